This is an optimization exercise on Yosys and OpenROAD, whose aim is small area, a short achievable clock period and few clock cycles per item, not a production implementation.
RTL that was checked went through simulation tests only; none was proved equivalent to the original.
The runs stand in the order in which they began. Some may have run side by side, so a run need not build on the results above it, and the first need not be the original design.
Not every run is shown, and edits may drop behaviour that the tests do not exercise.
Only the layout flow was run in runs 2 and 3; the RTL was not checked for function there.
Power is estimated from default activity; no workload was simulated.

[flow/run.sh]
#!/bin/bash
# synth_recipe.tcl (not shown) runs the flow's synth.tcl, then flattens the netlist and writes it again
# the make line also repeats each setting of config.mk as NAME=value (left out here)
make -C /OpenROAD-flow-scripts/flow DESIGN_CONFIG=/design/flow/config.mk WORK_HOME=/design/flow/orfs CLKGATE_MAP_FILE= SYNTH_SCRIPT=/design/flow/synth_recipe.tcl finish
[flow/design.v]
module md5round(
  input  [31:0] io_a,
  input  [31:0] io_b,
  input  [31:0] io_c,
  input  [31:0] io_d,
  input  [31:0] io_m,
  input  [4:0]  io_s,
  input  [31:0] io_t,
  input  [1:0]  io_r,
  output [31:0] io_next_a
);
  wire [31:0] _add_res_T = io_b & io_c;  
  wire [31:0] _add_res_T_1 = ~io_b;  
  wire [31:0] _add_res_T_2 = _add_res_T_1 & io_d;  
  wire [31:0] _add_res_T_3 = _add_res_T | _add_res_T_2;  
  wire [31:0] _add_res_T_5 = io_a + _add_res_T_3;  
  wire [31:0] _add_res_T_7 = _add_res_T_5 + io_m;  
  wire [31:0] _add_res_T_9 = _add_res_T_7 + io_t;  
  wire [31:0] _add_res_T_10 = io_b & io_d;  
  wire [31:0] _add_res_T_11 = ~io_d;  
  wire [31:0] _add_res_T_12 = io_c & _add_res_T_11;  
  wire [31:0] _add_res_T_13 = _add_res_T_10 | _add_res_T_12;  
  wire [31:0] _add_res_T_15 = io_a + _add_res_T_13;  
  wire [31:0] _add_res_T_17 = _add_res_T_15 + io_m;  
  wire [31:0] _add_res_T_19 = _add_res_T_17 + io_t;  
  wire [31:0] _add_res_T_20 = io_b ^ io_c;  
  wire [31:0] _add_res_T_21 = _add_res_T_20 ^ io_d;  
  wire [31:0] _add_res_T_23 = io_a + _add_res_T_21;  
  wire [31:0] _add_res_T_25 = _add_res_T_23 + io_m;  
  wire [31:0] _add_res_T_27 = _add_res_T_25 + io_t;  
  wire [31:0] _add_res_T_29 = io_b | _add_res_T_11;  
  wire [31:0] _add_res_T_30 = io_c ^ _add_res_T_29;  
  wire [31:0] _add_res_T_32 = io_a + _add_res_T_30;  
  wire [31:0] _add_res_T_34 = _add_res_T_32 + io_m;  
  wire [31:0] _add_res_T_36 = _add_res_T_34 + io_t;  
  wire [31:0] _GEN_0 = 2'h3 == io_r ? _add_res_T_36 : 32'h0;  
  wire [31:0] _GEN_1 = 2'h2 == io_r ? _add_res_T_27 : _GEN_0;  
  wire [31:0] _GEN_2 = 2'h1 == io_r ? _add_res_T_19 : _GEN_1;  
  wire [31:0] add_res = 2'h0 == io_r ? _add_res_T_9 : _GEN_2;  
  wire [62:0] _GEN_3 = {{31'd0}, add_res};  
  wire [62:0] _T = _GEN_3 << io_s;  
  wire [5:0] _GEN_4 = {{1'd0}, io_s};  
  wire [5:0] _T_2 = 6'h20 - _GEN_4;  
  wire [31:0] rot_res_1 = add_res >> _T_2;  
  wire [31:0] rot_res_0 = _T[31:0];  
  wire [31:0] _io_next_a_T = rot_res_0 | rot_res_1;  
  assign io_next_a = io_b + _io_next_a_T;  
endmodule
module md5(
  input          clock,
  input          reset,
  input  [127:0] io_in,
  input          io_in_valid,
  output [127:0] io_out,
  output         io_out_valid,
  output         io_ready
);
  wire [31:0] r_io_a;  
  wire [31:0] r_io_b;  
  wire [31:0] r_io_c;  
  wire [31:0] r_io_d;  
  wire [31:0] r_io_m;  
  wire [4:0] r_io_s;  
  wire [31:0] r_io_t;  
  wire [1:0] r_io_r;  
  wire [31:0] r_io_next_a;  
  reg [31:0] A;  
  reg [31:0] B;  
  reg [31:0] C;  
  reg [31:0] D;  
  reg [31:0] AA;  
  reg [31:0] BB;  
  reg [31:0] CC;  
  reg [31:0] DD;  
  reg [3:0] phase;  
  reg [7:0] state;  
  reg [511:0] msg;  
  reg  out_r;  
  wire [7:0] _out_r_T = {{5'd0}, state[7:5]};  
  wire [95:0] _io_out_T_1 = {A,B,C};  
  wire [7:0] _T_140 = {{6'd0}, state[7:6]};  
  wire [7:0] _T_110 = {{4'd0}, state[7:4]};  
  wire  _T_135 = phase == 4'hf;  
  wire [7:0] _T_84 = {{3'd0}, state[7:3]};  
  wire [7:0] _T_58 = {{2'd0}, state[7:2]};  
  wire [7:0] _T_32 = {{1'd0}, state[7:1]};  
  wire [7:0] _GEN_15 = io_in_valid ? 8'h2 : state;  
  wire [7:0] _GEN_16 = state[0] ? _GEN_15 : state;  
  wire [7:0] _GEN_91 = _T_135 ? 8'h4 : _GEN_16;  
  wire [7:0] _GEN_104 = _T_32[0] ? _GEN_91 : _GEN_16;  
  wire [7:0] _GEN_163 = _T_135 ? 8'h8 : _GEN_104;  
  wire [7:0] _GEN_176 = _T_58[0] ? _GEN_163 : _GEN_104;  
  wire [7:0] _GEN_235 = _T_135 ? 8'h10 : _GEN_176;  
  wire [7:0] _GEN_248 = _T_84[0] ? _GEN_235 : _GEN_176;  
  wire [7:0] _GEN_307 = phase == 4'hf ? 8'h20 : _GEN_248;  
  wire [7:0] _GEN_320 = _T_110[0] ? _GEN_307 : _GEN_248;  
  wire [7:0] _GEN_325 = _out_r_T[0] ? 8'h40 : _GEN_320;  
  wire [7:0] next_state = _T_140[0] ? 8'h1 : _GEN_325;  
  wire [7:0] _T_2 = {{1'd0}, next_state[7:1]};  
  wire  _T_6 = _T_2[0] & state[0];  
  wire [31:0] _next_A_T_1 = AA + A;  
  wire  _T_115 = 2'h0 == phase[1:0];  
  wire [31:0] _GEN_39 = _T_115 ? r_io_next_a : A;  
  wire [31:0] _GEN_93 = _T_32[0] ? _GEN_39 : A;  
  wire [31:0] _GEN_111 = _T_115 ? r_io_next_a : _GEN_93;  
  wire [31:0] _GEN_165 = _T_58[0] ? _GEN_111 : _GEN_93;  
  wire [31:0] _GEN_183 = _T_115 ? r_io_next_a : _GEN_165;  
  wire [31:0] _GEN_237 = _T_84[0] ? _GEN_183 : _GEN_165;  
  wire [31:0] _GEN_255 = 2'h0 == phase[1:0] ? r_io_next_a : _GEN_237;  
  wire [31:0] _next_B_T_1 = BB + B;  
  wire  _T_38 = 2'h1 == phase[1:0];  
  wire  _T_39 = 2'h2 == phase[1:0];  
  wire  _T_40 = 2'h3 == phase[1:0];  
  wire [31:0] _GEN_33 = 2'h3 == phase[1:0] ? r_io_next_a : B;  
  wire [31:0] _GEN_35 = 2'h2 == phase[1:0] ? B : _GEN_33;  
  wire [31:0] _GEN_38 = 2'h1 == phase[1:0] ? B : _GEN_35;  
  wire [31:0] _GEN_42 = _T_115 ? B : _GEN_38;  
  wire [31:0] _GEN_96 = _T_32[0] ? _GEN_42 : B;  
  wire [31:0] _GEN_105 = _T_40 ? r_io_next_a : _GEN_96;  
  wire [31:0] _GEN_107 = _T_39 ? _GEN_96 : _GEN_105;  
  wire [31:0] _GEN_110 = _T_38 ? _GEN_96 : _GEN_107;  
  wire [31:0] _GEN_114 = _T_115 ? _GEN_96 : _GEN_110;  
  wire [31:0] _GEN_168 = _T_58[0] ? _GEN_114 : _GEN_96;  
  wire [31:0] _GEN_177 = _T_40 ? r_io_next_a : _GEN_168;  
  wire [31:0] _GEN_179 = _T_39 ? _GEN_168 : _GEN_177;  
  wire [31:0] _GEN_182 = _T_38 ? _GEN_168 : _GEN_179;  
  wire [31:0] _GEN_186 = _T_115 ? _GEN_168 : _GEN_182;  
  wire [31:0] _GEN_240 = _T_84[0] ? _GEN_186 : _GEN_168;  
  wire [31:0] _GEN_249 = _T_40 ? r_io_next_a : _GEN_240;  
  wire [31:0] _GEN_251 = _T_39 ? _GEN_240 : _GEN_249;  
  wire [31:0] _GEN_254 = _T_38 ? _GEN_240 : _GEN_251;  
  wire [31:0] _GEN_258 = 2'h0 == phase[1:0] ? _GEN_240 : _GEN_254;  
  wire [31:0] _next_C_T_1 = CC + C;  
  wire [31:0] _GEN_34 = 2'h2 == phase[1:0] ? r_io_next_a : C;  
  wire [31:0] _GEN_37 = 2'h1 == phase[1:0] ? C : _GEN_34;  
  wire [31:0] _GEN_41 = _T_115 ? C : _GEN_37;  
  wire [31:0] _GEN_95 = _T_32[0] ? _GEN_41 : C;  
  wire [31:0] _GEN_106 = _T_39 ? r_io_next_a : _GEN_95;  
  wire [31:0] _GEN_109 = _T_38 ? _GEN_95 : _GEN_106;  
  wire [31:0] _GEN_113 = _T_115 ? _GEN_95 : _GEN_109;  
  wire [31:0] _GEN_167 = _T_58[0] ? _GEN_113 : _GEN_95;  
  wire [31:0] _GEN_178 = _T_39 ? r_io_next_a : _GEN_167;  
  wire [31:0] _GEN_181 = _T_38 ? _GEN_167 : _GEN_178;  
  wire [31:0] _GEN_185 = _T_115 ? _GEN_167 : _GEN_181;  
  wire [31:0] _GEN_239 = _T_84[0] ? _GEN_185 : _GEN_167;  
  wire [31:0] _GEN_250 = _T_39 ? r_io_next_a : _GEN_239;  
  wire [31:0] _GEN_253 = _T_38 ? _GEN_239 : _GEN_250;  
  wire [31:0] _GEN_257 = 2'h0 == phase[1:0] ? _GEN_239 : _GEN_253;  
  wire [31:0] _next_D_T_1 = DD + D;  
  wire [31:0] _GEN_36 = 2'h1 == phase[1:0] ? r_io_next_a : D;  
  wire [31:0] _GEN_40 = _T_115 ? D : _GEN_36;  
  wire [31:0] _GEN_94 = _T_32[0] ? _GEN_40 : D;  
  wire [31:0] _GEN_108 = _T_38 ? r_io_next_a : _GEN_94;  
  wire [31:0] _GEN_112 = _T_115 ? _GEN_94 : _GEN_108;  
  wire [31:0] _GEN_166 = _T_58[0] ? _GEN_112 : _GEN_94;  
  wire [31:0] _GEN_180 = _T_38 ? r_io_next_a : _GEN_166;  
  wire [31:0] _GEN_184 = _T_115 ? _GEN_166 : _GEN_180;  
  wire [31:0] _GEN_238 = _T_84[0] ? _GEN_184 : _GEN_166;  
  wire [31:0] _GEN_252 = _T_38 ? r_io_next_a : _GEN_238;  
  wire [31:0] _GEN_256 = 2'h0 == phase[1:0] ? _GEN_238 : _GEN_252;  
  wire [3:0] _phase_T_1 = phase + 4'h1;  
  wire [511:0] _msg_T = {io_in,io_in,io_in,io_in};  
  wire  _T_24 = ~reset;  
  wire [31:0] _GEN_17 = _T_40 ? B : 32'h0;  
  wire [31:0] _GEN_18 = _T_40 ? C : 32'h0;  
  wire [31:0] _GEN_19 = _T_40 ? D : 32'h0;  
  wire [31:0] _GEN_20 = _T_40 ? A : 32'h0;  
  wire [31:0] _GEN_21 = _T_39 ? C : _GEN_17;  
  wire [31:0] _GEN_22 = _T_39 ? D : _GEN_18;  
  wire [31:0] _GEN_23 = _T_39 ? A : _GEN_19;  
  wire [31:0] _GEN_24 = _T_39 ? B : _GEN_20;  
  wire [31:0] _GEN_25 = _T_38 ? D : _GEN_21;  
  wire [31:0] _GEN_26 = _T_38 ? A : _GEN_22;  
  wire [31:0] _GEN_27 = _T_38 ? B : _GEN_23;  
  wire [31:0] _GEN_28 = _T_38 ? C : _GEN_24;  
  wire [31:0] cya = _T_115 ? A : _GEN_25;  
  wire [31:0] cyb = _T_115 ? B : _GEN_26;  
  wire [31:0] cyc = _T_115 ? C : _GEN_27;  
  wire [31:0] cyd = _T_115 ? D : _GEN_28;  
  wire  _T_41 = phase == 4'h0;  
  wire [31:0] _GEN_43 = phase == 4'h0 ? msg[31:0] : 32'h0;  
  wire [4:0] _GEN_44 = phase == 4'h0 ? 5'h7 : 5'h0;  
  wire [31:0] _GEN_45 = phase == 4'h0 ? 32'hd76aa478 : 32'h0;  
  wire  _T_42 = phase == 4'h1;  
  wire [31:0] _GEN_46 = phase == 4'h1 ? msg[63:32] : _GEN_43;  
  wire [4:0] _GEN_47 = phase == 4'h1 ? 5'hc : _GEN_44;  
  wire [31:0] _GEN_48 = phase == 4'h1 ? 32'he8c7b756 : _GEN_45;  
  wire  _T_43 = phase == 4'h2;  
  wire [31:0] _GEN_49 = phase == 4'h2 ? msg[95:64] : _GEN_46;  
  wire [4:0] _GEN_50 = phase == 4'h2 ? 5'h11 : _GEN_47;  
  wire [31:0] _GEN_51 = phase == 4'h2 ? 32'h242070db : _GEN_48;  
  wire  _T_44 = phase == 4'h3;  
  wire [31:0] _GEN_52 = phase == 4'h3 ? msg[127:96] : _GEN_49;  
  wire [4:0] _GEN_53 = phase == 4'h3 ? 5'h16 : _GEN_50;  
  wire [31:0] _GEN_54 = phase == 4'h3 ? 32'hc1bdceee : _GEN_51;  
  wire  _T_45 = phase == 4'h4;  
  wire [31:0] _GEN_55 = phase == 4'h4 ? msg[159:128] : _GEN_52;  
  wire [4:0] _GEN_56 = phase == 4'h4 ? 5'h7 : _GEN_53;  
  wire [31:0] _GEN_57 = phase == 4'h4 ? 32'hf57c0faf : _GEN_54;  
  wire  _T_46 = phase == 4'h5;  
  wire [31:0] _GEN_58 = phase == 4'h5 ? msg[191:160] : _GEN_55;  
  wire [4:0] _GEN_59 = phase == 4'h5 ? 5'hc : _GEN_56;  
  wire [31:0] _GEN_60 = phase == 4'h5 ? 32'h4787c62a : _GEN_57;  
  wire  _T_47 = phase == 4'h6;  
  wire [31:0] _GEN_61 = phase == 4'h6 ? msg[223:192] : _GEN_58;  
  wire [4:0] _GEN_62 = phase == 4'h6 ? 5'h11 : _GEN_59;  
  wire [31:0] _GEN_63 = phase == 4'h6 ? 32'ha8304613 : _GEN_60;  
  wire  _T_48 = phase == 4'h7;  
  wire [31:0] _GEN_64 = phase == 4'h7 ? msg[255:224] : _GEN_61;  
  wire [4:0] _GEN_65 = phase == 4'h7 ? 5'h16 : _GEN_62;  
  wire [31:0] _GEN_66 = phase == 4'h7 ? 32'hfd469501 : _GEN_63;  
  wire  _T_49 = phase == 4'h8;  
  wire [31:0] _GEN_67 = phase == 4'h8 ? msg[287:256] : _GEN_64;  
  wire [4:0] _GEN_68 = phase == 4'h8 ? 5'h7 : _GEN_65;  
  wire [31:0] _GEN_69 = phase == 4'h8 ? 32'h698098d8 : _GEN_66;  
  wire  _T_50 = phase == 4'h9;  
  wire [31:0] _GEN_70 = phase == 4'h9 ? msg[319:288] : _GEN_67;  
  wire [4:0] _GEN_71 = phase == 4'h9 ? 5'hc : _GEN_68;  
  wire [31:0] _GEN_72 = phase == 4'h9 ? 32'h8b44f7af : _GEN_69;  
  wire  _T_51 = phase == 4'ha;  
  wire [31:0] _GEN_73 = phase == 4'ha ? msg[351:320] : _GEN_70;  
  wire [4:0] _GEN_74 = phase == 4'ha ? 5'h11 : _GEN_71;  
  wire [31:0] _GEN_75 = phase == 4'ha ? 32'hffff5bb1 : _GEN_72;  
  wire  _T_52 = phase == 4'hb;  
  wire [31:0] _GEN_76 = phase == 4'hb ? msg[383:352] : _GEN_73;  
  wire [4:0] _GEN_77 = phase == 4'hb ? 5'h16 : _GEN_74;  
  wire [31:0] _GEN_78 = phase == 4'hb ? 32'h895cd7be : _GEN_75;  
  wire  _T_53 = phase == 4'hc;  
  wire [31:0] _GEN_79 = phase == 4'hc ? msg[415:384] : _GEN_76;  
  wire [4:0] _GEN_80 = phase == 4'hc ? 5'h7 : _GEN_77;  
  wire [31:0] _GEN_81 = phase == 4'hc ? 32'h6b901122 : _GEN_78;  
  wire  _T_54 = phase == 4'hd;  
  wire [31:0] _GEN_82 = phase == 4'hd ? msg[447:416] : _GEN_79;  
  wire [4:0] _GEN_83 = phase == 4'hd ? 5'hc : _GEN_80;  
  wire [31:0] _GEN_84 = phase == 4'hd ? 32'hfd987193 : _GEN_81;  
  wire  _T_55 = phase == 4'he;  
  wire [31:0] _GEN_85 = phase == 4'he ? msg[479:448] : _GEN_82;  
  wire [4:0] _GEN_86 = phase == 4'he ? 5'h11 : _GEN_83;  
  wire [31:0] _GEN_87 = phase == 4'he ? 32'ha679438e : _GEN_84;  
  wire [31:0] _GEN_88 = _T_135 ? msg[511:480] : _GEN_85;  
  wire [4:0] _GEN_89 = _T_135 ? 5'h16 : _GEN_86;  
  wire [31:0] _GEN_90 = _T_135 ? 32'h49b40821 : _GEN_87;  
  wire [31:0] _GEN_97 = _T_32[0] ? cya : 32'h0;  
  wire [31:0] _GEN_98 = _T_32[0] ? cyb : 32'h0;  
  wire [31:0] _GEN_99 = _T_32[0] ? cyc : 32'h0;  
  wire [31:0] _GEN_100 = _T_32[0] ? cyd : 32'h0;  
  wire [31:0] _GEN_101 = _T_32[0] ? _GEN_88 : 32'h0;  
  wire [4:0] _GEN_102 = _T_32[0] ? _GEN_89 : 5'h0;  
  wire [31:0] _GEN_103 = _T_32[0] ? _GEN_90 : 32'h0;  
  wire [31:0] _GEN_115 = _T_41 ? msg[31:0] : _GEN_101;  
  wire [4:0] _GEN_116 = _T_41 ? 5'h5 : _GEN_102;  
  wire [31:0] _GEN_117 = _T_41 ? 32'hf61e2562 : _GEN_103;  
  wire [31:0] _GEN_118 = _T_42 ? msg[287:256] : _GEN_115;  
  wire [4:0] _GEN_119 = _T_42 ? 5'h9 : _GEN_116;  
  wire [31:0] _GEN_120 = _T_42 ? 32'hc040b340 : _GEN_117;  
  wire [31:0] _GEN_121 = _T_43 ? msg[63:32] : _GEN_118;  
  wire [4:0] _GEN_122 = _T_43 ? 5'he : _GEN_119;  
  wire [31:0] _GEN_123 = _T_43 ? 32'h265e5a51 : _GEN_120;  
  wire [31:0] _GEN_124 = _T_44 ? msg[319:288] : _GEN_121;  
  wire [4:0] _GEN_125 = _T_44 ? 5'h14 : _GEN_122;  
  wire [31:0] _GEN_126 = _T_44 ? 32'he9b6c7aa : _GEN_123;  
  wire [31:0] _GEN_127 = _T_45 ? msg[95:64] : _GEN_124;  
  wire [4:0] _GEN_128 = _T_45 ? 5'h5 : _GEN_125;  
  wire [31:0] _GEN_129 = _T_45 ? 32'hd62f105d : _GEN_126;  
  wire [31:0] _GEN_130 = _T_46 ? msg[351:320] : _GEN_127;  
  wire [4:0] _GEN_131 = _T_46 ? 5'h9 : _GEN_128;  
  wire [31:0] _GEN_132 = _T_46 ? 32'h2441453 : _GEN_129;  
  wire [31:0] _GEN_133 = _T_47 ? msg[127:96] : _GEN_130;  
  wire [4:0] _GEN_134 = _T_47 ? 5'he : _GEN_131;  
  wire [31:0] _GEN_135 = _T_47 ? 32'hd8a1e681 : _GEN_132;  
  wire [31:0] _GEN_136 = _T_48 ? msg[383:352] : _GEN_133;  
  wire [4:0] _GEN_137 = _T_48 ? 5'h14 : _GEN_134;  
  wire [31:0] _GEN_138 = _T_48 ? 32'he7d3fbc8 : _GEN_135;  
  wire [31:0] _GEN_139 = _T_49 ? msg[159:128] : _GEN_136;  
  wire [4:0] _GEN_140 = _T_49 ? 5'h5 : _GEN_137;  
  wire [31:0] _GEN_141 = _T_49 ? 32'h21e1cde6 : _GEN_138;  
  wire [31:0] _GEN_142 = _T_50 ? msg[415:384] : _GEN_139;  
  wire [4:0] _GEN_143 = _T_50 ? 5'h9 : _GEN_140;  
  wire [31:0] _GEN_144 = _T_50 ? 32'hc33707d6 : _GEN_141;  
  wire [31:0] _GEN_145 = _T_51 ? msg[191:160] : _GEN_142;  
  wire [4:0] _GEN_146 = _T_51 ? 5'he : _GEN_143;  
  wire [31:0] _GEN_147 = _T_51 ? 32'hf4d50d87 : _GEN_144;  
  wire [31:0] _GEN_148 = _T_52 ? msg[447:416] : _GEN_145;  
  wire [4:0] _GEN_149 = _T_52 ? 5'h14 : _GEN_146;  
  wire [31:0] _GEN_150 = _T_52 ? 32'h455a14ed : _GEN_147;  
  wire [31:0] _GEN_151 = _T_53 ? msg[223:192] : _GEN_148;  
  wire [4:0] _GEN_152 = _T_53 ? 5'h5 : _GEN_149;  
  wire [31:0] _GEN_153 = _T_53 ? 32'ha9e3e905 : _GEN_150;  
  wire [31:0] _GEN_154 = _T_54 ? msg[479:448] : _GEN_151;  
  wire [4:0] _GEN_155 = _T_54 ? 5'h9 : _GEN_152;  
  wire [31:0] _GEN_156 = _T_54 ? 32'hfcefa3f8 : _GEN_153;  
  wire [31:0] _GEN_157 = _T_55 ? msg[255:224] : _GEN_154;  
  wire [4:0] _GEN_158 = _T_55 ? 5'he : _GEN_155;  
  wire [31:0] _GEN_159 = _T_55 ? 32'h676f02d9 : _GEN_156;  
  wire [31:0] _GEN_160 = _T_135 ? msg[511:480] : _GEN_157;  
  wire [4:0] _GEN_161 = _T_135 ? 5'h14 : _GEN_158;  
  wire [31:0] _GEN_162 = _T_135 ? 32'h8d2a4c8a : _GEN_159;  
  wire [31:0] _GEN_169 = _T_58[0] ? cya : _GEN_97;  
  wire [31:0] _GEN_170 = _T_58[0] ? cyb : _GEN_98;  
  wire [31:0] _GEN_171 = _T_58[0] ? cyc : _GEN_99;  
  wire [31:0] _GEN_172 = _T_58[0] ? cyd : _GEN_100;  
  wire [31:0] _GEN_173 = _T_58[0] ? _GEN_160 : _GEN_101;  
  wire [4:0] _GEN_174 = _T_58[0] ? _GEN_161 : _GEN_102;  
  wire [31:0] _GEN_175 = _T_58[0] ? _GEN_162 : _GEN_103;  
  wire [31:0] _GEN_187 = _T_41 ? msg[31:0] : _GEN_173;  
  wire [4:0] _GEN_188 = _T_41 ? 5'h4 : _GEN_174;  
  wire [31:0] _GEN_189 = _T_41 ? 32'hfffa3942 : _GEN_175;  
  wire [31:0] _GEN_190 = _T_42 ? msg[159:128] : _GEN_187;  
  wire [4:0] _GEN_191 = _T_42 ? 5'hb : _GEN_188;  
  wire [31:0] _GEN_192 = _T_42 ? 32'h8771f681 : _GEN_189;  
  wire [31:0] _GEN_193 = _T_43 ? msg[287:256] : _GEN_190;  
  wire [4:0] _GEN_194 = _T_43 ? 5'h10 : _GEN_191;  
  wire [31:0] _GEN_195 = _T_43 ? 32'h6d9d6122 : _GEN_192;  
  wire [31:0] _GEN_196 = _T_44 ? msg[415:384] : _GEN_193;  
  wire [4:0] _GEN_197 = _T_44 ? 5'h17 : _GEN_194;  
  wire [31:0] _GEN_198 = _T_44 ? 32'hfde5380c : _GEN_195;  
  wire [31:0] _GEN_199 = _T_45 ? msg[63:32] : _GEN_196;  
  wire [4:0] _GEN_200 = _T_45 ? 5'h4 : _GEN_197;  
  wire [31:0] _GEN_201 = _T_45 ? 32'ha4beea44 : _GEN_198;  
  wire [31:0] _GEN_202 = _T_46 ? msg[191:160] : _GEN_199;  
  wire [4:0] _GEN_203 = _T_46 ? 5'hb : _GEN_200;  
  wire [31:0] _GEN_204 = _T_46 ? 32'h4bdecfa9 : _GEN_201;  
  wire [31:0] _GEN_205 = _T_47 ? msg[319:288] : _GEN_202;  
  wire [4:0] _GEN_206 = _T_47 ? 5'h10 : _GEN_203;  
  wire [31:0] _GEN_207 = _T_47 ? 32'hf6bb4b60 : _GEN_204;  
  wire [31:0] _GEN_208 = _T_48 ? msg[447:416] : _GEN_205;  
  wire [4:0] _GEN_209 = _T_48 ? 5'h17 : _GEN_206;  
  wire [31:0] _GEN_210 = _T_48 ? 32'hbebfbc70 : _GEN_207;  
  wire [31:0] _GEN_211 = _T_49 ? msg[95:64] : _GEN_208;  
  wire [4:0] _GEN_212 = _T_49 ? 5'h4 : _GEN_209;  
  wire [31:0] _GEN_213 = _T_49 ? 32'h289b7ec6 : _GEN_210;  
  wire [31:0] _GEN_214 = _T_50 ? msg[223:192] : _GEN_211;  
  wire [4:0] _GEN_215 = _T_50 ? 5'hb : _GEN_212;  
  wire [31:0] _GEN_216 = _T_50 ? 32'heaa127fa : _GEN_213;  
  wire [31:0] _GEN_217 = _T_51 ? msg[351:320] : _GEN_214;  
  wire [4:0] _GEN_218 = _T_51 ? 5'h10 : _GEN_215;  
  wire [31:0] _GEN_219 = _T_51 ? 32'hd4ef3085 : _GEN_216;  
  wire [31:0] _GEN_220 = _T_52 ? msg[479:448] : _GEN_217;  
  wire [4:0] _GEN_221 = _T_52 ? 5'h17 : _GEN_218;  
  wire [31:0] _GEN_222 = _T_52 ? 32'h4881d05 : _GEN_219;  
  wire [31:0] _GEN_223 = _T_53 ? msg[127:96] : _GEN_220;  
  wire [4:0] _GEN_224 = _T_53 ? 5'h4 : _GEN_221;  
  wire [31:0] _GEN_225 = _T_53 ? 32'hd9d4d039 : _GEN_222;  
  wire [31:0] _GEN_226 = _T_54 ? msg[255:224] : _GEN_223;  
  wire [4:0] _GEN_227 = _T_54 ? 5'hb : _GEN_224;  
  wire [31:0] _GEN_228 = _T_54 ? 32'he6db99e5 : _GEN_225;  
  wire [31:0] _GEN_229 = _T_55 ? msg[383:352] : _GEN_226;  
  wire [4:0] _GEN_230 = _T_55 ? 5'h10 : _GEN_227;  
  wire [31:0] _GEN_231 = _T_55 ? 32'h1fa27cf8 : _GEN_228;  
  wire [31:0] _GEN_232 = _T_135 ? msg[511:480] : _GEN_229;  
  wire [4:0] _GEN_233 = _T_135 ? 5'h17 : _GEN_230;  
  wire [31:0] _GEN_234 = _T_135 ? 32'hc4ac5665 : _GEN_231;  
  wire [1:0] _GEN_236 = _T_84[0] ? 2'h2 : {{1'd0}, _T_58[0]};  
  wire [31:0] _GEN_241 = _T_84[0] ? cya : _GEN_169;  
  wire [31:0] _GEN_242 = _T_84[0] ? cyb : _GEN_170;  
  wire [31:0] _GEN_243 = _T_84[0] ? cyc : _GEN_171;  
  wire [31:0] _GEN_244 = _T_84[0] ? cyd : _GEN_172;  
  wire [31:0] _GEN_245 = _T_84[0] ? _GEN_232 : _GEN_173;  
  wire [4:0] _GEN_246 = _T_84[0] ? _GEN_233 : _GEN_174;  
  wire [31:0] _GEN_247 = _T_84[0] ? _GEN_234 : _GEN_175;  
  wire [31:0] _GEN_259 = _T_41 ? msg[31:0] : _GEN_245;  
  wire [4:0] _GEN_260 = _T_41 ? 5'h6 : _GEN_246;  
  wire [31:0] _GEN_261 = _T_41 ? 32'hf4292244 : _GEN_247;  
  wire [31:0] _GEN_262 = _T_42 ? msg[95:64] : _GEN_259;  
  wire [4:0] _GEN_263 = _T_42 ? 5'ha : _GEN_260;  
  wire [31:0] _GEN_264 = _T_42 ? 32'h432aff97 : _GEN_261;  
  wire [31:0] _GEN_265 = _T_43 ? msg[159:128] : _GEN_262;  
  wire [4:0] _GEN_266 = _T_43 ? 5'hf : _GEN_263;  
  wire [31:0] _GEN_267 = _T_43 ? 32'hab9423a7 : _GEN_264;  
  wire [31:0] _GEN_268 = _T_44 ? msg[223:192] : _GEN_265;  
  wire [4:0] _GEN_269 = _T_44 ? 5'h15 : _GEN_266;  
  wire [31:0] _GEN_270 = _T_44 ? 32'hfc93a039 : _GEN_267;  
  wire [31:0] _GEN_271 = _T_45 ? msg[287:256] : _GEN_268;  
  wire [4:0] _GEN_272 = _T_45 ? 5'h6 : _GEN_269;  
  wire [31:0] _GEN_273 = _T_45 ? 32'h655b59c3 : _GEN_270;  
  wire [31:0] _GEN_274 = _T_46 ? msg[351:320] : _GEN_271;  
  wire [4:0] _GEN_275 = _T_46 ? 5'ha : _GEN_272;  
  wire [31:0] _GEN_276 = _T_46 ? 32'h8f0ccc92 : _GEN_273;  
  wire [31:0] _GEN_277 = _T_47 ? msg[415:384] : _GEN_274;  
  wire [4:0] _GEN_278 = _T_47 ? 5'hf : _GEN_275;  
  wire [31:0] _GEN_279 = _T_47 ? 32'hffeff47d : _GEN_276;  
  wire [31:0] _GEN_280 = _T_48 ? msg[479:448] : _GEN_277;  
  wire [4:0] _GEN_281 = _T_48 ? 5'h15 : _GEN_278;  
  wire [31:0] _GEN_282 = _T_48 ? 32'h85845dd1 : _GEN_279;  
  wire [31:0] _GEN_283 = _T_49 ? msg[63:32] : _GEN_280;  
  wire [4:0] _GEN_284 = _T_49 ? 5'h6 : _GEN_281;  
  wire [31:0] _GEN_285 = _T_49 ? 32'h6fa87e4f : _GEN_282;  
  wire [31:0] _GEN_286 = _T_50 ? msg[127:96] : _GEN_283;  
  wire [4:0] _GEN_287 = _T_50 ? 5'ha : _GEN_284;  
  wire [31:0] _GEN_288 = _T_50 ? 32'hfe2ce6e0 : _GEN_285;  
  wire [31:0] _GEN_289 = _T_51 ? msg[191:160] : _GEN_286;  
  wire [4:0] _GEN_290 = _T_51 ? 5'hf : _GEN_287;  
  wire [31:0] _GEN_291 = _T_51 ? 32'ha3014314 : _GEN_288;  
  wire [31:0] _GEN_292 = _T_52 ? msg[255:224] : _GEN_289;  
  wire [4:0] _GEN_293 = _T_52 ? 5'h15 : _GEN_290;  
  wire [31:0] _GEN_294 = _T_52 ? 32'h4e0811a1 : _GEN_291;  
  wire [31:0] _GEN_295 = _T_53 ? msg[319:288] : _GEN_292;  
  wire [4:0] _GEN_296 = _T_53 ? 5'h6 : _GEN_293;  
  wire [31:0] _GEN_297 = _T_53 ? 32'hf7537e82 : _GEN_294;  
  wire [31:0] _GEN_298 = _T_54 ? msg[383:352] : _GEN_295;  
  wire [4:0] _GEN_299 = _T_54 ? 5'ha : _GEN_296;  
  wire [31:0] _GEN_300 = _T_54 ? 32'hbd3af235 : _GEN_297;  
  wire [31:0] _GEN_301 = _T_55 ? msg[447:416] : _GEN_298;  
  wire [4:0] _GEN_302 = _T_55 ? 5'hf : _GEN_299;  
  wire [31:0] _GEN_303 = _T_55 ? 32'h2ad7d2bb : _GEN_300;  
  wire [31:0] _GEN_304 = _T_135 ? msg[511:480] : _GEN_301;  
  wire [4:0] _GEN_305 = _T_135 ? 5'h15 : _GEN_302;  
  wire [31:0] _GEN_306 = _T_135 ? 32'heb86d391 : _GEN_303;  
  md5round r (  
    .io_a(r_io_a),
    .io_b(r_io_b),
    .io_c(r_io_c),
    .io_d(r_io_d),
    .io_m(r_io_m),
    .io_s(r_io_s),
    .io_t(r_io_t),
    .io_r(r_io_r),
    .io_next_a(r_io_next_a)
  );
  assign io_out = {_io_out_T_1,D};  
  assign io_out_valid = out_r;  
  assign io_ready = state[0];  
  assign r_io_a = _T_110[0] ? cya : _GEN_241;  
  assign r_io_b = _T_110[0] ? cyb : _GEN_242;  
  assign r_io_c = _T_110[0] ? cyc : _GEN_243;  
  assign r_io_d = _T_110[0] ? cyd : _GEN_244;  
  assign r_io_m = _T_110[0] ? _GEN_304 : _GEN_245;  
  assign r_io_s = _T_110[0] ? _GEN_305 : _GEN_246;  
  assign r_io_t = _T_110[0] ? _GEN_306 : _GEN_247;  
  assign r_io_r = _T_110[0] ? 2'h3 : _GEN_236;  
  always @(posedge clock) begin
    if (reset) begin  
      A <= 32'h67452301;  
    end else if (next_state[0]) begin  
      A <= 32'h67452301;  
    end else if (_out_r_T[0]) begin  
      A <= _next_A_T_1;  
    end else if (_T_110[0]) begin  
      A <= _GEN_255;
    end else begin
      A <= _GEN_237;
    end
    if (reset) begin  
      B <= 32'hefcdab89;  
    end else if (next_state[0]) begin  
      B <= 32'hefcdab89;  
    end else if (_out_r_T[0]) begin  
      B <= _next_B_T_1;  
    end else if (_T_110[0]) begin  
      B <= _GEN_258;
    end else begin
      B <= _GEN_240;
    end
    if (reset) begin  
      C <= 32'h98badcfe;  
    end else if (next_state[0]) begin  
      C <= 32'h98badcfe;  
    end else if (_out_r_T[0]) begin  
      C <= _next_C_T_1;  
    end else if (_T_110[0]) begin  
      C <= _GEN_257;
    end else begin
      C <= _GEN_239;
    end
    if (reset) begin  
      D <= 32'h10325476;  
    end else if (next_state[0]) begin  
      D <= 32'h10325476;  
    end else if (_out_r_T[0]) begin  
      D <= _next_D_T_1;  
    end else if (_T_110[0]) begin  
      D <= _GEN_256;
    end else begin
      D <= _GEN_238;
    end
    if (reset) begin  
      AA <= 32'h0;  
    end else if (next_state[0]) begin  
      AA <= 32'h0;  
    end else if (_T_2[0] & state[0]) begin  
      AA <= A;  
    end
    if (reset) begin  
      BB <= 32'h0;  
    end else if (next_state[0]) begin  
      BB <= 32'h0;  
    end else if (_T_2[0] & state[0]) begin  
      BB <= B;  
    end
    if (reset) begin  
      CC <= 32'h0;  
    end else if (next_state[0]) begin  
      CC <= 32'h0;  
    end else if (_T_2[0] & state[0]) begin  
      CC <= C;  
    end
    if (reset) begin  
      DD <= 32'h0;  
    end else if (next_state[0]) begin  
      DD <= 32'h0;  
    end else if (_T_2[0] & state[0]) begin  
      DD <= D;  
    end
    if (reset) begin  
      phase <= 4'h0;  
    end else if (_T_6) begin  
      phase <= 4'h0;  
    end else begin
      phase <= _phase_T_1;  
    end
    if (reset) begin  
      state <= 8'h1;  
    end else if (_T_140[0]) begin  
      state <= 8'h1;  
    end else if (_out_r_T[0]) begin  
      state <= 8'h40;  
    end else if (_T_110[0]) begin  
      state <= _GEN_307;
    end else begin
      state <= _GEN_248;
    end
    if (reset) begin  
      msg <= 512'h0;  
    end else if (next_state[0]) begin  
      msg <= 512'h0;  
    end else if (_T_6) begin  
      msg <= _msg_T;  
    end
    if (reset) begin  
      out_r <= 1'h0;  
    end else begin
      out_r <= _out_r_T[0];  
    end
  end
endmodule
[flow/constraint.sdc]
create_clock -name core_clock -period 13.5 [get_ports {clock}]
set_input_delay 2.7000 -clock core_clock [delete_from_list [all_inputs] [get_ports {clock}]]
set_output_delay 2.7000 -clock core_clock [all_outputs]
set_load 0.01 [all_outputs]
[flow/config.mk]
export PLATFORM = sky130hd
export DESIGN_NAME = md5
export DESIGN_NICKNAME = md5
export VERILOG_FILES = /design/flow/design.v
export SDC_FILE = /design/flow/constraint.sdc
export NUM_CORES = 8
export LEC_CHECK = 0
export CAP_MARGIN = 20
export CORE_MARGIN = 2
export CORE_UTILIZATION = 25
export SLEW_MARGIN = 20
==> reports/metrics.cfg, run 1 <==
[setup_path]
crit_fanout = 14
worst_setup_path_start_kind = flop
crit_type = flop to flop
max_stage_delay_ns = 0.76
reg2reg_slack_ns = 0.47
arrival_ns = 13.56
r2r-start = phase[0]
end_kind = flop
crit_path_frequent_cell = buf_4
required_ns = 14.02
slowest_stage = or4b_2
rr_worst_depth = 60
reg2reg_to = C[27]

[synth]
syn_nets = 9747
synth_seq_area_share_pct = 12.9
async_reset_ff_share_pct = 0
synthFlopType = dfxtp_1
synthCells = 9078
synth_seq_cells = 396
synth_cell_types = 110
syn_area_mm2 = 0.0613
synth.avg_cell_area_um2 = 6.75
ys_warn_count = 1
synth_edf_count = 0

[cells_and_area]
area_growth_pct = 29.5
fin_util_pct = 32.6
drive_above_1_share_pct = 18.1
fin_nets = 10800

[power_and_ir_drop]
p_clk_share_pct = 17.6
vdd_drop_max_uv = 111
p_total_uw = 7970
p_sw_uw = 3810
combPwrFrac_pct = 65.7
seqPwrFrac_pct = 16.7
leakagePower_uw = 0.0335
switching_share_pct = 47.8
p_int_uw = 4160
p_per_area_mw_per_mm2 = 100

[placement]
hpwl_um = 356000
numPortBuffers = 260
routabilityCongestion = 1.18

[timing]
layout_min_cycle_time_ns = 13.03
max_freq_ghz = 0.0767
report.final.hold_viol_count = 0
fin_crit_sh_pct = 96.5
finClkSkew_ns = 0.0266
tightest_slew_ns = 1.35
slew_headroom_pct = 9.67
drv_slew = 0
final-setup-viol-count = 0
tns_ns = 0

[routing]
num_vias = 83000
drt-pass1-iter-count = 14
ant_nets = 0
drc = 0
post_drt_wl_per_cell_um = 34.2
first_iter_violations = 13200
via_per_inst = 6.21
routed_wl_um = 457000

[clock_network]
cts-root-buf = clkbuf_16
cts_buffers = 49
clock_latency_ns = 0.70
cts_max_level = 2
cts.sinks = 396
cts_tree = done
ctsHoldBuffers = 0
clk_pin_slew_ns = 0.06
clock_tree.buffer_depth = 3

[floorplanning]
io_pins = 261
die_h_um = 499
rows = 181
die_x_um = 499
core-area_mm2 = 0.243
dieArea_mm2 = 0.249
start_util_pct = 25.2

[grt]
gr-total-overflow = 0
grt_usage_pct = 34.9
antenna_found_initial = 50
grt_pass1_wl_um = 621000
grt_max_degree = 147
first_global_vias = 77300

[hold_path]
min_path_type = flop to flop
hold-path-endpoint = CC[28]
min_path_cells = 2
hold_start = CC[28]

[flow_run]
max-cap-violations = 0

[run_status]
status = no timing/DRC/antenna violations

==> repair_timing <==
item / in CTS / in global routing
pin swaps: 1 / 16
setup endpoints to repair: 12 / 60
setup buffers: 1 / 22
gates resized for setup: 3 / 81
==> synthesized netlist by cell type (all sizes together) (40+ instances only) <==
master     n  area, um2
a211oi   182       1370
a21o     107        803
a21oi   1045       5230
a221o     40        400
a221oi   188       1650
a22oi    150       1130
a31oi    118        753
and2      51        319
and3     178       1110
buf      159        744
clkbuf   645       2420
dfxtp    396       7930
fa       253       5060
ha       285       3570
inv      442       1660
mux2i    118       1180
nand2   1293       4860
nand2b    73        457
nand3    122        611
nor2     793       3000
nor2b     50        315
nor3     163        816
o211ai   154       1180
o21a     111        833
o21ai    743       3730
o221ai    94        823
o22ai    125        782
o31ai     46        345
or3       49        307
xnor2    175       1530
xor2      97        865
==> registers in the layout, summed over array words and instances, names as in the netlist <==
name   flops
B         32
DD        32
C         32
D         32
AA        32
msg      128
phase      4
A         32
out_r      1
state      7
CC        32
BB        32
==> final cells by class <==
type / instances / area, um2
fillers: 26700 / 164000
multi-input cells: 7434 / 49100
repair buffers: 1765 / 14900
flip-flops and latches: 396 / 7950
well taps: 3202 / 4010
inverters: 444 / 1680
clock buffers: 72 / 1430
clock inverters: 17 / 218
diodes: 31 / 77.6
==> layout by cell type, fill, tap and decap left out, drive strengths merged, types with 107 or more instances in the layout <==
master,instances
buf,1504
nand2,1293
a21oi,1045
nor2,793
o21ai,743
inv,444
dfxtp,396
ha,285
clkdlybuf4s50,260
fa,253
a221oi,188
a211oi,182
and3,178
xnor2,175
nor3,163
o211ai,154
a22oi,150
o22ai,125
nand3,122
a31oi,118
mux2i,118
o21a,111
a21o,107
==> worst max path at each step <==
stage | to | from
5_1_grt | C[27] | phase[1]
4_1_cts | A[28] | phase[1]
3_3_place_gp | A[28] | phase[1]
3_5_place_dp | A[28] | phase[1]
2_1_floorplan | D[27] | phase[0]
6_report | C[27] | phase[0]
==> power by group through the flow <==
stage                     sequential, uW  combinational (uW)  clock [uW]
after floorplan                     1270                2550           0
after global placement              1350                4980           0
after detailed placement            1350                4960           0
after CTS                           1320                4990        1420
after global routing                1330                5500        1460
final                               1330                5240        1400
==> per-layer routing <==
layer	vias up	part of all wire, %	wire (um)	GRT usage [%]
li1	35100	-	-	-
met1	39400	36	164000	39.8
met2	6224	40	184000	50.4
met3	2194	13	57200	13.0
met4	50	11	51900	31.9
met5	-	0.11	524	0.540
==> through the flow <==
step,cells,hold WS (ns),setup WS (ns),area [um2]
finish,13400,0.458,0.466,79400
CTS,13300,0.460,0.0266,78800
floorplan,9078,0.438,1.84,61300
global route,13300,0.474,-0.0755,79300
global placement,13200,0.446,-0.112,77100
detailed placement,13200,0.452,-0.173,77100
==> cell families (layout without fill, tap and decap cells) <==
logic type | Yosys count | in the layout | share of synthesized area [%]
XOR/XNOR | 273 | 273 | 3.95
other | 0 | 31 | 0
flip-flops | 396 | 396 | 12.9
AND/OR/NAND/NOR | 2959 | 2959 | 21.5
buffers and inverters | 1248 | 2298 | 7.89
multiplexers | 145 | 145 | 2.44
adder cells (fa/ha/maj) | 539 | 539 | 14.1
AO/OA/AOI/OAI | 3518 | 3518 | 37.2
==> critical path: cells and delay by family (launching register included) <==
kind	cells	cell delay [ns]
compound gates	28	5.06
xor+xnor	2	0.31
fa+ha+maj	5	1.74
buf+inv	13	2.27
flops	1	0.31
mux	2	0.45
simple gates	10	2.66
Testbench counts, summed over its fixed seeds: cycles 51,456, items 768.
==> run 2, diff against run 1 <==
==> flow/design.v (replaced) <==
module md5(
  input          clock,
  input          reset,
  input  [127:0] io_in,
  input          io_in_valid,
  output [127:0] io_out,
  output         io_out_valid,
  output         io_ready
);
  reg         v0;
  reg [3:0]   p0;
  reg [127:0] x0;
  reg [31:0]  pre0, b0, c0, d0;
  reg         v1;
  reg [3:0]   p1;
  reg [127:0] x1;
  reg [31:0]  pre1, b1, c1, d1;
  reg         v2;
  reg [3:0]   p2;
  reg [127:0] x2;
  reg [31:0]  pre2, b2, c2, d2;
  reg         v3;
  reg [3:0]   p3;
  reg [127:0] x3;
  reg [31:0]  pre3, b3, c3, d3;
  reg         ov;
  wire done = v3 & (p3 == 4'd15);
  wire free = ~v3 | done;
  wire accept = free & io_in_valid & ~reset;
  assign io_ready = free;
  assign io_out_valid = ov;
  assign io_out = {pre0, b0, c0, d0};
  wire [1:0] r0 = p0[3:2];
  wire first = (p0 == 4'd0);
  reg [31:0] f0;
  always @* begin
    case (r0)
      2'd0: f0 = (b0 & c0) | (~b0 & d0);
      2'd1: f0 = (b0 & d0) | (c0 & ~d0);
      2'd2: f0 = b0 ^ c0 ^ d0;
      default: f0 = c0 ^ (b0 | ~d0);
    endcase
  end
  wire [31:0] opa0 = first ? x0[31:0] : pre0;
  wire [31:0] opb0 = first ? 32'hd76aa477 : f0;
  wire [31:0] sum0 = opa0 + opb0;
  wire [31:0] be0 = first ? 32'hefcdab89 : b0;
  wire [31:0] ce0 = first ? 32'h98badcfe : c0;
  wire [31:0] de0 = first ? 32'h10325476 : d0;
  reg [31:0] rot0;
  always @* begin
    case (r0)
      2'd0: rot0 = {sum0[24:0], sum0[31:25]};
      2'd1: rot0 = {sum0[26:0], sum0[31:27]};
      2'd2: rot0 = {sum0[27:0], sum0[31:28]};
      default: rot0 = {sum0[25:0], sum0[31:26]};
    endcase
  end
  wire [31:0] kn0 =
    ({32{p0 == 4'd0}} & 32'he8c7b756) |
    ({32{p0 == 4'd1}} & 32'h4787c62a) |
    ({32{p0 == 4'd2}} & 32'h8b44f7af) |
    ({32{p0 == 4'd3}} & 32'hfd987193) |
    ({32{p0 == 4'd4}} & 32'hc040b340) |
    ({32{p0 == 4'd5}} & 32'h02441453) |
    ({32{p0 == 4'd6}} & 32'hc33707d6) |
    ({32{p0 == 4'd7}} & 32'hfcefa3f8) |
    ({32{p0 == 4'd8}} & 32'h8771f681) |
    ({32{p0 == 4'd9}} & 32'h4bdecfa9) |
    ({32{p0 == 4'd10}} & 32'heaa127fa) |
    ({32{p0 == 4'd11}} & 32'he6db99e5) |
    ({32{p0 == 4'd12}} & 32'h432aff97) |
    ({32{p0 == 4'd13}} & 32'h8f0ccc92) |
    ({32{p0 == 4'd14}} & 32'hfe2ce6e0) |
    ({32{p0 == 4'd15}} & 32'hbd3af235);
  wire [1:0] ws0 =
    ({2{p0 == 4'd0}} & 2'd1) |
    ({2{p0 == 4'd1}} & 2'd1) |
    ({2{p0 == 4'd2}} & 2'd1) |
    ({2{p0 == 4'd3}} & 2'd1) |
    ({2{p0 == 4'd4}} & 2'd0) |
    ({2{p0 == 4'd5}} & 2'd2) |
    ({2{p0 == 4'd6}} & 2'd0) |
    ({2{p0 == 4'd7}} & 2'd2) |
    ({2{p0 == 4'd8}} & 2'd0) |
    ({2{p0 == 4'd9}} & 2'd1) |
    ({2{p0 == 4'd10}} & 2'd2) |
    ({2{p0 == 4'd11}} & 2'd3) |
    ({2{p0 == 4'd12}} & 2'd2) |
    ({2{p0 == 4'd13}} & 2'd2) |
    ({2{p0 == 4'd14}} & 2'd3) |
    ({2{p0 == 4'd15}} & 2'd3);
  reg [31:0] wn0;
  always @* begin
    case (ws0)
      2'd0: wn0 = x0[31:0];
      2'd1: wn0 = x0[63:32];
      2'd2: wn0 = x0[95:64];
      default: wn0 = x0[127:96];
    endcase
  end
  wire [31:0] npre0 = de0 + wn0 + kn0;
  wire [31:0] nb0 = be0 + rot0;
  wire [31:0] nc0 = be0;
  wire [31:0] nd0 = ce0;
  wire [1:0] r1 = p1[3:2];
  reg [31:0] f1;
  always @* begin
    case (r1)
      2'd0: f1 = (b1 & c1) | (~b1 & d1);
      2'd1: f1 = (b1 & d1) | (c1 & ~d1);
      2'd2: f1 = b1 ^ c1 ^ d1;
      default: f1 = c1 ^ (b1 | ~d1);
    endcase
  end
  wire [31:0] sum1 = pre1 + f1;
  wire [31:0] be1 = b1;
  wire [31:0] ce1 = c1;
  wire [31:0] de1 = d1;
  reg [31:0] rot1;
  always @* begin
    case (r1)
      2'd0: rot1 = {sum1[19:0], sum1[31:20]};
      2'd1: rot1 = {sum1[22:0], sum1[31:23]};
      2'd2: rot1 = {sum1[20:0], sum1[31:21]};
      default: rot1 = {sum1[21:0], sum1[31:22]};
    endcase
  end
  wire [31:0] kn1 =
    ({32{p1 == 4'd0}} & 32'h242070db) |
    ({32{p1 == 4'd1}} & 32'ha8304613) |
    ({32{p1 == 4'd2}} & 32'hffff5bb1) |
    ({32{p1 == 4'd3}} & 32'ha679438e) |
    ({32{p1 == 4'd4}} & 32'h265e5a51) |
    ({32{p1 == 4'd5}} & 32'hd8a1e681) |
    ({32{p1 == 4'd6}} & 32'hf4d50d87) |
    ({32{p1 == 4'd7}} & 32'h676f02d9) |
    ({32{p1 == 4'd8}} & 32'h6d9d6122) |
    ({32{p1 == 4'd9}} & 32'hf6bb4b60) |
    ({32{p1 == 4'd10}} & 32'hd4ef3085) |
    ({32{p1 == 4'd11}} & 32'h1fa27cf8) |
    ({32{p1 == 4'd12}} & 32'hab9423a7) |
    ({32{p1 == 4'd13}} & 32'hffeff47d) |
    ({32{p1 == 4'd14}} & 32'ha3014314) |
    ({32{p1 == 4'd15}} & 32'h2ad7d2bb);
  wire [1:0] ws1 =
    ({2{p1 == 4'd0}} & 2'd2) |
    ({2{p1 == 4'd1}} & 2'd2) |
    ({2{p1 == 4'd2}} & 2'd2) |
    ({2{p1 == 4'd3}} & 2'd2) |
    ({2{p1 == 4'd4}} & 2'd1) |
    ({2{p1 == 4'd5}} & 2'd3) |
    ({2{p1 == 4'd6}} & 2'd1) |
    ({2{p1 == 4'd7}} & 2'd3) |
    ({2{p1 == 4'd8}} & 2'd0) |
    ({2{p1 == 4'd9}} & 2'd1) |
    ({2{p1 == 4'd10}} & 2'd2) |
    ({2{p1 == 4'd11}} & 2'd3) |
    ({2{p1 == 4'd12}} & 2'd0) |
    ({2{p1 == 4'd13}} & 2'd0) |
    ({2{p1 == 4'd14}} & 2'd1) |
    ({2{p1 == 4'd15}} & 2'd1);
  reg [31:0] wn1;
  always @* begin
    case (ws1)
      2'd0: wn1 = x1[31:0];
      2'd1: wn1 = x1[63:32];
      2'd2: wn1 = x1[95:64];
      default: wn1 = x1[127:96];
    endcase
  end
  wire [31:0] npre1 = de1 + wn1 + kn1;
  wire [31:0] nb1 = be1 + rot1;
  wire [31:0] nc1 = be1;
  wire [31:0] nd1 = ce1;
  wire [1:0] r2 = p2[3:2];
  reg [31:0] f2;
  always @* begin
    case (r2)
      2'd0: f2 = (b2 & c2) | (~b2 & d2);
      2'd1: f2 = (b2 & d2) | (c2 & ~d2);
      2'd2: f2 = b2 ^ c2 ^ d2;
      default: f2 = c2 ^ (b2 | ~d2);
    endcase
  end
  wire [31:0] sum2 = pre2 + f2;
  wire [31:0] be2 = b2;
  wire [31:0] ce2 = c2;
  wire [31:0] de2 = d2;
  reg [31:0] rot2;
  always @* begin
    case (r2)
      2'd0: rot2 = {sum2[14:0], sum2[31:15]};
      2'd1: rot2 = {sum2[17:0], sum2[31:18]};
      2'd2: rot2 = {sum2[15:0], sum2[31:16]};
      default: rot2 = {sum2[16:0], sum2[31:17]};
    endcase
  end
  wire [31:0] kn2 =
    ({32{p2 == 4'd0}} & 32'hc1bdceee) |
    ({32{p2 == 4'd1}} & 32'hfd469501) |
    ({32{p2 == 4'd2}} & 32'h895cd7be) |
    ({32{p2 == 4'd3}} & 32'h49b40821) |
    ({32{p2 == 4'd4}} & 32'he9b6c7aa) |
    ({32{p2 == 4'd5}} & 32'he7d3fbc8) |
    ({32{p2 == 4'd6}} & 32'h455a14ed) |
    ({32{p2 == 4'd7}} & 32'h8d2a4c8a) |
    ({32{p2 == 4'd8}} & 32'hfde5380c) |
    ({32{p2 == 4'd9}} & 32'hbebfbc70) |
    ({32{p2 == 4'd10}} & 32'h04881d05) |
    ({32{p2 == 4'd11}} & 32'hc4ac5665) |
    ({32{p2 == 4'd12}} & 32'hfc93a039) |
    ({32{p2 == 4'd13}} & 32'h85845dd1) |
    ({32{p2 == 4'd14}} & 32'h4e0811a1) |
    ({32{p2 == 4'd15}} & 32'heb86d391);
  wire [1:0] ws2 =
    ({2{p2 == 4'd0}} & 2'd3) |
    ({2{p2 == 4'd1}} & 2'd3) |
    ({2{p2 == 4'd2}} & 2'd3) |
    ({2{p2 == 4'd3}} & 2'd3) |
    ({2{p2 == 4'd4}} & 2'd1) |
    ({2{p2 == 4'd5}} & 2'd3) |
    ({2{p2 == 4'd6}} & 2'd1) |
    ({2{p2 == 4'd7}} & 2'd3) |
    ({2{p2 == 4'd8}} & 2'd0) |
    ({2{p2 == 4'd9}} & 2'd1) |
    ({2{p2 == 4'd10}} & 2'd2) |
    ({2{p2 == 4'd11}} & 2'd3) |
    ({2{p2 == 4'd12}} & 2'd2) |
    ({2{p2 == 4'd13}} & 2'd2) |
    ({2{p2 == 4'd14}} & 2'd3) |
    ({2{p2 == 4'd15}} & 2'd3);
  reg [31:0] wn2;
  always @* begin
    case (ws2)
      2'd0: wn2 = x2[31:0];
      2'd1: wn2 = x2[63:32];
      2'd2: wn2 = x2[95:64];
      default: wn2 = x2[127:96];
    endcase
  end
  wire [31:0] npre2 = de2 + wn2 + kn2;
  wire [31:0] nb2 = be2 + rot2;
  wire [31:0] nc2 = be2;
  wire [31:0] nd2 = ce2;
  wire [1:0] r3 = p3[3:2];
  wire last = (p3 == 4'd15);
  reg [31:0] f3;
  always @* begin
    case (r3)
      2'd0: f3 = (b3 & c3) | (~b3 & d3);
      2'd1: f3 = (b3 & d3) | (c3 & ~d3);
      2'd2: f3 = b3 ^ c3 ^ d3;
      default: f3 = c3 ^ (b3 | ~d3);
    endcase
  end
  wire [31:0] sum3 = pre3 + f3;
  wire [31:0] be3 = b3;
  wire [31:0] ce3 = c3;
  wire [31:0] de3 = d3;
  reg [31:0] rot3;
  always @* begin
    case (r3)
      2'd0: rot3 = {sum3[9:0], sum3[31:10]};
      2'd1: rot3 = {sum3[11:0], sum3[31:12]};
      2'd2: rot3 = {sum3[8:0], sum3[31:9]};
      default: rot3 = {sum3[10:0], sum3[31:11]};
    endcase
  end
  wire [31:0] kn3 =
    ({32{p3 == 4'd0}} & 32'hf57c0faf) |
    ({32{p3 == 4'd1}} & 32'h698098d8) |
    ({32{p3 == 4'd2}} & 32'h6b901122) |
    ({32{p3 == 4'd3}} & 32'hf61e2562) |
    ({32{p3 == 4'd4}} & 32'hd62f105d) |
    ({32{p3 == 4'd5}} & 32'h21e1cde6) |
    ({32{p3 == 4'd6}} & 32'ha9e3e905) |
    ({32{p3 == 4'd7}} & 32'hfffa3942) |
    ({32{p3 == 4'd8}} & 32'ha4beea44) |
    ({32{p3 == 4'd9}} & 32'h289b7ec6) |
    ({32{p3 == 4'd10}} & 32'hd9d4d039) |
    ({32{p3 == 4'd11}} & 32'hf4292244) |
    ({32{p3 == 4'd12}} & 32'h655b59c3) |
    ({32{p3 == 4'd13}} & 32'h6fa87e4f) |
    ({32{p3 == 4'd14}} & 32'hf7537e82) |
    ({32{p3 == 4'd15}} & 32'h67452301);
  wire [1:0] ws3 =
    ({2{p3 == 4'd0}} & 2'd0) |
    ({2{p3 == 4'd1}} & 2'd0) |
    ({2{p3 == 4'd2}} & 2'd0) |
    ({2{p3 == 4'd3}} & 2'd0) |
    ({2{p3 == 4'd4}} & 2'd2) |
    ({2{p3 == 4'd5}} & 2'd0) |
    ({2{p3 == 4'd6}} & 2'd2) |
    ({2{p3 == 4'd7}} & 2'd0) |
    ({2{p3 == 4'd8}} & 2'd1) |
    ({2{p3 == 4'd9}} & 2'd2) |
    ({2{p3 == 4'd10}} & 2'd3) |
    ({2{p3 == 4'd11}} & 2'd0) |
    ({2{p3 == 4'd12}} & 2'd0) |
    ({2{p3 == 4'd13}} & 2'd1) |
    ({2{p3 == 4'd14}} & 2'd1) |
    ({2{p3 == 4'd15}} & 2'd0);
  reg [31:0] wn3;
  always @* begin
    case (ws3)
      2'd0: wn3 = x3[31:0];
      2'd1: wn3 = x3[63:32];
      2'd2: wn3 = x3[95:64];
      default: wn3 = x3[127:96];
    endcase
  end
  wire [31:0] wm3 = last ? 32'd0 : wn3;
  wire [31:0] npre3 = de3 + wm3 + kn3;
  wire [31:0] bb3 = last ? b3 + 32'hefcdab89 : b3;
  wire [31:0] nb3 = bb3 + rot3;
  wire [31:0] nc3 = last ? b3 + 32'h98badcfe : b3;
  wire [31:0] nd3 = last ? c3 + 32'h10325476 : c3;
  always @(posedge clock) begin
    ov <= ~reset & done;
    v0 <= accept | (~reset & v3 & ~done);
    p0 <= v3 ? p3 + 4'd1 : 4'd0;
    x0 <= free ? io_in : x3;
    pre0 <= npre3; b0 <= nb3; c0 <= nc3; d0 <= nd3;
    v1 <= ~reset & v0;
    p1 <= p0;
    x1 <= x0;
    pre1 <= npre0; b1 <= nb0; c1 <= nc0; d1 <= nd0;
    v2 <= ~reset & v1;
    p2 <= p1;
    x2 <= x1;
    pre2 <= npre1; b2 <= nb1; c2 <= nc1; d2 <= nd1;
    v3 <= ~reset & v2;
    p3 <= p2;
    x3 <= x2;
    pre3 <= npre2; b3 <= nb2; c3 <= nc2; d3 <= nd2;
  end
endmodule
==> reports/metrics.cfg, run 2 <==
[routing]
routed_wl_um = 294000  ; was 457000 um
top_layer = met4  ; was met5
m1WireLength_um = 123000  ; was 164000 um
num_vias = 60800  ; was 83000
ant_nets = 0  ; unchanged
via_per_inst = 5.34  ; was 6.21
post_drt_wl_per_cell_um = 25.8  ; was 34.2 um
first_iter_violations = 8470  ; was 13200
wl_met2_um = 124000  ; was 184000 um
drc = 0  ; unchanged
drt-pass1-iter-count = 6  ; was 14
wl_met3_um = 31100  ; was 57200 um

[setup_path]
rr_worst_depth = 27  ; was 60
reg2reg_slack_ns = 4.10  ; was 0.47 ns
reg2reg_to = b1[31]  ; was C[27]
crit_fanout = 56  ; was 14
r2r-start = p0[3]  ; was phase[0]
arrival_ns = 10.05  ; was 13.56 ns
worst_setup_path_start_kind = flop  ; unchanged
end_kind = flop  ; unchanged
crit_type = flop to flop  ; unchanged
required_ns = 14.14  ; was 14.02 ns

[hold_path]
min_path_type = flop to flop  ; unchanged
hold_start = x1[29]  ; was CC[28]
hold-path-endpoint = x2[29]  ; was CC[28]
min_path_cells = 0  ; was 2

[synth]
ys_top_cells_by_count = 1045 x dfxtp_1, 937 x a21oi_1, 917 x nand2_1  ; was 1292 x nand2_1, 1044 x a21oi_1, 785 x nor2_1
synth.avg_cell_area_um2 = 8.28  ; was 6.75 um2
synth_seq_cells = 1045  ; was 396
ys_warn_count = 1  ; unchanged
syn_nets = 8492  ; was 9747
async_reset_ff_share_pct = 0  ; unchanged
synth_cell_types = 91  ; was 110
yosysMostFrequentCell = dfxtp_1  ; was nand2_1
synthCells = 7848  ; was 9078
synth_top_cell_area_share_pct = 32.2  ; was 12.9%
synth_area_leaders = dfxtp_1 32%, ha_1 7.3%, a21oi_1 7.2%, nand2_1 5.3%, xnor2_1 5.0%  ; was dfxtp_1 13%, a21oi_1 8.5%, fa_1 8.3%, nand2_1 7.9%, o21ai_0 6.0%
syn_area_mm2 = 0.0650  ; was 0.0613 mm2
synth_edf_count = 0  ; unchanged
synthFlopType = dfxtp_1  ; unchanged
synth_area_leader_cell = dfxtp_1  ; unchanged
synth_seq_area_share_pct = 32.2  ; was 12.9%

[timing]
fin_crit_sh_pct = 69.6  ; was 96.5%
final-setup-viol-count = 0  ; unchanged
drv_slew = 0  ; unchanged
tightest_slew_ns = 1.41  ; was 1.35 ns
layout_min_cycle_time_ns = 9.40  ; was 13.03 ns
rsz0062_at_grt = false
tns_ns = 0  ; unchanged
report.final.hold_viol_count = 0  ; unchanged
finClkSkew_ns = 0.0737  ; was 0.0266 ns
worst_slack_ns = 4.10  ; was 0.466 ns
slew_headroom_pct = 5.49  ; was 9.67%
max_freq_ghz = 0.106  ; was 0.0767 GHz

[grt]
first_global_vias = 53900  ; was 77300
grt_pass1_wl_um = 401000  ; was 621000 um
grt_usage_pct = 21.3  ; was 34.9%
grt_max_degree = 177  ; was 147
antenna_found_initial = 29  ; was 50
gr-total-overflow = 0  ; unchanged

[power_and_ir_drop]
p_total_uw = 22300  ; was 7970 uW
p_per_area_mw_per_mm2 = 298  ; was 100 mW/mm2
vdd_drop_max_uv = 136  ; was 111 uV
leakagePower_uw = 0.0302  ; was 0.0335 uW

[placement]
dp_slack_ns = 4.27  ; was -0.173 ns
hpwl_um = 235000  ; was 356000 um
numPortBuffers = 260  ; unchanged
routabilityCongestion = 1.02  ; was 1.18

[cells_and_area]
final_common_cell = dfxtp_1  ; was buf_4
drive_above_1_share_pct = 7.62  ; was 18.1%
fin_nets = 8513  ; was 10800
final_cell_mix = 1036 x dfxtp_1, 935 x a21oi_1, 914 x nand2_1, 559 x nor2_1, 448 x o21ai_0  ; was 1423 x buf_4, 1289 x nand2_1, 1036 x a21oi_1, 764 x nor2_1, 710 x o21ai_0
area_growth_pct = 15.1  ; was 29.5%

[floorplanning]
die_h_um = 514  ; was 499 um
core-area_mm2 = 0.259  ; was 0.243 mm2
dieArea_mm2 = 0.264  ; was 0.249 mm2
start_util_pct = 25.1  ; was 25.2%
rows = 187  ; was 181
die_x_um = 514  ; was 499 um
io_pins = 261  ; unchanged

[clock_network]
cts_tree = done  ; unchanged
ctsHoldBuffers = 0  ; unchanged
cts.sinks = 1045  ; was 396
postCtsSetupBuffers = 0  ; was 1
cts_buffers = 108  ; was 49
clock_latency_ns = 0.80  ; was 0.70 ns
cts-root-buf = clkbuf_16  ; unchanged
clk_pin_slew_ns = 0.07  ; was 0.06 ns
clock_tree.buffer_depth = 3  ; unchanged
cts_max_level = 3  ; was 2
ctsResizeCount = 0  ; was 3

[flow_run]
max-cap-violations = 0  ; unchanged

[run_status]
status = no timing/DRC/antenna violations  ; unchanged

==> run 2: worst max path at each step <==
stage | end | startpoint | cells past startpoint
floorplan | b1[30] | p0[2] | 31
global placement | b1[31] | p0[3] | 27
detailed placement | b1[31] | p0[3] | 27
CTS | b1[31] | p0[3] | 27
global route | b1[30] | p0[3] | 29
finish | b1[31] | p0[3] | 27
==> run 2: cell type report <==
cell class                 count  area (um2)
fill                       27400      184000
multi-input combinational   6004       41200
sequential                  1045       21000
tap                         3402        4260
timing repair buffer         337        3200
clock buffer                 155        3140
inverter                     373        1400
clock inverter                47         599
antenna                       25        62.6
==> run 2: kinds of logic after synthesis <==
logic type | count (synthesis) | share of synthesized area [%]
compound gates | 2367 | 22.0
xor+xnor | 521 | 7.04
fa+ha+maj | 532 | 11.7
buf+inv | 799 | 4.62
flops | 1045 | 32.2
mux | 256 | 6.08
simple gates | 2328 | 16.4
==> run 2: per-layer routing <==
layer	up-vias	GRT usage, %
met5	-	0
met4	0	10.1
met3	526	4.60
met2	3262	31.8
met1	29000	28.9
li1	28000	-
==> run 2: per-stage QoR <==
| step | utilization (%) | hold WS (ns) | cell area, um2 | std cells |
|---|---|---|---|---|
| final | 28.9 | 0.338 | 74900 | 11400 |
| after global routing | 28.9 | 0.329 | 74800 | 11400 |
| after CTS | 28.9 | 0.329 | 74800 | 11400 |
| after global placement | 27.4 | 0.328 | 71000 | 11200 |
| after detailed placement | 27.4 | 0.331 | 71000 | 11200 |
| after floorplan | - | 0.326 | 65000 | 7848 |
==> run 2: report_power, final <==
part	internal [uW]	total, uW	switching [uW]
sequential	3940	5810	1870
clock	1760	3170	1410
combinational	5440	13300	7910
total	11100	22300	11200
==> run 2: worst max-delay path, cell delays in order, from the launching register on <==
cell	delay (ns)
dfxtp_4	0.77
buf_4	0.67
nor2_1	0.30
nand2_4	0.48
buf_4	0.53
nand2_1	0.12
ha_1	0.27
fa_1	0.47
a21oi_1	0.24
o21ai_1	0.12
a32o_1	0.28
o31a_1	0.36
o211ai_2	0.29
and3_1	0.23
nor3_1	0.08
or4_1	0.49
and2_1	0.18
mux4_2	0.47
ha_1	0.26
a211o_1	0.34
a2111oi_0	0.65
o31ai_1	0.27
nor4b_1	0.27
o211ai_1	0.29
nand3_1	0.17
a221oi_1	0.32
xnor2_1	0.12
xor2_1	0.17
==> run 3, diff against run 2 <==
--- a/flow/design.v
+++ b/flow/design.v
@@ -25,4 +25,5 @@
   reg [31:0]  pre3, b3, c3, d3;
   reg         ov;
+  reg         fst;    
   wire done = v3 & (p3 == 4'd15);
   wire free = ~v3 | done;
@@ -32,5 +33,5 @@
   assign io_out = {pre0, b0, c0, d0};
   wire [1:0] r0 = p0[3:2];
-  wire first = (p0 == 4'd0);
+  wire first = fst;
   reg [31:0] f0;
   always @* begin
@@ -321,4 +322,5 @@
     v0 <= accept | (~reset & v3 & ~done);
     p0 <= v3 ? p3 + 4'd1 : 4'd0;
+    fst <= ~v3 | (p3 == 4'd15);
     x0 <= free ? io_in : x3;
     pre0 <= npre3; b0 <= nb3; c0 <= nc3; d0 <= nd3;
==> flow/flow/run.sh (new file) <==
#!/bin/bash
cp standard.sh standard_sh.txt
export SETUP_SLACK_MARGIN=9.5
bash standard.sh > standard.log 2>&1
==> flow/standard.sh (new file) <==
#!/bin/bash
# synth_recipe.tcl (not shown) runs the flow's synth.tcl, then flattens the netlist and writes it again
# the make line also repeats each setting of config.mk as NAME=value (left out here)
make -C /OpenROAD-flow-scripts/flow DESIGN_CONFIG=/design/flow/config.mk WORK_HOME=/design/flow/orfs CLKGATE_MAP_FILE= SYNTH_SCRIPT=/design/flow/synth_recipe.tcl "${@:-finish}"
removed: flow/run.sh
==> reports/metrics.cfg, run 3 <==
[clock_network]
ctsHoldBuffers = 0  ; unchanged
cts_max_level = 3  ; unchanged
clock_latency_ns = 0.82  ; was 0.80 ns
clk_pin_slew_ns = 0.06  ; was 0.07 ns
clock_tree.buffer_depth = 3  ; unchanged
cts_buffers = 110  ; was 108
cts.sinks = 1046  ; was 1045
cts-root-buf = clkbuf_16  ; unchanged
cts_tree = done  ; unchanged

[setup_path]
reg2reg_slack_ns = 6.97  ; was 4.10 ns
required_ns = 14.25  ; was 14.14 ns
crit_path_frequent_cell = a21oi_2
reg2reg_to = b1[28]  ; was b1[31]
worst_setup_path_start_kind = flop  ; unchanged
startpoint = p0[2]  ; was p0[3]
slowest_stage = dfxtp_4  ; unchanged
crit_fanout = 7  ; was 56
rr_worst_depth = 33  ; was 27
max_stage_delay_ns = 0.44  ; was 0.77 ns
end_kind = flop  ; unchanged
arrival_ns = 7.28  ; was 10.05 ns
r2r-start = p0[2]  ; was p0[3]
crit_type = flop to flop  ; unchanged

[cells_and_area]
final_cell_mix = 860 x dfxtp_1, 733 x nand2_1, 623 x a21oi_1, 547 x buf_4, 430 x nor2_1  ; was 1036 x dfxtp_1, 935 x a21oi_1, 914 x nand2_1, 559 x nor2_1, 448 x o21ai_0
final_common_cell = dfxtp_1  ; unchanged
stdcell_area_mm2 = 0.0916  ; was 0.0749 mm2
final.fill_count = 25600  ; was 27400
fin_nets = 9124  ; was 8513
area_growth_pct = 42.5  ; was 15.1%
fin_util_pct = 35.7  ; was 28.9%
drive_above_1_share_pct = 31.2  ; was 7.62%
regArea_mm2 = 0.0215  ; was 0.0210 mm2
multiInputGateArea_mm2 = 0.0468  ; was 0.0412 mm2

[grt]
grt_pass1_wl_um = 484000  ; was 401000 um
grt_usage_pct = 26.2  ; was 21.3%
gr-total-overflow = 0  ; unchanged
antenna_found_initial = 49  ; was 29
first_global_vias = 61500  ; was 53900
grt_max_degree = 88  ; was 177

[power_and_ir_drop]
p_sw_uw = 14500  ; was 11200 uW
seqPwrFrac_pct = 19.6  ; was 26.0%
switching_share_pct = 48.1  ; was 50.1%
leakagePower_uw = 0.0370  ; was 0.0302 uW
vdd_drop_max_uv = 369  ; was 136 uV
combPwrFrac_pct = 69.3  ; was 59.8%
p_per_area_mw_per_mm2 = 328  ; was 298 mW/mm2
p_clk_share_pct = 11.1  ; was 14.2%
p_int_uw = 15600  ; was 11100 uW

[hold_path]
hold-path-endpoint = x1[35]  ; was x2[29]
hold_start = x0[35]  ; was x1[29]
min_path_cells = 0  ; unchanged
min_path_type = flop to flop  ; unchanged

[routing]
drt-pass1-iter-count = 9  ; was 6
post_drt_wl_per_cell_um = 30.1  ; was 25.8 um
first_iter_violations = 8311  ; was 8470
ant_nets = 0  ; unchanged
drc = 0  ; unchanged
routed_wl_um = 360000  ; was 294000 um
num_vias = 66000  ; was 60800
via_per_inst = 5.50  ; was 5.34

[synth]
async_reset_ff_share_pct = 0  ; unchanged
synthFlopType = dfxtp_1  ; unchanged
synth_edf_count = 0  ; unchanged
synth_cell_types = 89  ; was 91
yosysMostFrequentCell = dfxtp_1  ; unchanged
synth_seq_cells = 1046  ; was 1045
syn_nets = 8230  ; was 8492
ys_top_cells_by_count = 1046 x dfxtp_1, 780 x nand2_1, 778 x a21oi_1  ; was 1045 x dfxtp_1, 937 x a21oi_1, 917 x nand2_1
synth.avg_cell_area_um2 = 8.48  ; was 8.28 um2
synth_seq_area_share_pct = 32.6  ; was 32.2%
syn_area_mm2 = 0.0643  ; was 0.0650 mm2
synth_top_cell_area_share_pct = 32.6  ; was 32.2%
synth_area_leaders = dfxtp_1 33%, ha_1 7.4%, a21oi_1 6.1%, xnor2_1 5.8%, nand2_1 4.6%  ; was dfxtp_1 32%, ha_1 7.3%, a21oi_1 7.2%, nand2_1 5.3%, xnor2_1 5.0%
ys_warn_count = 1  ; unchanged
synth_area_leader_cell = dfxtp_1  ; unchanged
synthCells = 7585  ; was 7848

[timing]
slew_headroom_pct = 14.1  ; was 5.49%
rsz0062_at_grt = true  ; was false
max_freq_ghz = 0.153  ; was 0.106 GHz
fin_crit_sh_pct = 48.4  ; was 69.6%
drv_slew = 0  ; unchanged
finClkSkew_ns = 0.0664  ; was 0.0737 ns
tightest_slew_ns = 1.27  ; was 1.41 ns
final-setup-viol-count = 0  ; unchanged
report.final.hold_viol_count = 0  ; unchanged
layout_min_cycle_time_ns = 6.53  ; was 9.40 ns
tns_ns = 0  ; unchanged

[placement]
numPortBuffers = 260  ; unchanged
routabilityCongestion = 1.00  ; was 1.02
hpwl_um = 263000  ; was 235000 um
placed_area_mm2 = 0.0717  ; was 0.0710 mm2

[flow_run]
max-cap-violations = 0  ; unchanged

[floorplanning]
die_x_um = 511  ; was 514 um
rows = 186  ; was 187
die_h_um = 511  ; was 514 um
io_pins = 261  ; unchanged
dieArea_mm2 = 0.261  ; was 0.264 mm2
core-area_mm2 = 0.256  ; was 0.259 mm2
start_util_pct = 25.1  ; about the same

[run_status]
status = no timing/DRC/antenna violations  ; unchanged

[run 3: changes by cell type after synthesis, sizes merged, moves of 31 or more]
cell and delta:
a221oi -41, a21oi -157, or3 +39, nand2 -137
nor2 -73, xnor2 +60, mux2 +31, mux2i +43
o22ai -42, a22oi -31, o21ai +58
[run 3: worst max path at each step]
stage,depth (start not counted),endpoint,slack (ns)
after global placement,29,b2[30],5.69
final,33,b1[28],6.97
after floorplan,33,b1[31],7.65
after global routing,34,b2[16],6.72
after CTS,29,b1[31],7.11
after detailed placement,29,b2[30],5.66
[run 3: routing by layer]
metal | part of all wire, % | routed length [um] | global-route usage [%] | up-vias
li1 | - | - | - | 28600
met1 | 38 | 137000 | 32.1 | 32400
met2 | 42 | 151000 | 38.4 | 3876
met3 | 11 | 38300 | 7.22 | 1021
met4 | 9.5 | 34400 | 20.9 | 24
met5 | 0.041 | 149 | 0 | -
[run 3: logic make-up after synthesis]
kind of cell	count (synthesis)	synth area share [%]
compound gates	2179	20.4
xor+xnor	588	8.01
fa+ha+maj	515	11.6
buf+inv	756	4.43
flops	1046	32.6
mux	323	7.11
simple gates	2178	15.9
[run 3: per-stage QoR]
| stage | cells | hold WS (ns) | power [uW] | setup slack, ns |
|---|---|---|---|---|
| floorplan | 7585 | 0.323 | 14400 | 7.65 |
| global placement | 10900 | 0.329 | 19800 | 5.69 |
| detailed placement | 10900 | 0.331 | 19900 | 5.66 |
| CTS | 11800 | 0.341 | 27400 | 7.11 |
| global route | 12000 | 0.345 | 31200 | 6.72 |
| finish | 12000 | 0.335 | 30100 | 6.97 |
[run 3: timing repair]
item / in CTS / in global routing
gates resized for setup: 2040 / 461
pin swaps: 373 / 347
hold endpoints to repair: 0 / 0
cloned: 59 / 5
setup endpoints to repair: 497 / 361
setup buffers: 582 / 174
[run 3: final cells by class]
| class | instances | share of cell area, % |
|---|---|---|
| Clock inverter | 64 | 0.935 |
| Sequential cell | 1046 | 23.4 |
| Inverter | 353 | 1.58 |
| Clock buffer | 143 | 3.36 |
| Antenna cell | 26 | 0.0710 |
| Timing Repair inverter | 2 | 0.0273 |
| Multi-Input combinational cell | 5785 | 51.0 |
| Timing Repair Buffer | 1181 | 14.9 |
| Tap cell | 3384 | 4.62 |
[run 3: power by group through the flow]
stage	combinational, uW	sequential (uW)	clock [uW]
after global routing	21900	5860	3460
after global placement	13900	5960	0
after detailed placement	14000	5950	0
after CTS	18300	5750	3340
final	20800	5880	3340
after floorplan	9760	4650	0
[run 3: worst max-delay path, delay by kind of cell (launching register included)]
kind,cells,cell delay [ns]
AOI/OAI and AO/OA,19,3.46
buffers and inverters,6,0.92
adders and majority gates,2,0.68
and+or+nand+nor,4,0.54
DFF,1,0.44
xor gates and xnor gates,2,0.40
==> run 4, diff against run 3 <==
==> flow/design.v (replaced) <==
module md5(
  input          clock,
  input          reset,
  input  [127:0] io_in,
  input          io_in_valid,
  output [127:0] io_out,
  output         io_out_valid,
  output         io_ready
);
  reg         av0;
  reg [3:0]   ap0;
  reg [127:0] ax0;
  reg [31:0]  apre0, ab0, ac0, ad0;
  reg         bv0;
  reg [3:0]   bp0;
  reg [127:0] bx0;
  reg [31:0]  bsum0, bd0, bb0, bc0;
  reg [1:0]   bws0;
  reg         av1;
  reg [3:0]   ap1;
  reg [127:0] ax1;
  reg [31:0]  apre1, ab1, ac1, ad1;
  reg         bv1;
  reg [3:0]   bp1;
  reg [127:0] bx1;
  reg [31:0]  bsum1, bd1, bb1, bc1;
  reg [1:0]   bws1;
  reg         av2;
  reg [3:0]   ap2;
  reg [127:0] ax2;
  reg [31:0]  apre2, ab2, ac2, ad2;
  reg         bv2;
  reg [3:0]   bp2;
  reg [127:0] bx2;
  reg [31:0]  bsum2, bd2, bb2, bc2;
  reg [1:0]   bws2;
  reg         av3;
  reg [3:0]   ap3;
  reg [127:0] ax3;
  reg [31:0]  apre3, ab3, ac3, ad3;
  reg         bv3;
  reg [3:0]   bp3;
  reg [127:0] bx3;
  reg [31:0]  bsum3, bd3, bb3, bc3;
  reg [1:0]   bws3;
  reg         ov;
  reg         fst;    
  wire done = bv3 & (bp3 == 4'd15);
  reg         rdy;    
  wire free = rdy;
  wire accept = free & io_in_valid & ~reset;
  assign io_ready = free;
  assign io_out_valid = ov;
  assign io_out = {apre0, ab0, ac0, ad0};
  wire [1:0] ra0 = ap0[3:2];
  reg [31:0] f0;
  always @* begin
    case (ra0)
      2'd0: f0 = (ab0 & ac0) | (~ab0 & ad0);
      2'd1: f0 = (ab0 & ad0) | (ac0 & ~ad0);
      2'd2: f0 = ab0 ^ ac0 ^ ad0;
      default: f0 = ac0 ^ (ab0 | ~ad0);
    endcase
  end
  wire [31:0] opa0 = fst ? ax0[31:0] : apre0;
  wire [31:0] opb0 = fst ? 32'hd76aa477 : f0;
  wire [31:0] sum0 = opa0 + opb0;
  wire [31:0] be0 = fst ? 32'hefcdab89 : ab0;
  wire [31:0] ce0 = fst ? 32'h98badcfe : ac0;
  wire [31:0] de0 = fst ? 32'h10325476 : ad0;
  wire [1:0] ws0 =
    ({2{ap0 == 4'd0}} & 2'd1) |
    ({2{ap0 == 4'd1}} & 2'd1) |
    ({2{ap0 == 4'd2}} & 2'd1) |
    ({2{ap0 == 4'd3}} & 2'd1) |
    ({2{ap0 == 4'd4}} & 2'd0) |
    ({2{ap0 == 4'd5}} & 2'd2) |
    ({2{ap0 == 4'd6}} & 2'd0) |
    ({2{ap0 == 4'd7}} & 2'd2) |
    ({2{ap0 == 4'd8}} & 2'd0) |
    ({2{ap0 == 4'd9}} & 2'd1) |
    ({2{ap0 == 4'd10}} & 2'd2) |
    ({2{ap0 == 4'd11}} & 2'd3) |
    ({2{ap0 == 4'd12}} & 2'd2) |
    ({2{ap0 == 4'd13}} & 2'd2) |
    ({2{ap0 == 4'd14}} & 2'd3) |
    ({2{ap0 == 4'd15}} & 2'd3);
  wire [1:0] rb0 = bp0[3:2];
  reg [31:0] rot0;
  always @* begin
    case (rb0)
      2'd0: rot0 = {bsum0[24:0], bsum0[31:25]};
      2'd1: rot0 = {bsum0[26:0], bsum0[31:27]};
      2'd2: rot0 = {bsum0[27:0], bsum0[31:28]};
      default: rot0 = {bsum0[25:0], bsum0[31:26]};
    endcase
  end
  wire [31:0] kn0 =
    ({32{bp0 == 4'd0}} & 32'he8c7b756) |
    ({32{bp0 == 4'd1}} & 32'h4787c62a) |
    ({32{bp0 == 4'd2}} & 32'h8b44f7af) |
    ({32{bp0 == 4'd3}} & 32'hfd987193) |
    ({32{bp0 == 4'd4}} & 32'hc040b340) |
    ({32{bp0 == 4'd5}} & 32'h02441453) |
    ({32{bp0 == 4'd6}} & 32'hc33707d6) |
    ({32{bp0 == 4'd7}} & 32'hfcefa3f8) |
    ({32{bp0 == 4'd8}} & 32'h8771f681) |
    ({32{bp0 == 4'd9}} & 32'h4bdecfa9) |
    ({32{bp0 == 4'd10}} & 32'heaa127fa) |
    ({32{bp0 == 4'd11}} & 32'he6db99e5) |
    ({32{bp0 == 4'd12}} & 32'h432aff97) |
    ({32{bp0 == 4'd13}} & 32'h8f0ccc92) |
    ({32{bp0 == 4'd14}} & 32'hfe2ce6e0) |
    ({32{bp0 == 4'd15}} & 32'hbd3af235);
  reg [31:0] wn0;
  always @* begin
    case (bws0)
      2'd0: wn0 = bx0[31:0];
      2'd1: wn0 = bx0[63:32];
      2'd2: wn0 = bx0[95:64];
      default: wn0 = bx0[127:96];
    endcase
  end
  wire [31:0] nb0 = bb0 + rot0;
  wire [31:0] nc0 = bb0;
  wire [31:0] nd0 = bc0;
  wire [31:0] npre0 = bd0 + wn0 + kn0;
  wire [1:0] ra1 = ap1[3:2];
  reg [31:0] f1;
  always @* begin
    case (ra1)
      2'd0: f1 = (ab1 & ac1) | (~ab1 & ad1);
      2'd1: f1 = (ab1 & ad1) | (ac1 & ~ad1);
      2'd2: f1 = ab1 ^ ac1 ^ ad1;
      default: f1 = ac1 ^ (ab1 | ~ad1);
    endcase
  end
  wire [31:0] sum1 = apre1 + f1;
  wire [31:0] be1 = ab1;
  wire [31:0] ce1 = ac1;
  wire [31:0] de1 = ad1;
  wire [1:0] ws1 =
    ({2{ap1 == 4'd0}} & 2'd2) |
    ({2{ap1 == 4'd1}} & 2'd2) |
    ({2{ap1 == 4'd2}} & 2'd2) |
    ({2{ap1 == 4'd3}} & 2'd2) |
    ({2{ap1 == 4'd4}} & 2'd1) |
    ({2{ap1 == 4'd5}} & 2'd3) |
    ({2{ap1 == 4'd6}} & 2'd1) |
    ({2{ap1 == 4'd7}} & 2'd3) |
    ({2{ap1 == 4'd8}} & 2'd0) |
    ({2{ap1 == 4'd9}} & 2'd1) |
    ({2{ap1 == 4'd10}} & 2'd2) |
    ({2{ap1 == 4'd11}} & 2'd3) |
    ({2{ap1 == 4'd12}} & 2'd0) |
    ({2{ap1 == 4'd13}} & 2'd0) |
    ({2{ap1 == 4'd14}} & 2'd1) |
    ({2{ap1 == 4'd15}} & 2'd1);
  wire [1:0] rb1 = bp1[3:2];
  reg [31:0] rot1;
  always @* begin
    case (rb1)
      2'd0: rot1 = {bsum1[19:0], bsum1[31:20]};
      2'd1: rot1 = {bsum1[22:0], bsum1[31:23]};
      2'd2: rot1 = {bsum1[20:0], bsum1[31:21]};
      default: rot1 = {bsum1[21:0], bsum1[31:22]};
    endcase
  end
  wire [31:0] kn1 =
    ({32{bp1 == 4'd0}} & 32'h242070db) |
    ({32{bp1 == 4'd1}} & 32'ha8304613) |
    ({32{bp1 == 4'd2}} & 32'hffff5bb1) |
    ({32{bp1 == 4'd3}} & 32'ha679438e) |
    ({32{bp1 == 4'd4}} & 32'h265e5a51) |
    ({32{bp1 == 4'd5}} & 32'hd8a1e681) |
    ({32{bp1 == 4'd6}} & 32'hf4d50d87) |
    ({32{bp1 == 4'd7}} & 32'h676f02d9) |
    ({32{bp1 == 4'd8}} & 32'h6d9d6122) |
    ({32{bp1 == 4'd9}} & 32'hf6bb4b60) |
    ({32{bp1 == 4'd10}} & 32'hd4ef3085) |
    ({32{bp1 == 4'd11}} & 32'h1fa27cf8) |
    ({32{bp1 == 4'd12}} & 32'hab9423a7) |
    ({32{bp1 == 4'd13}} & 32'hffeff47d) |
    ({32{bp1 == 4'd14}} & 32'ha3014314) |
    ({32{bp1 == 4'd15}} & 32'h2ad7d2bb);
  reg [31:0] wn1;
  always @* begin
    case (bws1)
      2'd0: wn1 = bx1[31:0];
      2'd1: wn1 = bx1[63:32];
      2'd2: wn1 = bx1[95:64];
      default: wn1 = bx1[127:96];
    endcase
  end
  wire [31:0] nb1 = bb1 + rot1;
  wire [31:0] nc1 = bb1;
  wire [31:0] nd1 = bc1;
  wire [31:0] npre1 = bd1 + wn1 + kn1;
  wire [1:0] ra2 = ap2[3:2];
  reg [31:0] f2;
  always @* begin
    case (ra2)
      2'd0: f2 = (ab2 & ac2) | (~ab2 & ad2);
      2'd1: f2 = (ab2 & ad2) | (ac2 & ~ad2);
      2'd2: f2 = ab2 ^ ac2 ^ ad2;
      default: f2 = ac2 ^ (ab2 | ~ad2);
    endcase
  end
  wire [31:0] sum2 = apre2 + f2;
  wire [31:0] be2 = ab2;
  wire [31:0] ce2 = ac2;
  wire [31:0] de2 = ad2;
  wire [1:0] ws2 =
    ({2{ap2 == 4'd0}} & 2'd3) |
    ({2{ap2 == 4'd1}} & 2'd3) |
    ({2{ap2 == 4'd2}} & 2'd3) |
    ({2{ap2 == 4'd3}} & 2'd3) |
    ({2{ap2 == 4'd4}} & 2'd1) |
    ({2{ap2 == 4'd5}} & 2'd3) |
    ({2{ap2 == 4'd6}} & 2'd1) |
    ({2{ap2 == 4'd7}} & 2'd3) |
    ({2{ap2 == 4'd8}} & 2'd0) |
    ({2{ap2 == 4'd9}} & 2'd1) |
    ({2{ap2 == 4'd10}} & 2'd2) |
    ({2{ap2 == 4'd11}} & 2'd3) |
    ({2{ap2 == 4'd12}} & 2'd2) |
    ({2{ap2 == 4'd13}} & 2'd2) |
    ({2{ap2 == 4'd14}} & 2'd3) |
    ({2{ap2 == 4'd15}} & 2'd3);
  wire [1:0] rb2 = bp2[3:2];
  reg [31:0] rot2;
  always @* begin
    case (rb2)
      2'd0: rot2 = {bsum2[14:0], bsum2[31:15]};
      2'd1: rot2 = {bsum2[17:0], bsum2[31:18]};
      2'd2: rot2 = {bsum2[15:0], bsum2[31:16]};
      default: rot2 = {bsum2[16:0], bsum2[31:17]};
    endcase
  end
  wire [31:0] kn2 =
    ({32{bp2 == 4'd0}} & 32'hc1bdceee) |
    ({32{bp2 == 4'd1}} & 32'hfd469501) |
    ({32{bp2 == 4'd2}} & 32'h895cd7be) |
    ({32{bp2 == 4'd3}} & 32'h49b40821) |
    ({32{bp2 == 4'd4}} & 32'he9b6c7aa) |
    ({32{bp2 == 4'd5}} & 32'he7d3fbc8) |
    ({32{bp2 == 4'd6}} & 32'h455a14ed) |
    ({32{bp2 == 4'd7}} & 32'h8d2a4c8a) |
    ({32{bp2 == 4'd8}} & 32'hfde5380c) |
    ({32{bp2 == 4'd9}} & 32'hbebfbc70) |
    ({32{bp2 == 4'd10}} & 32'h04881d05) |
    ({32{bp2 == 4'd11}} & 32'hc4ac5665) |
    ({32{bp2 == 4'd12}} & 32'hfc93a039) |
    ({32{bp2 == 4'd13}} & 32'h85845dd1) |
    ({32{bp2 == 4'd14}} & 32'h4e0811a1) |
    ({32{bp2 == 4'd15}} & 32'heb86d391);
  reg [31:0] wn2;
  always @* begin
    case (bws2)
      2'd0: wn2 = bx2[31:0];
      2'd1: wn2 = bx2[63:32];
      2'd2: wn2 = bx2[95:64];
      default: wn2 = bx2[127:96];
    endcase
  end
  wire [31:0] nb2 = bb2 + rot2;
  wire [31:0] nc2 = bb2;
  wire [31:0] nd2 = bc2;
  wire [31:0] npre2 = bd2 + wn2 + kn2;
  wire [1:0] ra3 = ap3[3:2];
  reg [31:0] f3;
  always @* begin
    case (ra3)
      2'd0: f3 = (ab3 & ac3) | (~ab3 & ad3);
      2'd1: f3 = (ab3 & ad3) | (ac3 & ~ad3);
      2'd2: f3 = ab3 ^ ac3 ^ ad3;
      default: f3 = ac3 ^ (ab3 | ~ad3);
    endcase
  end
  wire [31:0] sum3 = apre3 + f3;
  wire [31:0] be3 = ab3;
  wire [31:0] ce3 = ac3;
  wire [31:0] de3 = ad3;
  wire [1:0] ws3 =
    ({2{ap3 == 4'd0}} & 2'd0) |
    ({2{ap3 == 4'd1}} & 2'd0) |
    ({2{ap3 == 4'd2}} & 2'd0) |
    ({2{ap3 == 4'd3}} & 2'd0) |
    ({2{ap3 == 4'd4}} & 2'd2) |
    ({2{ap3 == 4'd5}} & 2'd0) |
    ({2{ap3 == 4'd6}} & 2'd2) |
    ({2{ap3 == 4'd7}} & 2'd0) |
    ({2{ap3 == 4'd8}} & 2'd1) |
    ({2{ap3 == 4'd9}} & 2'd2) |
    ({2{ap3 == 4'd10}} & 2'd3) |
    ({2{ap3 == 4'd11}} & 2'd0) |
    ({2{ap3 == 4'd12}} & 2'd0) |
    ({2{ap3 == 4'd13}} & 2'd1) |
    ({2{ap3 == 4'd14}} & 2'd1) |
    ({2{ap3 == 4'd15}} & 2'd0);
  wire [1:0] rb3 = bp3[3:2];
  reg [31:0] rot3;
  always @* begin
    case (rb3)
      2'd0: rot3 = {bsum3[9:0], bsum3[31:10]};
      2'd1: rot3 = {bsum3[11:0], bsum3[31:12]};
      2'd2: rot3 = {bsum3[8:0], bsum3[31:9]};
      default: rot3 = {bsum3[10:0], bsum3[31:11]};
    endcase
  end
  wire [31:0] kn3 =
    ({32{bp3 == 4'd0}} & 32'hf57c0faf) |
    ({32{bp3 == 4'd1}} & 32'h698098d8) |
    ({32{bp3 == 4'd2}} & 32'h6b901122) |
    ({32{bp3 == 4'd3}} & 32'hf61e2562) |
    ({32{bp3 == 4'd4}} & 32'hd62f105d) |
    ({32{bp3 == 4'd5}} & 32'h21e1cde6) |
    ({32{bp3 == 4'd6}} & 32'ha9e3e905) |
    ({32{bp3 == 4'd7}} & 32'hfffa3942) |
    ({32{bp3 == 4'd8}} & 32'ha4beea44) |
    ({32{bp3 == 4'd9}} & 32'h289b7ec6) |
    ({32{bp3 == 4'd10}} & 32'hd9d4d039) |
    ({32{bp3 == 4'd11}} & 32'hf4292244) |
    ({32{bp3 == 4'd12}} & 32'h655b59c3) |
    ({32{bp3 == 4'd13}} & 32'h6fa87e4f) |
    ({32{bp3 == 4'd14}} & 32'hf7537e82) |
    ({32{bp3 == 4'd15}} & 32'h67452301);
  reg [31:0] wn3;
  always @* begin
    case (bws3)
      2'd0: wn3 = bx3[31:0];
      2'd1: wn3 = bx3[63:32];
      2'd2: wn3 = bx3[95:64];
      default: wn3 = bx3[127:96];
    endcase
  end
  wire blast = (bp3 == 4'd15);
  wire [31:0] bbx3 = blast ? bb3 + 32'hefcdab89 : bb3;
  wire [31:0] nb3 = bbx3 + rot3;
  wire [31:0] nc3 = blast ? bb3 + 32'h98badcfe : bb3;
  wire [31:0] nd3 = blast ? bc3 + 32'h10325476 : bc3;
  wire [31:0] wm3 = blast ? 32'd0 : wn3;
  wire [31:0] npre3 = bd3 + wm3 + kn3;
  always @(posedge clock) begin
    ov <= ~reset & done;
    av0 <= accept | (~reset & bv3 & ~done);
    ap0 <= bv3 ? bp3 + 4'd1 : 4'd0;
    fst <= free;
    rdy <= reset | ~av3 | (ap3 == 4'd15);
    ax0 <= free ? io_in : bx3;
    apre0 <= npre3; ab0 <= nb3; ac0 <= nc3; ad0 <= nd3;
    bv0 <= ~reset & av0;
    bp0 <= ap0;
    bx0 <= ax0;
    bsum0 <= sum0; bd0 <= de0; bb0 <= be0; bc0 <= ce0; bws0 <= ws0;
    av1 <= ~reset & bv0;
    ap1 <= bp0;
    ax1 <= bx0;
    apre1 <= npre0; ab1 <= nb0; ac1 <= nc0; ad1 <= nd0;
    bv1 <= ~reset & av1;
    bp1 <= ap1;
    bx1 <= ax1;
    bsum1 <= sum1; bd1 <= de1; bb1 <= be1; bc1 <= ce1; bws1 <= ws1;
    av2 <= ~reset & bv1;
    ap2 <= bp1;
    ax2 <= bx1;
    apre2 <= npre1; ab2 <= nb1; ac2 <= nc1; ad2 <= nd1;
    bv2 <= ~reset & av2;
    bp2 <= ap2;
    bx2 <= ax2;
    bsum2 <= sum2; bd2 <= de2; bb2 <= be2; bc2 <= ce2; bws2 <= ws2;
    av3 <= ~reset & bv2;
    ap3 <= bp2;
    ax3 <= bx2;
    apre3 <= npre2; ab3 <= nb2; ac3 <= nc2; ad3 <= nd2;
    bv3 <= ~reset & av3;
    bp3 <= ap3;
    bx3 <= ax3;
    bsum3 <= sum3; bd3 <= de3; bb3 <= be3; bc3 <= ce3; bws3 <= ws3;
  end
endmodule
==> flow/flow/run.sh (replaced) <==
#!/bin/bash
export SETUP_SLACK_MARGIN=9.2
bash standard.sh > standard.log 2>&1
==> reports/metrics.cfg, run 4 <==
[power_and_ir_drop]
vdd_drop_max_uv = 197  ; was 369 uV
leakagePower_uw = 0.0419  ; was 0.0370 uW
combPwrFrac_pct = 32.4  ; was 69.3%
p_int_uw = 14500  ; was 15600 uW
switching_share_pct = 37.3  ; was 48.1%
p_total_uw = 23200  ; was 30100 uW
p_sw_uw = 8650  ; was 14500 uW
p_per_area_mw_per_mm2 = 219  ; was 328 mW/mm2
p_clk_share_pct = 27.7  ; was 11.1%
seqPwrFrac_pct = 39.9  ; was 19.6%

[clock_network]
clock_latency_ns = 0.91  ; was 0.82 ns
clk_pin_slew_ns = 0.07  ; was 0.06 ns
cts_buffers = 205  ; was 110
cts.sinks = 2099  ; was 1046
cts_max_level = 4  ; was 3
clock_tree.buffer_depth = 3  ; unchanged
cts_tree = done  ; unchanged
cts-root-buf = clkbuf_16  ; unchanged

[timing]
finClkSkew_ns = 0.0742  ; was 0.0664 ns
final-setup-viol-count = 0  ; unchanged
tns_ns = 0  ; unchanged
report.final.hold_viol_count = 0  ; unchanged
tightest_slew_ns = 1.04  ; was 1.27 ns
max_freq_ghz = 0.226  ; was 0.153 GHz
layout_min_cycle_time_ns = 4.42  ; was 6.53 ns
drv_slew = 0  ; unchanged
slew_headroom_pct = 30.0  ; was 14.1%
rsz0062_at_grt = true  ; unchanged
hold-worst-slack_ns = 0.264  ; was 0.335 ns
fin_crit_sh_pct = 32.7  ; was 48.4%

[grt]
grt_max_degree = 128  ; was 88
gr-total-overflow = 0  ; unchanged
grt_pass1_wl_um = 440000  ; was 484000 um
antenna_found_initial = 36  ; was 49
first_global_vias = 58300  ; was 61500
grt_usage_pct = 18.2  ; was 26.2%

[routing]
num_vias = 63600  ; was 66000
ant_nets = 0  ; unchanged
routed_wl_um = 325000  ; was 360000 um
post_drt_wl_per_cell_um = 24.8  ; was 30.1 um
drt-pass1-iter-count = 6  ; was 9
drc = 0  ; unchanged
via_per_inst = 4.86  ; was 5.50
first_iter_violations = 7711  ; was 8311

[synth]
synthFlopType = dfxtp_1  ; unchanged
synth_top_cell_area_share_pct = 49.7  ; was 32.6%
synthCells = 7883  ; was 7585
syn_area_mm2 = 0.0845  ; was 0.0643 mm2
synth_cell_types = 89  ; unchanged
synth_area_leader_cell = dfxtp_1  ; unchanged
async_reset_ff_share_pct = 0  ; unchanged
yosysMostFrequentCell = dfxtp_1  ; unchanged
ys_warn_count = 1  ; unchanged
synth.avg_cell_area_um2 = 10.7  ; was 8.48 um2
ys_top_cells_by_count = 2099 x dfxtp_1, 680 x a21oi_1, 554 x nand2_1  ; was 1046 x dfxtp_1, 780 x nand2_1, 778 x a21oi_1
synth_area_leaders = dfxtp_1 50%, mux4_2 6.7%, ha_1 5.6%, a21oi_1 4.0%, fa_1 3.2%  ; was dfxtp_1 33%, ha_1 7.4%, a21oi_1 6.1%, xnor2_1 5.8%, nand2_1 4.6%
synth_edf_count = 0  ; unchanged
synth_seq_cells = 2099  ; was 1046
syn_nets = 8526  ; was 8230
synth_seq_area_share_pct = 49.7  ; was 32.6%

[setup_path]
slowest_stage = dfxtp_4  ; unchanged
arrival_ns = 5.16  ; was 7.28 ns
end_kind = flop  ; unchanged
max_stage_delay_ns = 0.40  ; was 0.44 ns
worst_setup_path_start_kind = flop  ; unchanged
required_ns = 14.24  ; was 14.25 ns
path_cells = buf_16 -> buf_8 -> nand2_2 -> o32a_1 -> o22a_1 -> fa_2 -> ha_4 -> inv_2 -> fa_2 -> nor2b_2 -> o31a_1 -> o31a_1 -> o41a_1 -> a221o_1 -> a21o_1 -> a21o_1 -> a221oi_2 -> o21ai_1 -> xor2_1
crit_type = flop to flop  ; unchanged
crit_fanout = 5  ; was 7

[flow_run]
max-cap-violations = 0  ; unchanged

[run_status]
status = no timing/DRC/antenna violations  ; unchanged

[floorplanning]
dieArea_mm2 = 0.343  ; was 0.261 mm2
core-area_mm2 = 0.336  ; was 0.256 mm2
start_util_pct = 25.1  ; about the same
rows = 213  ; was 186
die_x_um = 585  ; was 511 um
io_pins = 261  ; unchanged
die_h_um = 585  ; was 511 um

[cells_and_area]
fin_nets = 9034  ; was 9124
final_cell_mix = 1931 x dfxtp_1, 650 x a21oi_1, 546 x nand2_1, 477 x nor2_1, 331 x ha_1  ; was 860 x dfxtp_1, 733 x nand2_1, 623 x a21oi_1, 547 x buf_4, 430 x nor2_1
final.fill_count = 34000  ; was 25600
final_common_cell = dfxtp_1  ; unchanged
drive_above_1_share_pct = 19.8  ; was 31.2%
area_growth_pct = 25.2  ; was 42.5%
regArea_mm2 = 0.0425  ; was 0.0215 mm2
multiInputGateArea_mm2 = 0.0421  ; was 0.0468 mm2
stdcell_area_mm2 = 0.106  ; was 0.0916 mm2

[placement]
numPortBuffers = 260  ; unchanged
hpwl_um = 243000  ; was 263000 um
routabilityCongestion = 0.966  ; was 1.00
placed_area_mm2 = 0.0920  ; was 0.0717 mm2

[hold_path]
min_path_type = flop to flop  ; unchanged

-- run 4: cell count changes in the layout (fill, tap and decap cells not counted), sizes merged, moves of 135 or more --
cell   previous run  this run
mux4             91       252
inv             358       223
buf            1006       327
nand2           781       554
o21ai           554       354
dfxtp          1046      2099
-- run 4: path summary, 6_finish.rpt --
kind / startpoint / end / slack [ns] / cells after the start
max reg2reg: bp3[2] / apre0[21] / 9.08 / 19
max: bp3[2] / apre0[21] / 9.08 / 19
min reg2reg: bc2[30] / ad3[30] / 0.26 / 0
min: bc2[30] / ad3[30] / 0.26 / 0
-- run 4: stage by stage --
step                      utilization, %  std cells  setup slack [ns]
after floorplan                        -       7883              9.12
after global placement              27.3      12400              7.77
after detailed placement            27.3      12400              7.70
after CTS                           30.8      13000              9.12
after global routing                31.4      13100              8.98
final                               31.4      13100              9.08
-- run 4: logic make-up after synthesis --
| logic type | after synthesis | synth area share (%) |
|---|---|---|
| xor+xnor | 556 | 5.76 |
| flops | 2099 | 49.7 |
| mux | 422 | 8.97 |
| fa+ha+maj | 530 | 9.01 |
| simple gates | 1919 | 10.8 |
| compound gates | 1822 | 13.3 |
| buf+inv | 535 | 2.38 |
-- run 4: routing by layer --
metal | wire, um | global-route usage [%]
met5 | 57 | 0
met4 | 22600 | 10.9
met3 | 28200 | 3.80
met2 | 141000 | 27.9
met1 | 134000 | 23.4
-- run 4: timing repair --
item / in CTS / in global routing
cloned: 17 / 16
hold buffers: 0 / 0
setup endpoints to repair: 337 / 89
pin swaps: 52 / 117
gates resized for setup: 746 / 236
buffers inserted: 193 / 86
hold endpoints to repair: 0 / 0
-- run 4: cell type report --
cell class	instances	share of cell area, %
Antenna cell	10	0.0237
Clock buffer	264	5.42
Clock inverter	126	1.93
Inverter	223	0.818
Multi-Input combinational cell	5251	39.8
Sequential cell	2099	40.2
Tap cell	4515	5.34
Timing Repair Buffer	610	6.44
Timing Repair inverter	1	0.00473
-- run 4: power groups by stage --
| stage | Sequential [uW] | Clock [uW] | Combinational [uW] |
|---|---|---|---|
| after floorplan | 8250 | 0 | 4710 |
| final | 9240 | 6410 | 7520 |
| after global routing | 9280 | 6710 | 8110 |
| after global placement | 9350 | 0 | 6690 |
| after CTS | 9150 | 6450 | 7140 |
| after detailed placement | 9350 | 0 | 6710 |
-- run 4: worst max-delay path: cells and delay by family, from the launching register on --
family,cells,cell delay [ns]
compound gates,10,2.45
fa+ha+maj,3,0.76
flops,1,0.40
buf+inv,3,0.34
simple gates,2,0.16
xor+xnor,1,0.16
Testbench counts for the RTL of run 4, summed over its fixed seeds: cycles 12,360, items 768.
==> run 5, diff against run 4 <==
==> flow/run.sh (new file) <==
#!/bin/bash
# synth_recipe.tcl (not shown) runs the flow's synth.tcl, then flattens the netlist and writes it again
# the make line also repeats each setting of config.mk as NAME=value (left out here)
make -C /OpenROAD-flow-scripts/flow DESIGN_CONFIG=/design/flow/config.mk WORK_HOME=/design/flow/orfs CLKGATE_MAP_FILE= SYNTH_SCRIPT=/design/flow/synth_recipe.tcl finish
--- a/flow/config.mk
+++ b/flow/config.mk
@@ -9,3 +9,4 @@
 export CORE_MARGIN = 2
 export CORE_UTILIZATION = 25
+export SETUP_SLACK_MARGIN = 5
 export SLEW_MARGIN = 20
removed: flow/flow/run.sh
removed: flow/standard.sh
==> reports/metrics.cfg, run 5 <==
[run_status]
status = no timing/DRC/antenna violations  ; unchanged

[setup_path]
required_ns = 14.28  ; was 14.24 ns
worst_setup_path_start_kind = flop  ; unchanged
arrival_ns = 6.84  ; was 5.16 ns
rr_worst_depth = 17  ; was 19
end_kind = flop  ; unchanged
crit_type = flop to flop  ; unchanged
crit_fanout = 41  ; was 5

[cells_and_area]
stdcell_area_mm2 = 0.0992  ; was 0.106 mm2
area_growth_pct = 17.4  ; was 25.2%
final.fill_count = 34800  ; was 34000
final_cell_mix = 2073 x dfxtp_1, 680 x a21oi_1, 554 x nand2_1, 492 x nor2_1, 376 x ha_1  ; was 1931 x dfxtp_1, 650 x a21oi_1, 546 x nand2_1, 477 x nor2_1, 331 x ha_1
fin_nets = 8719  ; was 9034
final_common_cell = dfxtp_1  ; unchanged
multiInputGateArea_mm2 = 0.0405  ; was 0.0421 mm2
drive_above_1_share_pct = 11.3  ; was 19.8%
regArea_mm2 = 0.0421  ; was 0.0425 mm2

[synth]
synth_area_leader_cell = dfxtp_1  ; unchanged
synth.avg_cell_area_um2 = 10.7  ; unchanged
synthFlopType = dfxtp_1  ; unchanged
synthCells = 7883  ; unchanged
synth_top_cell_area_share_pct = 49.7  ; unchanged
synth_cell_types = 89  ; unchanged
synth_seq_cells = 2099  ; unchanged
async_reset_ff_share_pct = 0  ; unchanged
yosysMostFrequentCell = dfxtp_1  ; unchanged
syn_nets = 8526  ; unchanged
synth_seq_area_share_pct = 49.7  ; unchanged
ys_top_cells_by_count = 2099 x dfxtp_1, 680 x a21oi_1, 554 x nand2_1  ; unchanged
synth_edf_count = 0  ; unchanged
syn_area_mm2 = 0.0845  ; unchanged
ys_warn_count = 1  ; unchanged
synth_area_leaders = dfxtp_1 50%, mux4_2 6.7%, ha_1 5.6%, a21oi_1 4.0%, fa_1 3.2%  ; unchanged

[routing]
first_iter_violations = 6415  ; was 7711
post_drt_wl_per_cell_um = 23.5  ; was 24.8 um
wl_met2_um = 131000  ; was 141000 um
m1WireLength_um = 128000  ; was 134000 um
routed_wl_um = 301000  ; was 325000 um
num_vias = 60800  ; was 63600
drt-pass1-iter-count = 6  ; unchanged
ant_nets = 0  ; unchanged
wl_met3_um = 23000  ; was 28200 um
drc = 0  ; unchanged
top_layer = met5  ; unchanged
via_per_inst = 4.76  ; was 4.86

[floorplanning]
dieArea_mm2 = 0.343  ; unchanged
die_h_um = 585  ; unchanged
rows = 213  ; unchanged
core-area_mm2 = 0.336  ; unchanged
start_util_pct = 25.1  ; unchanged
die_x_um = 585  ; unchanged
io_pins = 261  ; unchanged

[placement]
hpwl_um = 239000  ; was 243000 um
numPortBuffers = 260  ; unchanged
placed_area_mm2 = 0.0919  ; was 0.0920 mm2
routabilityCongestion = 0.966  ; unchanged

[power_and_ir_drop]
p_per_area_mw_per_mm2 = 224  ; was 219 mW/mm2
leakagePower_uw = 0.0392  ; was 0.0419 uW
vdd_drop_max_uv = 154  ; was 197 uV

[clock_network]
cts_max_level = 4  ; unchanged
cts_buffers = 203  ; was 205
cts-root-buf = clkbuf_16  ; unchanged
clock_latency_ns = 0.90  ; was 0.91 ns
postCtsSetupBuffers = 0  ; was 193
clk_pin_slew_ns = 0.07  ; about the same
cts_tree = done  ; unchanged
clock_tree.buffer_depth = 3  ; unchanged
ctsResizeCount = 0  ; was 746
cts.sinks = 2099  ; unchanged
ctsHoldBuffers = 0  ; unchanged

[grt]
grt_max_degree = 134  ; was 128
grt_usage_pct = 17.0  ; was 18.2%
grt_pass1_wl_um = 413000  ; was 440000 um
gr-total-overflow = 0  ; unchanged
first_global_vias = 55700  ; was 58300
antenna_found_initial = 36  ; unchanged

[hold_path]
min_path_cells = 0  ; unchanged
min_path_type = flop to flop  ; unchanged

[timing]
rsz0062_at_grt = false  ; was true
max_freq_ghz = 0.165  ; was 0.226 GHz
drv_slew = 0  ; unchanged
tns_ns = 0  ; unchanged
tightest_slew_ns = 1.10  ; was 1.04 ns
fin_crit_sh_pct = 44.8  ; was 32.7%
report.final.hold_viol_count = 0  ; unchanged
layout_min_cycle_time_ns = 6.05  ; was 4.42 ns
final-setup-viol-count = 0  ; unchanged
slew_headroom_pct = 26.6  ; was 30.0%
finClkSkew_ns = 0.0787  ; was 0.0742 ns

[flow_run]
max-cap-violations = 0  ; unchanged

[run 5: cell counts after synthesis]
Identical to the previous run, type by type.
[run 5: worst paths after layout]
path	from	to	slack [ns]
max	bp3[2]	apre0[21]	7.45
min	bc2[17]	ad3[17]	0.27
max reg2reg	bp3[2]	apre0[21]	7.45
min reg2reg	bc2[17]	ad3[17]	0.27
[run 5: power by group]
group,total (uW),internal (uW),switching (uW)
clock network,6010,3440,2570
registers,9340,7340,2000
logic,6890,3080,3810
total,22200,13900,8380
[run 5: logic make-up (layout without fill, tap and decap cells)]
group | Yosys count | in the layout | synth area share (%)
AO/OA/AOI/OAI | 1822 | 1822 | 13.3
XOR/XNOR | 556 | 556 | 5.76
adder cells (fa/ha/maj) | 530 | 530 | 9.01
buffers and inverters | 535 | 899 | 2.38
flip-flops | 2099 | 2099 | 49.7
multiplexers | 422 | 422 | 8.97
other | 0 | 14 | 0
AND/OR/NAND/NOR | 1919 | 1919 | 10.8
[run 5: per-stage QoR]
step                      total power, uW  setup slack, ns  cells  hold slack, ns  utilization, %
after floorplan                     13000             8.59   7883           0.310               -
after global placement              16100             7.60  12400           0.309            27.3
after detailed placement            16100             7.57  12400           0.312            27.3
after CTS                           22100             7.58  12800           0.266            29.5
after global routing                23200             7.30  12800           0.276            29.5
final                               22200             7.45  12800           0.269            29.5
[run 5: per-layer routing]
layer | track usage (%) | vias up
met5 | 0 | -
met2 | 26.1 | 2351
met3 | 3.61 | 514
met1 | 22.2 | 29500
met4 | 9.59 | 2
li1 | - | 28400
[run 5: area by class of cell]
type,instances,share of cell area [%]
tap,4515,5.70
sequential,2099,42.4
antenna,14,0.0353
clock buffer,273,5.81
inverter,223,0.844
clock inverter,103,1.44
timing repair buffer,300,2.94
multi-input combinational,5249,40.8
[run 5: worst max-delay path, stage by stage, from the launching register on]
cell      delay [ns]
dfxtp_2         0.97
buf_4           0.52
nand3_4         0.68
and2_1          0.41
fa_1            0.39
ha_1            0.25
inv_1           0.09
fa_1            0.21
nor2b_1         0.07
o31a_1          0.27
o31a_1          0.29
o41a_1          0.44
a221o_1         0.36
a21o_1          0.20
a21o_1          0.20
a221oi_2        0.28
o21ai_1         0.11
xor2_1          0.16
==> run 6, diff against run 5 <==
--- a/flow/design.v
+++ b/flow/design.v
@@ -15,5 +15,5 @@
   reg [3:0]   bp0;
   reg [127:0] bx0;
-  reg [31:0]  bsum0, bd0, bb0, bc0;
+  reg [31:0]  bsum0, bdk0, bb0, bc0;
   reg [1:0]   bws0;
   reg         av1;
@@ -24,5 +24,5 @@
   reg [3:0]   bp1;
   reg [127:0] bx1;
-  reg [31:0]  bsum1, bd1, bb1, bc1;
+  reg [31:0]  bsum1, bdk1, bb1, bc1;
   reg [1:0]   bws1;
   reg         av2;
@@ -33,5 +33,5 @@
   reg [3:0]   bp2;
   reg [127:0] bx2;
-  reg [31:0]  bsum2, bd2, bb2, bc2;
+  reg [31:0]  bsum2, bdk2, bb2, bc2;
   reg [1:0]   bws2;
   reg         av3;
@@ -42,5 +42,5 @@
   reg [3:0]   bp3;
   reg [127:0] bx3;
-  reg [31:0]  bsum3, bd3, bb3, bc3;
+  reg [31:0]  bsum3, bdk3, bb3, bc3;
   reg [1:0]   bws3;
   reg         ov;
@@ -86,4 +86,22 @@
     ({2{ap0 == 4'd14}} & 2'd3) |
     ({2{ap0 == 4'd15}} & 2'd3);
+  wire [31:0] kn0 =
+    ({32{ap0 == 4'd0}} & 32'he8c7b756) |
+    ({32{ap0 == 4'd1}} & 32'h4787c62a) |
+    ({32{ap0 == 4'd2}} & 32'h8b44f7af) |
+    ({32{ap0 == 4'd3}} & 32'hfd987193) |
+    ({32{ap0 == 4'd4}} & 32'hc040b340) |
+    ({32{ap0 == 4'd5}} & 32'h02441453) |
+    ({32{ap0 == 4'd6}} & 32'hc33707d6) |
+    ({32{ap0 == 4'd7}} & 32'hfcefa3f8) |
+    ({32{ap0 == 4'd8}} & 32'h8771f681) |
+    ({32{ap0 == 4'd9}} & 32'h4bdecfa9) |
+    ({32{ap0 == 4'd10}} & 32'heaa127fa) |
+    ({32{ap0 == 4'd11}} & 32'he6db99e5) |
+    ({32{ap0 == 4'd12}} & 32'h432aff97) |
+    ({32{ap0 == 4'd13}} & 32'h8f0ccc92) |
+    ({32{ap0 == 4'd14}} & 32'hfe2ce6e0) |
+    ({32{ap0 == 4'd15}} & 32'hbd3af235);
+  wire [31:0] dk0 = de0 + kn0;
   wire [1:0] rb0 = bp0[3:2];
   reg [31:0] rot0;
@@ -96,21 +114,4 @@
     endcase
   end
-  wire [31:0] kn0 =
-    ({32{bp0 == 4'd0}} & 32'he8c7b756) |
-    ({32{bp0 == 4'd1}} & 32'h4787c62a) |
-    ({32{bp0 == 4'd2}} & 32'h8b44f7af) |
-    ({32{bp0 == 4'd3}} & 32'hfd987193) |
-    ({32{bp0 == 4'd4}} & 32'hc040b340) |
-    ({32{bp0 == 4'd5}} & 32'h02441453) |
-    ({32{bp0 == 4'd6}} & 32'hc33707d6) |
-    ({32{bp0 == 4'd7}} & 32'hfcefa3f8) |
-    ({32{bp0 == 4'd8}} & 32'h8771f681) |
-    ({32{bp0 == 4'd9}} & 32'h4bdecfa9) |
-    ({32{bp0 == 4'd10}} & 32'heaa127fa) |
-    ({32{bp0 == 4'd11}} & 32'he6db99e5) |
-    ({32{bp0 == 4'd12}} & 32'h432aff97) |
-    ({32{bp0 == 4'd13}} & 32'h8f0ccc92) |
-    ({32{bp0 == 4'd14}} & 32'hfe2ce6e0) |
-    ({32{bp0 == 4'd15}} & 32'hbd3af235);
   reg [31:0] wn0;
   always @* begin
@@ -125,5 +126,5 @@
   wire [31:0] nc0 = bb0;
   wire [31:0] nd0 = bc0;
-  wire [31:0] npre0 = bd0 + wn0 + kn0;
+  wire [31:0] npre0 = bdk0 + wn0;
   wire [1:0] ra1 = ap1[3:2];
   reg [31:0] f1;
@@ -157,4 +158,22 @@
     ({2{ap1 == 4'd14}} & 2'd1) |
     ({2{ap1 == 4'd15}} & 2'd1);
+  wire [31:0] kn1 =
+    ({32{ap1 == 4'd0}} & 32'h242070db) |
+    ({32{ap1 == 4'd1}} & 32'ha8304613) |
+    ({32{ap1 == 4'd2}} & 32'hffff5bb1) |
+    ({32{ap1 == 4'd3}} & 32'ha679438e) |
+    ({32{ap1 == 4'd4}} & 32'h265e5a51) |
+    ({32{ap1 == 4'd5}} & 32'hd8a1e681) |
+    ({32{ap1 == 4'd6}} & 32'hf4d50d87) |
+    ({32{ap1 == 4'd7}} & 32'h676f02d9) |
+    ({32{ap1 == 4'd8}} & 32'h6d9d6122) |
+    ({32{ap1 == 4'd9}} & 32'hf6bb4b60) |
+    ({32{ap1 == 4'd10}} & 32'hd4ef3085) |
+    ({32{ap1 == 4'd11}} & 32'h1fa27cf8) |
+    ({32{ap1 == 4'd12}} & 32'hab9423a7) |
+    ({32{ap1 == 4'd13}} & 32'hffeff47d) |
+    ({32{ap1 == 4'd14}} & 32'ha3014314) |
+    ({32{ap1 == 4'd15}} & 32'h2ad7d2bb);
+  wire [31:0] dk1 = de1 + kn1;
   wire [1:0] rb1 = bp1[3:2];
   reg [31:0] rot1;
@@ -167,21 +186,4 @@
     endcase
   end
-  wire [31:0] kn1 =
-    ({32{bp1 == 4'd0}} & 32'h242070db) |
-    ({32{bp1 == 4'd1}} & 32'ha8304613) |
-    ({32{bp1 == 4'd2}} & 32'hffff5bb1) |
-    ({32{bp1 == 4'd3}} & 32'ha679438e) |
-    ({32{bp1 == 4'd4}} & 32'h265e5a51) |
-    ({32{bp1 == 4'd5}} & 32'hd8a1e681) |
-    ({32{bp1 == 4'd6}} & 32'hf4d50d87) |
-    ({32{bp1 == 4'd7}} & 32'h676f02d9) |
-    ({32{bp1 == 4'd8}} & 32'h6d9d6122) |
-    ({32{bp1 == 4'd9}} & 32'hf6bb4b60) |
-    ({32{bp1 == 4'd10}} & 32'hd4ef3085) |
-    ({32{bp1 == 4'd11}} & 32'h1fa27cf8) |
-    ({32{bp1 == 4'd12}} & 32'hab9423a7) |
-    ({32{bp1 == 4'd13}} & 32'hffeff47d) |
-    ({32{bp1 == 4'd14}} & 32'ha3014314) |
-    ({32{bp1 == 4'd15}} & 32'h2ad7d2bb);
   reg [31:0] wn1;
   always @* begin
@@ -196,5 +198,5 @@
   wire [31:0] nc1 = bb1;
   wire [31:0] nd1 = bc1;
-  wire [31:0] npre1 = bd1 + wn1 + kn1;
+  wire [31:0] npre1 = bdk1 + wn1;
   wire [1:0] ra2 = ap2[3:2];
   reg [31:0] f2;
@@ -228,4 +230,22 @@
     ({2{ap2 == 4'd14}} & 2'd3) |
     ({2{ap2 == 4'd15}} & 2'd3);
+  wire [31:0] kn2 =
+    ({32{ap2 == 4'd0}} & 32'hc1bdceee) |
+    ({32{ap2 == 4'd1}} & 32'hfd469501) |
+    ({32{ap2 == 4'd2}} & 32'h895cd7be) |
+    ({32{ap2 == 4'd3}} & 32'h49b40821) |
+    ({32{ap2 == 4'd4}} & 32'he9b6c7aa) |
+    ({32{ap2 == 4'd5}} & 32'he7d3fbc8) |
+    ({32{ap2 == 4'd6}} & 32'h455a14ed) |
+    ({32{ap2 == 4'd7}} & 32'h8d2a4c8a) |
+    ({32{ap2 == 4'd8}} & 32'hfde5380c) |
+    ({32{ap2 == 4'd9}} & 32'hbebfbc70) |
+    ({32{ap2 == 4'd10}} & 32'h04881d05) |
+    ({32{ap2 == 4'd11}} & 32'hc4ac5665) |
+    ({32{ap2 == 4'd12}} & 32'hfc93a039) |
+    ({32{ap2 == 4'd13}} & 32'h85845dd1) |
+    ({32{ap2 == 4'd14}} & 32'h4e0811a1) |
+    ({32{ap2 == 4'd15}} & 32'heb86d391);
+  wire [31:0] dk2 = de2 + kn2;
   wire [1:0] rb2 = bp2[3:2];
   reg [31:0] rot2;
@@ -238,21 +258,4 @@
     endcase
   end
-  wire [31:0] kn2 =
-    ({32{bp2 == 4'd0}} & 32'hc1bdceee) |
-    ({32{bp2 == 4'd1}} & 32'hfd469501) |
-    ({32{bp2 == 4'd2}} & 32'h895cd7be) |
-    ({32{bp2 == 4'd3}} & 32'h49b40821) |
-    ({32{bp2 == 4'd4}} & 32'he9b6c7aa) |
-    ({32{bp2 == 4'd5}} & 32'he7d3fbc8) |
-    ({32{bp2 == 4'd6}} & 32'h455a14ed) |
-    ({32{bp2 == 4'd7}} & 32'h8d2a4c8a) |
-    ({32{bp2 == 4'd8}} & 32'hfde5380c) |
-    ({32{bp2 == 4'd9}} & 32'hbebfbc70) |
-    ({32{bp2 == 4'd10}} & 32'h04881d05) |
-    ({32{bp2 == 4'd11}} & 32'hc4ac5665) |
-    ({32{bp2 == 4'd12}} & 32'hfc93a039) |
-    ({32{bp2 == 4'd13}} & 32'h85845dd1) |
-    ({32{bp2 == 4'd14}} & 32'h4e0811a1) |
-    ({32{bp2 == 4'd15}} & 32'heb86d391);
   reg [31:0] wn2;
   always @* begin
@@ -267,5 +270,5 @@
   wire [31:0] nc2 = bb2;
   wire [31:0] nd2 = bc2;
-  wire [31:0] npre2 = bd2 + wn2 + kn2;
+  wire [31:0] npre2 = bdk2 + wn2;
   wire [1:0] ra3 = ap3[3:2];
   reg [31:0] f3;
@@ -299,4 +302,22 @@
     ({2{ap3 == 4'd14}} & 2'd1) |
     ({2{ap3 == 4'd15}} & 2'd0);
+  wire [31:0] kn3 =
+    ({32{ap3 == 4'd0}} & 32'hf57c0faf) |
+    ({32{ap3 == 4'd1}} & 32'h698098d8) |
+    ({32{ap3 == 4'd2}} & 32'h6b901122) |
+    ({32{ap3 == 4'd3}} & 32'hf61e2562) |
+    ({32{ap3 == 4'd4}} & 32'hd62f105d) |
+    ({32{ap3 == 4'd5}} & 32'h21e1cde6) |
+    ({32{ap3 == 4'd6}} & 32'ha9e3e905) |
+    ({32{ap3 == 4'd7}} & 32'hfffa3942) |
+    ({32{ap3 == 4'd8}} & 32'ha4beea44) |
+    ({32{ap3 == 4'd9}} & 32'h289b7ec6) |
+    ({32{ap3 == 4'd10}} & 32'hd9d4d039) |
+    ({32{ap3 == 4'd11}} & 32'hf4292244) |
+    ({32{ap3 == 4'd12}} & 32'h655b59c3) |
+    ({32{ap3 == 4'd13}} & 32'h6fa87e4f) |
+    ({32{ap3 == 4'd14}} & 32'hf7537e82) |
+    ({32{ap3 == 4'd15}} & 32'h67452301);
+  wire [31:0] dk3 = de3 + kn3;
   wire [1:0] rb3 = bp3[3:2];
   reg [31:0] rot3;
@@ -309,21 +330,4 @@
     endcase
   end
-  wire [31:0] kn3 =
-    ({32{bp3 == 4'd0}} & 32'hf57c0faf) |
-    ({32{bp3 == 4'd1}} & 32'h698098d8) |
-    ({32{bp3 == 4'd2}} & 32'h6b901122) |
-    ({32{bp3 == 4'd3}} & 32'hf61e2562) |
-    ({32{bp3 == 4'd4}} & 32'hd62f105d) |
-    ({32{bp3 == 4'd5}} & 32'h21e1cde6) |
-    ({32{bp3 == 4'd6}} & 32'ha9e3e905) |
-    ({32{bp3 == 4'd7}} & 32'hfffa3942) |
-    ({32{bp3 == 4'd8}} & 32'ha4beea44) |
-    ({32{bp3 == 4'd9}} & 32'h289b7ec6) |
-    ({32{bp3 == 4'd10}} & 32'hd9d4d039) |
-    ({32{bp3 == 4'd11}} & 32'hf4292244) |
-    ({32{bp3 == 4'd12}} & 32'h655b59c3) |
-    ({32{bp3 == 4'd13}} & 32'h6fa87e4f) |
-    ({32{bp3 == 4'd14}} & 32'hf7537e82) |
-    ({32{bp3 == 4'd15}} & 32'h67452301);
   reg [31:0] wn3;
   always @* begin
@@ -341,5 +345,5 @@
   wire [31:0] nd3 = blast ? bc3 + 32'h10325476 : bc3;
   wire [31:0] wm3 = blast ? 32'd0 : wn3;
-  wire [31:0] npre3 = bd3 + wm3 + kn3;
+  wire [31:0] npre3 = bdk3 + wm3;
   always @(posedge clock) begin
     ov <= ~reset & done;
@@ -353,5 +357,5 @@
     bp0 <= ap0;
     bx0 <= ax0;
-    bsum0 <= sum0; bd0 <= de0; bb0 <= be0; bc0 <= ce0; bws0 <= ws0;
+    bsum0 <= sum0; bdk0 <= dk0; bb0 <= be0; bc0 <= ce0; bws0 <= ws0;
     av1 <= ~reset & bv0;
     ap1 <= bp0;
@@ -361,5 +365,5 @@
     bp1 <= ap1;
     bx1 <= ax1;
-    bsum1 <= sum1; bd1 <= de1; bb1 <= be1; bc1 <= ce1; bws1 <= ws1;
+    bsum1 <= sum1; bdk1 <= dk1; bb1 <= be1; bc1 <= ce1; bws1 <= ws1;
     av2 <= ~reset & bv1;
     ap2 <= bp1;
@@ -369,5 +373,5 @@
     bp2 <= ap2;
     bx2 <= ax2;
-    bsum2 <= sum2; bd2 <= de2; bb2 <= be2; bc2 <= ce2; bws2 <= ws2;
+    bsum2 <= sum2; bdk2 <= dk2; bb2 <= be2; bc2 <= ce2; bws2 <= ws2;
     av3 <= ~reset & bv2;
     ap3 <= bp2;
@@ -377,5 +381,5 @@
     bp3 <= ap3;
     bx3 <= ax3;
-    bsum3 <= sum3; bd3 <= de3; bb3 <= be3; bc3 <= ce3; bws3 <= ws3;
+    bsum3 <= sum3; bdk3 <= dk3; bb3 <= be3; bc3 <= ce3; bws3 <= ws3;
   end
 endmodule
==> flow/flow/run.sh (new file) <==
#!/bin/bash
export SETUP_SLACK_MARGIN=9.3
bash standard.sh > standard.log 2>&1
==> flow/standard.sh (new file) <==
#!/bin/bash
# synth_recipe.tcl (not shown) runs the flow's synth.tcl, then flattens the netlist and writes it again
# the make line also repeats each setting of config.mk as NAME=value (left out here)
make -C /OpenROAD-flow-scripts/flow DESIGN_CONFIG=/design/flow/config.mk WORK_HOME=/design/flow/orfs CLKGATE_MAP_FILE= SYNTH_SCRIPT=/design/flow/synth_recipe.tcl "${@:-finish}"
--- a/flow/config.mk
+++ b/flow/config.mk
@@ -8,5 +8,4 @@
 export CAP_MARGIN = 20
 export CORE_MARGIN = 2
-export CORE_UTILIZATION = 25
-export SETUP_SLACK_MARGIN = 5
+export CORE_UTILIZATION = 60
 export SLEW_MARGIN = 20
removed: flow/run.sh
==> reports/metrics.cfg, run 6 <==
[hold_path]
min_path_cells = 0  ; unchanged
hold-path-endpoint = bx2[64]  ; was ad3[17]
min_path_type = flop to flop  ; unchanged
hold_start = ax2[64]  ; was bc2[17]

[cells_and_area]
stdcell_area_mm2 = 0.102  ; was 0.0992 mm2
final_common_cell = dfxtp_1  ; unchanged
final_cell_mix = 1949 x dfxtp_1, 776 x a21oi_1, 554 x nand2_1, 496 x ha_1, 490 x nor2_1  ; was 2073 x dfxtp_1, 680 x a21oi_1, 554 x nand2_1, 492 x nor2_1, 376 x ha_1
final.fill_count = 10300  ; was 34800
area_growth_pct = 16.6  ; was 17.4%
fin_nets = 9409  ; was 8719
drive_above_1_share_pct = 16.3  ; was 11.3%

[synth]
synth_cell_types = 95  ; was 89
synth_seq_cells = 2099  ; unchanged
ys_top_cells_by_count = 2099 x dfxtp_1, 793 x a21oi_1, 558 x nand2_1  ; was 2099 x dfxtp_1, 680 x a21oi_1, 554 x nand2_1
synth.avg_cell_area_um2 = 10.4  ; was 10.7 um2
synthCells = 8387  ; was 7883
synth_edf_count = 0  ; unchanged
synth_area_leader_cell = dfxtp_1  ; unchanged
synth_seq_area_share_pct = 48.1  ; was 49.7%
syn_area_mm2 = 0.0873  ; was 0.0845 mm2
syn_nets = 9035  ; was 8526
synth_top_cell_area_share_pct = 48.1  ; was 49.7%
synthFlopType = dfxtp_1  ; unchanged
synth_area_leaders = dfxtp_1 48%, ha_1 7.2%, mux4_2 6.2%, xnor2_1 4.8%, a21oi_1 4.5%  ; was dfxtp_1 50%, mux4_2 6.7%, ha_1 5.6%, a21oi_1 4.0%, fa_1 3.2%
ys_warn_count = 1  ; unchanged
async_reset_ff_share_pct = 0  ; unchanged
yosysMostFrequentCell = dfxtp_1  ; unchanged

[setup_path]
reg2reg_slack_ns = 9.34  ; was 7.45 ns
crit_buf_inv = 1  ; was 2
crit_family = flip-flops  ; was compound AO/OA/AOI/OAI gates
required_ns = 10.80  ; was 14.28 ns
crit_type = flop to output pin  ; was flop to flop
crit_fanout = 2  ; was 41
end_kind = output pin  ; was flop
slowest_stage = dfxtp_4  ; was dfxtp_2
path_cells = clkdlybuf4s15_2  ; was buf_4 -> nand3_4 -> and2_1 -> fa_1 -> ha_1 -> inv_1 -> fa_1 -> nor2b_1 -> o31a_1 -> o31a_1 -> o41a_1 -> a221o_1 -> a21o_1 -> a21o_1 -> a221oi_2 -> o21ai_1 -> xor2_1
rr_worst_depth = 14  ; was 17
arrival_ns = 1.52  ; was 6.84 ns
max_stage_delay_ns = 0.40  ; was 0.97 ns
r2r-start = bws2[0]  ; was bp3[2]
worst_setup_path_start_kind = flop  ; unchanged
reg2reg_to = apre3[23]  ; was apre0[21]

[floorplanning]
die_h_um = 385  ; was 585 um
core-area_mm2 = 0.144  ; was 0.336 mm2
die_x_um = 385  ; was 585 um
io_pins = 261  ; unchanged
start_util_pct = 60.6  ; was 25.1%
dieArea_mm2 = 0.149  ; was 0.343 mm2
rows = 139  ; was 213

[grt]
antenna_found_initial = 39  ; was 36
grt_max_degree = 111  ; was 134
gr-total-overflow = 0  ; unchanged
first_global_vias = 64000  ; was 55700
grt_usage_pct = 42.4  ; was 17.0%
grt_pass1_wl_um = 447000  ; was 413000 um

[timing]
tightest_slew_ns = 1.30  ; was 1.10 ns
rsz0062_at_grt = true  ; was false
max_freq_ghz = 0.237  ; was 0.165 GHz
report.final.hold_viol_count = 0  ; unchanged
finClkSkew_ns = 0.0849  ; was 0.0787 ns
final-setup-viol-count = 0  ; unchanged
layout_min_cycle_time_ns = 4.22  ; was 6.05 ns
drv_slew = 0  ; unchanged
fin_crit_sh_pct = 31.3  ; was 44.8%
tns_ns = 0  ; unchanged
slew_headroom_pct = 12.9  ; was 26.6%

[placement]
numPortBuffers = 260  ; unchanged
routabilityCongestion = 1.07  ; was 0.966
hpwl_um = 246000  ; was 239000 um
placed_area_mm2 = 0.0914  ; was 0.0919 mm2

[power_and_ir_drop]
switching_share_pct = 38.1  ; was 37.7%
leakagePower_uw = 0.0421  ; was 0.0392 uW
p_sw_uw = 8720  ; was 8380 uW
p_clk_share_pct = 26.5  ; was 27.0%
p_per_area_mw_per_mm2 = 225  ; was 224 mW/mm2
vdd_drop_max_uv = 175  ; was 154 uV
p_total_uw = 22900  ; was 22200 uW
combPwrFrac_pct = 33.2  ; was 31.0%
seqPwrFrac_pct = 40.3  ; was 42.0%
p_int_uw = 14200  ; was 13900 uW

[run_status]
status = no timing/DRC/antenna violations  ; unchanged

[routing]
drt-pass1-iter-count = 9  ; was 6
via_per_inst = 6.33  ; was 4.76
post_drt_wl_per_cell_um = 29.9  ; was 23.5 um
num_vias = 68800  ; was 60800
first_iter_violations = 8066  ; was 6415
ant_nets = 0  ; unchanged
routed_wl_um = 325000  ; was 301000 um
drc = 0  ; unchanged

[clock_network]
cts.sinks = 2099  ; unchanged
cts_buffers = 195  ; was 203
cts_max_level = 4  ; unchanged
cts-root-buf = clkbuf_16  ; unchanged
clock_tree.buffer_depth = 3  ; unchanged
clock_latency_ns = 0.91  ; was 0.90 ns
ctsHoldBuffers = 0  ; unchanged
cts_tree = done  ; unchanged
clk_pin_slew_ns = 0.07  ; about the same

[flow_run]
max-cap-violations = 0  ; unchanged

-- run 6: cell types whose count changed in the layout (fill, tap and decap cells not counted), moves of 43 or more --
cell / change
buf_4: +130
buf_2: +43
a21oi_1: +96
ha_1: +120
dfxtp_1: -124
fa_1: -121
nor3_1: -60
a21o_1: +97
xnor2_1: +165
clkdlybuf4s50_1: -130
dfxtp_4: +105
-- run 6: area by class of cell --
class                   count  area [um2]  area share (%)
diodes                     30        75.1          0.0737
clock buffers             257        5490            5.40
multi-input cells        5764       43900            43.1
flip-flops and latches   2099       42500            41.7
well taps                1903        2380            2.34
inverters                 202         782           0.768
repair buffers            499        4990            4.90
clock inverters           108        1680            1.65
-- run 6: worst max path at each step --
stage                     slack (ns)    start         end  cells past startpoint
after global routing            9.26   bb3[1]     ab0[29]                     18
after global placement          8.25   ap1[2]   bsum1[29]                     18
final                           9.28  ab0[10]  io_out[74]                      1
after floorplan                 9.31   ap0[2]   bsum0[30]                     20
after detailed placement        8.16   ap1[2]   bsum1[29]                     18
after CTS                       9.28   ap2[3]    bdk2[26]                     17
-- run 6: power by group through the flow --
stage	combinational [uW]	sequential, uW	clock [uW]
final	7600	9230	6060
after global routing	8090	9230	6300
after CTS	7270	9090	6040
after detailed placement	6620	9500	0
after global placement	6510	9480	0
after floorplan	4750	8240	0
-- run 6: per-layer routing --
layer / vias up / wire (um) / share of wire (%) / global-route usage, %
li1: 30800 / - / - / -
met1: 33300 / 125000 / 38 / 54.0
met2: 3798 / 139000 / 43 / 63.7
met3: 882 / 34200 / 11 / 10.7
met4: 10 / 26900 / 8.3 / 28.8
met5: - / 65 / 0.020 / 0
-- run 6: cells by family after synthesis --
kind of cell	after synthesis	synth area share (%)
xor+xnor	736	7.38
simple gates	1924	10.5
buf+inv	525	2.26
compound gates	2137	15.4
flops	2099	48.1
fa+ha+maj	535	7.75
mux	431	8.60
-- run 6: through the flow --
step / cells / hold slack [ns] / setup WS, ns / utilization, %
after floorplan: 8387 / 0.310 / 9.31 / -
after CTS: 10800 / 0.278 / 9.28 / 69.8
final: 10900 / 0.281 / 9.28 / 70.7
after global routing: 10800 / 0.287 / 9.26 / 70.7
after global placement: 10300 / 0.310 / 8.25 / 63.5
after detailed placement: 10300 / 0.312 / 8.16 / 63.5
-- run 6: what timing repair did --
action | in CTS | in global routing
setup endpoints to repair | 339 | 123
setup buffers | 119 | 68
resized for setup | 667 | 141
cloned | 5 | 6
pin swaps | 5 | 24
endpoints found under the hold margin | 0 | 0
Testbench counts for the RTL of run 6, summed over its fixed seeds: cycles 12,360, items 768.
==> run 7, diff against run 6 <==
--- a/flow/design.v
+++ b/flow/design.v
@@ -65,5 +65,6 @@
   wire [31:0] opa0 = fst ? ax0[31:0] : apre0;
   wire [31:0] opb0 = fst ? 32'hd76aa477 : f0;
-  wire [31:0] sum0 = opa0 + opb0;
+  wire [31:0] sum0;
+  add32_sk u_sum0(.a(opa0), .b(opb0), .s(sum0));
   wire [31:0] be0 = fst ? 32'hefcdab89 : ab0;
   wire [31:0] ce0 = fst ? 32'h98badcfe : ac0;
@@ -103,5 +104,6 @@
     ({32{ap0 == 4'd14}} & 32'hfe2ce6e0) |
     ({32{ap0 == 4'd15}} & 32'hbd3af235);
-  wire [31:0] dk0 = de0 + kn0;
+  wire [31:0] dk0;
+  add32_sk u_dk0(.a(de0), .b(kn0), .s(dk0));
   wire [1:0] rb0 = bp0[3:2];
   reg [31:0] rot0;
@@ -123,8 +125,10 @@
     endcase
   end
-  wire [31:0] nb0 = bb0 + rot0;
+  wire [31:0] nb0;
+  add32_sk u_nb0(.a(bb0), .b(rot0), .s(nb0));
   wire [31:0] nc0 = bb0;
   wire [31:0] nd0 = bc0;
-  wire [31:0] npre0 = bdk0 + wn0;
+  wire [31:0] npre0;
+  add32_sk u_npre0(.a(bdk0), .b(wn0), .s(npre0));
   wire [1:0] ra1 = ap1[3:2];
   reg [31:0] f1;
@@ -137,5 +141,6 @@
     endcase
   end
-  wire [31:0] sum1 = apre1 + f1;
+  wire [31:0] sum1;
+  add32_sk u_sum1(.a(apre1), .b(f1), .s(sum1));
   wire [31:0] be1 = ab1;
   wire [31:0] ce1 = ac1;
@@ -175,5 +180,6 @@
     ({32{ap1 == 4'd14}} & 32'ha3014314) |
     ({32{ap1 == 4'd15}} & 32'h2ad7d2bb);
-  wire [31:0] dk1 = de1 + kn1;
+  wire [31:0] dk1;
+  add32_sk u_dk1(.a(de1), .b(kn1), .s(dk1));
   wire [1:0] rb1 = bp1[3:2];
   reg [31:0] rot1;
@@ -195,8 +201,10 @@
     endcase
   end
-  wire [31:0] nb1 = bb1 + rot1;
+  wire [31:0] nb1;
+  add32_sk u_nb1(.a(bb1), .b(rot1), .s(nb1));
   wire [31:0] nc1 = bb1;
   wire [31:0] nd1 = bc1;
-  wire [31:0] npre1 = bdk1 + wn1;
+  wire [31:0] npre1;
+  add32_sk u_npre1(.a(bdk1), .b(wn1), .s(npre1));
   wire [1:0] ra2 = ap2[3:2];
   reg [31:0] f2;
@@ -209,5 +217,6 @@
     endcase
   end
-  wire [31:0] sum2 = apre2 + f2;
+  wire [31:0] sum2;
+  add32_sk u_sum2(.a(apre2), .b(f2), .s(sum2));
   wire [31:0] be2 = ab2;
   wire [31:0] ce2 = ac2;
@@ -247,5 +256,6 @@
     ({32{ap2 == 4'd14}} & 32'h4e0811a1) |
     ({32{ap2 == 4'd15}} & 32'heb86d391);
-  wire [31:0] dk2 = de2 + kn2;
+  wire [31:0] dk2;
+  add32_sk u_dk2(.a(de2), .b(kn2), .s(dk2));
   wire [1:0] rb2 = bp2[3:2];
   reg [31:0] rot2;
@@ -267,8 +277,10 @@
     endcase
   end
-  wire [31:0] nb2 = bb2 + rot2;
+  wire [31:0] nb2;
+  add32_sk u_nb2(.a(bb2), .b(rot2), .s(nb2));
   wire [31:0] nc2 = bb2;
   wire [31:0] nd2 = bc2;
-  wire [31:0] npre2 = bdk2 + wn2;
+  wire [31:0] npre2;
+  add32_sk u_npre2(.a(bdk2), .b(wn2), .s(npre2));
   wire [1:0] ra3 = ap3[3:2];
   reg [31:0] f3;
@@ -281,5 +293,6 @@
     endcase
   end
-  wire [31:0] sum3 = apre3 + f3;
+  wire [31:0] sum3;
+  add32_sk u_sum3(.a(apre3), .b(f3), .s(sum3));
   wire [31:0] be3 = ab3;
   wire [31:0] ce3 = ac3;
@@ -319,5 +332,6 @@
     ({32{ap3 == 4'd14}} & 32'hf7537e82) |
     ({32{ap3 == 4'd15}} & 32'h67452301);
-  wire [31:0] dk3 = de3 + kn3;
+  wire [31:0] dk3;
+  add32_sk u_dk3(.a(de3), .b(kn3), .s(dk3));
   wire [1:0] rb3 = bp3[3:2];
   reg [31:0] rot3;
@@ -341,9 +355,11 @@
   wire blast = (bp3 == 4'd15);
   wire [31:0] bbx3 = blast ? bb3 + 32'hefcdab89 : bb3;
-  wire [31:0] nb3 = bbx3 + rot3;
+  wire [31:0] nb3;
+  add32_sk u_nb3(.a(bbx3), .b(rot3), .s(nb3));
   wire [31:0] nc3 = blast ? bb3 + 32'h98badcfe : bb3;
   wire [31:0] nd3 = blast ? bc3 + 32'h10325476 : bc3;
   wire [31:0] wm3 = blast ? 32'd0 : wn3;
-  wire [31:0] npre3 = bdk3 + wm3;
+  wire [31:0] npre3;
+  add32_sk u_npre3(.a(bdk3), .b(wm3), .s(npre3));
   always @(posedge clock) begin
     ov <= ~reset & done;
@@ -384,2 +400,198 @@
   end
 endmodule
+module add32_sk(input [31:0] a, input [31:0] b, output [31:0] s);
+  wire [31:0] p0 = a ^ b;
+  wire [31:0] g0 = a & b;
+  wire gg1 = g0[1] | (p0[1] & g0[0]);
+  wire pp1 = p0[1] & p0[0];
+  wire gg2 = g0[3] | (p0[3] & g0[2]);
+  wire pp2 = p0[3] & p0[2];
+  wire gg3 = g0[5] | (p0[5] & g0[4]);
+  wire pp3 = p0[5] & p0[4];
+  wire gg4 = g0[7] | (p0[7] & g0[6]);
+  wire pp4 = p0[7] & p0[6];
+  wire gg5 = g0[9] | (p0[9] & g0[8]);
+  wire pp5 = p0[9] & p0[8];
+  wire gg6 = g0[11] | (p0[11] & g0[10]);
+  wire pp6 = p0[11] & p0[10];
+  wire gg7 = g0[13] | (p0[13] & g0[12]);
+  wire pp7 = p0[13] & p0[12];
+  wire gg8 = g0[15] | (p0[15] & g0[14]);
+  wire pp8 = p0[15] & p0[14];
+  wire gg9 = g0[17] | (p0[17] & g0[16]);
+  wire pp9 = p0[17] & p0[16];
+  wire gg10 = g0[19] | (p0[19] & g0[18]);
+  wire pp10 = p0[19] & p0[18];
+  wire gg11 = g0[21] | (p0[21] & g0[20]);
+  wire pp11 = p0[21] & p0[20];
+  wire gg12 = g0[23] | (p0[23] & g0[22]);
+  wire pp12 = p0[23] & p0[22];
+  wire gg13 = g0[25] | (p0[25] & g0[24]);
+  wire pp13 = p0[25] & p0[24];
+  wire gg14 = g0[27] | (p0[27] & g0[26]);
+  wire pp14 = p0[27] & p0[26];
+  wire gg15 = g0[29] | (p0[29] & g0[28]);
+  wire pp15 = p0[29] & p0[28];
+  wire gg16 = g0[31] | (p0[31] & g0[30]);
+  wire pp16 = p0[31] & p0[30];
+  wire gg17 = g0[2] | (p0[2] & gg1);
+  wire pp17 = p0[2] & pp1;
+  wire gg18 = gg2 | (pp2 & gg1);
+  wire pp18 = pp2 & pp1;
+  wire gg19 = g0[6] | (p0[6] & gg3);
+  wire pp19 = p0[6] & pp3;
+  wire gg20 = gg4 | (pp4 & gg3);
+  wire pp20 = pp4 & pp3;
+  wire gg21 = g0[10] | (p0[10] & gg5);
+  wire pp21 = p0[10] & pp5;
+  wire gg22 = gg6 | (pp6 & gg5);
+  wire pp22 = pp6 & pp5;
+  wire gg23 = g0[14] | (p0[14] & gg7);
+  wire pp23 = p0[14] & pp7;
+  wire gg24 = gg8 | (pp8 & gg7);
+  wire pp24 = pp8 & pp7;
+  wire gg25 = g0[18] | (p0[18] & gg9);
+  wire pp25 = p0[18] & pp9;
+  wire gg26 = gg10 | (pp10 & gg9);
+  wire pp26 = pp10 & pp9;
+  wire gg27 = g0[22] | (p0[22] & gg11);
+  wire pp27 = p0[22] & pp11;
+  wire gg28 = gg12 | (pp12 & gg11);
+  wire pp28 = pp12 & pp11;
+  wire gg29 = g0[26] | (p0[26] & gg13);
+  wire pp29 = p0[26] & pp13;
+  wire gg30 = gg14 | (pp14 & gg13);
+  wire pp30 = pp14 & pp13;
+  wire gg31 = g0[30] | (p0[30] & gg15);
+  wire pp31 = p0[30] & pp15;
+  wire gg32 = gg16 | (pp16 & gg15);
+  wire pp32 = pp16 & pp15;
+  wire gg33 = g0[4] | (p0[4] & gg18);
+  wire pp33 = p0[4] & pp18;
+  wire gg34 = gg3 | (pp3 & gg18);
+  wire pp34 = pp3 & pp18;
+  wire gg35 = gg19 | (pp19 & gg18);
+  wire pp35 = pp19 & pp18;
+  wire gg36 = gg20 | (pp20 & gg18);
+  wire pp36 = pp20 & pp18;
+  wire gg37 = g0[12] | (p0[12] & gg22);
+  wire pp37 = p0[12] & pp22;
+  wire gg38 = gg7 | (pp7 & gg22);
+  wire pp38 = pp7 & pp22;
+  wire gg39 = gg23 | (pp23 & gg22);
+  wire pp39 = pp23 & pp22;
+  wire gg40 = gg24 | (pp24 & gg22);
+  wire pp40 = pp24 & pp22;
+  wire gg41 = g0[20] | (p0[20] & gg26);
+  wire pp41 = p0[20] & pp26;
+  wire gg42 = gg11 | (pp11 & gg26);
+  wire pp42 = pp11 & pp26;
+  wire gg43 = gg27 | (pp27 & gg26);
+  wire pp43 = pp27 & pp26;
+  wire gg44 = gg28 | (pp28 & gg26);
+  wire pp44 = pp28 & pp26;
+  wire gg45 = g0[28] | (p0[28] & gg30);
+  wire pp45 = p0[28] & pp30;
+  wire gg46 = gg15 | (pp15 & gg30);
+  wire pp46 = pp15 & pp30;
+  wire gg47 = gg31 | (pp31 & gg30);
+  wire pp47 = pp31 & pp30;
+  wire gg48 = gg32 | (pp32 & gg30);
+  wire pp48 = pp32 & pp30;
+  wire gg49 = g0[8] | (p0[8] & gg36);
+  wire pp49 = p0[8] & pp36;
+  wire gg50 = gg5 | (pp5 & gg36);
+  wire pp50 = pp5 & pp36;
+  wire gg51 = gg21 | (pp21 & gg36);
+  wire pp51 = pp21 & pp36;
+  wire gg52 = gg22 | (pp22 & gg36);
+  wire pp52 = pp22 & pp36;
+  wire gg53 = gg37 | (pp37 & gg36);
+  wire pp53 = pp37 & pp36;
+  wire gg54 = gg38 | (pp38 & gg36);
+  wire pp54 = pp38 & pp36;
+  wire gg55 = gg39 | (pp39 & gg36);
+  wire pp55 = pp39 & pp36;
+  wire gg56 = gg40 | (pp40 & gg36);
+  wire pp56 = pp40 & pp36;
+  wire gg57 = g0[24] | (p0[24] & gg44);
+  wire pp57 = p0[24] & pp44;
+  wire gg58 = gg13 | (pp13 & gg44);
+  wire pp58 = pp13 & pp44;
+  wire gg59 = gg29 | (pp29 & gg44);
+  wire pp59 = pp29 & pp44;
+  wire gg60 = gg30 | (pp30 & gg44);
+  wire pp60 = pp30 & pp44;
+  wire gg61 = gg45 | (pp45 & gg44);
+  wire pp61 = pp45 & pp44;
+  wire gg62 = gg46 | (pp46 & gg44);
+  wire pp62 = pp46 & pp44;
+  wire gg63 = gg47 | (pp47 & gg44);
+  wire pp63 = pp47 & pp44;
+  wire gg64 = gg48 | (pp48 & gg44);
+  wire pp64 = pp48 & pp44;
+  wire gg65 = g0[16] | (p0[16] & gg56);
+  wire pp65 = p0[16] & pp56;
+  wire gg66 = gg9 | (pp9 & gg56);
+  wire pp66 = pp9 & pp56;
+  wire gg67 = gg25 | (pp25 & gg56);
+  wire pp67 = pp25 & pp56;
+  wire gg68 = gg26 | (pp26 & gg56);
+  wire pp68 = pp26 & pp56;
+  wire gg69 = gg41 | (pp41 & gg56);
+  wire pp69 = pp41 & pp56;
+  wire gg70 = gg42 | (pp42 & gg56);
+  wire pp70 = pp42 & pp56;
+  wire gg71 = gg43 | (pp43 & gg56);
+  wire pp71 = pp43 & pp56;
+  wire gg72 = gg44 | (pp44 & gg56);
+  wire pp72 = pp44 & pp56;
+  wire gg73 = gg57 | (pp57 & gg56);
+  wire pp73 = pp57 & pp56;
+  wire gg74 = gg58 | (pp58 & gg56);
+  wire pp74 = pp58 & pp56;
+  wire gg75 = gg59 | (pp59 & gg56);
+  wire pp75 = pp59 & pp56;
+  wire gg76 = gg60 | (pp60 & gg56);
+  wire pp76 = pp60 & pp56;
+  wire gg77 = gg61 | (pp61 & gg56);
+  wire pp77 = pp61 & pp56;
+  wire gg78 = gg62 | (pp62 & gg56);
+  wire pp78 = pp62 & pp56;
+  wire gg79 = gg63 | (pp63 & gg56);
+  wire pp79 = pp63 & pp56;
+  wire gg80 = gg64 | (pp64 & gg56);
+  wire pp80 = pp64 & pp56;
+  assign s[0] = p0[0];
+  assign s[1] = p0[1] ^ g0[0];
+  assign s[2] = p0[2] ^ gg1;
+  assign s[3] = p0[3] ^ gg17;
+  assign s[4] = p0[4] ^ gg18;
+  assign s[5] = p0[5] ^ gg33;
+  assign s[6] = p0[6] ^ gg34;
+  assign s[7] = p0[7] ^ gg35;
+  assign s[8] = p0[8] ^ gg36;
+  assign s[9] = p0[9] ^ gg49;
+  assign s[10] = p0[10] ^ gg50;
+  assign s[11] = p0[11] ^ gg51;
+  assign s[12] = p0[12] ^ gg52;
+  assign s[13] = p0[13] ^ gg53;
+  assign s[14] = p0[14] ^ gg54;
+  assign s[15] = p0[15] ^ gg55;
+  assign s[16] = p0[16] ^ gg56;
+  assign s[17] = p0[17] ^ gg65;
+  assign s[18] = p0[18] ^ gg66;
+  assign s[19] = p0[19] ^ gg67;
+  assign s[20] = p0[20] ^ gg68;
+  assign s[21] = p0[21] ^ gg69;
+  assign s[22] = p0[22] ^ gg70;
+  assign s[23] = p0[23] ^ gg71;
+  assign s[24] = p0[24] ^ gg72;
+  assign s[25] = p0[25] ^ gg73;
+  assign s[26] = p0[26] ^ gg74;
+  assign s[27] = p0[27] ^ gg75;
+  assign s[28] = p0[28] ^ gg76;
+  assign s[29] = p0[29] ^ gg77;
+  assign s[30] = p0[30] ^ gg78;
+  assign s[31] = p0[31] ^ gg79;
+endmodule
--- a/flow/config.mk
+++ b/flow/config.mk
@@ -9,3 +9,5 @@
 export CORE_MARGIN = 2
 export CORE_UTILIZATION = 60
+export CTS_CLUSTER_DIAMETER = 100
+export CTS_CLUSTER_SIZE = 25
 export SLEW_MARGIN = 20
==> reports/metrics.cfg, run 7 <==
[routing]
num_vias = 61200  ; was 68800
drc = 0  ; unchanged
post_drt_wl_per_cell_um = 30.0  ; was 29.9 um
wl_met2_um = 126000  ; was 139000 um
routed_wl_um = 295000  ; was 325000 um
m1WireLength_um = 114000  ; was 125000 um
via_per_inst = 6.22  ; was 6.33
ant_nets = 0  ; unchanged
wl_met3_um = 30300  ; was 34200 um
drt-pass1-iter-count = 7  ; was 9
first_iter_violations = 6938  ; was 8066
top_layer = met5  ; unchanged

[cells_and_area]
final_common_cell = dfxtp_1  ; unchanged
final_cell_mix = 1963 x dfxtp_1, 584 x nand2_1, 559 x a21oi_1, 480 x nor2_1, 478 x ha_1  ; was 1949 x dfxtp_1, 776 x a21oi_1, 554 x nand2_1, 496 x ha_1, 490 x nor2_1
fin_util_pct = 68.0  ; was 70.7%
area_growth_pct = 12.5  ; was 16.6%
drive_above_1_share_pct = 14.3  ; was 16.3%
fin_nets = 8698  ; was 9409
final.fill_count = 10300  ; about the same

[floorplanning]
die_x_um = 377  ; was 385 um
rows = 136  ; was 139
die_h_um = 377  ; was 385 um
start_util_pct = 60.5  ; was 60.6%
core-area_mm2 = 0.138  ; was 0.144 mm2
io_pins = 261  ; unchanged
dieArea_mm2 = 0.142  ; was 0.149 mm2

[clock_network]
clock_tree.buffer_depth = 3  ; unchanged
cts_tree = done  ; unchanged
cts.sinks = 2099  ; unchanged
cts_max_level = 3  ; was 4
clk_pin_slew_ns = 0.11  ; was 0.07 ns
cts_buffers = 95  ; was 195
cts-root-buf = clkbuf_16  ; unchanged
clock_latency_ns = 0.81  ; was 0.91 ns

[synth]
synth_cell_types = 82  ; was 95
ys_top_cells_by_count = 2099 x dfxtp_1, 586 x nand2_1, 575 x a21oi_1  ; was 2099 x dfxtp_1, 793 x a21oi_1, 558 x nand2_1
synth_top_cell_area_share_pct = 50.5  ; was 48.1%
synthFlopType = dfxtp_1  ; unchanged
synth_area_leader_cell = dfxtp_1  ; unchanged
synth_area_leaders = dfxtp_1 50%, ha_1 7.3%, mux4_2 6.7%, xnor2_1 4.3%, a21oi_1 3.5%  ; was dfxtp_1 48%, ha_1 7.2%, mux4_2 6.2%, xnor2_1 4.8%, a21oi_1 4.5%
syn_nets = 8395  ; was 9035
synth_seq_area_share_pct = 50.5  ; was 48.1%
synth.avg_cell_area_um2 = 10.8  ; was 10.4 um2
async_reset_ff_share_pct = 0  ; unchanged
synthCells = 7699  ; was 8387
synth_edf_count = 0  ; unchanged
yosysMostFrequentCell = dfxtp_1  ; unchanged
synth_seq_cells = 2099  ; unchanged
syn_area_mm2 = 0.0833  ; was 0.0873 mm2
ys_warn_count = 1  ; unchanged

[setup_path]
reg2reg_slack_ns = 9.36  ; was 9.34 ns
path_cells = clkdlybuf4s15_1  ; was clkdlybuf4s15_2
crit_fanout = 2  ; unchanged
reg2reg_to = bsum0[31]  ; was apre3[23]
arrival_ns = 1.51  ; was 1.52 ns
end_kind = output pin  ; unchanged
crit_cells = 1  ; unchanged
slowest_stage = dfxtp_4  ; unchanged
required_ns = 10.80  ; about the same
crit_type = flop to output pin  ; unchanged
crit_buf_inv = 1  ; unchanged
crit_family = flip-flops  ; unchanged
max_stage_delay_ns = 0.43  ; was 0.40 ns
r2r-start = ap0[2]  ; was bws2[0]
worst_setup_path_start_kind = flop  ; unchanged
rr_worst_depth = 16  ; was 14

[timing]
fin_crit_sh_pct = 31.2  ; was 31.3%
report.final.hold_viol_count = 0  ; unchanged
slew_headroom_pct = 19.0  ; was 12.9%
tightest_slew_ns = 1.20  ; was 1.30 ns
final-setup-viol-count = 0  ; unchanged
drv_slew = 0  ; unchanged
hold-worst-slack_ns = 0.298  ; was 0.281 ns
rsz0062_at_grt = true  ; unchanged
worst_slack_ns = 9.29  ; was 9.28 ns
max_freq_ghz = 0.238  ; was 0.237 GHz
finClkSkew_ns = 0.0736  ; was 0.0849 ns
tns_ns = 0  ; unchanged
layout_min_cycle_time_ns = 4.21  ; was 4.22 ns

[grt]
grt_usage_pct = 40.3  ; was 42.4%
gr-total-overflow = 0  ; unchanged
antenna_found_initial = 36  ; was 39
grt_max_degree = 98  ; was 111
grt_pass1_wl_um = 401000  ; was 447000 um
first_global_vias = 56100  ; was 64000

[placement]
numPortBuffers = 260  ; unchanged
dp_slack_ns = 8.20  ; was 8.16 ns
hpwl_um = 224000  ; was 246000 um
routabilityCongestion = 1.03  ; was 1.07

[hold_path]
hold-path-endpoint = bx1[65]  ; was bx2[64]
hold_start = ax1[65]  ; was ax2[64]
min_path_cells = 0  ; unchanged
min_path_type = flop to flop  ; unchanged

[power_and_ir_drop]
vdd_drop_max_uv = 188  ; was 175 uV
p_per_area_mw_per_mm2 = 202  ; was 225 mW/mm2
leakagePower_uw = 0.0381  ; was 0.0421 uW
p_total_uw = 19000  ; was 22900 uW

[flow_run]
max-cap-violations = 0  ; unchanged

[run_status]
status = no timing/DRC/antenna violations  ; unchanged

[run 7: what timing repair did]
item,4_1_cts,5_1_grt
resized for setup,550,148
cloned,9,7
endpoints found under the setup margin,390,106
buffers inserted,129,67
pin swaps,15,63
hold buffers,0,0
[run 7: cell type report]
cell class              instances  area (um2)  share of cell area [%]
clock inverters                13         233                   0.248
multi-input cells            5125       40200                    42.9
repair buffers                514        5420                    5.79
diodes                         15        37.5                  0.0401
flip-flops and latches       2099       42500                    45.3
inverters                     167         647                   0.691
clock buffers                 106        2450                    2.62
well taps                    1794        2240                    2.40
[run 7: cells by family after synthesis]
logic type	share of synthesized area (%)
muxes	9.02
adders and majority gates	9.21
DFF	50.5
xor gates and xnor gates	6.58
and+or+nand+nor	11.0
buffers and inverters	2.15
AOI/OAI and AO/OA	11.6
[run 7: where the power goes]
| group | internal, uW | total (uW) | switching (uW) |
|---|---|---|---|
| clock | 1320 | 3320 | 2000 |
| combinational | 2840 | 6500 | 3660 |
| sequential | 7430 | 9140 | 1710 |
| total | 11600 | 19000 | 7370 |
[run 7: worst register-to-register path, cell delays in order, from the launching register on]
cell and delay (ns):
dfxtp_4 0.42, buf_4 0.19, or2_2 0.51, nor2_1 0.16, o21bai_1 0.08, a31o_2 0.25, ha_1 0.29, a21oi_2 0.06
nor2_1 0.17, nor3b_2 0.09, or3_1 0.41, a2111o_1 0.46, a211oi_2 0.27, o221a_2 0.26, a21o_1 0.15, a21oi_1 0.08
xnor2_1 0.13
[run 7: worst max-delay path by stage]
stage,start,endpoint,slack [ns]
final,ab0[14],io_out[78],9.29
after floorplan,ap3[3],bsum3[23],9.25
after global placement,ap3[2],bsum3[31],8.21
after detailed placement,bws0[0],apre1[31],8.20
after global routing,ap0[2],bsum0[31],9.13
after CTS,ap0[3],bsum0[31],9.19
[run 7: metrics by stage]
stage,std cells,cell area [um2]
final,9833,93700
after global routing,9821,93600
after CTS,9744,92400
after detailed placement,9487,87400
after global placement,9487,87400
after floorplan,7699,83300
[run 7: per-layer routing]
metal / GRT usage (%) / vias to the layer above
li1: - / 27600
met1: 52.0 / 29600
met2: 60.6 / 3143
met3: 8.93 / 733
met4: 27.6 / 16
met5: 0 / -
Testbench counts for the RTL of run 7, summed over its fixed seeds: cycles 12,360, items 768.
==> run 8, diff against run 7 <==
--- a/flow/design.v
+++ b/flow/design.v
@@ -70,4 +70,6 @@
   wire [31:0] ce0 = fst ? 32'h98badcfe : ac0;
   wire [31:0] de0 = fst ? 32'h10325476 : ad0;
+  wire [31:0] bq0 = be0;
+  wire [31:0] cq0 = ce0;
   wire [1:0] ws0 =
     ({2{ap0 == 4'd0}} & 2'd1) |
@@ -146,4 +148,6 @@
   wire [31:0] ce1 = ac1;
   wire [31:0] de1 = ad1;
+  wire [31:0] bq1 = be1;
+  wire [31:0] cq1 = ce1;
   wire [1:0] ws1 =
     ({2{ap1 == 4'd0}} & 2'd2) |
@@ -222,4 +226,6 @@
   wire [31:0] ce2 = ac2;
   wire [31:0] de2 = ad2;
+  wire [31:0] bq2 = be2;
+  wire [31:0] cq2 = ce2;
   wire [1:0] ws2 =
     ({2{ap2 == 4'd0}} & 2'd3) |
@@ -298,4 +304,7 @@
   wire [31:0] ce3 = ac3;
   wire [31:0] de3 = ad3;
+  wire alast = (ap3 == 4'd15);
+  wire [31:0] bq3 = alast ? be3 + 32'hefcdab89 : be3;
+  wire [31:0] cq3 = alast ? ce3 + 32'h10325476 : ce3;
   wire [1:0] ws3 =
     ({2{ap3 == 4'd0}} & 2'd0) |
@@ -354,9 +363,8 @@
   end
   wire blast = (bp3 == 4'd15);
-  wire [31:0] bbx3 = blast ? bb3 + 32'hefcdab89 : bb3;
   wire [31:0] nb3;
-  add32_sk u_nb3(.a(bbx3), .b(rot3), .s(nb3));
-  wire [31:0] nc3 = blast ? bb3 + 32'h98badcfe : bb3;
-  wire [31:0] nd3 = blast ? bc3 + 32'h10325476 : bc3;
+  add32_sk u_nb3(.a(bb3), .b(rot3), .s(nb3));
+  wire [31:0] nc3 = blast ? bb3 + 32'ha8ed3175 : bb3;
+  wire [31:0] nd3 = bc3;
   wire [31:0] wm3 = blast ? 32'd0 : wn3;
   wire [31:0] npre3;
@@ -373,5 +381,5 @@
     bp0 <= ap0;
     bx0 <= ax0;
-    bsum0 <= sum0; bdk0 <= dk0; bb0 <= be0; bc0 <= ce0; bws0 <= ws0;
+    bsum0 <= sum0; bdk0 <= dk0; bb0 <= bq0; bc0 <= cq0; bws0 <= ws0;
     av1 <= ~reset & bv0;
     ap1 <= bp0;
@@ -381,5 +389,5 @@
     bp1 <= ap1;
     bx1 <= ax1;
-    bsum1 <= sum1; bdk1 <= dk1; bb1 <= be1; bc1 <= ce1; bws1 <= ws1;
+    bsum1 <= sum1; bdk1 <= dk1; bb1 <= bq1; bc1 <= cq1; bws1 <= ws1;
     av2 <= ~reset & bv1;
     ap2 <= bp1;
@@ -389,5 +397,5 @@
     bp2 <= ap2;
     bx2 <= ax2;
-    bsum2 <= sum2; bdk2 <= dk2; bb2 <= be2; bc2 <= ce2; bws2 <= ws2;
+    bsum2 <= sum2; bdk2 <= dk2; bb2 <= bq2; bc2 <= cq2; bws2 <= ws2;
     av3 <= ~reset & bv2;
     ap3 <= bp2;
@@ -397,5 +405,5 @@
     bp3 <= ap3;
     bx3 <= ax3;
-    bsum3 <= sum3; bdk3 <= dk3; bb3 <= be3; bc3 <= ce3; bws3 <= ws3;
+    bsum3 <= sum3; bdk3 <= dk3; bb3 <= bq3; bc3 <= cq3; bws3 <= ws3;
   end
 endmodule
==> flow/flow/run.sh (replaced) <==
#!/bin/bash
# The standard layout (standard.sh: unchanged synthesis, SDC and steps)
# with two resizer settings changed:
# - the port buffers are buf_4 cells rather than the default delay-buffer
#   cells (every port still gets its own buffer).
export SETUP_SLACK_MARGIN=9.3
export BUFFER_PORTS_ARGS="-buffer_cell sky130_fd_sc_hd__buf_4"
bash standard.sh > standard.log 2>&1
--- a/flow/config.mk
+++ b/flow/config.mk
@@ -9,5 +9,5 @@
 export CORE_MARGIN = 2
 export CORE_UTILIZATION = 60
-export CTS_CLUSTER_DIAMETER = 100
+export CTS_CLUSTER_DIAMETER = 80
 export CTS_CLUSTER_SIZE = 25
 export SLEW_MARGIN = 20
==> reports/metrics.cfg, run 8 <==
[placement]
numPortBuffers = 260  ; unchanged
routabilityCongestion = 1.07  ; was 1.03
hpwl_um = 220000  ; was 224000 um

[floorplanning]
die_h_um = 377  ; unchanged
rows = 136  ; unchanged
core-area_mm2 = 0.138  ; unchanged
die_x_um = 377  ; unchanged
io_pins = 261  ; unchanged
dieArea_mm2 = 0.142  ; unchanged
start_util_pct = 60.5  ; unchanged

[grt]
first_global_vias = 55700  ; was 56100
grt_pass1_wl_um = 396000  ; was 401000 um
gr-total-overflow = 0  ; unchanged
antenna_found_initial = 22  ; was 36
grt_usage_pct = 39.6  ; was 40.3%
grt_max_degree = 89  ; was 98

[clock_network]
clock_latency_ns = 0.82  ; was 0.81 ns
cts_max_level = 3  ; unchanged
clock_tree.buffer_depth = 3  ; unchanged
cts.sinks = 2099  ; unchanged
cts-root-buf = clkbuf_16  ; unchanged
cts_buffers = 105  ; was 95
clk_pin_slew_ns = 0.09  ; was 0.11 ns
ctsHoldBuffers = 0  ; unchanged
cts_tree = done  ; unchanged

[synth]
synthFlopType = dfxtp_1  ; unchanged
synth_area_leaders = dfxtp_1 50%, ha_1 7.3%, mux4_2 6.7%, xnor2_1 4.0%, a21oi_1 3.0%  ; was dfxtp_1 50%, ha_1 7.3%, mux4_2 6.7%, xnor2_1 4.3%, a21oi_1 3.5%
yosysMostFrequentCell = dfxtp_1  ; unchanged
ys_top_cells_by_count = 2099 x dfxtp_1, 506 x a21oi_1, 505 x nor2_1  ; was 2099 x dfxtp_1, 586 x nand2_1, 575 x a21oi_1
syn_nets = 8331  ; was 8395
synth_edf_count = 0  ; unchanged
synth_area_leader_cell = dfxtp_1  ; unchanged
synth_seq_cells = 2099  ; unchanged
synth_top_cell_area_share_pct = 50.5  ; unchanged
syn_area_mm2 = 0.0833  ; unchanged
synth_seq_area_share_pct = 50.5  ; unchanged
ys_warn_count = 1  ; unchanged
synth_cell_types = 79  ; was 82
async_reset_ff_share_pct = 0  ; unchanged
synth.avg_cell_area_um2 = 10.9  ; was 10.8 um2
synthCells = 7636  ; was 7699

[routing]
num_vias = 60400  ; was 61200
post_drt_wl_per_cell_um = 29.7  ; was 30.0 um
drt-pass1-iter-count = 6  ; was 7
drc = 0  ; unchanged
ant_nets = 0  ; unchanged
routed_wl_um = 288000  ; was 295000 um
via_per_inst = 6.22  ; about the same
first_iter_violations = 7355  ; was 6938

[power_and_ir_drop]
p_clk_share_pct = 19.8  ; was 17.5%
vdd_drop_max_uv = 164  ; was 188 uV
p_sw_uw = 7190  ; was 7370 uW
p_per_area_mw_per_mm2 = 203  ; was 202 mW/mm2
seqPwrFrac_pct = 49.0  ; was 48.2%
combPwrFrac_pct = 31.3  ; was 34.3%
switching_share_pct = 38.1  ; was 38.9%
p_int_uw = 11700  ; was 11600 uW
leakagePower_uw = 0.0384  ; was 0.0381 uW

[cells_and_area]
area_growth_pct = 11.8  ; was 12.5%
final_common_cell = dfxtp_1  ; unchanged
final.fill_count = 10400  ; was 10300
fin_nets = 8547  ; was 8698
final_cell_mix = 1998 x dfxtp_1, 498 x nor2_1, 493 x a21oi_1, 490 x nand2_1, 476 x ha_1  ; was 1963 x dfxtp_1, 584 x nand2_1, 559 x a21oi_1, 480 x nor2_1, 478 x ha_1
multiInputGateArea_mm2 = 0.0401  ; was 0.0402 mm2
drive_above_1_share_pct = 16.8  ; was 14.3%
regArea_mm2 = 0.0422  ; was 0.0425 mm2

[timing]
slew_headroom_pct = 21.9  ; was 19.0%
rsz0062_at_grt = true  ; unchanged
tightest_slew_ns = 1.17  ; was 1.20 ns
hold-worst-slack_ns = 0.315  ; was 0.298 ns
drv_slew = 0  ; unchanged
layout_min_cycle_time_ns = 4.19  ; was 4.21 ns
final-setup-viol-count = 0  ; unchanged
report.final.hold_viol_count = 0  ; unchanged
finClkSkew_ns = 0.0852  ; was 0.0736 ns
fin_crit_sh_pct = 31.1  ; was 31.2%
max_freq_ghz = 0.238  ; about the same
tns_ns = 0  ; unchanged

[setup_path]
r2r-start = bws3[0]  ; was ap0[2]
max_stage_delay_ns = 0.53  ; was 0.43 ns
crit_buf_inv = 1  ; unchanged
rr_worst_depth = 15  ; was 16
crit_fanout = 5  ; was 2
crit_family = flip-flops  ; unchanged
required_ns = 10.80  ; about the same
arrival_ns = 1.49  ; was 1.51 ns
reg2reg_slack_ns = 9.33  ; was 9.36 ns
path_cells = buf_4  ; was clkdlybuf4s15_1
reg2reg_to = apre0[31]  ; was bsum0[31]
slowest_stage = dfxtp_2  ; was dfxtp_4
end_kind = output pin  ; unchanged
worst_setup_path_start_kind = flop  ; unchanged
startpoint = ad0[7]  ; was ab0[14]
crit_type = flop to output pin  ; unchanged

[flow_run]
max-cap-violations = 0  ; unchanged

[run_status]
status = no timing/DRC/antenna violations  ; unchanged

[hold_path]
hold-path-endpoint = bx0[69]  ; was bx1[65]
min_path_type = flop to flop  ; unchanged
min_path_cells = 0  ; unchanged
hold_start = ax0[69]  ; was ax1[65]

[run 8: cell types whose count changed in the layout (fill, tap and decap cells not counted), sizes merged, moves of 33 or more]
cell	before	now
a21oi	575	506
buf	250	408
clkdlybuf4s50	130	0
dlygate4sd2	86	0
inv	170	244
nand2	586	490
nand3	86	119
nor3	291	227
xor2	216	253
[run 8: repair_timing]
item | CTS | global route
gates resized for setup | 268 | 137
cloned | 9 | 6
endpoints found under the setup margin | 346 | 107
setup buffers | 69 | 24
pin swaps | 19 | 35
[run 8: final cells by class]
| type | count | share of cell area, % |
|---|---|---|
| sequential | 2099 | 45.4 |
| multi-input combinational | 4999 | 43.0 |
| timing repair buffer | 423 | 4.63 |
| clock buffer | 116 | 2.92 |
| tap | 1794 | 2.41 |
| inverter | 224 | 0.914 |
| clock inverter | 39 | 0.711 |
| antenna | 7 | 0.0188 |
[run 8: layer usage]
metal / global-route usage, % / wire length, um / vias up
li1: - / - / 27300
met1: 51.7 / 113000 / 29400
met2: 58.7 / 122000 / 3033
met3: 9.18 / 28300 / 724
met4: 26.7 / 23800 / 10
met5: 1.23 / 302 / -
[run 8: logic make-up (layout without fill, tap and decap cells)]
family | Yosys count | count (layout) | synth area share (%)
AND/OR/NAND/NOR | 1822 | 1822 | 10.3
multiplexers | 419 | 419 | 9.00
AO/OA/AOI/OAI | 1529 | 1529 | 11.5
buffers and inverters | 538 | 802 | 2.43
flip-flops | 2099 | 2099 | 50.5
XOR/XNOR | 636 | 636 | 6.69
adder cells (fa/ha/maj) | 593 | 593 | 9.54
other | 0 | 7 | 0
[run 8: power groups by stage]
stage / clock network, uW / logic [uW] / registers [uW]
3_3_place_gp: 0 / 5390 / 9190
6_report: 3730 / 5900 / 9240
3_5_place_dp: 0 / 5510 / 9200
4_1_cts: 3750 / 5680 / 9120
5_1_grt: 3980 / 6340 / 9270
2_1_floorplan: 0 / 3810 / 8240
[run 8: worst max path at each step]
stage	endpoint	slack, ns	depth (start not counted)
6_report	io_out[7]	9.31	1
3_5_place_dp	bdk1[31]	7.81	16
5_1_grt	bdk1[30]	9.16	16
3_3_place_gp	bsum3[30]	8.03	14
2_1_floorplan	apre0[31]	9.22	16
4_1_cts	io_out[55]	9.29	1
[run 8: metrics by stage]
step	cell area, um2	setup WS, ns	util (%)	std cells	power, uW
floorplan	83300	9.22	-	7636	12100
global placement	86800	8.03	63.0	9431	14600
detailed placement	86800	7.81	63.0	9431	14700
CTS	92100	9.29	66.9	9664	18600
global route	93100	9.16	67.6	9694	19600
finish	93100	9.31	67.6	9701	18900
Testbench counts for the RTL of run 8, summed over its fixed seeds: cycles 12,360, items 768.
==> run 9, diff against run 8 <==
--- a/flow/design.v
+++ b/flow/design.v
@@ -66,5 +66,5 @@
   wire [31:0] opb0 = fst ? 32'hd76aa477 : f0;
   wire [31:0] sum0;
-  add32_sk u_sum0(.a(opa0), .b(opb0), .s(sum0));
+  add32_bk u_sum0(.a(opa0), .b(opb0), .s(sum0));
   wire [31:0] be0 = fst ? 32'hefcdab89 : ab0;
   wire [31:0] ce0 = fst ? 32'h98badcfe : ac0;
@@ -107,5 +107,5 @@
     ({32{ap0 == 4'd15}} & 32'hbd3af235);
   wire [31:0] dk0;
-  add32_sk u_dk0(.a(de0), .b(kn0), .s(dk0));
+  add32_bk u_dk0(.a(de0), .b(kn0), .s(dk0));
   wire [1:0] rb0 = bp0[3:2];
   reg [31:0] rot0;
@@ -128,9 +128,9 @@
   end
   wire [31:0] nb0;
-  add32_sk u_nb0(.a(bb0), .b(rot0), .s(nb0));
+  add32_bk u_nb0(.a(bb0), .b(rot0), .s(nb0));
   wire [31:0] nc0 = bb0;
   wire [31:0] nd0 = bc0;
   wire [31:0] npre0;
-  add32_sk u_npre0(.a(bdk0), .b(wn0), .s(npre0));
+  add32_bk u_npre0(.a(bdk0), .b(wn0), .s(npre0));
   wire [1:0] ra1 = ap1[3:2];
   reg [31:0] f1;
@@ -144,5 +144,5 @@
   end
   wire [31:0] sum1;
-  add32_sk u_sum1(.a(apre1), .b(f1), .s(sum1));
+  add32_bk u_sum1(.a(apre1), .b(f1), .s(sum1));
   wire [31:0] be1 = ab1;
   wire [31:0] ce1 = ac1;
@@ -185,5 +185,5 @@
     ({32{ap1 == 4'd15}} & 32'h2ad7d2bb);
   wire [31:0] dk1;
-  add32_sk u_dk1(.a(de1), .b(kn1), .s(dk1));
+  add32_bk u_dk1(.a(de1), .b(kn1), .s(dk1));
   wire [1:0] rb1 = bp1[3:2];
   reg [31:0] rot1;
@@ -206,9 +206,9 @@
   end
   wire [31:0] nb1;
-  add32_sk u_nb1(.a(bb1), .b(rot1), .s(nb1));
+  add32_bk u_nb1(.a(bb1), .b(rot1), .s(nb1));
   wire [31:0] nc1 = bb1;
   wire [31:0] nd1 = bc1;
   wire [31:0] npre1;
-  add32_sk u_npre1(.a(bdk1), .b(wn1), .s(npre1));
+  add32_bk u_npre1(.a(bdk1), .b(wn1), .s(npre1));
   wire [1:0] ra2 = ap2[3:2];
   reg [31:0] f2;
@@ -222,5 +222,5 @@
   end
   wire [31:0] sum2;
-  add32_sk u_sum2(.a(apre2), .b(f2), .s(sum2));
+  add32_bk u_sum2(.a(apre2), .b(f2), .s(sum2));
   wire [31:0] be2 = ab2;
   wire [31:0] ce2 = ac2;
@@ -263,5 +263,5 @@
     ({32{ap2 == 4'd15}} & 32'heb86d391);
   wire [31:0] dk2;
-  add32_sk u_dk2(.a(de2), .b(kn2), .s(dk2));
+  add32_bk u_dk2(.a(de2), .b(kn2), .s(dk2));
   wire [1:0] rb2 = bp2[3:2];
   reg [31:0] rot2;
@@ -284,9 +284,9 @@
   end
   wire [31:0] nb2;
-  add32_sk u_nb2(.a(bb2), .b(rot2), .s(nb2));
+  add32_bk u_nb2(.a(bb2), .b(rot2), .s(nb2));
   wire [31:0] nc2 = bb2;
   wire [31:0] nd2 = bc2;
   wire [31:0] npre2;
-  add32_sk u_npre2(.a(bdk2), .b(wn2), .s(npre2));
+  add32_bk u_npre2(.a(bdk2), .b(wn2), .s(npre2));
   wire [1:0] ra3 = ap3[3:2];
   reg [31:0] f3;
@@ -300,5 +300,5 @@
   end
   wire [31:0] sum3;
-  add32_sk u_sum3(.a(apre3), .b(f3), .s(sum3));
+  add32_bk u_sum3(.a(apre3), .b(f3), .s(sum3));
   wire [31:0] be3 = ab3;
   wire [31:0] ce3 = ac3;
@@ -342,5 +342,5 @@
     ({32{ap3 == 4'd15}} & 32'h67452301);
   wire [31:0] dk3;
-  add32_sk u_dk3(.a(de3), .b(kn3), .s(dk3));
+  add32_bk u_dk3(.a(de3), .b(kn3), .s(dk3));
   wire [1:0] rb3 = bp3[3:2];
   reg [31:0] rot3;
@@ -364,10 +364,10 @@
   wire blast = (bp3 == 4'd15);
   wire [31:0] nb3;
-  add32_sk u_nb3(.a(bb3), .b(rot3), .s(nb3));
+  add32_bk u_nb3(.a(bb3), .b(rot3), .s(nb3));
   wire [31:0] nc3 = blast ? bb3 + 32'ha8ed3175 : bb3;
   wire [31:0] nd3 = bc3;
   wire [31:0] wm3 = blast ? 32'd0 : wn3;
   wire [31:0] npre3;
-  add32_sk u_npre3(.a(bdk3), .b(wm3), .s(npre3));
+  add32_bk u_npre3(.a(bdk3), .b(wm3), .s(npre3));
   always @(posedge clock) begin
     ov <= ~reset & done;
@@ -408,5 +408,5 @@
   end
 endmodule
-module add32_sk(input [31:0] a, input [31:0] b, output [31:0] s);
+module add32_bk(input [31:0] a, input [31:0] b, output [31:0] s);
   wire [31:0] p0 = a ^ b;
   wire [31:0] g0 = a & b;
@@ -443,163 +443,117 @@
   wire gg16 = g0[31] | (p0[31] & g0[30]);
   wire pp16 = p0[31] & p0[30];
-  wire gg17 = g0[2] | (p0[2] & gg1);
-  wire pp17 = p0[2] & pp1;
-  wire gg18 = gg2 | (pp2 & gg1);
-  wire pp18 = pp2 & pp1;
-  wire gg19 = g0[6] | (p0[6] & gg3);
-  wire pp19 = p0[6] & pp3;
-  wire gg20 = gg4 | (pp4 & gg3);
-  wire pp20 = pp4 & pp3;
-  wire gg21 = g0[10] | (p0[10] & gg5);
-  wire pp21 = p0[10] & pp5;
-  wire gg22 = gg6 | (pp6 & gg5);
-  wire pp22 = pp6 & pp5;
-  wire gg23 = g0[14] | (p0[14] & gg7);
-  wire pp23 = p0[14] & pp7;
-  wire gg24 = gg8 | (pp8 & gg7);
-  wire pp24 = pp8 & pp7;
-  wire gg25 = g0[18] | (p0[18] & gg9);
-  wire pp25 = p0[18] & pp9;
-  wire gg26 = gg10 | (pp10 & gg9);
-  wire pp26 = pp10 & pp9;
-  wire gg27 = g0[22] | (p0[22] & gg11);
-  wire pp27 = p0[22] & pp11;
-  wire gg28 = gg12 | (pp12 & gg11);
-  wire pp28 = pp12 & pp11;
-  wire gg29 = g0[26] | (p0[26] & gg13);
-  wire pp29 = p0[26] & pp13;
-  wire gg30 = gg14 | (pp14 & gg13);
-  wire pp30 = pp14 & pp13;
-  wire gg31 = g0[30] | (p0[30] & gg15);
-  wire pp31 = p0[30] & pp15;
-  wire gg32 = gg16 | (pp16 & gg15);
-  wire pp32 = pp16 & pp15;
-  wire gg33 = g0[4] | (p0[4] & gg18);
-  wire pp33 = p0[4] & pp18;
-  wire gg34 = gg3 | (pp3 & gg18);
-  wire pp34 = pp3 & pp18;
-  wire gg35 = gg19 | (pp19 & gg18);
-  wire pp35 = pp19 & pp18;
-  wire gg36 = gg20 | (pp20 & gg18);
-  wire pp36 = pp20 & pp18;
-  wire gg37 = g0[12] | (p0[12] & gg22);
-  wire pp37 = p0[12] & pp22;
-  wire gg38 = gg7 | (pp7 & gg22);
-  wire pp38 = pp7 & pp22;
-  wire gg39 = gg23 | (pp23 & gg22);
-  wire pp39 = pp23 & pp22;
-  wire gg40 = gg24 | (pp24 & gg22);
-  wire pp40 = pp24 & pp22;
-  wire gg41 = g0[20] | (p0[20] & gg26);
-  wire pp41 = p0[20] & pp26;
-  wire gg42 = gg11 | (pp11 & gg26);
-  wire pp42 = pp11 & pp26;
-  wire gg43 = gg27 | (pp27 & gg26);
-  wire pp43 = pp27 & pp26;
-  wire gg44 = gg28 | (pp28 & gg26);
-  wire pp44 = pp28 & pp26;
-  wire gg45 = g0[28] | (p0[28] & gg30);
-  wire pp45 = p0[28] & pp30;
-  wire gg46 = gg15 | (pp15 & gg30);
-  wire pp46 = pp15 & pp30;
-  wire gg47 = gg31 | (pp31 & gg30);
-  wire pp47 = pp31 & pp30;
-  wire gg48 = gg32 | (pp32 & gg30);
-  wire pp48 = pp32 & pp30;
-  wire gg49 = g0[8] | (p0[8] & gg36);
-  wire pp49 = p0[8] & pp36;
-  wire gg50 = gg5 | (pp5 & gg36);
-  wire pp50 = pp5 & pp36;
-  wire gg51 = gg21 | (pp21 & gg36);
-  wire pp51 = pp21 & pp36;
-  wire gg52 = gg22 | (pp22 & gg36);
-  wire pp52 = pp22 & pp36;
-  wire gg53 = gg37 | (pp37 & gg36);
-  wire pp53 = pp37 & pp36;
-  wire gg54 = gg38 | (pp38 & gg36);
-  wire pp54 = pp38 & pp36;
-  wire gg55 = gg39 | (pp39 & gg36);
-  wire pp55 = pp39 & pp36;
-  wire gg56 = gg40 | (pp40 & gg36);
-  wire pp56 = pp40 & pp36;
-  wire gg57 = g0[24] | (p0[24] & gg44);
-  wire pp57 = p0[24] & pp44;
-  wire gg58 = gg13 | (pp13 & gg44);
-  wire pp58 = pp13 & pp44;
-  wire gg59 = gg29 | (pp29 & gg44);
-  wire pp59 = pp29 & pp44;
-  wire gg60 = gg30 | (pp30 & gg44);
-  wire pp60 = pp30 & pp44;
-  wire gg61 = gg45 | (pp45 & gg44);
-  wire pp61 = pp45 & pp44;
-  wire gg62 = gg46 | (pp46 & gg44);
-  wire pp62 = pp46 & pp44;
-  wire gg63 = gg47 | (pp47 & gg44);
-  wire pp63 = pp47 & pp44;
-  wire gg64 = gg48 | (pp48 & gg44);
-  wire pp64 = pp48 & pp44;
-  wire gg65 = g0[16] | (p0[16] & gg56);
-  wire pp65 = p0[16] & pp56;
-  wire gg66 = gg9 | (pp9 & gg56);
-  wire pp66 = pp9 & pp56;
-  wire gg67 = gg25 | (pp25 & gg56);
-  wire pp67 = pp25 & pp56;
-  wire gg68 = gg26 | (pp26 & gg56);
-  wire pp68 = pp26 & pp56;
-  wire gg69 = gg41 | (pp41 & gg56);
-  wire pp69 = pp41 & pp56;
-  wire gg70 = gg42 | (pp42 & gg56);
-  wire pp70 = pp42 & pp56;
-  wire gg71 = gg43 | (pp43 & gg56);
-  wire pp71 = pp43 & pp56;
-  wire gg72 = gg44 | (pp44 & gg56);
-  wire pp72 = pp44 & pp56;
-  wire gg73 = gg57 | (pp57 & gg56);
-  wire pp73 = pp57 & pp56;
-  wire gg74 = gg58 | (pp58 & gg56);
-  wire pp74 = pp58 & pp56;
-  wire gg75 = gg59 | (pp59 & gg56);
-  wire pp75 = pp59 & pp56;
-  wire gg76 = gg60 | (pp60 & gg56);
-  wire pp76 = pp60 & pp56;
-  wire gg77 = gg61 | (pp61 & gg56);
-  wire pp77 = pp61 & pp56;
-  wire gg78 = gg62 | (pp62 & gg56);
-  wire pp78 = pp62 & pp56;
-  wire gg79 = gg63 | (pp63 & gg56);
-  wire pp79 = pp63 & pp56;
-  wire gg80 = gg64 | (pp64 & gg56);
-  wire pp80 = pp64 & pp56;
+  wire gg17 = gg2 | (pp2 & gg1);
+  wire pp17 = pp2 & pp1;
+  wire gg18 = gg4 | (pp4 & gg3);
+  wire pp18 = pp4 & pp3;
+  wire gg19 = gg6 | (pp6 & gg5);
+  wire pp19 = pp6 & pp5;
+  wire gg20 = gg8 | (pp8 & gg7);
+  wire pp20 = pp8 & pp7;
+  wire gg21 = gg10 | (pp10 & gg9);
+  wire pp21 = pp10 & pp9;
+  wire gg22 = gg12 | (pp12 & gg11);
+  wire pp22 = pp12 & pp11;
+  wire gg23 = gg14 | (pp14 & gg13);
+  wire pp23 = pp14 & pp13;
+  wire gg24 = gg16 | (pp16 & gg15);
+  wire pp24 = pp16 & pp15;
+  wire gg25 = gg18 | (pp18 & gg17);
+  wire pp25 = pp18 & pp17;
+  wire gg26 = gg20 | (pp20 & gg19);
+  wire pp26 = pp20 & pp19;
+  wire gg27 = gg22 | (pp22 & gg21);
+  wire pp27 = pp22 & pp21;
+  wire gg28 = gg24 | (pp24 & gg23);
+  wire pp28 = pp24 & pp23;
+  wire gg29 = gg26 | (pp26 & gg25);
+  wire pp29 = pp26 & pp25;
+  wire gg30 = gg28 | (pp28 & gg27);
+  wire pp30 = pp28 & pp27;
+  wire gg31 = gg30 | (pp30 & gg29);
+  wire pp31 = pp30 & pp29;
+  wire gg32 = gg27 | (pp27 & gg29);
+  wire pp32 = pp27 & pp29;
+  wire gg33 = gg19 | (pp19 & gg25);
+  wire pp33 = pp19 & pp25;
+  wire gg34 = gg21 | (pp21 & gg29);
+  wire pp34 = pp21 & pp29;
+  wire gg35 = gg23 | (pp23 & gg32);
+  wire pp35 = pp23 & pp32;
+  wire gg36 = gg3 | (pp3 & gg17);
+  wire pp36 = pp3 & pp17;
+  wire gg37 = gg5 | (pp5 & gg25);
+  wire pp37 = pp5 & pp25;
+  wire gg38 = gg7 | (pp7 & gg33);
+  wire pp38 = pp7 & pp33;
+  wire gg39 = gg9 | (pp9 & gg29);
+  wire pp39 = pp9 & pp29;
+  wire gg40 = gg11 | (pp11 & gg34);
+  wire pp40 = pp11 & pp34;
+  wire gg41 = gg13 | (pp13 & gg32);
+  wire pp41 = pp13 & pp32;
+  wire gg42 = gg15 | (pp15 & gg35);
+  wire pp42 = pp15 & pp35;
+  wire gg43 = g0[2] | (p0[2] & gg1);
+  wire pp43 = p0[2] & pp1;
+  wire gg44 = g0[4] | (p0[4] & gg17);
+  wire pp44 = p0[4] & pp17;
+  wire gg45 = g0[6] | (p0[6] & gg36);
+  wire pp45 = p0[6] & pp36;
+  wire gg46 = g0[8] | (p0[8] & gg25);
+  wire pp46 = p0[8] & pp25;
+  wire gg47 = g0[10] | (p0[10] & gg37);
+  wire pp47 = p0[10] & pp37;
+  wire gg48 = g0[12] | (p0[12] & gg33);
+  wire pp48 = p0[12] & pp33;
+  wire gg49 = g0[14] | (p0[14] & gg38);
+  wire pp49 = p0[14] & pp38;
+  wire gg50 = g0[16] | (p0[16] & gg29);
+  wire pp50 = p0[16] & pp29;
+  wire gg51 = g0[18] | (p0[18] & gg39);
+  wire pp51 = p0[18] & pp39;
+  wire gg52 = g0[20] | (p0[20] & gg34);
+  wire pp52 = p0[20] & pp34;
+  wire gg53 = g0[22] | (p0[22] & gg40);
+  wire pp53 = p0[22] & pp40;
+  wire gg54 = g0[24] | (p0[24] & gg32);
+  wire pp54 = p0[24] & pp32;
+  wire gg55 = g0[26] | (p0[26] & gg41);
+  wire pp55 = p0[26] & pp41;
+  wire gg56 = g0[28] | (p0[28] & gg35);
+  wire pp56 = p0[28] & pp35;
+  wire gg57 = g0[30] | (p0[30] & gg42);
+  wire pp57 = p0[30] & pp42;
   assign s[0] = p0[0];
   assign s[1] = p0[1] ^ g0[0];
   assign s[2] = p0[2] ^ gg1;
-  assign s[3] = p0[3] ^ gg17;
-  assign s[4] = p0[4] ^ gg18;
-  assign s[5] = p0[5] ^ gg33;
-  assign s[6] = p0[6] ^ gg34;
-  assign s[7] = p0[7] ^ gg35;
-  assign s[8] = p0[8] ^ gg36;
-  assign s[9] = p0[9] ^ gg49;
-  assign s[10] = p0[10] ^ gg50;
-  assign s[11] = p0[11] ^ gg51;
-  assign s[12] = p0[12] ^ gg52;
-  assign s[13] = p0[13] ^ gg53;
-  assign s[14] = p0[14] ^ gg54;
-  assign s[15] = p0[15] ^ gg55;
-  assign s[16] = p0[16] ^ gg56;
-  assign s[17] = p0[17] ^ gg65;
-  assign s[18] = p0[18] ^ gg66;
-  assign s[19] = p0[19] ^ gg67;
-  assign s[20] = p0[20] ^ gg68;
-  assign s[21] = p0[21] ^ gg69;
-  assign s[22] = p0[22] ^ gg70;
-  assign s[23] = p0[23] ^ gg71;
-  assign s[24] = p0[24] ^ gg72;
-  assign s[25] = p0[25] ^ gg73;
-  assign s[26] = p0[26] ^ gg74;
-  assign s[27] = p0[27] ^ gg75;
-  assign s[28] = p0[28] ^ gg76;
-  assign s[29] = p0[29] ^ gg77;
-  assign s[30] = p0[30] ^ gg78;
-  assign s[31] = p0[31] ^ gg79;
+  assign s[3] = p0[3] ^ gg43;
+  assign s[4] = p0[4] ^ gg17;
+  assign s[5] = p0[5] ^ gg44;
+  assign s[6] = p0[6] ^ gg36;
+  assign s[7] = p0[7] ^ gg45;
+  assign s[8] = p0[8] ^ gg25;
+  assign s[9] = p0[9] ^ gg46;
+  assign s[10] = p0[10] ^ gg37;
+  assign s[11] = p0[11] ^ gg47;
+  assign s[12] = p0[12] ^ gg33;
+  assign s[13] = p0[13] ^ gg48;
+  assign s[14] = p0[14] ^ gg38;
+  assign s[15] = p0[15] ^ gg49;
+  assign s[16] = p0[16] ^ gg29;
+  assign s[17] = p0[17] ^ gg50;
+  assign s[18] = p0[18] ^ gg39;
+  assign s[19] = p0[19] ^ gg51;
+  assign s[20] = p0[20] ^ gg34;
+  assign s[21] = p0[21] ^ gg52;
+  assign s[22] = p0[22] ^ gg40;
+  assign s[23] = p0[23] ^ gg53;
+  assign s[24] = p0[24] ^ gg32;
+  assign s[25] = p0[25] ^ gg54;
+  assign s[26] = p0[26] ^ gg41;
+  assign s[27] = p0[27] ^ gg55;
+  assign s[28] = p0[28] ^ gg35;
+  assign s[29] = p0[29] ^ gg56;
+  assign s[30] = p0[30] ^ gg42;
+  assign s[31] = p0[31] ^ gg57;
 endmodule
--- a/flow/config.mk
+++ b/flow/config.mk
@@ -12,2 +12,3 @@
 export CTS_CLUSTER_SIZE = 25
 export SLEW_MARGIN = 20
+export SYNTH_HIERARCHICAL = 1
==> reports/metrics.cfg, run 9 <==
[setup_path]
end_kind = output pin  ; unchanged
slowest_stage = dfxtp_2  ; unchanged
worst_setup_path_start_kind = flop  ; unchanged
crit_buf_inv = 1  ; unchanged
path_cells = buf_4  ; unchanged
crit_type = flop to output pin  ; unchanged
required_ns = 10.80  ; about the same
crit_fanout = 5  ; unchanged
crit_family = flip-flops  ; unchanged
reg2reg_slack_ns = 9.34  ; was 9.33 ns
max_stage_delay_ns = 0.58  ; was 0.53 ns
arrival_ns = 1.52  ; was 1.49 ns

[routing]
via_per_inst = 6.12  ; was 6.22
num_vias = 58700  ; was 60400
drt-pass1-iter-count = 6  ; unchanged
routed_wl_um = 284000  ; was 288000 um
drc = 0  ; unchanged
first_iter_violations = 6624  ; was 7355
ant_nets = 0  ; unchanged
post_drt_wl_per_cell_um = 29.6  ; was 29.7 um

[floorplanning]
start_util_pct = 60.3  ; was 60.5%
core-area_mm2 = 0.141  ; was 0.138 mm2
dieArea_mm2 = 0.145  ; was 0.142 mm2
die_h_um = 381  ; was 377 um
die_x_um = 381  ; was 377 um
rows = 138  ; was 136
io_pins = 261  ; unchanged

[synth]
syn_area_mm2 = 0.0853  ; was 0.0833 mm2
synth_seq_cells = 2099  ; unchanged
synth.avg_cell_area_um2 = 11.4  ; was 10.9 um2
yosysMostFrequentCell = dfxtp_1  ; unchanged
synth_edf_count = 0  ; unchanged
synthXorXnorAreaFrac_pct = 4.99  ; was 6.69%
synth_cell_types = 81  ; was 79
synth_area_leaders = dfxtp_1 49%, ha_1 6.9%, mux4_2 6.8%, fa_1 6.0%, a21oi_1 3.3%  ; was dfxtp_1 50%, ha_1 7.3%, mux4_2 6.7%, xnor2_1 4.0%, a21oi_1 3.0%
ys_warn_count = 7  ; was 1
async_reset_ff_share_pct = 0  ; unchanged
synth_adder_area_share_pct = 13.7  ; was 9.54%
synth_compound_area_share_pct = 11.8  ; was 11.5%
synth_top_family_by_area = adder cells  ; was compound AO/OA/AOI/OAI gates
ys_top_cells_by_count = 2099 x dfxtp_1, 560 x a21oi_1, 526 x nand2_1  ; was 2099 x dfxtp_1, 506 x a21oi_1, 505 x nor2_1
synthMuxAreaShare_pct = 8.89  ; was 9.00%
synthFlopType = dfxtp_1  ; unchanged
yosys.area_share.simple_pct = 8.02  ; was 10.3%
synth_top_cell_area_share_pct = 49.2  ; was 50.5%
synth_area_leader_cell = dfxtp_1  ; unchanged
syn_nets = 8351  ; was 8331
synth_seq_area_share_pct = 49.2  ; was 50.5%
synthCells = 7496  ; was 7636

[run_status]
status = no timing/DRC/antenna violations  ; unchanged

[timing]
max_freq_ghz = 0.237  ; was 0.238 GHz
report.final.hold_viol_count = 0  ; unchanged
layout_min_cycle_time_ns = 4.22  ; was 4.19 ns
drv_slew = 0  ; unchanged
finClkSkew_ns = 0.0845  ; was 0.0852 ns
tns_ns = 0  ; unchanged
fin_crit_sh_pct = 31.2  ; was 31.1%
worst_slack_ns = 9.28  ; was 9.31 ns
slew_headroom_pct = 9.80  ; was 21.9%
final-setup-viol-count = 0  ; unchanged
rsz0062_at_grt = false  ; was true
tightest_slew_ns = 1.35  ; was 1.17 ns

[clock_network]
cts-root-buf = clkbuf_16  ; unchanged
ctsHoldBuffers = 0  ; unchanged
cts_buffers = 105  ; unchanged
clock_latency_ns = 0.81  ; was 0.82 ns
clock_tree.buffer_depth = 3  ; unchanged
cts_max_level = 3  ; unchanged
clk_pin_slew_ns = 0.10  ; was 0.09 ns
cts.sinks = 2099  ; unchanged
cts_tree = done  ; unchanged

[cells_and_area]
final.fill_count = 10800  ; was 10400
drive_above_1_share_pct = 17.4  ; was 16.8%
fin_util_pct = 66.2  ; was 67.6%
final_common_cell = dfxtp_1  ; unchanged
stdcell_area_mm2 = 0.0936  ; was 0.0931 mm2
final_cells = 9583  ; was 9701
area_growth_pct = 9.70  ; was 11.8%
final_cell_mix = 1969 x dfxtp_1, 553 x a21oi_1, 526 x nand2_1, 467 x ha_1, 421 x inv_1  ; was 1998 x dfxtp_1, 498 x nor2_1, 493 x a21oi_1, 490 x nand2_1, 476 x ha_1
fin_nets = 8492  ; was 8547

[grt]
grt_max_degree = 119  ; was 89
first_global_vias = 55000  ; was 55700
grt_pass1_wl_um = 392000  ; was 396000 um
gr-total-overflow = 0  ; unchanged
antenna_found_initial = 33  ; was 22
grt_usage_pct = 38.3  ; was 39.6%

[power_and_ir_drop]
vdd_drop_max_uv = 214  ; was 164 uV
p_per_area_mw_per_mm2 = 200  ; was 203 mW/mm2
leakagePower_uw = 0.0388  ; was 0.0384 uW

[placement]
dp_slack_ns = 8.31  ; was 7.81 ns
numPortBuffers = 260  ; unchanged
placed_area_mm2 = 0.0888  ; was 0.0868 mm2
place_inst = 9360  ; was 9431
routabilityCongestion = 1.06  ; was 1.07
hpwl_um = 224000  ; was 220000 um

[flow_run]
max-cap-violations = 0  ; unchanged

[hold_path]
min_path_type = flop to flop  ; unchanged

-- run 9: changes by cell type in the layout (fill, tap and decap cells not counted), moves of 84 or more --
cell,change
xnor2_1,-154
nor3_1,-85
inv_1,+201
o21ai_0,-84
fa_1,+179
nor2_1,-157
-- run 9: where the power goes --
group,leakage (uW),total (uW),switching [uW],internal (uW)
Sequential,0.0176,9680,2270,7410
Combinational,0.0196,5400,2970,2430
Clock,0.00160,3660,2090,1570
-- run 9: stage by stage --
step	hold slack (ns)	power (uW)
2_1_floorplan	0.310	11900
3_3_place_gp	0.310	14700
3_5_place_dp	0.312	14800
4_1_cts	0.308	18500
5_1_grt	0.321	19500
6_report	0.311	18700
-- run 9: path summary, 6_finish.rpt --
path | startpoint | endpoint | cells past startpoint
max | ad0[31] | io_out[31] | 1
min reg2reg | bc0[1] | ad1[1] | 0
min | bc0[1] | ad1[1] | 0
max reg2reg | bws2[1] | apre3[30] | 12
-- run 9: cell families after synthesis --
family | count (synthesis)
flops | 2099
simple gates | 1477
compound gates | 1464
fa+ha+maj | 795
buf+inv | 757
xor+xnor | 486
mux | 418
-- run 9: repair_timing --
action                                  in CTS  in global routing
gates cloned                                 0                  7
endpoints found under the setup margin     284                106
resized for setup                          201                 82
pin swaps                                    2                  7
buffers inserted                            20                 33
-- run 9: layout make-up --
type	count	area, um2	area share, %
diodes	12	30.0	0.0321
clock inverters	36	591	0.631
inverters	428	1620	1.73
multi-input cells	4640	40600	43.4
repair buffers	363	3320	3.54
flip-flops and latches	2099	42300	45.2
well taps	1890	2360	2.53
clock buffers	115	2740	2.92
-- run 9: modules after synthesis, one instance, submodules excluded --
module | flops+latches | copies in the design
add32_bk | 0 | 16
md5 | 2099 | 1
-- run 9: layer usage --
metal / vias up / wire length (um) / global-route usage (%)
met1: 28900 / 113000 / 50.9
met2: 2822 / 123000 / 57.3
met5: - / 69 / 0
met3: 667 / 26100 / 8.09
li1: 26300 / - / -
met4: 10 / 21900 / 24.0
Testbench counts for the RTL of run 9, summed over its fixed seeds: cycles 12,360, items 768.
==> run 10, diff against run 9 <==
==> flow/design.v: back to that of run 8 <==
==> flow/run.sh (new file) <==
#!/bin/bash
# synth_recipe.tcl (not shown) runs the flow's synth.tcl, then flattens the netlist and writes it again
# the make line also repeats each setting of config.mk as NAME=value (left out here)
make -C /OpenROAD-flow-scripts/flow DESIGN_CONFIG=/design/flow/config.mk WORK_HOME=/design/flow/orfs CLKGATE_MAP_FILE= SYNTH_SCRIPT=/design/flow/synth_recipe.tcl finish
--- a/flow/config.mk
+++ b/flow/config.mk
@@ -11,4 +11,4 @@
 export CTS_CLUSTER_DIAMETER = 80
 export CTS_CLUSTER_SIZE = 25
+export SETUP_SLACK_MARGIN = 5
 export SLEW_MARGIN = 20
-export SYNTH_HIERARCHICAL = 1
removed: flow/flow/run.sh
removed: flow/standard.sh
==> reports/metrics.cfg, run 10 <==
[run_status]
status = no timing/DRC/antenna violations  ; unchanged

[hold_path]
min_path_type = flop to flop  ; unchanged

[cells_and_area]
final_common_cell = dfxtp_1  ; unchanged
area_growth_pct = 9.06  ; was 9.70%
fin_nets = 8440  ; was 8492
final_cell_mix = 2076 x dfxtp_1, 506 x a21oi_1, 503 x nor2_1, 490 x nand2_1, 484 x ha_1  ; was 1969 x dfxtp_1, 553 x a21oi_1, 526 x nand2_1, 467 x ha_1, 421 x inv_1
drive_above_1_share_pct = 9.92  ; was 17.4%

[power_and_ir_drop]
p_total_uw = 18900  ; was 18700 uW
p_sw_uw = 7280  ; was 7330 uW
vdd_drop_max_uv = 192  ; was 214 uV
leakagePower_uw = 0.0371  ; was 0.0388 uW
p_int_uw = 11600  ; was 11400 uW
combPwrFrac_pct = 30.9  ; was 28.8%
seqPwrFrac_pct = 49.4  ; was 51.6%
switching_share_pct = 38.6  ; was 39.1%
p_clk_share_pct = 19.7  ; was 19.6%
p_per_area_mw_per_mm2 = 208  ; was 200 mW/mm2

[clock_network]
cts_max_level = 3  ; unchanged
cts_buffers = 108  ; was 105
postCtsSetupBuffers = 0  ; was 20
clk_pin_slew_ns = 0.09  ; was 0.10 ns
clock_tree.buffer_depth = 3  ; unchanged
cts-root-buf = clkbuf_16  ; unchanged
ctsHoldBuffers = 0  ; unchanged
ctsResizeCount = 0  ; was 201
clock_latency_ns = 0.78  ; was 0.81 ns
cts_tree = done  ; unchanged
cts.sinks = 2099  ; unchanged

[timing]
fin_crit_sh_pct = 43.0  ; was 31.2%
slew_headroom_pct = 17.3  ; was 9.80%
layout_min_cycle_time_ns = 5.81  ; was 4.22 ns
finClkSkew_ns = 0.0586  ; was 0.0845 ns
rsz0062_at_grt = false  ; unchanged
report.final.hold_viol_count = 0  ; unchanged
max_freq_ghz = 0.172  ; was 0.237 GHz
final-setup-viol-count = 0  ; unchanged
drv_slew = 0  ; unchanged
tns_ns = 0  ; unchanged
tightest_slew_ns = 1.23  ; was 1.35 ns

[grt]
antenna_found_initial = 30  ; was 33
grt_max_degree = 97  ; was 119
gr-total-overflow = 0  ; unchanged
grt_usage_pct = 39.2  ; was 38.3%
grt_pass1_wl_um = 393000  ; was 392000 um
first_global_vias = 55600  ; was 55000

[synth]
synth_seq_cells = 2099  ; unchanged
yosysMostFrequentCell = dfxtp_1  ; unchanged
synthCells = 7636  ; was 7496
synth_edf_count = 0  ; unchanged
syn_nets = 8331  ; was 8351
synthFlopType = dfxtp_1  ; unchanged
synth_area_leader_cell = dfxtp_1  ; unchanged
ys_warn_count = 1  ; was 7
synth.avg_cell_area_um2 = 10.9  ; was 11.4 um2
ys_top_cells_by_count = 2099 x dfxtp_1, 506 x a21oi_1, 505 x nor2_1  ; was 2099 x dfxtp_1, 560 x a21oi_1, 526 x nand2_1
synth_seq_area_share_pct = 50.5  ; was 49.2%
async_reset_ff_share_pct = 0  ; unchanged
synth_cell_types = 79  ; was 81
synth_top_cell_area_share_pct = 50.5  ; was 49.2%
synth_area_leaders = dfxtp_1 50%, ha_1 7.3%, mux4_2 6.7%, xnor2_1 4.0%, a21oi_1 3.0%  ; was dfxtp_1 49%, ha_1 6.9%, mux4_2 6.8%, fa_1 6.0%, a21oi_1 3.3%
syn_area_mm2 = 0.0833  ; was 0.0853 mm2

[floorplanning]
die_h_um = 377  ; was 381 um
rows = 136  ; was 138
io_pins = 261  ; unchanged
core-area_mm2 = 0.138  ; was 0.141 mm2
start_util_pct = 60.5  ; was 60.3%
die_x_um = 377  ; was 381 um
dieArea_mm2 = 0.142  ; was 0.145 mm2

[setup_path]
worst_setup_path_start_kind = flop  ; unchanged
max_stage_delay_ns = 0.99  ; was 0.58 ns
path_cells = inv_1 -> buf_4 -> nor2_2 -> buf_4 -> a31oi_1 -> o221a_2 -> ha_1 -> o2111ai_1 -> nor4b_1 -> o21ai_0 -> a2111oi_0 -> o21a_1 -> o21ai_0 -> a21boi_0 -> xor2_1  ; was buf_4
required_ns = 14.21  ; was 10.80 ns
crit_type = flop to flop  ; was flop to output pin
arrival_ns = 6.51  ; was 1.52 ns
slowest_stage = a2111oi_0  ; was dfxtp_2
crit_fanout = 62  ; was 5
end_kind = flop  ; was output pin

[flow_run]
max-cap-violations = 0  ; unchanged

[placement]
hpwl_um = 225000  ; was 224000 um
numPortBuffers = 260  ; unchanged
routabilityCongestion = 1.05  ; was 1.06

[routing]
routed_wl_um = 282000  ; was 284000 um
post_drt_wl_per_cell_um = 29.3  ; was 29.6 um
first_iter_violations = 7046  ; was 6624
drt-pass1-iter-count = 6  ; unchanged
ant_nets = 0  ; unchanged
num_vias = 59700  ; was 58700
drc = 0  ; unchanged
via_per_inst = 6.22  ; was 6.12

==> run 10: changes by cell type after synthesis, sizes merged, moves of 32 or more <==
cell,change
nor2,+160
nor3b,+32
a21oi,-54
nor3,+86
fa,-176
inv,-202
nand2,-36
maj3,-42
o21ai,+74
a31oi,-33
o221a,-42
nor2b,+34
a21o,+76
xnor2,+157
==> run 10: layer usage <==
metal	part of all wire [%]	GRT usage, %	vias up
li1	-	-	27100
met2	43	58.8	2958
met3	9.4	7.23	662
met5	0.029	0	-
met1	40	52.1	29100
met4	7.8	25.7	12
==> run 10: worst paths after layout <==
kind	depth (start not counted)	end	from	slack, ns
worst max-delay path	15	bsum3[30]	ap3[3]	7.69
worst max register to register	15	bsum3[30]	ap3[3]	7.69
worst min-delay path	0	ad0[15]	bc3[15]	0.31
worst min register to register	0	ad0[15]	bc3[15]	0.31
==> run 10: worst max-delay path: cells and delay by family (launching register included) <==
kind	cells	cell delay, ns
buffers and inverters	3	0.75
adder cells (fa/ha/maj)	1	0.33
flip-flops	1	0.79
XOR/XNOR	1	0.19
AO/OA/AOI/OAI	8	2.67
AND/OR/NAND/NOR	2	0.96
==> run 10: power by group through the flow <==
stage | logic (uW) | clock network, uW | registers, uW
6_report | 5840 | 3720 | 9320
3_5_place_dp | 5680 | 0 | 9320
5_1_grt | 6290 | 3950 | 9320
2_1_floorplan | 3810 | 0 | 8240
4_1_cts | 5720 | 3730 | 9200
3_3_place_gp | 5560 | 0 | 9310
==> run 10: cells by family (layout without fill, tap and decap cells) <==
| family | Yosys count | count (layout) | synth area share, % |
|---|---|---|---|
| muxes | 419 | 419 | 9.00 |
| xor gates and xnor gates | 636 | 636 | 6.69 |
| AOI/OAI and AO/OA | 1529 | 1529 | 11.5 |
| other | 0 | 18 | 0 |
| adders and majority gates | 593 | 593 | 9.54 |
| buffers and inverters | 538 | 696 | 2.43 |
| DFF | 2099 | 2099 | 50.5 |
| and+or+nand+nor | 1822 | 1822 | 10.3 |
==> run 10: final cells by class <==
cell class              instances  area [um2]
clock inverters                45         614
clock buffers                 114        2750
diodes                         18        45.0
well taps                    1794        2240
fillers                     10500       46800
multi-input cells            4999       39200
flip-flops and latches       2099       42100
repair buffers                313        3000
inverters                     224         841
==> run 10: per-stage QoR <==
step / hold slack [ns] / setup slack, ns / utilization [%] / instance area, um2 / instances
after floorplan: 0.310 / 8.99 / - / 83300 / 7636
after global placement: 0.310 / 8.00 / 63.5 / 87400 / 9428
after detailed placement: 0.312 / 7.90 / 63.5 / 87400 / 9428
after CTS: 0.292 / 7.86 / 65.9 / 90800 / 9587
after global routing: 0.315 / 7.51 / 65.9 / 90800 / 9593
final: 0.306 / 7.69 / 66.0 / 90800 / 9606
Testbench counts for the RTL of run 10, summed over its fixed seeds: cycles 12,360, items 768.
==> run 11, diff against run 10 <==
--- a/flow/design.v
+++ b/flow/design.v
@@ -12,8 +12,10 @@
   reg [127:0] ax0;
   reg [31:0]  apre0, ab0, ac0, ad0;
+  reg [3:0]   aro0;   
   reg         bv0;
   reg [3:0]   bp0;
   reg [127:0] bx0;
   reg [31:0]  bsum0, bdk0, bb0, bc0;
+  reg [3:0]   bro0;   
   reg [1:0]   bws0;
   reg         av1;
@@ -21,8 +23,10 @@
   reg [127:0] ax1;
   reg [31:0]  apre1, ab1, ac1, ad1;
+  reg [3:0]   aro1;   
   reg         bv1;
   reg [3:0]   bp1;
   reg [127:0] bx1;
   reg [31:0]  bsum1, bdk1, bb1, bc1;
+  reg [3:0]   bro1;   
   reg [1:0]   bws1;
   reg         av2;
@@ -30,8 +34,10 @@
   reg [127:0] ax2;
   reg [31:0]  apre2, ab2, ac2, ad2;
+  reg [3:0]   aro2;   
   reg         bv2;
   reg [3:0]   bp2;
   reg [127:0] bx2;
   reg [31:0]  bsum2, bdk2, bb2, bc2;
+  reg [3:0]   bro2;   
   reg [1:0]   bws2;
   reg         av3;
@@ -39,8 +45,10 @@
   reg [127:0] ax3;
   reg [31:0]  apre3, ab3, ac3, ad3;
+  reg [3:0]   aro3;   
   reg         bv3;
   reg [3:0]   bp3;
   reg [127:0] bx3;
   reg [31:0]  bsum3, bdk3, bb3, bc3;
+  reg [3:0]   bro3;   
   reg [1:0]   bws3;
   reg         ov;
@@ -54,13 +62,9 @@
   assign io_out = {apre0, ab0, ac0, ad0};
   wire [1:0] ra0 = ap0[3:2];
-  reg [31:0] f0;
-  always @* begin
-    case (ra0)
-      2'd0: f0 = (ab0 & ac0) | (~ab0 & ad0);
-      2'd1: f0 = (ab0 & ad0) | (ac0 & ~ad0);
-      2'd2: f0 = ab0 ^ ac0 ^ ad0;
-      default: f0 = ac0 ^ (ab0 | ~ad0);
-    endcase
-  end
+  wire [31:0] f0 =
+    ({32{aro0[0]}} & ((ab0 & ac0) | (~ab0 & ad0))) |
+    ({32{aro0[1]}} & ((ab0 & ad0) | (ac0 & ~ad0))) |
+    ({32{aro0[2]}} & (ab0 ^ ac0 ^ ad0)) |
+    ({32{aro0[3]}} & (ac0 ^ (ab0 | ~ad0)));
   wire [31:0] opa0 = fst ? ax0[31:0] : apre0;
   wire [31:0] opb0 = fst ? 32'hd76aa477 : f0;
@@ -109,13 +113,9 @@
   add32_sk u_dk0(.a(de0), .b(kn0), .s(dk0));
   wire [1:0] rb0 = bp0[3:2];
-  reg [31:0] rot0;
-  always @* begin
-    case (rb0)
-      2'd0: rot0 = {bsum0[24:0], bsum0[31:25]};
-      2'd1: rot0 = {bsum0[26:0], bsum0[31:27]};
-      2'd2: rot0 = {bsum0[27:0], bsum0[31:28]};
-      default: rot0 = {bsum0[25:0], bsum0[31:26]};
-    endcase
-  end
+  wire [31:0] rot0 =
+    ({32{bro0[0]}} & {bsum0[24:0], bsum0[31:25]}) |
+    ({32{bro0[1]}} & {bsum0[26:0], bsum0[31:27]}) |
+    ({32{bro0[2]}} & {bsum0[27:0], bsum0[31:28]}) |
+    ({32{bro0[3]}} & {bsum0[25:0], bsum0[31:26]});
   reg [31:0] wn0;
   always @* begin
@@ -134,13 +134,9 @@
   add32_sk u_npre0(.a(bdk0), .b(wn0), .s(npre0));
   wire [1:0] ra1 = ap1[3:2];
-  reg [31:0] f1;
-  always @* begin
-    case (ra1)
-      2'd0: f1 = (ab1 & ac1) | (~ab1 & ad1);
-      2'd1: f1 = (ab1 & ad1) | (ac1 & ~ad1);
-      2'd2: f1 = ab1 ^ ac1 ^ ad1;
-      default: f1 = ac1 ^ (ab1 | ~ad1);
-    endcase
-  end
+  wire [31:0] f1 =
+    ({32{aro1[0]}} & ((ab1 & ac1) | (~ab1 & ad1))) |
+    ({32{aro1[1]}} & ((ab1 & ad1) | (ac1 & ~ad1))) |
+    ({32{aro1[2]}} & (ab1 ^ ac1 ^ ad1)) |
+    ({32{aro1[3]}} & (ac1 ^ (ab1 | ~ad1)));
   wire [31:0] sum1;
   add32_sk u_sum1(.a(apre1), .b(f1), .s(sum1));
@@ -187,13 +183,9 @@
   add32_sk u_dk1(.a(de1), .b(kn1), .s(dk1));
   wire [1:0] rb1 = bp1[3:2];
-  reg [31:0] rot1;
-  always @* begin
-    case (rb1)
-      2'd0: rot1 = {bsum1[19:0], bsum1[31:20]};
-      2'd1: rot1 = {bsum1[22:0], bsum1[31:23]};
-      2'd2: rot1 = {bsum1[20:0], bsum1[31:21]};
-      default: rot1 = {bsum1[21:0], bsum1[31:22]};
-    endcase
-  end
+  wire [31:0] rot1 =
+    ({32{bro1[0]}} & {bsum1[19:0], bsum1[31:20]}) |
+    ({32{bro1[1]}} & {bsum1[22:0], bsum1[31:23]}) |
+    ({32{bro1[2]}} & {bsum1[20:0], bsum1[31:21]}) |
+    ({32{bro1[3]}} & {bsum1[21:0], bsum1[31:22]});
   reg [31:0] wn1;
   always @* begin
@@ -212,13 +204,9 @@
   add32_sk u_npre1(.a(bdk1), .b(wn1), .s(npre1));
   wire [1:0] ra2 = ap2[3:2];
-  reg [31:0] f2;
-  always @* begin
-    case (ra2)
-      2'd0: f2 = (ab2 & ac2) | (~ab2 & ad2);
-      2'd1: f2 = (ab2 & ad2) | (ac2 & ~ad2);
-      2'd2: f2 = ab2 ^ ac2 ^ ad2;
-      default: f2 = ac2 ^ (ab2 | ~ad2);
-    endcase
-  end
+  wire [31:0] f2 =
+    ({32{aro2[0]}} & ((ab2 & ac2) | (~ab2 & ad2))) |
+    ({32{aro2[1]}} & ((ab2 & ad2) | (ac2 & ~ad2))) |
+    ({32{aro2[2]}} & (ab2 ^ ac2 ^ ad2)) |
+    ({32{aro2[3]}} & (ac2 ^ (ab2 | ~ad2)));
   wire [31:0] sum2;
   add32_sk u_sum2(.a(apre2), .b(f2), .s(sum2));
@@ -265,13 +253,9 @@
   add32_sk u_dk2(.a(de2), .b(kn2), .s(dk2));
   wire [1:0] rb2 = bp2[3:2];
-  reg [31:0] rot2;
-  always @* begin
-    case (rb2)
-      2'd0: rot2 = {bsum2[14:0], bsum2[31:15]};
-      2'd1: rot2 = {bsum2[17:0], bsum2[31:18]};
-      2'd2: rot2 = {bsum2[15:0], bsum2[31:16]};
-      default: rot2 = {bsum2[16:0], bsum2[31:17]};
-    endcase
-  end
+  wire [31:0] rot2 =
+    ({32{bro2[0]}} & {bsum2[14:0], bsum2[31:15]}) |
+    ({32{bro2[1]}} & {bsum2[17:0], bsum2[31:18]}) |
+    ({32{bro2[2]}} & {bsum2[15:0], bsum2[31:16]}) |
+    ({32{bro2[3]}} & {bsum2[16:0], bsum2[31:17]});
   reg [31:0] wn2;
   always @* begin
@@ -290,13 +274,9 @@
   add32_sk u_npre2(.a(bdk2), .b(wn2), .s(npre2));
   wire [1:0] ra3 = ap3[3:2];
-  reg [31:0] f3;
-  always @* begin
-    case (ra3)
-      2'd0: f3 = (ab3 & ac3) | (~ab3 & ad3);
-      2'd1: f3 = (ab3 & ad3) | (ac3 & ~ad3);
-      2'd2: f3 = ab3 ^ ac3 ^ ad3;
-      default: f3 = ac3 ^ (ab3 | ~ad3);
-    endcase
-  end
+  wire [31:0] f3 =
+    ({32{aro3[0]}} & ((ab3 & ac3) | (~ab3 & ad3))) |
+    ({32{aro3[1]}} & ((ab3 & ad3) | (ac3 & ~ad3))) |
+    ({32{aro3[2]}} & (ab3 ^ ac3 ^ ad3)) |
+    ({32{aro3[3]}} & (ac3 ^ (ab3 | ~ad3)));
   wire [31:0] sum3;
   add32_sk u_sum3(.a(apre3), .b(f3), .s(sum3));
@@ -344,13 +324,9 @@
   add32_sk u_dk3(.a(de3), .b(kn3), .s(dk3));
   wire [1:0] rb3 = bp3[3:2];
-  reg [31:0] rot3;
-  always @* begin
-    case (rb3)
-      2'd0: rot3 = {bsum3[9:0], bsum3[31:10]};
-      2'd1: rot3 = {bsum3[11:0], bsum3[31:12]};
-      2'd2: rot3 = {bsum3[8:0], bsum3[31:9]};
-      default: rot3 = {bsum3[10:0], bsum3[31:11]};
-    endcase
-  end
+  wire [31:0] rot3 =
+    ({32{bro3[0]}} & {bsum3[9:0], bsum3[31:10]}) |
+    ({32{bro3[1]}} & {bsum3[11:0], bsum3[31:12]}) |
+    ({32{bro3[2]}} & {bsum3[8:0], bsum3[31:9]}) |
+    ({32{bro3[3]}} & {bsum3[10:0], bsum3[31:11]});
   reg [31:0] wn3;
   always @* begin
@@ -370,8 +346,11 @@
   wire [31:0] npre3;
   add32_sk u_npre3(.a(bdk3), .b(wm3), .s(npre3));
+  wire [3:0] ap0n = bv3 ? bp3 + 4'd1 : 4'd0;
+  wire [1:0] ap0n_r = ap0n[3:2];
   always @(posedge clock) begin
     ov <= ~reset & done;
     av0 <= accept | (~reset & bv3 & ~done);
     ap0 <= bv3 ? bp3 + 4'd1 : 4'd0;
+    aro0 <= 4'd1 << ap0n_r;
     fst <= free;
     rdy <= reset | ~av3 | (ap3 == 4'd15);
@@ -380,28 +359,35 @@
     bv0 <= ~reset & av0;
     bp0 <= ap0;
+    bro0 <= aro0;
     bx0 <= ax0;
     bsum0 <= sum0; bdk0 <= dk0; bb0 <= bq0; bc0 <= cq0; bws0 <= ws0;
     av1 <= ~reset & bv0;
     ap1 <= bp0;
+    aro1 <= bro0;
     ax1 <= bx0;
     apre1 <= npre0; ab1 <= nb0; ac1 <= nc0; ad1 <= nd0;
     bv1 <= ~reset & av1;
     bp1 <= ap1;
+    bro1 <= aro1;
     bx1 <= ax1;
     bsum1 <= sum1; bdk1 <= dk1; bb1 <= bq1; bc1 <= cq1; bws1 <= ws1;
     av2 <= ~reset & bv1;
     ap2 <= bp1;
+    aro2 <= bro1;
     ax2 <= bx1;
     apre2 <= npre1; ab2 <= nb1; ac2 <= nc1; ad2 <= nd1;
     bv2 <= ~reset & av2;
     bp2 <= ap2;
+    bro2 <= aro2;
     bx2 <= ax2;
     bsum2 <= sum2; bdk2 <= dk2; bb2 <= bq2; bc2 <= cq2; bws2 <= ws2;
     av3 <= ~reset & bv2;
     ap3 <= bp2;
+    aro3 <= bro2;
     ax3 <= bx2;
     apre3 <= npre2; ab3 <= nb2; ac3 <= nc2; ad3 <= nd2;
     bv3 <= ~reset & av3;
     bp3 <= ap3;
+    bro3 <= aro3;
     bx3 <= ax3;
     bsum3 <= sum3; bdk3 <= dk3; bb3 <= bq3; bc3 <= cq3; bws3 <= ws3;
==> flow/flow/run.sh (new file) <==
#!/bin/bash
# The standard layout (standard.sh: unchanged synthesis, SDC and steps)
# with two resizer settings changed:
# - the port buffers are buf_4 cells rather than the default delay-buffer
#   cells (every port still gets its own buffer).
export SETUP_SLACK_MARGIN=9.3
export BUFFER_PORTS_ARGS="-buffer_cell sky130_fd_sc_hd__buf_4"
bash standard.sh > standard.log 2>&1
==> flow/standard.sh (new file) <==
#!/bin/bash
# synth_recipe.tcl (not shown) runs the flow's synth.tcl, then flattens the netlist and writes it again
# the make line also repeats each setting of config.mk as NAME=value (left out here)
make -C /OpenROAD-flow-scripts/flow DESIGN_CONFIG=/design/flow/config.mk WORK_HOME=/design/flow/orfs CLKGATE_MAP_FILE= SYNTH_SCRIPT=/design/flow/synth_recipe.tcl "${@:-finish}"
--- a/flow/config.mk
+++ b/flow/config.mk
@@ -11,4 +11,3 @@
 export CTS_CLUSTER_DIAMETER = 80
 export CTS_CLUSTER_SIZE = 25
-export SETUP_SLACK_MARGIN = 5
 export SLEW_MARGIN = 20
removed: flow/run.sh
==> reports/metrics.cfg, run 11 <==
[cells_and_area]
area_growth_pct = 9.43  ; was 9.06%
final_cells = 10000  ; was 9606
fin_nets = 8765  ; was 8440
final_cell_mix = 1999 x dfxtp_1, 624 x nand2_1, 545 x xnor2_1, 484 x ha_1, 456 x a21oi_1  ; was 2076 x dfxtp_1, 506 x a21oi_1, 503 x nor2_1, 490 x nand2_1, 484 x ha_1
drive_above_1_share_pct = 12.9  ; was 9.92%
final_common_cell = dfxtp_1  ; unchanged
stdcell_area_mm2 = 0.0924  ; was 0.0908 mm2

[placement]
place_inst = 9814  ; was 9428
numPortBuffers = 260  ; unchanged
hpwl_um = 233000  ; was 225000 um
placed_area_mm2 = 0.0880  ; was 0.0874 mm2
routabilityCongestion = 1.06  ; was 1.05

[grt]
first_global_vias = 57600  ; was 55600
grt_usage_pct = 40.9  ; was 39.2%
grt_pass1_wl_um = 413000  ; was 393000 um
gr-total-overflow = 0  ; unchanged
antenna_found_initial = 40  ; was 30
grt_max_degree = 79  ; was 97

[routing]
ant_nets = 0  ; unchanged
num_vias = 62400  ; was 59700
post_drt_wl_per_cell_um = 29.8  ; was 29.3 um
first_iter_violations = 7529  ; was 7046
drt-pass1-iter-count = 6  ; unchanged
via_per_inst = 6.24  ; was 6.22
routed_wl_um = 298000  ; was 282000 um
drc = 0  ; unchanged

[timing]
max_freq_ghz = 0.238  ; was 0.172 GHz
layout_min_cycle_time_ns = 4.21  ; was 5.81 ns
tns_ns = 0  ; unchanged
final-setup-viol-count = 0  ; unchanged
finClkSkew_ns = 0.0660  ; was 0.0586 ns
drv_slew = 0  ; unchanged
tightest_slew_ns = 1.10  ; was 1.23 ns
slew_headroom_pct = 26.3  ; was 17.3%
fin_crit_sh_pct = 31.2  ; was 43.0%
rsz0062_at_grt = true  ; was false
report.final.hold_viol_count = 0  ; unchanged
hold-worst-slack_ns = 0.286  ; was 0.306 ns

[synth]
yosysMostFrequentCell = dfxtp_1  ; unchanged
synth_area_leaders = dfxtp_1 51%, ha_1 7.2%, xnor2_1 5.7%, mux4_2 3.4%, nand2_1 2.8%  ; was dfxtp_1 50%, ha_1 7.3%, mux4_2 6.7%, xnor2_1 4.0%, a21oi_1 3.0%
syn_area_mm2 = 0.0845  ; was 0.0833 mm2
synth_edf_count = 0  ; unchanged
ys_top_cells_by_count = 2131 x dfxtp_1, 626 x nand2_1, 546 x xnor2_1  ; was 2099 x dfxtp_1, 506 x a21oi_1, 505 x nor2_1
synth.avg_cell_area_um2 = 10.6  ; was 10.9 um2
synth_top_cell_area_share_pct = 50.5  ; about the same
async_reset_ff_share_pct = 0  ; unchanged
ys_warn_count = 1  ; unchanged
synthCells = 7953  ; was 7636
synth_seq_cells = 2131  ; was 2099
synthFlopType = dfxtp_1  ; unchanged
syn_nets = 8648  ; was 8331
synth_area_leader_cell = dfxtp_1  ; unchanged
synth_cell_types = 81  ; was 79
synth_seq_area_share_pct = 50.5  ; about the same

[setup_path]
worst_setup_path_start_kind = flop  ; unchanged
end_kind = output pin  ; was flop
arrival_ns = 1.51  ; was 6.51 ns
slowest_stage = dfxtp_2  ; was a2111oi_0
reg2reg_slack_ns = 9.34  ; was 7.69 ns
crit_fanout = 4  ; was 62
crit_type = flop to output pin  ; was flop to flop
crit_buf_inv = 1  ; was 3
max_stage_delay_ns = 0.54  ; was 0.99 ns
path_cells = buf_4  ; was inv_1 -> buf_4 -> nor2_2 -> buf_4 -> a31oi_1 -> o221a_2 -> ha_1 -> o2111ai_1 -> nor4b_1 -> o21ai_0 -> a2111oi_0 -> o21a_1 -> o21ai_0 -> a21boi_0 -> xor2_1
crit_family = flip-flops  ; was compound AO/OA/AOI/OAI gates
required_ns = 10.80  ; was 14.21 ns

[power_and_ir_drop]
p_clk_share_pct = 19.1  ; was 19.7%
seqPwrFrac_pct = 49.3  ; was 49.4%
p_sw_uw = 7820  ; was 7280 uW
vdd_drop_max_uv = 186  ; was 192 uV
leakagePower_uw = 0.0384  ; was 0.0371 uW
switching_share_pct = 39.7  ; was 38.6%
p_total_uw = 19700  ; was 18900 uW
combPwrFrac_pct = 31.7  ; was 30.9%
p_per_area_mw_per_mm2 = 213  ; was 208 mW/mm2
p_int_uw = 11900  ; was 11600 uW

[clock_network]
ctsHoldBuffers = 0  ; unchanged
cts.sinks = 2131  ; was 2099
cts_max_level = 3  ; unchanged
cts_buffers = 108  ; unchanged
cts-root-buf = clkbuf_16  ; unchanged
clock_latency_ns = 0.82  ; was 0.78 ns
cts_tree = done  ; unchanged
clock_tree.buffer_depth = 3  ; unchanged
clk_pin_slew_ns = 0.10  ; was 0.09 ns

[floorplanning]
die_h_um = 379  ; was 377 um
die_x_um = 379  ; was 377 um
core-area_mm2 = 0.140  ; was 0.138 mm2
dieArea_mm2 = 0.144  ; was 0.142 mm2
start_util_pct = 60.5  ; about the same
io_pins = 261  ; unchanged
rows = 137  ; was 136

[flow_run]
max-cap-violations = 0  ; unchanged

[run_status]
status = no timing/DRC/antenna violations  ; unchanged

[hold_path]
min_path_type = flop to flop  ; unchanged

==> run 11: changes by cell type after synthesis, sizes merged, moves of 37 or more <==
cell and change:
o21ai -46, nor3 -55, a211oi +37, xor2 -68, mux4 -122, a22oi +289
nor2 -59, xnor2 +163, clkbuf +39, a31oi -114, o22ai +79, a21oi -43
nand2 +136
==> run 11: final cells by class <==
type,instances,area (um2)
fill,10800,47100
sequential,2131,43000
tap,1876,2350
inverter,220,861
multi-input combinational,5273,40000
clock buffer,115,2790
clock inverter,37,618
timing repair buffer,336,2770
antenna,12,30.0
==> run 11: worst paths after layout <==
kind	cells past startpoint	startpoint	to
worst min-delay path	0	bc0[24]	ad1[24]
worst max register to register	15	aro3[1]	bsum3[17]
worst max-delay path	1	ac0[31]	io_out[63]
worst min register to register	0	bc0[24]	ad1[24]
==> run 11: repair_timing <==
item / in CTS / in global routing
cloned: 1 / 0
resized for setup: 218 / 91
endpoints found under the setup margin: 269 / 99
pin swaps: 3 / 4
setup buffers: 8 / 13
==> run 11: kinds of logic after synthesis <==
logic type	synth area share, %
XOR/XNOR	7.58
AND/OR/NAND/NOR	10.5
adder cells (fa/ha/maj)	9.07
flip-flops	50.5
AO/OA/AOI/OAI	14.1
buffers and inverters	2.44
multiplexers	5.86
==> run 11: power groups by stage <==
stage               registers (uW)  clock network, uW  logic, uW
floorplan                     8340                  0       4250
global placement              9590                  0       5830
detailed placement            9590                  0       5920
CTS                           9530               3770       6020
global route                  9690               3980       6710
finish                        9700               3750       6240
==> run 11: layer usage <==
metal / routed length [um] / track usage [%] / up-vias
li1: - / - / 28200
met1: 118000 / 53.5 / 30300
met2: 127000 / 61.2 / 3154
met3: 29300 / 8.68 / 694
met4: 23400 / 26.5 / 10
met5: 64 / 0 / -
==> run 11: worst reg2reg max path: cells and delay by family, from the launching register on <==
| family | cells | cell delay (ns) |
|---|---|---|
| AO/OA/AOI/OAI | 7 | 1.30 |
| adder cells (fa/ha/maj) | 3 | 1.08 |
| AND/OR/NAND/NOR | 3 | 0.57 |
| flip-flops | 1 | 0.43 |
| XOR/XNOR | 1 | 0.36 |
| buffers and inverters | 1 | 0.25 |
==> run 11: through the flow <==
step | setup slack, ns | utilization (%)
4_1_cts | 9.29 | 65.9
3_5_place_dp | 8.17 | 63.0
3_3_place_gp | 8.18 | 63.0
5_1_grt | 9.22 | 66.2
6_report | 9.29 | 66.2
2_1_floorplan | 9.44 | -
Testbench counts for the RTL of run 11, summed over its fixed seeds: cycles 12,360, items 768.

afterwards: timing with drivers on the ports:
The results above use ideal ports. As a check the final layouts listed here were re-extracted and re-timed, cells and wires unchanged. Step 1 (the two cells are an assumption about what drives the block):
set clk [get_ports {clock}]
set_driving_cell -lib_cell sky130_fd_sc_hd__clkbuf_16 $clk
set_driving_cell -lib_cell sky130_fd_sc_hd__buf_2 [delete_from_list [all_inputs] $clk]
Step 2 moves the port delays by t, midway between the first and last clock arrival at a register: inputs arrive t later, outputs are due t later. That takes back most of the time a late clock gives input paths. Three values: ideal ports, drivers, drivers and shift; two values: the first two.
run | shift t [ns] | setup slack, ns | worst data-port slew with drivers (ns)
run 1 | 0.774 | 0.466 / 0.466 / 0.466 | 0.13
run 2 | 0.865 | 4.098 / 4.098 / 4.098 | 0.16
run 3 | 0.887 | 6.971 / 6.971 / 6.971 | 0.10
run 4 | 0.963 | 9.083 / 9.083 / 9.083 | 0.06
run 5 | 0.949 | 7.448 / 7.448 / 7.448 | 0.11
run 6 | 0.943 | 9.279 / 9.195 / 9.339 | 0.06
run 7 | 0.855 | 9.293 / 9.212 / 8.826 | 0.05
run 8 | 0.856 | 9.306 / 9.226 / 9.333 | 0.12
run 9 | 0.856 | 9.284 / 9.201 / 9.343 | 0.06
run 10 | 0.842 | 7.693 / 7.693 / 7.693 | 0.06
run 11 | 0.871 | 9.290 / 9.208 / 9.344 | 0.06
After both steps every run listed still meets setup and hold. For run 7, which loses most, drivers alone change the setup slack by -0.081 ns; drivers and shift together by -0.467 ns.
